This is an optimization exercise on Yosys and OpenROAD, whose aim is small area and few clock cycles, not a production implementation. Where RTL was checked, it was by simulation tests only, not by an equivalence proof against the original. Runs are listed by start time; runs that overlapped did not see each other's results, and the first one shown may already differ from the original design. The series may have gaps, and a smaller design here may also do less where the tests do not look. No functional check of the RTL was part of runs 2 to 4, 6, 8 to 11, 14, 15, 21 and 25. No activity file was given, so power comes from the tool's default toggle rates.

[flow/run.sh]
#!/bin/bash
# synth_recipe.tcl (not shown) runs the flow's synth.tcl, then flattens the netlist and writes it again
# the make line also repeats each setting of config.mk as NAME=value (left out here)
make -C /OpenROAD-flow-scripts/flow DESIGN_CONFIG=/design/flow/config.mk WORK_HOME=/design/flow/orfs CLKGATE_MAP_FILE= SYNTH_SCRIPT=/design/flow/synth_recipe.tcl finish
[flow/config.mk]
export PLATFORM = sky130hd
export DESIGN_NAME = mul_divider
export DESIGN_NICKNAME = mul_divider
export VERILOG_FILES = /design/flow/design.v
export SDC_FILE = /design/flow/constraint.sdc
export NUM_CORES = 4
export LEC_CHECK = 0
export CAP_MARGIN = 20
export CORE_MARGIN = 2
export CORE_UTILIZATION = 40
export SLEW_MARGIN = 20
[flow/constraint.sdc]
create_clock -name core_clock -period 5.0 [get_ports {clk}]
set_input_delay 1.0000 -clock core_clock [delete_from_list [all_inputs] [get_ports {clk}]]
set_output_delay 1.0000 -clock core_clock [all_outputs]
set_load 0.01 [all_outputs]
[flow/design.v]
`timescale 1ns/1ns
module mul_divider
(
    input   wire    rst,
    input   wire    clk,
    output  wire    muldiv_int,
                                        input   wire    muldiv_cn_wctrl,
                                        input   wire    muldiv_ar_wctrl,
    output  wire  [7:0] muldiv_br,      input   wire    muldiv_br_wctrl,
    output  wire  [7:0] muldiv_hr,      input   wire    muldiv_hr_wctrl,
    output  wire  [7:0] muldiv_cr,      input   wire    muldiv_cr_wctrl,
    input   wire  [7:0] dbus_wdata
  );
reg           muldiv_run;      
reg           muldiv_f;
reg           muldiv_md;       
reg   [1:0]   muldiv_sm;       
reg   [7:0]   ar_reg;
reg   [7:0]   br_reg;
reg   [7:0]   hr_reg;
reg   [7:0]   cr_reg;
reg   [3:0]   cnt_reg;
assign  muldiv_br   =br_reg;
assign  muldiv_hr   =hr_reg;
assign  muldiv_cr   =cr_reg;
assign  muldiv_int  = muldiv_f;
wire  [8:0] cr_div={cr_reg,hr_reg[7]}-{1'b0,ar_reg};
always
@(negedge rst or posedge clk)
begin
  if(~rst)
  begin
    {muldiv_f,muldiv_run,muldiv_md,muldiv_sm}<=5'h0;
    ar_reg <=8'h0;
    br_reg <=8'h0;
    hr_reg <=8'h0;
    cr_reg <=8'h0;
    cnt_reg <=4'h0;
  end
  else  
  begin
    if(muldiv_run)
    begin
      if(~muldiv_md)   
      begin
        cnt_reg<=cnt_reg+1'b1;
        if(cnt_reg==4'h7) begin muldiv_run<=1'b0; muldiv_f<=1'b1; end
        if(ar_reg[7]) {hr_reg,cr_reg}<={hr_reg[6:0],cr_reg,1'b0}+br_reg;
        else          {hr_reg,cr_reg}<={hr_reg[6:0],cr_reg,1'b0};
        ar_reg<={ar_reg[6:0],ar_reg[7]};
      end
      else             
      begin
        cnt_reg<=cnt_reg+1'b1;
        if({cr_reg,hr_reg[7]}>={1'b0,ar_reg})
        begin
          cr_reg<=cr_div[7:0];
          {hr_reg,br_reg}<={hr_reg[6:0],br_reg,1'b1};
        end
        else
        begin
          cr_reg<={cr_reg[6:0],hr_reg[7]};
          {hr_reg,br_reg}<={hr_reg[6:0],br_reg,1'b0};
        end
        if(cnt_reg==4'hf) begin muldiv_run<=1'b0; muldiv_f<=1'b1; end
      end
    end
    else  cnt_reg<=4'h0;
    if(muldiv_cn_wctrl) begin {muldiv_f,muldiv_run,muldiv_md,muldiv_sm}<={dbus_wdata[6:5],dbus_wdata[3],dbus_wdata[1:0]};if(dbus_wdata[5]) cr_reg<=8'h0; end
    if(muldiv_ar_wctrl) begin ar_reg<=dbus_wdata; if(muldiv_sm==2'h1) begin muldiv_f<=1'b0; muldiv_run<=1'b1;   cr_reg<=8'h0;  end  end
    if(muldiv_br_wctrl) begin br_reg<=dbus_wdata; if(muldiv_sm==2'h2) begin muldiv_f<=1'b0; muldiv_run<=1'b1;   cr_reg<=8'h0;  end  end
    if(muldiv_hr_wctrl) begin hr_reg<=dbus_wdata; if(muldiv_sm==2'h3) begin muldiv_f<=1'b0; muldiv_run<=1'b1;   cr_reg<=8'h0;  end  end
    if(muldiv_cr_wctrl)       cr_reg<=dbus_wdata;
  end
end
endmodule
==> impl_metrics.yaml, run 1 <==
final_layout:
  final_area_um2: 3470
  final_cell_mix: "dfrtp_1 (41), clkdlybuf4s50_1 (38), o21ai_0 (34)"
  diodes: 0
  multi_input_area_um2: 1770
  area_growth_pct: 18.7
  seq_area_um2: 1030
  final_common_cell: "dfrtp_1"
  fill_cells: 697
  drive_above_1_share_pct: 6.20
  finalNetCount: 403
  utilization_pct: 48.3
timing:
  tns_ns: 0
  period_needed_ns: 3.49
  slew_viol_final: 0
  finClkSkew_ns: 0.00589
  clock.fmax_ghz: 0.287
  rsz0062_at_grt: "false"
  setup_violations: 0
  worst_pin_slew_ns: 0.946
  fin_crit_sh_pct: 69.8
  hold_viol_final: 0
  slew_headroom_pct: 37.0
power_and_ir_drop:
  seqPwrFrac_pct: 37.6
  p_leak_nw: 1.42
  power_frac_clock_pct: 19.2
  power_mw: 1.20
  vdd_ir_drop_max_mv: 0.210
  intPower_uw: 721
  comb_power_share_pct: 43.2
  power_density_nw_per_um2: 346
  power.switching_uw: 480
  switching_share_pct: 40.0
logic_synthesis:
  synth-async-reset-ratio_pct: 100
  synth_area_um2: 2920
  ys_seq_area_share_pct: 35.1
  synthesis.instances: 339
  ys_warn_count: 1
  synth_edf_count: 0
  ys_ff_latch: 41
  synth.distinct_cells: 59
  synth.avg_cell_area_um2: 8.62
  synth_nets: 372
  ys.flop_type: "dfrtp_1"
placed_design:
  dpl_cell_area_um2: 3380
  dp_hpwl_um: 5890
  port_buffers: 39
  place_congestion: 0.853
floorplan:
  core_um2: 7180
  ioPinCount: 40
  placementRows: 31
  fp.dieH_um: 89.5
  dieArea_um2: 8000
  start_util_pct: 40.7
  die_x_um: 89.5
detailed_routing:
  first_iter_violations: 236
  routedWlPerCell_um: 17.2
  wl_um: 8070
  drt-vias-per-instance: 5.69
  drc: 0
  dr.pass1.iters: 5
  vias: 2675
  antenna_left: 0
clock_network:
  path_clk_slew_ns: 0.09
  hold_buffers: 0
  clock_path_buffers: 2
  h-tree-depth: 2
  cts-resized-gates: 0
  ctsRootBufferMaster: "clkbuf_8"
  numClockSinks: 41
  insertion_delay_ns: 0.30
  tritoncts: "done"
  cts_buffers: 5
  cts_setup_buffers: 0
global_route:
  grt_max_degree: 42
  gr-usage-all-layers_pct: 22.0
  overflow: 0
  grt_pass1_wl_um: 13300
  grt_antenna_before_repair: 0
  grt_pass1_vias: 2562
critical_path:
  timing.setup.critical_path_class: "in -> reg"
  cp-end-kind: "flop"
  cp-start-kind: "input pin"
  reg2reg_depth: 7
  cp_max_fo: 20
  crit_required_ns: 5.20
  cp.arrival_ns: 3.69
  r2r_setup_slack_ns: 2.15
min_path:
  whs_path_depth: 1
  holdCritPathClass: "reg -> reg"
outcome:
  status: "complete, no violations"
run:
  maxCapViolCount: 0
-- Yosys cell counts, types with 3 or more instances --
cell type  instances  area [um^2]
inv_1             15         56.3
xnor2_1            7         61.3
nor2b_1            5         31.3
nand2b_1           4         25.0
nor3b_1            7         52.6
buf_2              4         20.0
o31ai_1            7         52.6
o21a_1             4         30.0
nand3_1            3         15.0
nor3_1             5         25.0
o21ai_0           34          170
a21oi_1           23          115
mux2_2             5         56.3
nor2_1            31          116
dfrtp_1           41         1030
o211ai_1           3         22.5
xor2_1             7         61.3
clkbuf_1          12         45.0
nand2_1           33          124
mux2i_1           10          100
a32oi_1            3         26.3
ha_1              16          200
a211oi_1           5         37.5
a21o_1             3         22.5
a22oi_1            4         30.0
-- cell type report --
cell class,count,share of cell area [%]
multi-input combinational,265,50.9
tap,99,3.57
timing repair buffer,41,11.5
clock inverter,3,0.649
clock buffer,5,1.98
inverter,16,1.73
sequential,41,29.6
-- cells by family after synthesis --
family	share of synthesized area (%)
AOI/OAI and AO/OA	24.5
and+or+nand+nor	18.2
DFF	35.1
buffers and inverters	4.41
adders and majority gates	8.22
muxes	5.35
xor gates and xnor gates	4.20
-- metal layers --
layer  vias to the layer above  track usage [%]  part of all wire [%]
met4                         0             4.07                   1.1
met1                      1286             31.0                    47
li1                       1298                -                     -
met5                         -                0                     0
met2                        80             36.5                    47
met3                        11             3.05                   4.6
-- worst paths after layout --
kind                                 start         end
setup reg to reg                 ar_reg[7]   cr_reg[4]
min in group asynchronous              rst   br_reg[5]
hold reg to reg                 cnt_reg[0]  cnt_reg[0]
setup / recovery           muldiv_hr_wctrl   cr_reg[1]
hold / removal                  cnt_reg[0]  cnt_reg[0]
max in group asynchronous              rst   cr_reg[5]
-- critical path, cell delays in order --
cell	delay, ns
clkdlybuf4s50_1	0.73
mux2_2	0.44
a221oi_1	0.48
nor2b_1	0.59
nand2_1	0.15
o31ai_1	0.29
-- power groups by stage --
| stage | Combinational, mW | Sequential (mW) | Clock, mW |
|---|---|---|---|
| 5_1_grt | 0.580 | 0.462 | 0.248 |
| 6_report | 0.519 | 0.452 | 0.230 |
| 3_3_place_gp | 0.511 | 0.458 | 0 |
| 3_5_place_dp | 0.516 | 0.459 | 0 |
| 2_1_floorplan | 0.347 | 0.447 | 0 |
| 4_1_cts | 0.519 | 0.452 | 0.233 |
-- metrics by stage --
stage | hold slack (ns) | cells | setup WS, ns
after global routing | 0.487 | 470 | 1.30
after CTS | 0.464 | 470 | 1.62
final | 0.469 | 470 | 1.51
after detailed placement | 0.451 | 462 | 1.29
after global placement | 0.451 | 462 | 1.36
after floorplan | 0.425 | 339 | 2.66
Testbench counts, summed over its fixed seeds: cycles 266,321.
==> run 2: changes to the inputs <==
==> flow/design.v (replaced) <==
`timescale 1ns/1ns
module mul_divider
#(parameter RM = 2, parameter RD = 2)
(
    input   wire    rst,
    input   wire    clk,
    output  wire    muldiv_int,
                                        input   wire    muldiv_cn_wctrl,
                                        input   wire    muldiv_ar_wctrl,
    output  wire  [7:0] muldiv_br,      input   wire    muldiv_br_wctrl,
    output  wire  [7:0] muldiv_hr,      input   wire    muldiv_hr_wctrl,
    output  wire  [7:0] muldiv_cr,      input   wire    muldiv_cr_wctrl,
    input   wire  [7:0] dbus_wdata
  );
localparam NM = 8/RM;      
localparam ND = 16/RD;     
reg           muldiv_run;
reg           muldiv_f;
reg           muldiv_md;
reg   [1:0]   muldiv_sm;
reg   [7:0]   ar_reg;
reg   [7:0]   br_reg;
reg   [7:0]   hr_reg;
reg   [7:0]   cr_reg;
reg   [3:0]   cnt_reg;
assign  muldiv_br   =br_reg;
assign  muldiv_hr   =hr_reg;
assign  muldiv_cr   =cr_reg;
assign  muldiv_int  = muldiv_f;
wire  [7:0] a0 = muldiv_ar_wctrl ? dbus_wdata : ar_reg;
wire  [7:0] b0 = muldiv_br_wctrl ? dbus_wdata : br_reg;
wire  [7:0] h0 = muldiv_hr_wctrl ? dbus_wdata : hr_reg;
wire        start = (muldiv_cn_wctrl & dbus_wdata[5])
                  | (muldiv_ar_wctrl & (muldiv_sm==2'h1))
                  | (muldiv_br_wctrl & (muldiv_sm==2'h2))
                  | (muldiv_hr_wctrl & (muldiv_sm==2'h3));
wire        md_eff = muldiv_cn_wctrl ? dbus_wdata[3] : muldiv_md;
wire  [7:0]    m_h = start ? 8'h0 : hr_reg;
wire  [7:0]    m_c = start ? a0   : cr_reg;
wire  [RM+7:0] m_s = m_h + m_c[RM-1:0] * b0;
wire  [15:0]   m_next = {m_s, m_c[7:RM]};       
wire           m_last = (NM == 1) | (~start & (cnt_reg == NM-2));
reg   [7:0]  r_rem;
reg   [15:0] r_x;
reg   [8:0]  r_t;
reg   [9:0]  r_d;
integer j;
always @*
begin
  r_rem = start ? 8'h0 : cr_reg;
  r_x   = {h0, b0};
  for (j = 0; j < RD; j = j + 1)
  begin
    r_t   = {r_rem, r_x[15]};
    r_d   = {1'b0, r_t} - {2'b0, a0};
    r_rem = r_d[9] ? r_t[7:0] : r_d[7:0];
    r_x   = {r_x[14:0], ~r_d[9]};
  end
end
wire           d_last = ~start & (cnt_reg == ND-2);
always
@(negedge rst or posedge clk)
begin
  if(~rst)
  begin
    {muldiv_f,muldiv_run,muldiv_md,muldiv_sm}<=5'h0;
    ar_reg <=8'h0;
    br_reg <=8'h0;
    hr_reg <=8'h0;
    cr_reg <=8'h0;
    cnt_reg <=4'h0;
  end
  else
  begin
    if(muldiv_cn_wctrl) {muldiv_f,muldiv_run,muldiv_md,muldiv_sm}<={dbus_wdata[6:5],dbus_wdata[3],dbus_wdata[1:0]};
    if(muldiv_ar_wctrl) ar_reg<=dbus_wdata;
    if(muldiv_br_wctrl) br_reg<=dbus_wdata;
    if(muldiv_hr_wctrl) hr_reg<=dbus_wdata;
    if(muldiv_cr_wctrl) cr_reg<=dbus_wdata;
    if(start | muldiv_run)
    begin
      cnt_reg <= start ? 4'h0 : cnt_reg + 1'b1;
      if(~md_eff)
      begin
        {hr_reg,cr_reg} <= m_next;
        muldiv_f   <= m_last;
        muldiv_run <= ~m_last;
      end
      else
      begin
        {hr_reg,br_reg} <= r_x;
        cr_reg <= r_rem;
        muldiv_f   <= d_last;
        muldiv_run <= ~d_last;
      end
      if(muldiv_cn_wctrl & ~dbus_wdata[5])
      begin
        muldiv_f   <= dbus_wdata[6];
        muldiv_run <= 1'b0;
      end
    end
  end
end
endmodule
--- a/flow/config.mk
+++ b/flow/config.mk
@@ -7,2 +7,3 @@
 export LEC_CHECK = 0
+export ABC_AREA = 1
 export CAP_MARGIN = 20
==> impl_metrics.yaml, run 2 <==
outcome:
  status: "complete, no violations"
placed_design:
  dp_hpwl_um: 8890
  port_buffers: 39
  place_ws_ns: -0.0356
  dp.cells: 713
  dpl_cell_area_um2: 4460
  place_congestion: 0.938
detailed_routing:
  antenna_left: 0
  wl_um: 11200
  drc: 0
  first_iter_violations: 238
  vias: 3750
  routedWlPerCell_um: 15.5
  dr.pass1.iters: 5
  drt-vias-per-instance: 5.20
logic_synthesis:
  synth_area_um2: 3710
  ys_ff_latch: 41
  synth.avg_cell_area_um2: 6.90
  yosysMostFrequentCell: "nand2_1"
  synth_edf_count: 0
  synthesis.instances: 538
  synth-async-reset-ratio_pct: 100
  synth_area_leader_cell: "dfrtp_1"
  ys_seq_area_share_pct: 27.6
  ys_warn_count: 1
  synth_nets: 589
  synthTopCellsByCount: "nand2_1 (170), inv_1 (84), o21ai_0 (48)"
  ys.flop_type: "dfrtp_1"
  synth.distinct_cells: 40
  ys_top_cells_by_area: "dfrtp_1 (28%), nand2_1 (17%), ha_1 (8.8%), inv_1 (8.5%), o21ai_0 (6.5%)"
  synth_top_area_share_pct: 27.6
timing:
  fin_crit_sh_pct: 92.5
  worst_pin_slew_ns: 0.964
  period_needed_ns: 4.62
  hold_viol_final: 0
  setup_violations: 0
  rsz0062_at_grt: "false"
  slew_headroom_pct: 35.8
  tns_ns: 0
  finClkSkew_ns: 0.00644
  setup_ws_ns: 0.376
  slew_viol_final: 0
  clock.fmax_ghz: 0.216
final_layout:
  final_common_cell: "nand2_1"
  drive_above_1_share_pct: 13.3
  final_area_um2: 4600
  fin_cells: 721
  finalNetCount: 660
  area_growth_pct: 23.9
  fill_cells: 903
  diodes: 0
  final_cell_mix: "nand2_1 (169), inv_1 (84), o21ai_0 (48)"
critical_path:
  worstReg2RegEnd: "cr_reg[4]"
  cp-end-kind: "flop"
  cp-start-kind: "input pin"
  rr_startpoint: "muldiv_sm[1]"
  cp_max_fo: 10
  r2r_setup_slack_ns: 1.12
  cp_slowest_cell: "clkdlybuf4s50_1"
  timing.setup.critical_path_class: "in -> reg"
  cp.arrival_ns: 4.86
  reg2reg_depth: 32
  cp_common_cell: "nand2_1"
  max_stage_delay_ns: 0.51
  crit_required_ns: 5.24
clock_network:
  insertion_delay_ns: 0.30
  hold_buffers: 0
  numClockSinks: 41
  clock_path_buffers: 2
  ctsRootBufferMaster: "clkbuf_8"
  tritoncts: "done"
  h-tree-depth: 2
  path_clk_slew_ns: 0.08
  cts_buffers: 5
power_and_ir_drop:
  intPower_mw: 1.33
  switching_share_pct: 46.3
  power.switching_mw: 1.14
  power_frac_clock_pct: 13.2
  power_mw: 2.47
  vdd_ir_drop_max_mv: 0.202
  comb_power_share_pct: 65.4
  seqPwrFrac_pct: 21.3
  power_density_nw_per_um2: 537
  p_leak_nw: 2.45
min_path:
  min_from: "cr_reg[4]"
  hold_end: "cr_reg[4]"
  whs_path_depth: 2
  holdCritPathClass: "reg -> reg"
floorplan:
  core_um2: 9110
  dieArea_um2: 10100
  ioPinCount: 40
  fp.dieH_um: 100
  die_x_um: 100
  placementRows: 35
  start_util_pct: 40.8
global_route:
  overflow: 0
  grt_pass1_wl_um: 18100
  grt_pass1_vias: 3556
  grt_max_degree: 42
  grt_antenna_before_repair: 0
  gr-usage-all-layers_pct: 22.9
run:
  maxCapViolCount: 0
[run 2: changes by cell type after synthesis, sizes merged, moves of 12 or more]
cell | before | now
nand4 | 2 | 14
o21ai | 34 | 52
nand3 | 3 | 28
inv | 16 | 93
nand2 | 33 | 176
[run 2: how the worst max path moves through the flow]
stage / start / end / slack, ns / depth (start not counted)
detailed placement: muldiv_br_wctrl / cr_reg[4] / -0.04 / 31
floorplan: muldiv_br_wctrl / cr_reg[6] / 0.48 / 31
CTS: muldiv_hr_wctrl / cr_reg[5] / 0.25 / 31
global placement: muldiv_hr_wctrl / cr_reg[5] / 0.04 / 31
finish: muldiv_hr_wctrl / cr_reg[4] / 0.38 / 32
global route: muldiv_ar_wctrl / hr_reg[6] / 0.01 / 21
[run 2: layer usage]
metal,global-route usage (%),part of all wire [%],up-vias
met5,0,0,-
met3,2.72,4.9,21
met4,7.59,2.4,0
met1,31.0,46,1752
li1,-,-,1853
met2,38.1,47,124
[run 2: layout make-up]
cell class	count	area (um^2)	area share, %
clock buffer	5	68.8	1.49
clock inverter	3	65.1	1.41
inverter	95	359	7.80
multi-input combinational	390	2280	49.6
sequential	41	1030	22.3
tap	111	139	3.02
timing repair buffer	76	663	14.4
[run 2: worst max-delay path: cells and delay by family]
kind                       cells  cell delay, ns
and+or+nand+nor               20            1.84
buffers and inverters          6            0.89
adders and majority gates      2            0.58
AOI/OAI and AO/OA              4            0.52
[run 2: cell families (layout without fill, tap and decap cells)]
| kind of cell | count (synthesis) | after routing | synth area share (%) |
|---|---|---|---|
| compound gates | 91 | 91 | 13.4 |
| flops | 41 | 41 | 27.6 |
| fa+ha+maj | 36 | 36 | 14.1 |
| simple gates | 252 | 252 | 30.9 |
| xor+xnor | 11 | 11 | 2.59 |
| buf+inv | 107 | 179 | 11.3 |
[run 2: power groups by stage]
stage	Combinational [mW]	Sequential [mW]	Clock [mW]
detailed placement	1.59	0.532	0
global route	1.81	0.537	0.344
CTS	1.60	0.527	0.331
finish	1.62	0.527	0.327
global placement	1.57	0.528	0
floorplan	1.00	0.540	0
[run 2: repair_timing]
action	CTS	global route
gates resized for setup	0	4
setup endpoints to repair	0	8
setup buffers	0	0
[run 2: stage by stage]
stage	util (%)	hold WS [ns]
floorplan	-	0.492
global placement	48.9	0.519
detailed placement	48.9	0.532
CTS	50.4	0.558
global route	50.5	0.588
finish	50.5	0.551
==> run 3: changes to the inputs <==
--- a/flow/config.mk
+++ b/flow/config.mk
@@ -11,2 +11,3 @@
 export CORE_UTILIZATION = 40
+export GPL_TIMING_DRIVEN = 0
 export SLEW_MARGIN = 20
==> impl_metrics.yaml, run 3 <==
outcome:
  status: "complete, no violations"
detailed_routing:
  wl_um: 10700
  vias: 3644
  antenna_left: 0
  drt-vias-per-instance: 5.18
  dr.pass1.iters: 4
  drc: 0
  routedWlPerCell_um: 15.2
  first_iter_violations: 191
critical_path:
  cp_max_fo: 9
  crit_buf_inv: 7
  crit_required_ns: 5.23
  timing.setup.critical_path_class: "in -> reg"
  crit_family: "simple AND/OR/NAND/NOR gates"
  cp-start-kind: "input pin"
  cp.arrival_ns: 4.91
  cp-end-kind: "flop"
  max_stage_delay_ns: 0.47
  cp_common_cell: "nand2_1"
  cp_slowest_cell: "clkdlybuf4s50_1"
timing:
  fin_crit_sh_pct: 93.5
  finClkSkew_ns: 0.00763
  setup_violations: 0
  worst_pin_slew_ns: 0.961
  tns_ns: 0
  hold_viol_final: 0
  clock.fmax_ghz: 0.214
  rsz0062_at_grt: "false"
  period_needed_ns: 4.68
  slew_viol_final: 0
  slew_headroom_pct: 35.3
logic_synthesis:
  synth-async-reset-ratio_pct: 100
  synthMuxAreaShare_pct: 0
  synth_area_um2: 3710
  synthAdderAreaFrac_pct: 14.1
  yosys.area_share.xor_xnor_pct: 2.59
  synth_compound_area_share_pct: 13.4
  yosys.area_share.simple_pct: 30.9
  ys_ff_latch: 41
  ys.flop_type: "dfrtp_1"
  synth_nets: 589
  synthesis.instances: 538
  ys_warn_count: 1
  synth.avg_cell_area_um2: 6.90
  yosysMostFrequentCell: "nand2_1"
  synthTopCellsByCount: "nand2_1 (170), inv_1 (84), o21ai_0 (48)"
  synth.distinct_cells: 40
  synth_top_area_share_pct: 27.6
  synth_area_leader_cell: "dfrtp_1"
  ys_seq_area_share_pct: 27.6
  ys_top_cells_by_area: "dfrtp_1 (28%), nand2_1 (17%), ha_1 (8.8%), inv_1 (8.5%), o21ai_0 (6.5%)"
  synth_top_family_by_area: "simple AND/OR/NAND/NOR gates"
  synth_edf_count: 0
power_and_ir_drop:
  comb_power_share_pct: 68.5
  seqPwrFrac_pct: 22.3
  vdd_ir_drop_max_mv: 0.180
  p_leak_nw: 2.34
  switching_share_pct: 48.7
  intPower_mw: 1.20
  power_density_nw_per_um2: 521
  power_frac_clock_pct: 9.2
  power.switching_mw: 1.14
clock_network:
  cts_buffers: 5
  path_clk_slew_ns: 0.08
  numClockSinks: 41
  ctsRootBufferMaster: "clkbuf_8"
  hold_buffers: 0
  insertion_delay_ns: 0.29
  h-tree-depth: 2
  tritoncts: "done"
  clock_path_buffers: 2
final_layout:
  diodes: 0
  final_cell_mix: "nand2_1 (164), inv_1 (82), o21ai_0 (47)"
  final_common_cell: "nand2_1"
  utilization_pct: 49.3
  drive_above_1_share_pct: 11.7
  area_growth_pct: 20.8
  finalNetCount: 642
floorplan:
  start_util_pct: 40.8
  placementRows: 35
  die_x_um: 100
  fp.dieH_um: 100
  dieArea_um2: 10100
  core_um2: 9110
  ioPinCount: 40
global_route:
  busiest_layer: "met2"
  grt_antenna_before_repair: 0
  grt_pass1_vias: 3385
  grt_pass1_wl_um: 16900
  grt.met1_usage_pct: 27.7
  grt_max_degree: 32
  overflow: 0
  gr-usage-all-layers_pct: 21.3
  met2_usage_pct: 37.1
  use_met3_pct: 2.72
placed_design:
  place_congestion: 0.920
  dp_hpwl_um: 8560
  port_buffers: 38
min_path:
  holdCritPathClass: "reg -> reg"
run:
  maxCapViolCount: 0
-- run 3: through the flow --
step | cell area [um^2] | setup WS, ns | hold WS, ns | std cells | total power, mW
after floorplan | 3710 | 0.481 | 0.492 | 538 | 1.54
after global placement | 4230 | -0.800 | 0.514 | 687 | 1.99
after detailed placement | 4250 | -0.810 | 0.514 | 688 | 2.02
after CTS | 4340 | 0.00809 | 0.540 | 696 | 2.25
after global routing | 4490 | 0.0122 | 0.565 | 703 | 2.56
final | 4490 | 0.323 | 0.536 | 703 | 2.34
-- run 3: logic make-up after synthesis --
kind of cell / Yosys count
and+or+nand+nor: 252
buffers and inverters: 107
AOI/OAI and AO/OA: 91
DFF: 41
adders and majority gates: 36
xor gates and xnor gates: 11
-- run 3: per-layer routing --
| metal | vias up | part of all wire [%] | wire length [um] |
|---|---|---|---|
| met5 | - | 0 | 0 |
| met2 | 89 | 49 | 5220 |
| met3 | 13 | 4.1 | 440 |
| met1 | 1715 | 46 | 4900 |
| li1 | 1827 | - | - |
| met4 | 0 | 1.4 | 145 |
-- run 3: cell type report --
type | count | area (um^2)
clock buffer | 8 | 80.1
timing repair buffer | 45 | 438
multi-input combinational | 391 | 2380
inverter | 95 | 362
buffer | 12 | 67.6
fill | 946 | 4620
sequential | 41 | 1030
tap | 111 | 139
-- run 3: worst paths after layout --
| check | startpoint | endpoint | slack [ns] | cells past startpoint |
|---|---|---|---|---|
| setup / recovery | dbus_wdata[5] | cr_reg[2] | 0.32 | 32 |
| hold / removal | cr_reg[4] | cr_reg[4] | 0.54 | 2 |
| setup reg to reg | muldiv_sm[1] | cr_reg[2] | 0.99 | 32 |
| hold reg to reg | cr_reg[4] | cr_reg[4] | 0.54 | 2 |
| max in group asynchronous | rst | br_reg[1] | 3.96 | 2 |
| min in group asynchronous | rst | cnt_reg[3] | 0.58 | 1 |
-- run 3: power groups by stage --
stage          logic [mW]  registers (mW)  clock network [mW]
2_1_floorplan        1.00           0.540                   0
3_3_place_gp         1.46           0.521                   0
3_5_place_dp         1.49           0.523                   0
4_1_cts              1.51           0.517               0.217
5_1_grt              1.80           0.533               0.232
6_report             1.60           0.521               0.216
-- run 3: repair_timing --
| item | in CTS | in global routing |
|---|---|---|
| endpoints found under the setup margin | 12 | 12 |
| cloned | 0 | 1 |
| pin swaps | 0 | 6 |
| setup buffers | 0 | 6 |
| resized for setup | 7 | 20 |
-- run 3: worst register-to-register path: cells and delay by family (launching register included) --
| family | cells | cell delay [ns] |
|---|---|---|
| compound gates | 3 | 0.46 |
| flops | 1 | 0.42 |
| fa+ha+maj | 2 | 0.51 |
| buf+inv | 7 | 0.73 |
| simple gates | 20 | 1.78 |
==> run 4: changes to the inputs <==
--- a/flow/config.mk
+++ b/flow/config.mk
@@ -10,4 +10,5 @@
 export CORE_MARGIN = 2
-export CORE_UTILIZATION = 40
+export CORE_UTILIZATION = 65
 export GPL_TIMING_DRIVEN = 0
+export PLACE_DENSITY = 0.75
 export SLEW_MARGIN = 20
==> impl_metrics.yaml, run 4 <==
outcome:
  status: "complete, no violations"
clock_network:
  cts_buffers: 5
  clock_path_buffers: 2
  tritoncts: "done"
  numClockSinks: 41
  h-tree-depth: 2
  insertion_delay_ns: 0.31
  ctsRootBufferMaster: "clkbuf_8"
  path_clk_slew_ns: 0.10
  hold_buffers: 0
run:
  maxCapViolCount: 0
global_route:
  grt_antenna_before_repair: 0
  grt_pass1_wl_um: 17200
  grt_max_degree: 32
  gr-usage-all-layers_pct: 35.3
  overflow: 0
  grt_pass1_vias: 3656
critical_path:
  cp_max_fo: 9
  max_stage_delay_ns: 0.47
  cp.arrival_ns: 4.93
  timing.setup.critical_path_class: "in -> reg"
  cp-end-kind: "flop"
  cp-start-kind: "input pin"
  crit_buf_inv: 8
  crit_family: "simple AND/OR/NAND/NOR gates"
  cp_slowest_cell: "clkdlybuf4s50_1"
  cp_common_cell: "nand2_1"
  crit_required_ns: 5.21
final_layout:
  final_common_cell: "nand2_1"
  drive_above_1_share_pct: 11.9
  diodes: 0
  utilization_pct: 81.0
  fill_cells: 396
  finalNetCount: 645
  area_growth_pct: 20.1
  multi_input_area_um2: 2370
  final_cell_mix: "nand2_1 (169), inv_1 (82), o21ai_0 (44)"
  seq_area_um2: 1030
timing:
  period_needed_ns: 4.72
  slew_viol_final: 0
  slew_headroom_pct: 42.2
  setup_violations: 0
  tns_ns: 0
  hold_viol_final: 0
  finClkSkew_ns: 0.0127
  worst_pin_slew_ns: 0.858
  clock.fmax_ghz: 0.212
  fin_crit_sh_pct: 94.4
logic_synthesis:
  synth.avg_cell_area_um2: 6.90
  ys_ff_latch: 41
  ys_top_cells_by_area: "dfrtp_1 (28%), nand2_1 (17%), ha_1 (8.8%), inv_1 (8.5%), o21ai_0 (6.5%)"
  ys_seq_area_share_pct: 27.6
  synthTopCellsByCount: "nand2_1 (170), inv_1 (84), o21ai_0 (48)"
  synth.distinct_cells: 40
  synth-async-reset-ratio_pct: 100
  synth_top_area_share_pct: 27.6
  synth_nets: 589
  synth_edf_count: 0
  yosysMostFrequentCell: "nand2_1"
  ys.flop_type: "dfrtp_1"
  ys_warn_count: 1
  synthesis.instances: 538
  synth_area_um2: 3710
  synth_area_leader_cell: "dfrtp_1"
power_and_ir_drop:
  power_density_nw_per_um2: 541
  vdd_ir_drop_max_mv: 0.349
  power_mw: 2.41
  p_leak_nw: 2.36
min_path:
  holdCritPathClass: "reg -> reg"
floorplan:
  fp.dieH_um: 79.6
  placementRows: 27
  die_x_um: 79.6
  ioPinCount: 40
  core_um2: 5510
  dieArea_um2: 6340
  start_util_pct: 67.5
detailed_routing:
  drc: 0
  drt-vias-per-instance: 5.85
  wl_um: 10900
  antenna_left: 0
  dr.pass1.iters: 5
  routedWlPerCell_um: 16.3
  vias: 3899
  first_iter_violations: 388
placed_design:
  dp_hpwl_um: 8290
  port_buffers: 38
  place_congestion: 0.978
==> run 4: cell counts after synthesis <==
No cell type changed its count.
==> run 4: report_power, final <==
part	leakage (nW)	internal (mW)	total [mW]	switching, mW
registers	0.489	0.430	0.513	0.0832
clock network	0.0447	0.101	0.238	0.137
logic	1.83	0.693	1.66	0.969
total	2.36	1.22	2.41	1.19
==> run 4: final timing paths <==
kind,from,to,slack [ns],depth (start not counted)
hold / removal,cr_reg[4],cr_reg[4],0.52,2
min in group asynchronous,rst,cr_reg[4],0.57,1
setup / recovery,dbus_wdata[5],cr_reg[4],0.28,34
max in group asynchronous,rst,hr_reg[4],3.95,2
hold reg to reg,cr_reg[4],cr_reg[4],0.52,2
setup reg to reg,muldiv_sm[0],cr_reg[4],0.90,33
==> run 4: logic make-up after synthesis <==
kind of cell               share of synthesized area (%)
adders and majority gates                           14.1
buffers and inverters                               11.3
and+or+nand+nor                                     30.9
AOI/OAI and AO/OA                                   13.4
xor gates and xnor gates                            2.59
DFF                                                 27.6
==> run 4: layout make-up <==
type / instances / area share (%)
Buffer: 12 / 1.51
Clock buffer: 5 / 1.54
Timing Repair Buffer: 48 / 10.2
Multi-Input combinational cell: 391 / 53.0
Clock inverter: 3 / 0.561
Inverter: 95 / 8.11
Sequential cell: 41 / 23.0
Tap cell: 72 / 2.02
==> run 4: repair_timing <==
action	4_1_cts	5_1_grt
endpoints found under the setup margin	10	12
setup buffers	0	9
pin swaps	0	7
gates resized for setup	9	16
cloned	0	1
==> run 4: routing by layer <==
metal	up-vias	track usage [%]	part of all wire (%)
li1	1839	-	-
met1	1816	44.6	41
met2	213	61.4	49
met3	31	3.39	7.0
met4	0	15.0	3.1
met5	-	0	0
==> run 4: tightest hold or removal path, cell delays in order (launching register included) <==
cell	delay, ns
dfrtp_1	0.38
nand2_1	0.06
nand2_1	0.06
==> run 4: stage by stage <==
stage	worst slack (ns)	cell area, um^2	cells	hold WS (ns)
3_5_place_dp	-0.887	4200	649	0.507
4_1_cts	0.0115	4310	657	0.528
2_1_floorplan	0.481	3710	538	0.492
5_1_grt	-0.0161	4460	667	0.547
3_3_place_gp	-0.768	4190	648	0.489
6_report	0.280	4460	667	0.523
==> run 5: changes to the inputs <==
--- a/flow/design.v
+++ b/flow/design.v
@@ -24,3 +24,3 @@
 reg   [7:0]   cr_reg;
-reg   [3:0]   cnt_reg;
+reg   [2:0]   cnt_reg;
 assign  muldiv_br   =br_reg;
@@ -70,3 +70,3 @@
     cr_reg <=8'h0;
-    cnt_reg <=4'h0;
+    cnt_reg <=3'h0;
   end
@@ -81,3 +81,3 @@
     begin
-      cnt_reg <= start ? 4'h0 : cnt_reg + 1'b1;
+      cnt_reg <= start ? 3'h0 : cnt_reg + 1'b1;
       if(~md_eff)
--- a/flow/config.mk
+++ b/flow/config.mk
@@ -7,8 +7,7 @@
 export LEC_CHECK = 0
-export ABC_AREA = 1
+export ABC_AREA = 0
 export CAP_MARGIN = 20
 export CORE_MARGIN = 2
-export CORE_UTILIZATION = 65
+export CORE_UTILIZATION = 40
 export GPL_TIMING_DRIVEN = 0
-export PLACE_DENSITY = 0.75
 export SLEW_MARGIN = 20
==> impl_metrics.yaml, run 5 <==
outcome:
  status: "complete, no violations"
power_and_ir_drop:
  power.switching_mw: 1.28
  seqPwrFrac_pct: 19.1
  comb_power_share_pct: 71.2
  switching_share_pct: 44.8
  vdd_ir_drop_max_mv: 0.273
  power_density_nw_per_um2: 600
  intPower_mw: 1.57
  power_frac_clock_pct: 9.7
  p_leak_nw: 2.08
detailed_routing:
  vias: 3472
  first_iter_violations: 184
  dr.pass1.iters: 7
  drc: 0
  antenna_left: 0
  drt-vias-per-instance: 5.90
  routedWlPerCell_um: 19.5
  wl_um: 11400
global_route:
  grt_pass1_wl_um: 18200
  overflow: 0
  grt_antenna_before_repair: 0
  grt_max_degree: 22
  gr-usage-all-layers_pct: 22.9
  grt_pass1_vias: 3382
logic_synthesis:
  synth.avg_cell_area_um2: 9.03
  synth.distinct_cells: 66
  ys.flop_type: "dfrtp_1"
  ys_seq_area_share_pct: 26.5
  ys_warn_count: 1
  synthTopCellsByCount: "nand2_1 (47), dfrtp_1 (40), inv_1 (35)"
  synth_top_area_share_pct: 26.5
  ys_top_cells_by_area: "dfrtp_1 (27%), ha_1 (8.6%), mux2i_1 (6.9%), fa_1 (5.3%), nand2_1 (4.7%)"
  yosysMostFrequentCell: "nand2_1"
  synth_area_leader_cell: "dfrtp_1"
  synth-async-reset-ratio_pct: 100
  synthesis.instances: 418
  synth_area_um2: 3770
  synth_nets: 469
  ys_ff_latch: 40
  synth_edf_count: 0
placed_design:
  place_congestion: 0.873
  place_ws_ns: -1.27
  port_buffers: 34
  dpl_cell_area_um2: 4370
  dp.cells: 564
  dp_hpwl_um: 8460
timing:
  clock.fmax_ghz: 0.203
  setup_violations: 0
  fin_crit_sh_pct: 98.7
  slew_viol_final: 0
  worst_pin_slew_ns: 0.725
  hold_viol_final: 0
  rsz0062_at_grt: "true"
  setup_ws_ns: 0.0652
  period_needed_ns: 4.93
  slew_headroom_pct: 51.5
  finClkSkew_ns: 0.00607
critical_path:
  cp-start-kind: "input pin"
  path_cells: "buf_12, mux2i_4, o211a_4, and2_4, ha_4, a21oi_4, nand2_2, o2111ai_4, a31o_4, and2_4, mux2i_4, ha_1, nor2b_1, o21a_1, o21a_1, o31a_1, o31ai_4, o21a_4, mux2_2, o31ai_2"
  crit_buf_inv: 1
  cp-end-kind: "flop"
  max_stage_delay_ns: 0.35
  crit_family: "compound AO/OA/AOI/OAI gates"
  crit_required_ns: 5.21
  cp_slowest_cell: "mux2_2"
  timing.setup.critical_path_class: "in -> reg"
  cp_max_fo: 9
  cp.arrival_ns: 5.14
final_layout:
  final_common_cell: "nand2_1"
  final_cell_mix: "nand2_1 (44), dfrtp_1 (40), inv_1 (33)"
  drive_above_1_share_pct: 20.5
  fin_cells: 588
  diodes: 0
  area_growth_pct: 26.0
  final_area_um2: 4750
  utilization_pct: 51.7
  finalNetCount: 527
floorplan:
  ioPinCount: 40
  fp.dieH_um: 101
  placementRows: 35
  dieArea_um2: 10200
  core_um2: 9200
  die_x_um: 101
  start_util_pct: 41.0
clock_network:
  insertion_delay_ns: 0.30
  path_clk_slew_ns: 0.08
  tritoncts: "done"
  h-tree-depth: 2
  ctsRootBufferMaster: "clkbuf_8"
  numClockSinks: 40
  clock_path_buffers: 2
  cts_buffers: 5
min_path:
  holdCritPathClass: "reg -> reg"
run:
  maxCapViolCount: 0
run 5: final timing paths:
path,slack [ns],to,cells after the start,startpoint
max,0.07,cr_reg[0],20,muldiv_hr_wctrl
min,0.54,ar_reg[0],1,ar_reg[0]
max reg2reg,0.32,cr_reg[0],19,muldiv_sm[0]
min reg2reg,0.54,ar_reg[0],1,ar_reg[0]
max in group asynchronous,3.81,ar_reg[0],2,rst
min in group asynchronous,0.68,muldiv_sm[0],1,rst
run 5: cells by family (layout without fill, tap and decap cells):
kind of cell | count (synthesis) | in the layout | share of synthesized area, %
mux | 46 | 46 | 14.9
buf+inv | 51 | 110 | 5.77
flops | 40 | 40 | 26.5
xor+xnor | 11 | 11 | 2.55
fa+ha+maj | 36 | 36 | 13.9
simple gates | 117 | 117 | 14.4
compound gates | 117 | 117 | 21.9
run 5: timing repair:
| item | 4_1_cts | 5_1_grt |
|---|---|---|
| gates resized for setup | 28 | 26 |
| hold buffers | 0 | 0 |
| pin swaps | 5 | 9 |
| endpoints found under the setup margin | 12 | 10 |
| setup buffers | 14 | 2 |
run 5: per-layer routing:
layer	vias to the layer above	track usage, %	share of wire (%)	wire length, um
met5	-	0	0	0
met3	9	3.04	5.1	587
li1	1622	-	-	-
met1	1724	33.7	47	5430
met4	0	4.57	0.68	78
met2	117	36.4	47	5340
run 5: metrics by stage:
step / TNS [ns] / total power, mW / hold slack, ns
after floorplan: -0.0608 / 1.82 / 0.486
after global placement: -10.53 / 2.32 / 0.512
after detailed placement: -11.33 / 2.35 / 0.520
after CTS: 0 / 2.75 / 0.540
after global routing: -0.258 / 3.08 / 0.557
final: 0 / 2.85 / 0.542
run 5: area by class of cell:
class                      count  area (um^2)
fill                         872         4440
multi-input combinational    327         2790
sequential                    40         1000
timing repair buffer          51          475
inverter                      37          139
tap                          111          139
buffer                        14          101
clock buffer                   5         68.8
clock inverter                 3         42.5
run 5: power by group through the flow:
| stage | logic [mW] | clock network [mW] | registers, mW |
|---|---|---|---|
| after floorplan | 1.27 | 0 | 0.547 |
| after global placement | 1.78 | 0 | 0.543 |
| after detailed placement | 1.81 | 0 | 0.545 |
| after CTS | 1.93 | 0.282 | 0.542 |
| after global routing | 2.22 | 0.296 | 0.558 |
| final | 2.03 | 0.277 | 0.544 |
Testbench counts for the RTL of run 5, summed over its fixed seeds: cycles 154,097.
==> run 6: changes to the inputs <==
--- a/flow/design.v
+++ b/flow/design.v
@@ -37,11 +37,9 @@
 wire        md_eff = muldiv_cn_wctrl ? dbus_wdata[3] : muldiv_md;
-wire  [7:0]    m_h = start ? 8'h0 : hr_reg;
-wire  [7:0]    m_c = start ? a0   : cr_reg;
-wire  [RM+7:0] m_s = m_h + m_c[RM-1:0] * b0;
-wire  [15:0]   m_next = {m_s, m_c[7:RM]};       
-wire           m_last = (NM == 1) | (~start & (cnt_reg == NM-2));
-reg   [7:0]  r_rem;
-reg   [15:0] r_x;
-reg   [8:0]  r_t;
-reg   [9:0]  r_d;
+wire           sub = md_eff;
+reg   [7:0]  u_h;        
+reg   [7:0]  u_c;        
+reg   [7:0]  u_rem;      
+reg   [15:0] u_x;        
+reg   [8:0]  u_a, u_b;
+reg   [9:0]  u_s;
 integer j;
@@ -49,12 +47,21 @@
 begin
-  r_rem = start ? 8'h0 : cr_reg;
-  r_x   = {h0, b0};
-  for (j = 0; j < RD; j = j + 1)
+  u_h   = start ? 8'h0 : hr_reg;
+  u_c   = start ? a0   : cr_reg;
+  u_rem = start ? 8'h0 : cr_reg;
+  u_x   = {h0, b0};
+  for (j = 0; j < 2; j = j + 1)
   begin
-    r_t   = {r_rem, r_x[15]};
-    r_d   = {1'b0, r_t} - {2'b0, a0};
-    r_rem = r_d[9] ? r_t[7:0] : r_d[7:0];
-    r_x   = {r_x[14:0], ~r_d[9]};
+    u_a = sub ? {u_rem, u_x[15]} : {1'b0, u_h};
+    u_b = sub ? ~{1'b0, a0}      : {1'b0, b0 & {8{u_c[0]}}};
+    u_s = {1'b0, u_a} + {1'b0, u_b} + {9'h0, sub};
+    u_rem = u_s[9] ? u_s[7:0] : u_a[7:0];
+    u_x   = {u_x[14:0], u_s[9]};
+    u_h   = u_s[8:1];
+    u_c   = {u_s[0], u_c[7:1]};
   end
 end
+wire  [15:0]   m_next = {u_h, u_c};
+wire           m_last = ~start & (cnt_reg == NM-2);
+wire  [7:0]    r_rem = u_rem;
+wire  [15:0]   r_x = u_x;
 wire           d_last = ~start & (cnt_reg == ND-2);
--- a/flow/config.mk
+++ b/flow/config.mk
@@ -7,3 +7,3 @@
 export LEC_CHECK = 0
-export ABC_AREA = 0
+export ABC_AREA = 1
 export CAP_MARGIN = 20
==> impl_metrics.yaml, run 6 <==
logic_synthesis:
  synth_area_leader_cell: "dfrtp_1"
  synth.avg_cell_area_um2: 6.61
  synth-async-reset-ratio_pct: 100
  yosysMostFrequentCell: "nand2_1"
  ys_seq_area_share_pct: 28.3
  synth_area_um2: 3540
  synthesis.instances: 536
  ys_ff_latch: 40
  synth.distinct_cells: 37
  synth_top_area_share_pct: 28.3
  synth_edf_count: 0
  synth_nets: 571
  ys_top_cells_by_area: "dfrtp_1 (28%), nand2_1 (20%), o21ai_0 (7.1%), inv_1 (6.7%), ha_1 (5.7%)"
  ys.flop_type: "dfrtp_1"
  ys_warn_count: 1
  synthTopCellsByCount: "nand2_1 (193), inv_1 (63), o21ai_0 (50)"
final_layout:
  fill_cells: 881
  drive_above_1_share_pct: 20.4
  final_area_um2: 4510
  diodes: 0
  finalNetCount: 634
  seq_area_um2: 1000
  final_common_cell: "nand2_1"
  area_growth_pct: 27.4
  final_cell_mix: "nand2_1 (185), inv_1 (58), o21ai_0 (40), dfrtp_1 (40), clkdlybuf4s50_1 (30)"
  multi_input_area_um2: 2320
critical_path:
  crit_end: "cr_reg[4]"
  cp_max_fo: 10
  crit_start: "muldiv_ar_wctrl"
  crit_required_ns: 5.20
  cp_slowest_cell: "o21ai_0"
  reg2reg_depth: 34
  cp.arrival_ns: 5.04
  timing.setup.critical_path_class: "in -> reg"
  cp-end-kind: "flop"
  cp-start-kind: "input pin"
  max_stage_delay_ns: 0.50
  cp_common_cell: "nand2_1"
  rr_startpoint: "muldiv_sm[0]"
  r2r_setup_slack_ns: 0.67
  worstReg2RegEnd: "cr_reg[4]"
placed_design:
  dp_hpwl_um: 9250
  dpl_cell_area_um2: 4060
  port_buffers: 37
  place_congestion: 0.922
  place_ws_ns: -1.11
global_route:
  grt_pass1_vias: 3522
  gr-usage-all-layers_pct: 24.8
  grt_pass1_wl_um: 18600
  grt_antenna_before_repair: 0
  grt_max_degree: 32
  overflow: 0
clock_network:
  hold_buffers: 0
  ctsRootBufferMaster: "clkbuf_8"
  clock_path_buffers: 2
  numClockSinks: 40
  insertion_delay_ns: 0.30
  path_clk_slew_ns: 0.09
  cts_buffers: 5
  tritoncts: "done"
  h-tree-depth: 2
detailed_routing:
  drc: 0
  wl_um: 12100
  antenna_left: 0
  routedWlPerCell_um: 17.1
  vias: 3762
  first_iter_violations: 210
  dr.pass1.iters: 5
  drt-vias-per-instance: 5.32
timing:
  setup_ws_ns: 0.165
  clock.fmax_ghz: 0.207
  fin_crit_sh_pct: 96.7
  setup_violations: 0
  slew_viol_final: 0
  tns_ns: 0
  slew_headroom_pct: 53.8
  period_needed_ns: 4.84
  finClkSkew_ns: 0.0112
  hold_viol_final: 0
  worst_pin_slew_ns: 0.690
floorplan:
  core_um2: 8640
  ioPinCount: 40
  die_x_um: 98.1
  dieArea_um2: 9620
  placementRows: 34
  start_util_pct: 41.0
  fp.dieH_um: 98.1
power_and_ir_drop:
  p_leak_nw: 2.25
  power_density_nw_per_um2: 559
  vdd_ir_drop_max_mv: 0.202
outcome:
  status: "complete, no violations"
min_path:
  whs_path_depth: 2
  holdCritPathClass: "reg -> reg"
run:
  maxCapViolCount: 0
run 6: kinds of logic after synthesis:
logic type | Yosys count | share of synthesized area, %
compound gates | 112 | 17.4
xor+xnor | 10 | 2.47
fa+ha+maj | 20 | 7.91
buf+inv | 91 | 12.2
flops | 40 | 28.3
simple gates | 263 | 31.8
run 6: worst min-delay path by stage:
stage               start    endpoint  slack, ns
4_1_cts        cnt_reg[1]  cnt_reg[1]       0.53
5_1_grt               rst  cnt_reg[2]       0.56
2_1_floorplan   ar_reg[6]   ar_reg[6]       0.48
3_3_place_gp   cnt_reg[1]  cnt_reg[1]       0.50
6_report       cnt_reg[1]  cnt_reg[1]       0.53
3_5_place_dp   cnt_reg[1]  cnt_reg[1]       0.51
run 6: layout make-up:
| class | count | area share [%] |
|---|---|---|
| Tap cell | 108 | 2.99 |
| Sequential cell | 40 | 22.2 |
| Clock buffer | 5 | 1.52 |
| Inverter | 72 | 6.43 |
| Multi-Input combinational cell | 405 | 51.5 |
| Buffer | 19 | 3.85 |
| Clock inverter | 2 | 0.277 |
| Timing Repair Buffer | 56 | 11.3 |
run 6: per-layer routing:
| layer | track usage, % | vias to the layer above | part of all wire, % | wire (um) |
|---|---|---|---|---|
| li1 | - | 1845 | - | - |
| met2 | 40.9 | 118 | 48 | 5770 |
| met1 | 35.1 | 1779 | 45 | 5450 |
| met4 | 4.59 | 0 | 1.8 | 220 |
| met5 | 0 | - | 0 | 0 |
| met3 | 3.36 | 20 | 5.3 | 642 |
run 6: stage by stage:
| stage | total power [mW] | std cells | utilization (%) | hold slack [ns] |
|---|---|---|---|---|
| 2_1_floorplan | 1.53 | 536 | - | 0.478 |
| 3_3_place_gp | 2.01 | 681 | 46.9 | 0.504 |
| 3_5_place_dp | 2.03 | 682 | 47.0 | 0.510 |
| 4_1_cts | 2.31 | 698 | 49.2 | 0.532 |
| 5_1_grt | 2.74 | 707 | 52.3 | 0.562 |
| 6_report | 2.52 | 707 | 52.3 | 0.533 |
run 6: report_power, final:
part / internal, mW / switching, mW
clock: 0.0947 / 0.122
combinational: 0.756 / 1.03
sequential: 0.426 / 0.0965
total: 1.28 / 1.25
run 6: timing repair:
action,CTS,global route
buffers inserted,9,9
setup endpoints to repair,17,13
gates resized for setup,25,64
pin swaps,7,20
run 6: worst max-delay path: cells and delay by family:
family          cells  cell delay, ns
fa+ha+maj           2            0.55
compound gates      8            1.38
simple gates       13            1.22
buf+inv             6            0.88
==> run 7: changes to the inputs <==
--- a/flow/design.v
+++ b/flow/design.v
@@ -37,9 +37,11 @@
 wire        md_eff = muldiv_cn_wctrl ? dbus_wdata[3] : muldiv_md;
-wire           sub = md_eff;
-reg   [7:0]  u_h;        
-reg   [7:0]  u_c;        
-reg   [7:0]  u_rem;      
-reg   [15:0] u_x;        
-reg   [8:0]  u_a, u_b;
-reg   [9:0]  u_s;
+wire  [7:0]    m_h = start ? 8'h0 : hr_reg;
+wire  [7:0]    m_c = start ? a0   : cr_reg;
+wire  [RM+7:0] m_s = m_h + m_c[RM-1:0] * b0;
+wire  [15:0]   m_next = {m_s, m_c[7:RM]};       
+wire           m_last = (NM == 1) | (~start & (cnt_reg == NM-2));
+reg   [7:0]  r_rem;
+reg   [15:0] r_x;
+reg   [8:0]  r_t;
+reg   [9:0]  r_d;
 integer j;
@@ -47,21 +49,12 @@
 begin
-  u_h   = start ? 8'h0 : hr_reg;
-  u_c   = start ? a0   : cr_reg;
-  u_rem = start ? 8'h0 : cr_reg;
-  u_x   = {h0, b0};
-  for (j = 0; j < 2; j = j + 1)
+  r_rem = start ? 8'h0 : cr_reg;
+  r_x   = {h0, b0};
+  for (j = 0; j < RD; j = j + 1)
   begin
-    u_a = sub ? {u_rem, u_x[15]} : {1'b0, u_h};
-    u_b = sub ? ~{1'b0, a0}      : {1'b0, b0 & {8{u_c[0]}}};
-    u_s = {1'b0, u_a} + {1'b0, u_b} + {9'h0, sub};
-    u_rem = u_s[9] ? u_s[7:0] : u_a[7:0];
-    u_x   = {u_x[14:0], u_s[9]};
-    u_h   = u_s[8:1];
-    u_c   = {u_s[0], u_c[7:1]};
+    r_t   = {r_rem, r_x[15]};
+    r_d   = {1'b0, r_t} - {2'b0, a0};
+    r_rem = r_d[9] ? r_t[7:0] : r_d[7:0];
+    r_x   = {r_x[14:0], ~r_d[9]};
   end
 end
-wire  [15:0]   m_next = {u_h, u_c};
-wire           m_last = ~start & (cnt_reg == NM-2);
-wire  [7:0]    r_rem = u_rem;
-wire  [15:0]   r_x = u_x;
 wire           d_last = ~start & (cnt_reg == ND-2);
==> impl_metrics.yaml, run 7 <==
min_path:
  whs_path_depth: 2
  min_from: "cnt_reg[1]"
  hold_end: "cnt_reg[1]"
  holdCritPathClass: "reg -> reg"
timing:
  fin_crit_sh_pct: 95.0
  slew_headroom_pct: 42.5
  setup_violations: 0
  period_needed_ns: 4.75
  rsz0062_at_grt: "true"
  slew_viol_final: 0
  hold_viol_final: 0
  clock.fmax_ghz: 0.211
  finClkSkew_ns: 0.00860
  worst_pin_slew_ns: 0.854
  setup_ws_ns: 0.250
logic_synthesis:
  ys.flop_type: "dfrtp_1"
  ys_warn_count: 1
  synth.avg_cell_area_um2: 6.88
  synth_edf_count: 0
  synthTopCellsByCount: "nand2_1 (171), inv_1 (80), o21ai_0 (50)"
  synth_area_um2: 3650
  synth_area_leader_cell: "dfrtp_1"
  synthesis.instances: 530
  ys_ff_latch: 40
  synth_nets: 581
  ys_top_cells_by_area: "dfrtp_1 (27%), nand2_1 (18%), ha_1 (8.9%), inv_1 (8.2%), o21ai_0 (6.9%)"
  yosysMostFrequentCell: "nand2_1"
  synth_top_area_share_pct: 27.4
  synth.distinct_cells: 38
  ys_seq_area_share_pct: 27.4
  synth-async-reset-ratio_pct: 100
critical_path:
  reg2reg_depth: 31
  cp-start-kind: "input pin"
  crit_required_ns: 5.20
  cp_common_cell: "nand2_1"
  crit_family: "simple AND/OR/NAND/NOR gates"
  crit_buf_inv: 3
  timing.setup.critical_path_class: "in -> reg"
  cp-end-kind: "flop"
  max_stage_delay_ns: 0.49
  worstReg2RegEnd: "cr_reg[4]"
  r2r_setup_slack_ns: 0.98
  cp_slowest_cell: "clkdlybuf4s50_1"
  cp_max_fo: 9
  rr_startpoint: "muldiv_sm[1]"
  cp.arrival_ns: 4.95
floorplan:
  placementRows: 34
  die_x_um: 99.5
  ioPinCount: 40
  fp.dieH_um: 99.5
  core_um2: 8760
  dieArea_um2: 9900
  start_util_pct: 41.6
clock_network:
  hold_buffers: 0
  insertion_delay_ns: 0.30
  cts_buffers: 5
  tritoncts: "done"
  path_clk_slew_ns: 0.09
  clock_path_buffers: 2
  h-tree-depth: 2
  ctsRootBufferMaster: "clkbuf_8"
  numClockSinks: 40
placed_design:
  dp_hpwl_um: 8550
  port_buffers: 38
  place_ws_ns: -0.793
  dpl_cell_area_um2: 4190
  place_congestion: 0.919
detailed_routing:
  routedWlPerCell_um: 15.7
  drc: 0
  first_iter_violations: 192
  wl_um: 10900
  drt-vias-per-instance: 5.15
  dr.pass1.iters: 5
  vias: 3555
  antenna_left: 0
final_layout:
  fill_cells: 914
  area_growth_pct: 21.5
  final_cell_mix: "nand2_1 (166), inv_1 (79), o21ai_0 (47)"
  multi_input_area_um2: 2330
  drive_above_1_share_pct: 10.8
  final_area_um2: 4430
  seq_area_um2: 1000
  diodes: 0
  final_common_cell: "nand2_1"
  finalNetCount: 632
global_route:
  gr-usage-all-layers_pct: 22.6
  grt_antenna_before_repair: 0
  overflow: 0
  grt_max_degree: 22
  grt_pass1_wl_um: 17500
  grt_pass1_vias: 3316
power_and_ir_drop:
  power.switching_mw: 1.13
  p_leak_nw: 2.31
  vdd_ir_drop_max_mv: 0.232
  power_mw: 2.39
  power_density_nw_per_um2: 540
  seqPwrFrac_pct: 21.2
  intPower_mw: 1.27
  comb_power_share_pct: 66.3
  switching_share_pct: 47.1
  power_frac_clock_pct: 12.5
outcome:
  status: "complete, no violations"
run:
  maxCapViolCount: 0
## run 7: cell types whose count changed after synthesis, moves of 5 or more
cell | before | now
o21ai_1 | 6 | 1
clkbuf_1 | 3 | 8
nand4_1 | 1 | 12
ha_1 | 16 | 26
nand2_1 | 193 | 171
nand3_1 | 28 | 23
a21oi_1 | 36 | 23
inv_1 | 63 | 80
fa_1 | 4 | 10
buf_6 | 6 | 0
## run 7: cells by family (layout without fill, tap and decap cells)
family | Yosys count | after routing | share of synthesized area [%]
XOR/XNOR | 10 | 10 | 2.40
buffers and inverters | 102 | 154 | 10.8
adder cells (fa/ha/maj) | 36 | 36 | 14.4
AND/OR/NAND/NOR | 250 | 250 | 31.0
flip-flops | 40 | 40 | 27.4
AO/OA/AOI/OAI | 92 | 92 | 13.9
## run 7: worst max path at each step
stage                                from        end  cells after the start
final                       dbus_wdata[5]  cr_reg[4]                     27
after global routing        dbus_wdata[2]  cr_reg[4]                     29
after CTS                 muldiv_ar_wctrl  cr_reg[4]                     31
after detailed placement  muldiv_ar_wctrl  cr_reg[4]                     31
after global placement    muldiv_ar_wctrl  cr_reg[4]                     31
after floorplan           muldiv_br_wctrl  cr_reg[6]                     30
## run 7: repair_timing
action | in CTS | in global routing
pin swaps | 0 | 2
cloned | 0 | 0
gates resized for setup | 6 | 21
buffers inserted | 0 | 5
setup endpoints to repair | 14 | 12
## run 7: per-layer routing
layer  part of all wire [%]  up-vias  wire length, um  global-route usage, %
li1                       -     1801                -                      -
met1                     49     1642             5310                   33.9
met2                     44      104             4830                   35.8
met3                    5.9        8              639                   2.53
met4                   0.72        0               78                   3.79
met5                      0        -                0                      0
## run 7: area by class of cell
type / instances / share of cell area, %
Multi-Input combinational cell: 388 / 52.7
Clock inverter: 1 / 0.678
Tap cell: 108 / 3.05
Timing Repair Buffer: 44 / 9.80
Buffer: 11 / 1.10
Clock buffer: 7 / 2.17
Inverter: 91 / 7.93
Sequential cell: 40 / 22.6
## run 7: worst register-to-register path: cells and delay by family, from the launching register on
kind / cells / cell delay (ns)
AOI/OAI and AO/OA: 3 / 0.44
adders and majority gates: 2 / 0.62
buffers and inverters: 5 / 0.37
DFF: 1 / 0.41
and+or+nand+nor: 21 / 2.10
## run 7: power by group through the flow
stage / logic [mW] / clock network [mW] / registers, mW
after floorplan: 1.00 / 0 / 0.531
after detailed placement: 1.49 / 0 / 0.512
final: 1.59 / 0.300 / 0.508
after global routing: 1.79 / 0.312 / 0.522
after CTS: 1.51 / 0.300 / 0.506
after global placement: 1.47 / 0 / 0.511
## run 7: per-stage QoR
step | setup TNS (ns) | hold slack, ns | util (%) | std cells
2_1_floorplan | 0 | 0.481 | - | 530
3_5_place_dp | -8.91 | 0.497 | 47.8 | 677
3_3_place_gp | -8.40 | 0.489 | 47.5 | 676
4_1_cts | -0.00934 | 0.514 | 49.3 | 685
6_report | 0 | 0.526 | 50.6 | 690
5_1_grt | -0.0896 | 0.558 | 50.6 | 690
Testbench counts for the RTL of run 7, summed over its fixed seeds: cycles 154,097.
==> run 8: changes to the inputs <==
==> flow/design.v (replaced) <==
`timescale 1ns/1ns
module mul_divider
(
    input   wire    rst,
    input   wire    clk,
    output  wire    muldiv_int,
                                        input   wire    muldiv_cn_wctrl,
                                        input   wire    muldiv_ar_wctrl,
    output  wire  [7:0] muldiv_br,      input   wire    muldiv_br_wctrl,
    output  wire  [7:0] muldiv_hr,      input   wire    muldiv_hr_wctrl,
    output  wire  [7:0] muldiv_cr,      input   wire    muldiv_cr_wctrl,
    input   wire  [7:0] dbus_wdata
  );
reg           muldiv_f;
reg           muldiv_md;       
reg   [1:0]   muldiv_sm;       
reg   [7:0]   ar_reg;
reg   [7:0]   br_reg;
reg   [7:0]   hr_reg;
reg   [7:0]   cr_reg;
reg   [2:0]   cnt_reg;
wire          muldiv_run = |cnt_reg;
assign  muldiv_br   =br_reg;
assign  muldiv_hr   =hr_reg;
assign  muldiv_cr   =cr_reg;
assign  muldiv_int  = muldiv_f;
wire  [7:0] a0 = muldiv_ar_wctrl ? dbus_wdata : ar_reg;
wire  [7:0] b0 = muldiv_br_wctrl ? dbus_wdata : br_reg;
wire  [7:0] h0 = muldiv_hr_wctrl ? dbus_wdata : hr_reg;
wire        start = (muldiv_cn_wctrl & dbus_wdata[5])
                  | (muldiv_ar_wctrl & (muldiv_sm==2'h1))
                  | (muldiv_br_wctrl & (muldiv_sm==2'h2))
                  | (muldiv_hr_wctrl & (muldiv_sm==2'h3));
wire        md_eff = muldiv_cn_wctrl ? dbus_wdata[3] : muldiv_md;
wire        last   = ~start & (cnt_reg == 3'h7);
function [9:0] add9;
  input [8:0] a;
  input [8:0] b;
  input       cin;
  reg   [9:0] g, p, gg, pp, ng, np;
  integer i, l, d;
  begin
    g  = {a & b, cin};
    p  = {a ^ b, 1'b0};
    gg = g; pp = p;
    for (l = 0; l < 4; l = l + 1)
    begin
      d  = 1 << l;
      ng = gg; np = pp;
      for (i = 0; i < 10; i = i + 1)
        if ((i / d) % 2 == 1)
        begin
          ng[i] = gg[i] | (pp[i] & gg[(i / d) * d - 1]);
          np[i] = pp[i] & pp[(i / d) * d - 1];
        end
      gg = ng; pp = np;
    end
    add9 = {gg[9], p[9:1] ^ gg[8:0]};
  end
endfunction
reg   [7:0]  u_h;
reg   [7:0]  u_c;
reg   [7:0]  r_rem;
reg   [15:0] r_x;
reg   [8:0]  u_a, u_b;
reg   [9:0]  u_s;
integer j;
always @*
begin
  u_h   = start ? 8'h0 : hr_reg;
  u_c   = start ? a0   : cr_reg;
  r_rem = start ? 8'h0 : cr_reg;
  r_x   = {h0, b0};
  for (j = 0; j < 2; j = j + 1)
  begin
    u_a   = md_eff ? {r_rem, r_x[15]} : {1'b0, u_h};
    u_b   = md_eff ? ~{1'b0, a0}      : {1'b0, b0 & {8{u_c[0]}}};
    u_s   = add9(u_a, u_b, md_eff);
    r_rem = u_s[9] ? u_s[7:0] : u_a[7:0];
    r_x   = {r_x[14:0], u_s[9]};
    u_h   = u_s[8:1];
    u_c   = {u_s[0], u_c[7:1]};
  end
end
wire  [15:0] m_next = {u_h, u_c};
always
@(negedge rst or posedge clk)
begin
  if(~rst)
  begin
    {muldiv_f,muldiv_md,muldiv_sm}<=4'h0;
    ar_reg <=8'h0;
    br_reg <=8'h0;
    hr_reg <=8'h0;
    cr_reg <=8'h0;
    cnt_reg <=3'h0;
  end
  else
  begin
    if(muldiv_cn_wctrl) begin {muldiv_f,muldiv_md,muldiv_sm}<={dbus_wdata[6],dbus_wdata[3],dbus_wdata[1:0]}; cnt_reg<=3'h0; end
    if(muldiv_ar_wctrl) ar_reg<=dbus_wdata;
    if(muldiv_br_wctrl) br_reg<=dbus_wdata;
    if(muldiv_hr_wctrl) hr_reg<=dbus_wdata;
    if(muldiv_cr_wctrl) cr_reg<=dbus_wdata;
    if(start | (muldiv_run & ~muldiv_cn_wctrl))
    begin
      cnt_reg <= start ? (md_eff ? 3'h1 : 3'h5) : cnt_reg + 1'b1;
      muldiv_f <= last;
      if(~md_eff)
        {hr_reg,cr_reg} <= m_next;
      else
      begin
        {hr_reg,br_reg} <= r_x;
        cr_reg <= r_rem;
      end
    end
  end
end
endmodule
==> flow/flow/run.sh (new file) <==
#!/bin/bash
# Standard layout (standard.sh), with the port buffers made from the
# smallest buffer cell instead of the default one.
export BUFFER_PORTS_ARGS="-buffer_cell sky130_fd_sc_hd__buf_1"
bash standard.sh > standard.log 2>&1
==> flow/standard.sh (new file) <==
#!/bin/bash
# synth_recipe.tcl (not shown) runs the flow's synth.tcl, then flattens the netlist and writes it again
# the make line also repeats each setting of config.mk as NAME=value (left out here)
make -C /OpenROAD-flow-scripts/flow DESIGN_CONFIG=/design/flow/config.mk WORK_HOME=/design/flow/orfs CLKGATE_MAP_FILE= SYNTH_SCRIPT=/design/flow/synth_recipe.tcl "${@:-finish}"
removed: flow/run.sh
==> impl_metrics.yaml, run 8 <==
floorplan:
  ioPinCount: 40
  start_util_pct: 41.4
  die_x_um: 96.2
  fp.dieH_um: 96.2
  core_um2: 8220
  dieArea_um2: 9260
  placementRows: 33
critical_path:
  cp.arrival_ns: 4.94
  worstReg2RegEnd: "cr_reg[7]"
  timing.setup.critical_path_class: "in -> reg"
  rr_startpoint: "muldiv_sm[0]"
  crit_required_ns: 5.19
  cp-end-kind: "flop"
  cp-start-kind: "input pin"
  crit_start: "muldiv_br_wctrl"
  cp_max_fo: 7
  r2r_setup_slack_ns: 0.65
  crit_end: "cr_reg[7]"
  reg2reg_depth: 27
detailed_routing:
  dr.pass1.iters: 5
  antenna_left: 0
  drt-vias-per-instance: 5.23
  vias: 3485
  drc: 0
  routedWlPerCell_um: 16.4
  first_iter_violations: 221
  wl_um: 10900
logic_synthesis:
  synth_nets: 542
  yosysMostFrequentCell: "nand2_1"
  synth_area_leader_cell: "dfrtp_1"
  synthesis.instances: 502
  synth-async-reset-ratio_pct: 100
  yosys.area_share.xor_xnor_pct: 2.06
  ys_warn_count: 1
  ys_top_cells_by_area: "dfrtp_1 (29%), nand2_1 (19%), o21ai_0 (7.5%), inv_1 (6.5%), ha_1 (6.3%)"
  synth.avg_cell_area_um2: 6.77
  synthMuxAreaShare_pct: 0
  ys_seq_area_share_pct: 28.7
  synth.distinct_cells: 38
  synth_area_um2: 3400
  synth_top_family_by_area: "simple AND/OR/NAND/NOR gates"
  ys.flop_type: "dfrtp_1"
  ys_ff_latch: 39
  synthTopCellsByCount: "nand2_1 (170), inv_1 (59), o21ai_0 (51)"
  synthAdderAreaFrac_pct: 11.0
  synth_top_area_share_pct: 28.7
  yosys.area_share.simple_pct: 31.4
  synth_edf_count: 0
  synth_compound_area_share_pct: 16.6
global_route:
  gr-usage-all-layers_pct: 24.7
  grt_max_degree: 25
  grt_antenna_before_repair: 0
  grt_pass1_vias: 3321
  grt_pass1_wl_um: 17100
  overflow: 0
placed_design:
  port_buffers: 38
  dp_hpwl_um: 8700
  dp.cells: 646
  place_congestion: 0.918
timing:
  period_needed_ns: 4.76
  rsz0062_at_grt: "false"
  clock.fmax_ghz: 0.210
  slew_headroom_pct: 49.3
  worst_pin_slew_ns: 0.752
  fin_crit_sh_pct: 95.1
  tns_ns: 0
  slew_viol_final: 0
  hold_viol_final: 0
  finClkSkew_ns: 0.0174
  setup_violations: 0
final_layout:
  final_cell_mix: "nand2_1 (161), inv_1 (54), o21ai_0 (41)"
  diodes: 0
  fin_cells: 666
  area_growth_pct: 22.1
  drive_above_1_share_pct: 20.5
  finalNetCount: 600
  final_common_cell: "nand2_1"
outcome:
  status: "complete, no violations"
clock_network:
  numClockSinks: 39
  tritoncts: "done"
  path_clk_slew_ns: 0.08
  insertion_delay_ns: 0.30
  ctsRootBufferMaster: "clkbuf_8"
  clock_path_buffers: 2
  h-tree-depth: 2
  cts_buffers: 5
power_and_ir_drop:
  power_density_nw_per_um2: 506
  p_leak_nw: 2.08
  vdd_ir_drop_max_mv: 0.232
run:
  maxCapViolCount: 0
min_path:
  whs_path_depth: 2
  holdCritPathClass: "reg -> reg"
[run 8: changes by cell type in the layout (fill, tap and decap cells not counted), sizes merged, moves of 9 or more]
cell / previous run / this run
clkdlybuf4s50: 34 / 0
buf: 10 / 62
inv: 89 / 68
nand4: 14 / 1
ha: 26 / 17
a21oi: 23 / 38
[run 8: final cells by class]
type / count / area [um^2]
plain buffers: 15 / 125
clock buffers: 5 / 68.8
clock inverters: 3 / 43.8
fillers: 852 / 4060
inverters: 68 / 268
multi-input cells: 379 / 2260
flip-flops and latches: 39 / 976
well taps: 105 / 131
repair buffers: 52 / 283
[run 8: worst min path at each step]
stage / startpoint / endpoint
floorplan: ar_reg[2] / ar_reg[2]
global placement: ar_reg[6] / ar_reg[6]
detailed placement: ar_reg[6] / ar_reg[6]
CTS: ar_reg[4] / ar_reg[4]
global route: ar_reg[0] / ar_reg[0]
finish: ar_reg[0] / ar_reg[0]
[run 8: where the power goes]
part	internal [mW]	switching (mW)	leakage, nW	total, mW
Combinational	0.507	0.832	1.57	1.34
Sequential	0.407	0.0859	0.460	0.493
Clock	0.149	0.121	0.0581	0.270
[run 8: cells by family after synthesis]
family | count (synthesis)
buffers and inverters | 84
AOI/OAI and AO/OA | 106
and+or+nand+nor | 240
xor gates and xnor gates | 8
DFF | 39
adders and majority gates | 25
[run 8: repair_timing]
item | CTS | global route
gates resized for setup | 26 | 65
pin swaps | 5 | 23
gates cloned | 0 | 1
buffers inserted | 1 | 11
setup endpoints to repair | 15 | 14
hold buffers | 0 | 0
[run 8: metal layers]
layer  vias up  routed length (um)  GRT usage (%)
met4         0                 238           6.43
met3        19                 645           4.46
met2       126                4990           39.9
met5         -                   0              0
li1       1728                   -              -
met1      1612                5030           33.9
[run 8: stage by stage]
step	power [mW]	util [%]	instance area (um^2)	setup WS, ns	hold WS (ns)
after floorplan	1.33	-	3400	0.107	0.481
after global placement	1.64	44.7	3670	-0.879	0.523
after detailed placement	1.66	45.1	3700	-1.01	0.530
after CTS	1.96	47.2	3880	0.00386	0.557
after global routing	2.29	50.6	4150	0.0176	0.559
final	2.10	50.6	4150	0.244	0.519
[run 8: critical path, stage by stage]
cell and delay, ns:
buf_4 0.14, inv_4 0.06, nand2_1 0.06, nand3_2 0.13, nand2_2 0.09, buf_12 0.14
o21ai_4 0.19, inv_4 0.08, nand2_2 0.07, a21oi_2 0.05, ha_1 0.33, a21oi_2 0.16
nand2_2 0.10, fa_2 0.41, xnor2_2 0.16, a21oi_1 0.09, o21ai_1 0.15, nand2_1 0.08
ha_1 0.34, nand2_1 0.08, inv_1 0.06, nand3_2 0.08, nand3_2 0.10, fa_1 0.50
nand2_1 0.07, nand3_1 0.07, nand2_1 0.08, nand2_1 0.05
==> run 9: changes to the inputs <==
--- a/flow/design.v
+++ b/flow/design.v
@@ -60,8 +60,10 @@
 endfunction
-reg   [7:0]  u_h;
-reg   [7:0]  u_c;
+wire  [7:0]    m_h = start ? 8'h0 : hr_reg;
+wire  [7:0]    m_c = start ? a0   : cr_reg;
+wire  [9:0]    m_s = m_h + m_c[1:0] * b0;
+wire  [15:0]   m_next = {m_s, m_c[7:2]};
 reg   [7:0]  r_rem;
 reg   [15:0] r_x;
-reg   [8:0]  u_a, u_b;
-reg   [9:0]  u_s;
+reg   [8:0]  r_t;
+reg   [9:0]  r_d;
 integer j;
@@ -69,4 +71,2 @@
 begin
-  u_h   = start ? 8'h0 : hr_reg;
-  u_c   = start ? a0   : cr_reg;
   r_rem = start ? 8'h0 : cr_reg;
@@ -75,12 +75,9 @@
   begin
-    u_a   = md_eff ? {r_rem, r_x[15]} : {1'b0, u_h};
-    u_b   = md_eff ? ~{1'b0, a0}      : {1'b0, b0 & {8{u_c[0]}}};
-    u_s   = add9(u_a, u_b, md_eff);
-    r_rem = u_s[9] ? u_s[7:0] : u_a[7:0];
-    r_x   = {r_x[14:0], u_s[9]};
-    u_h   = u_s[8:1];
-    u_c   = {u_s[0], u_c[7:1]};
+    r_t   = {r_rem, r_x[15]};
+    r_d   = add9(r_t, ~{1'b0, a0}, 1'b1);
+    r_d[9] = ~r_d[9];
+    r_rem = r_d[9] ? r_t[7:0] : r_d[7:0];
+    r_x   = {r_x[14:0], ~r_d[9]};
   end
 end
-wire  [15:0] m_next = {u_h, u_c};
 always
==> impl_metrics.yaml, run 9 <==
detailed_routing:
  routedWlPerCell_um: 16.2
  drt-vias-per-instance: 5.19
  drc: 0
  vias: 3423
  antenna_left: 0
  first_iter_violations: 168
  wl_um: 10700
  dr.pass1.iters: 4
final_layout:
  area_growth_pct: 15.8
  drive_above_1_share_pct: 13.0
  final_cell_mix: "nand2_1 (154), inv_1 (73), dfrtp_1 (39)"
  diodes: 0
  fill_cells: 890
  finalNetCount: 604
  fin_cells: 660
  final_common_cell: "nand2_1"
  final_area_um2: 4090
  utilization_pct: 47.4
floorplan:
  ioPinCount: 40
  placementRows: 34
  die_x_um: 98.0
  core_um2: 8640
  start_util_pct: 40.9
  fp.dieH_um: 98.0
  dieArea_um2: 9600
clock_network:
  insertion_delay_ns: 0.30
  cts_buffers: 5
  clock_path_buffers: 2
  tritoncts: "done"
  path_clk_slew_ns: 0.08
  h-tree-depth: 2
  numClockSinks: 39
  hold_buffers: 0
  ctsRootBufferMaster: "clkbuf_8"
critical_path:
  cp_slowest_cell: "ha_4"
  cp.arrival_ns: 4.92
  cp_common_cell: "nand2_1"
  crit_required_ns: 5.20
  cp-start-kind: "input pin"
  timing.setup.critical_path_class: "in -> reg"
  max_stage_delay_ns: 0.23
  cp_max_fo: 10
  cp-end-kind: "flop"
logic_synthesis:
  synth_area_um2: 3530
  synth_edf_count: 0
  ys.flop_type: "dfrtp_1"
  ys_ff_latch: 39
  synth_nets: 554
  synth.distinct_cells: 42
  synth_area_leader_cell: "dfrtp_1"
  yosysMostFrequentCell: "nand2_1"
  ys_top_cells_by_area: "dfrtp_1 (28%), nand2_1 (17%), ha_1 (9.6%), inv_1 (7.9%), fa_1 (6.2%)"
  ys_seq_area_share_pct: 27.6
  synthTopCellsByCount: "nand2_1 (156), inv_1 (74), o21ai_0 (40)"
  synth_top_area_share_pct: 27.6
  synthesis.instances: 501
  synth-async-reset-ratio_pct: 100
  synth.avg_cell_area_um2: 7.05
  ys_warn_count: 1
power_and_ir_drop:
  vdd_ir_drop_max_mv: 0.250
  power_density_nw_per_um2: 512
  p_leak_nw: 2.13
placed_design:
  dp_hpwl_um: 8320
  dp.cells: 647
  place_congestion: 0.938
  dpl_cell_area_um2: 3830
  port_buffers: 37
outcome:
  status: "complete, no violations"
global_route:
  gr-usage-all-layers_pct: 22.7
  grt_antenna_before_repair: 0
  grt_pass1_wl_um: 17300
  grt_pass1_vias: 3346
  overflow: 0
  grt_max_degree: 26
timing:
  hold_viol_final: 0
  slew_viol_final: 0
  slew_headroom_pct: 56.3
  worst_pin_slew_ns: 0.648
  clock.fmax_ghz: 0.212
  whs_ns: 0.527
  period_needed_ns: 4.72
  fin_crit_sh_pct: 94.5
  finClkSkew_ns: 0.00776
  setup_violations: 0
min_path:
  holdCritPathClass: "reg -> reg"
run:
  maxCapViolCount: 0
run 9: cell count changes after synthesis, moves of 4 or more:
cell,previous run,this run
inv_1,59,74
o21ai_2,1,7
o22ai_1,6,2
nand2_2,9,5
nor2_1,24,29
ha_1,17,27
nand2_1,170,156
a21oi_1,37,20
o21ai_0,51,40
run 9: logic make-up (layout without fill, tap and decap cells):
family / after synthesis / count (layout) / share of synthesized area (%)
buffers and inverters: 93 / 144 / 10.7
and+or+nand+nor: 232 / 232 / 28.9
xor gates and xnor gates: 9 / 9 / 2.23
adders and majority gates: 38 / 38 / 15.8
DFF: 39 / 39 / 27.6
AOI/OAI and AO/OA: 90 / 90 / 14.8
run 9: area by class of cell:
cell class | instances | area (um^2) | area share, %
clock buffer | 8 | 100 | 2.45
buffer | 12 | 88.8 | 2.17
timing repair buffer | 43 | 206 | 5.05
inverter | 81 | 312 | 7.62
multi-input combinational | 369 | 2270 | 55.6
sequential | 39 | 976 | 23.9
tap | 108 | 135 | 3.30
run 9: final timing paths:
| check | end | from | depth (start not counted) | slack, ns |
|---|---|---|---|---|
| worst min register to register | cr_reg[1] | cr_reg[1] | 2 | 0.53 |
| max in group asynchronous | muldiv_sm[0] | rst | 2 | 3.92 |
| worst max-delay path | cr_reg[1] | muldiv_br_wctrl | 35 | 0.28 |
| worst min-delay path | cr_reg[1] | cr_reg[1] | 2 | 0.53 |
| min in group asynchronous | cnt_reg[1] | rst | 1 | 0.60 |
| worst max register to register | cr_reg[1] | muldiv_sm[0] | 35 | 0.67 |
run 9: stage by stage:
step | total power [mW] | setup slack, ns | setup TNS, ns
after floorplan | 1.41 | 0.0784 | 0
after global placement | 1.72 | -1.00 | -9.03
after detailed placement | 1.76 | -1.11 | -10.15
after CTS | 2.03 | 0.00770 | 0
after global routing | 2.30 | -0.0188 | -0.0353
final | 2.10 | 0.276 | 0
run 9: power breakdown:
group / switching (mW) / internal [mW] / leakage [nW]
Clock: 0.119 / 0.126 / 0.0515
Combinational: 0.853 / 0.515 / 1.62
Sequential: 0.0765 / 0.406 / 0.461
run 9: what timing repair did:
action / in CTS / in global routing
gates cloned: 0 / 0
gates resized for setup: 15 / 18
pin swaps: 4 / 6
endpoints found under the setup margin: 10 / 9
buffers inserted: 3 / 2
run 9: per-layer routing:
metal	track usage [%]	up-vias	wire, um
met5	0	-	0
li1	-	1700	-
met4	7.91	0	204
met2	37.5	94	5120
met3	2.72	17	445
met1	30.9	1612	4910
run 9: critical path: cells and delay by family:
family | cells | cell delay [ns]
compound gates | 6 | 0.85
fa+ha+maj | 2 | 0.44
buf+inv | 6 | 0.75
simple gates | 21 | 1.88
==> run 10: changes to the inputs <==
--- a/flow/config.mk
+++ b/flow/config.mk
@@ -11,2 +11,4 @@
 export CORE_UTILIZATION = 40
+export CTS_CLUSTER_DIAMETER = 100
+export CTS_CLUSTER_SIZE = 50
 export GPL_TIMING_DRIVEN = 0
==> impl_metrics.yaml, run 10 <==
logic_synthesis:
  synth_area_leader_cell: "dfrtp_1"
  ys_ff_latch: 39
  ys_top_cells_by_area: "dfrtp_1 (28%), nand2_1 (17%), ha_1 (9.6%), inv_1 (7.9%), fa_1 (6.2%)"
  ys_seq_area_share_pct: 27.6
  synth_edf_count: 0
  synth_area_um2: 3530
  ys_warn_count: 1
  synthesis.instances: 501
  synth-async-reset-ratio_pct: 100
  synth.distinct_cells: 42
  synth.avg_cell_area_um2: 7.05
  ys.flop_type: "dfrtp_1"
  synthTopCellsByCount: "nand2_1 (156), inv_1 (74), o21ai_0 (40)"
  synth_nets: 554
  synth_top_area_share_pct: 27.6
  yosysMostFrequentCell: "nand2_1"
timing:
  worst_pin_slew_ns: 0.648
  fin_crit_sh_pct: 94.5
  tns_ns: 0
  clock.fmax_ghz: 0.212
  setup_violations: 0
  slew_viol_final: 0
  period_needed_ns: 4.72
  setup_ws_ns: 0.276
  hold_viol_final: 0
  whs_ns: 0.527
  slew_headroom_pct: 56.3
  finClkSkew_ns: 0.00776
critical_path:
  r2r_setup_slack_ns: 0.67
  cp.arrival_ns: 4.92
  cp_slowest_cell: "ha_4"
  timing.setup.critical_path_class: "in -> reg"
  cp_max_fo: 10
  crit_buf_inv: 6
  cp_common_cell: "nand2_1"
  max_stage_delay_ns: 0.23
  cp-end-kind: "flop"
  crit_required_ns: 5.20
  crit_family: "simple AND/OR/NAND/NOR gates"
  cp-start-kind: "input pin"
placed_design:
  place_congestion: 0.938
  port_buffers: 37
  dp.cells: 647
  place_ws_ns: -1.11
  dp_hpwl_um: 8320
  dpl_cell_area_um2: 3830
global_route:
  grt_pass1_wl_um: 17300
  gr-usage-all-layers_pct: 22.7
  grt_pass1_vias: 3346
  grt_antenna_before_repair: 0
  grt_max_degree: 26
  overflow: 0
clock_network:
  ctsRootBufferMaster: "clkbuf_8"
  cts_buffers: 5
  path_clk_slew_ns: 0.08
  h-tree-depth: 2
  hold_buffers: 0
  numClockSinks: 39
  clock_path_buffers: 2
  insertion_delay_ns: 0.30
  tritoncts: "done"
power_and_ir_drop:
  power_density_nw_per_um2: 512
  p_leak_nw: 2.13
  power_mw: 2.10
  vdd_ir_drop_max_mv: 0.250
outcome:
  status: "complete, no violations"
floorplan:
  placementRows: 34
  core_um2: 8640
  ioPinCount: 40
  fp.dieH_um: 98.0
  die_x_um: 98.0
  start_util_pct: 40.9
  dieArea_um2: 9600
final_layout:
  final_area_um2: 4090
  final_common_cell: "nand2_1"
  final_cell_mix: "nand2_1 (154), inv_1 (73), dfrtp_1 (39)"
  area_growth_pct: 15.8
  utilization_pct: 47.4
  finalNetCount: 604
  fin_cells: 660
  drive_above_1_share_pct: 13.0
  diodes: 0
detailed_routing:
  routedWlPerCell_um: 16.2
  antenna_left: 0
  wl_um: 10700
  drt-vias-per-instance: 5.19
  vias: 3423
  first_iter_violations: 168
  drc: 0
  dr.pass1.iters: 4
run:
  maxCapViolCount: 0
min_path:
  holdCritPathClass: "reg -> reg"
[run 10: worst register-to-register path, delay by kind of cell, from the launching register on]
| kind | cells | cell delay (ns) |
|---|---|---|
| simple gates | 20 | 1.74 |
| flops | 1 | 0.42 |
| compound gates | 6 | 0.90 |
| buf+inv | 7 | 0.61 |
| fa+ha+maj | 2 | 0.55 |
[run 10: final timing paths]
check,startpoint,endpoint,cells past startpoint
worst max-delay path,muldiv_br_wctrl,cr_reg[1],35
worst min-delay path,cr_reg[1],cr_reg[1],2
worst max register to register,muldiv_sm[0],cr_reg[1],35
worst min register to register,cr_reg[1],cr_reg[1],2
max in group asynchronous,rst,muldiv_sm[0],2
min in group asynchronous,rst,cnt_reg[1],1
[run 10: layout make-up]
cell class	count	area, um^2
fill	890	4550
buffer	12	88.8
inverter	81	312
timing repair buffer	43	206
tap	108	135
multi-input combinational	369	2270
sequential	39	976
clock buffer	8	100
[run 10: cell families after synthesis]
group,count (synthesis),synth area share (%)
and+or+nand+nor,232,28.9
buffers and inverters,93,10.7
DFF,39,27.6
xor gates and xnor gates,9,2.23
AOI/OAI and AO/OA,90,14.8
adders and majority gates,38,15.8
[run 10: where the power goes]
| part | internal, mW | total, mW | switching (mW) |
|---|---|---|---|
| clock network | 0.126 | 0.246 | 0.119 |
| logic | 0.515 | 1.37 | 0.853 |
| registers | 0.406 | 0.483 | 0.0765 |
| total | 1.05 | 2.10 | 1.05 |
[run 10: metal layers]
| layer | global-route usage [%] | routed length, um |
|---|---|---|
| met5 | 0 | 0 |
| met4 | 7.91 | 204 |
| met3 | 2.72 | 445 |
| met2 | 37.5 | 5120 |
| met1 | 30.9 | 4910 |
[run 10: what timing repair did]
item | CTS | global route
pin swaps | 4 | 6
endpoints found under the setup margin | 10 | 9
setup buffers | 3 | 2
gates resized for setup | 15 | 18
gates cloned | 0 | 0
==> run 11: changes to the inputs <==
--- a/flow/config.mk
+++ b/flow/config.mk
@@ -11,4 +11,4 @@
 export CORE_UTILIZATION = 40
-export CTS_CLUSTER_DIAMETER = 100
-export CTS_CLUSTER_SIZE = 50
+export CTS_BUF_LIST = sky130_fd_sc_hd__clkbuf_4 sky130_fd_sc_hd__clkbuf_8
+export CTS_CLUSTER_SIZE = 20
 export GPL_TIMING_DRIVEN = 0
==> impl_metrics.yaml, run 11 <==
timing:
  slew_headroom_pct: 56.3
  fin_crit_sh_pct: 94.3
  finClkSkew_ns: 0.00747
  hold_viol_final: 0
  period_needed_ns: 4.71
  slew_viol_final: 0
  worst_pin_slew_ns: 0.648
  clock.fmax_ghz: 0.212
  setup_violations: 0
clock_network:
  path_clk_slew_ns: 0.08
  clock_path_buffers: 2
  numClockSinks: 39
  ctsRootBufferMaster: "clkbuf_8"
  tritoncts: "done"
  cts_buffers: 5
  h-tree-depth: 2
  insertion_delay_ns: 0.30
global_route:
  overflow: 0
  grt_pass1_wl_um: 17300
  grt_max_degree: 26
  gr-usage-all-layers_pct: 22.7
  grt_pass1_vias: 3346
  grt_antenna_before_repair: 0
detailed_routing:
  first_iter_violations: 167
  drt-vias-per-instance: 5.20
  vias: 3432
  routedWlPerCell_um: 16.2
  drc: 0
  wl_um: 10700
  dr.pass1.iters: 7
  antenna_left: 0
final_layout:
  final_common_cell: "nand2_1"
  finalNetCount: 604
  fill_cells: 888
  diodes: 0
  multi_input_area_um2: 2270
  drive_above_1_share_pct: 13.2
  final_area_um2: 4090
  seq_area_um2: 976
  area_growth_pct: 15.9
  final_cell_mix: "nand2_1 (154), inv_1 (73), dfrtp_1 (39)"
floorplan:
  dieArea_um2: 9600
  core_um2: 8640
  fp.dieH_um: 98.0
  die_x_um: 98.0
  placementRows: 34
  start_util_pct: 40.9
  ioPinCount: 40
power_and_ir_drop:
  power_mw: 2.10
  power_density_nw_per_um2: 514
  vdd_ir_drop_max_mv: 0.250
  p_leak_nw: 2.13
critical_path:
  reg2reg_depth: 35
  crit_end: "cr_reg[1]"
  cp_common_cell: "nand2_1"
  worstReg2RegEnd: "cr_reg[1]"
  crit_family: "simple AND/OR/NAND/NOR gates"
  cp-end-kind: "flop"
  rr_startpoint: "muldiv_sm[0]"
  cp_max_fo: 10
  crit_start: "muldiv_br_wctrl"
  cp_slowest_cell: "ha_4"
  crit_required_ns: 5.20
  r2r_setup_slack_ns: 0.68
  crit_buf_inv: 6
  cp.depth: 35
  max_stage_delay_ns: 0.23
  cp.arrival_ns: 4.91
  timing.setup.critical_path_class: "in -> reg"
  cp-start-kind: "input pin"
placed_design:
  place_congestion: 0.938
  dpl_cell_area_um2: 3830
  dp_hpwl_um: 8320
  port_buffers: 37
logic_synthesis:
  synth_top_area_share_pct: 27.6
  synth.avg_cell_area_um2: 7.05
  ys_seq_area_share_pct: 27.6
  synthTopCellsByCount: "nand2_1 (156), inv_1 (74), o21ai_0 (40)"
  ys_warn_count: 1
  synth-async-reset-ratio_pct: 100
  ys.flop_type: "dfrtp_1"
  ys_top_cells_by_area: "dfrtp_1 (28%), nand2_1 (17%), ha_1 (9.6%), inv_1 (7.9%), fa_1 (6.2%)"
  ys_ff_latch: 39
  synth_area_um2: 3530
  synth_edf_count: 0
  synth.distinct_cells: 42
  synth_area_leader_cell: "dfrtp_1"
  synth_nets: 554
  yosysMostFrequentCell: "nand2_1"
  synthesis.instances: 501
run:
  maxCapViolCount: 0
outcome:
  status: "complete, no violations"
min_path:
  holdCritPathClass: "reg -> reg"
==> run 11: cells by family (layout without fill, tap and decap cells) <==
family          count (synthesis)  in the layout  synth area share (%)
compound gates                 90             90                  14.8
fa+ha+maj                      38             38                  15.8
simple gates                  232            232                  28.9
buf+inv                        93            144                  10.7
flops                          39             39                  27.6
xor+xnor                        9              9                  2.23
==> run 11: timing repair <==
item / in CTS / in global routing
endpoints found under the setup margin: 10 / 9
resized for setup: 15 / 18
hold buffers: 0 / 0
pin swaps: 4 / 6
buffers inserted: 3 / 2
==> run 11: metrics by stage <==
step           instances  util [%]  hold WS, ns  TNS (ns)  worst slack (ns)
2_1_floorplan        501         -        0.487         0            0.0784
3_3_place_gp         646      44.1        0.504     -9.03             -1.00
3_5_place_dp         647      44.3        0.512    -10.15             -1.11
4_1_cts              658      46.3        0.534         0           0.00770
5_1_grt              660      47.4        0.563   -0.0358           -0.0193
6_report             660      47.4        0.527         0             0.285
==> run 11: cell type report <==
type | instances | area share [%]
plain buffers | 12 | 2.17
multi-input cells | 369 | 55.5
flip-flops and latches | 39 | 23.8
repair buffers | 43 | 5.04
clock buffers | 8 | 2.54
well taps | 108 | 3.30
inverters | 81 | 7.61
==> run 11: how the worst min path moves through the flow <==
| stage | start | endpoint | cells past startpoint |
|---|---|---|---|
| after detailed placement | cr_reg[1] | cr_reg[1] | 2 |
| after floorplan | ar_reg[5] | ar_reg[5] | 2 |
| after global placement | cr_reg[1] | cr_reg[1] | 2 |
| after CTS | cr_reg[1] | cr_reg[1] | 2 |
| after global routing | cr_reg[1] | cr_reg[1] | 2 |
| final | cr_reg[1] | cr_reg[1] | 2 |
==> run 11: metal layers <==
metal / vias up / GRT usage [%] / wire length, um
met4: 0 / 7.91 / 206
met5: - / 0 / 0
met2: 107 / 37.5 / 5120
li1: 1702 / - / -
met1: 1606 / 30.9 / 4810
met3: 17 / 2.72 / 561
==> run 11: power breakdown <==
group | total (mW) | switching (mW) | internal (mW)
combinational | 1.37 | 0.852 | 0.515
sequential | 0.482 | 0.0763 | 0.406
clock | 0.253 | 0.122 | 0.132
total | 2.10 | 1.05 | 1.05
==> run 11: worst reg2reg max path, delay by kind of cell (launching register included) <==
family,cells,cell delay [ns]
buffers and inverters,7,0.61
AO/OA/AOI/OAI,6,0.90
AND/OR/NAND/NOR,20,1.74
adder cells (fa/ha/maj),2,0.55
flip-flops,1,0.42
==> run 12: changes to the inputs <==
--- a/flow/design.v
+++ b/flow/design.v
@@ -60,4 +60,4 @@
 endfunction
-wire  [7:0]    m_h = start ? 8'h0 : hr_reg;
-wire  [7:0]    m_c = start ? a0   : cr_reg;
+wire  [7:0]    m_h = muldiv_run ? hr_reg : 8'h0;
+wire  [7:0]    m_c = muldiv_run ? cr_reg : a0;
 wire  [9:0]    m_s = m_h + m_c[1:0] * b0;
@@ -71,3 +71,3 @@
 begin
-  r_rem = start ? 8'h0 : cr_reg;
+  r_rem = muldiv_run ? cr_reg : 8'h0;
   r_x   = {h0, b0};
--- a/flow/config.mk
+++ b/flow/config.mk
@@ -11,4 +11,2 @@
 export CORE_UTILIZATION = 40
-export CTS_BUF_LIST = sky130_fd_sc_hd__clkbuf_4 sky130_fd_sc_hd__clkbuf_8
-export CTS_CLUSTER_SIZE = 20
 export GPL_TIMING_DRIVEN = 0
==> impl_metrics.yaml, run 12 <==
outcome:
  status: "complete, no violations"
final_layout:
  area_growth_pct: 11.8
  finalNetCount: 609
  fill_cells: 928
  seq_area_um2: 976
  diodes: 0
  multi_input_area_um2: 2210
  utilization_pct: 45.8
  fin_cells: 665
  final_common_cell: "nand2_1"
  drive_above_1_share_pct: 10.4
  final_cell_mix: "nand2_1 (155), inv_1 (77), dfrtp_1 (39)"
detailed_routing:
  first_iter_violations: 203
  wl_um: 10500
  vias: 3465
  routedWlPerCell_um: 15.8
  drt-vias-per-instance: 5.21
  antenna_left: 0
  dr.pass1.iters: 5
  drc: 0
critical_path:
  cp_max_fo: 10
  cp-end-kind: "flop"
  cp_common_cell: "nand2_1"
  max_stage_delay_ns: 0.34
  crit_buf_inv: 5
  cp-start-kind: "input pin"
  crit_required_ns: 5.19
  cp.arrival_ns: 4.74
  timing.setup.critical_path_class: "in -> reg"
  crit_family: "simple AND/OR/NAND/NOR gates"
  cp_slowest_cell: "ha_1"
floorplan:
  fp.dieH_um: 98.3
  dieArea_um2: 9650
  die_x_um: 98.3
  start_util_pct: 40.9
  core_um2: 8680
  ioPinCount: 40
  placementRows: 34
logic_synthesis:
  synth_area_leader_cell: "dfrtp_1"
  synth_top_area_share_pct: 27.5
  yosysMostFrequentCell: "nand2_1"
  ys.flop_type: "dfrtp_1"
  synthTopCellsByCount: "nand2_1 (155), inv_1 (77), dfrtp_1 (39), o21ai_0 (39), nor2_1 (29)"
  ys_top_cells_by_area: "dfrtp_1 (27%), nand2_1 (16%), ha_1 (9.5%), inv_1 (8.1%), fa_1 (6.2%)"
  synth_edf_count: 0
  ys_warn_count: 1
  ys_seq_area_share_pct: 27.5
  ys_ff_latch: 39
  synthesis.instances: 511
  synth.distinct_cells: 34
  synth.avg_cell_area_um2: 6.95
  synth_nets: 564
  synth-async-reset-ratio_pct: 100
  synth_area_um2: 3550
clock_network:
  ctsRootBufferMaster: "clkbuf_8"
  clock_path_buffers: 2
  numClockSinks: 39
  hold_buffers: 0
  insertion_delay_ns: 0.30
  tritoncts: "done"
  cts_buffers: 5
  path_clk_slew_ns: 0.08
  h-tree-depth: 2
timing:
  hold_viol_final: 0
  finClkSkew_ns: 0.00848
  fin_crit_sh_pct: 91.0
  tns_ns: 0
  worst_pin_slew_ns: 0.734
  slew_headroom_pct: 50.6
  rsz0062_at_grt: "false"
  setup_violations: 0
  period_needed_ns: 4.55
  clock.fmax_ghz: 0.220
  slew_viol_final: 0
placed_design:
  place_congestion: 0.877
  port_buffers: 37
  dp_hpwl_um: 8240
  dp.cells: 657
global_route:
  grt_pass1_wl_um: 17500
  gr-usage-all-layers_pct: 22.8
  overflow: 0
  grt_antenna_before_repair: 0
  grt_max_degree: 23
  grt_pass1_vias: 3427
min_path:
  holdCritPathClass: "reg -> reg"
run:
  maxCapViolCount: 0
run 12: layer usage:
metal | vias to the layer above | part of all wire (%) | track usage (%)
li1 | 1713 | - | -
met1 | 1612 | 47 | 33.8
met2 | 128 | 45 | 35.9
met3 | 12 | 7.3 | 3.08
met4 | 0 | 1.2 | 4.64
met5 | - | 0 | 0
run 12: final cells by class:
type,count,share of cell area (%)
multi-input cells,378,55.5
flip-flops and latches,39,24.6
inverters,83,7.84
repair buffers,38,4.25
well taps,108,3.40
clock buffers,5,1.73
plain buffers,11,1.57
clock inverters,3,1.10
run 12: cell families (layout without fill, tap and decap cells):
kind of cell / count (synthesis) / after routing / synth area share (%)
simple gates: 234 / 234 / 28.4
compound gates: 97 / 97 / 15.7
buf+inv: 94 / 140 / 10.5
flops: 39 / 39 / 27.5
fa+ha+maj: 38 / 38 / 15.7
xor+xnor: 9 / 9 / 2.22
run 12: path summary, 6_finish.rpt:
path                                 start         to  slack [ns]  cells past startpoint
max in group asynchronous              rst  ar_reg[7]        3.80                      2
max reg2reg                     cnt_reg[0]  cr_reg[3]        0.64                     28
min in group asynchronous              rst  ar_reg[5]        0.69                      1
max                        muldiv_ar_wctrl  cr_reg[3]        0.45                     27
min                              cr_reg[3]  cr_reg[3]        0.52                      2
min reg2reg                      cr_reg[3]  cr_reg[3]        0.52                      2
run 12: what timing repair did:
item / CTS / global route
buffers inserted: 0 / 0
endpoints found under the setup margin: 0 / 9
endpoints found under the hold margin: 0 / 0
resized for setup: 0 / 4
run 12: worst reg2reg max path: cells and delay by family, from the launching register on:
family | cells | cell delay [ns]
AO/OA/AOI/OAI | 5 | 0.93
buffers and inverters | 5 | 0.51
flip-flops | 1 | 0.39
adder cells (fa/ha/maj) | 3 | 0.78
AND/OR/NAND/NOR | 15 | 1.63
run 12: stage by stage:
stage	hold slack (ns)	cell area (um^2)	worst slack, ns
4_1_cts	0.520	3970	0.125
5_1_grt	0.548	3970	0.0997
3_5_place_dp	0.499	3860	-0.177
6_report	0.515	3970	0.449
3_3_place_gp	0.494	3830	-0.0728
2_1_floorplan	0.485	3550	0.813
Testbench counts for the RTL of run 12, summed over its fixed seeds: cycles 154,097.
Power of run 12 is not shown: the default activity estimate is doubtful for this run.
==> run 13: changes to the inputs <==
--- a/flow/config.mk
+++ b/flow/config.mk
@@ -8,3 +8,3 @@
 export ABC_AREA = 1
-export CAP_MARGIN = 20
+export CAP_MARGIN = 0
 export CORE_MARGIN = 2
@@ -12,2 +12,2 @@
 export GPL_TIMING_DRIVEN = 0
-export SLEW_MARGIN = 20
+export SLEW_MARGIN = 0
==> impl_metrics.yaml, run 13 <==
timing:
  setup_ws_ns: 0.428
  slew_headroom_pct: 50.1
  setup_violations: 0
  slew_viol_final: 0
  period_needed_ns: 4.57
  clock.fmax_ghz: 0.219
  worst_pin_slew_ns: 0.741
  fin_crit_sh_pct: 91.4
  rsz0062_at_grt: "false"
  hold_viol_final: 0
  finClkSkew_ns: 0.0104
  whs_ns: 0.512
logic_synthesis:
  synth.avg_cell_area_um2: 6.95
  synth_edf_count: 0
  synthesis.instances: 511
  synthAdderAreaFrac_pct: 15.7
  synth_top_family_by_area: "simple AND/OR/NAND/NOR gates"
  ys_ff_latch: 39
  ys.flop_type: "dfrtp_1"
  yosys.area_share.simple_pct: 28.4
  synthMuxAreaShare_pct: 0
  synth.distinct_cells: 34
  ys_seq_area_share_pct: 27.5
  ys_top_cells_by_area: "dfrtp_1 (27%), nand2_1 (16%), ha_1 (9.5%), inv_1 (8.1%), fa_1 (6.2%)"
  synth_top_area_share_pct: 27.5
  yosysMostFrequentCell: "nand2_1"
  synthTopCellsByCount: "nand2_1 (155), inv_1 (77), dfrtp_1 (39), o21ai_0 (39), nor2_1 (29)"
  synth_nets: 564
  synth-async-reset-ratio_pct: 100
  yosys.area_share.xor_xnor_pct: 2.22
  synth_area_um2: 3550
  ys_warn_count: 1
  synth_compound_area_share_pct: 15.7
  synth_area_leader_cell: "dfrtp_1"
clock_network:
  h-tree-depth: 2
  path_clk_slew_ns: 0.09
  ctsRootBufferMaster: "clkbuf_8"
  clock_path_buffers: 2
  hold_buffers: 0
  cts_buffers: 5
  numClockSinks: 39
  tritoncts: "done"
  insertion_delay_ns: 0.31
placed_design:
  dpl_cell_area_um2: 3850
  port_buffers: 37
  place_ws_ns: -0.139
  dp.cells: 657
  place_congestion: 0.877
  dp_hpwl_um: 8240
critical_path:
  cp-end-kind: "flop"
  cp_max_fo: 10
  reg2reg_depth: 28
  timing.setup.critical_path_class: "in -> reg"
  cp-start-kind: "input pin"
  crit_end: "cr_reg[3]"
  r2r_setup_slack_ns: 0.59
  worstReg2RegEnd: "cr_reg[3]"
  cp.arrival_ns: 4.78
  crit_start: "muldiv_ar_wctrl"
  crit_required_ns: 5.20
  rr_startpoint: "cnt_reg[0]"
outcome:
  status: "complete, no violations"
min_path:
  holdCritPathClass: "in -> async"
global_route:
  overflow: 0
  grt_pass1_vias: 3433
  gr-usage-all-layers_pct: 23.0
  grt_max_degree: 35
  grt_pass1_wl_um: 17600
  grt_antenna_before_repair: 0
final_layout:
  drive_above_1_share_pct: 10.4
  area_growth_pct: 11.6
  final_cell_mix: "nand2_1 (155), inv_1 (77), dfrtp_1 (39)"
  diodes: 0
  finalNetCount: 609
  final_area_um2: 3970
  final_common_cell: "nand2_1"
  fin_cells: 665
floorplan:
  die_x_um: 98.3
  core_um2: 8680
  fp.dieH_um: 98.3
  placementRows: 34
  start_util_pct: 40.9
  ioPinCount: 40
  dieArea_um2: 9650
detailed_routing:
  dr.pass1.iters: 5
  drt-vias-per-instance: 5.28
  routedWlPerCell_um: 16.0
  antenna_left: 0
  vias: 3511
  first_iter_violations: 286
  drc: 0
  wl_um: 10700
run:
  maxCapViolCount: 0
-- run 13: changes by cell type in the layout (fill, tap and decap cells not counted) --
cell	change
buf_12	+1
buf_16	-1
-- run 13: cells by family (layout without fill, tap and decap cells) --
kind of cell,after synthesis,after routing
compound gates,97,97
xor+xnor,9,9
fa+ha+maj,38,38
buf+inv,94,140
flops,39,39
simple gates,234,234
-- run 13: worst min-delay path by stage --
stage / from / to / slack, ns / cells past startpoint
final: rst / ar_reg[1] / 0.51 / 1
after global placement: cr_reg[5] / cr_reg[5] / 0.49 / 2
after floorplan: ar_reg[5] / ar_reg[5] / 0.49 / 2
after CTS: rst / cr_reg[2] / 0.52 / 1
after global routing: rst / ar_reg[3] / 0.53 / 1
after detailed placement: cr_reg[5] / cr_reg[5] / 0.50 / 2
-- run 13: timing repair --
action / CTS / global route
gates resized for setup: 0 / 4
buffers inserted: 0 / 0
setup endpoints to repair: 0 / 9
-- run 13: critical path, stage by stage --
cell,delay (ns)
clkbuf_2,0.15
inv_2,0.09
or2_2,0.29
o21ai_2,0.12
ha_1,0.33
a21o_1,0.20
nand2_1,0.06
nand2_1,0.07
a21oi_2,0.17
nand2_2,0.09
nand2_4,0.09
nand2_4,0.08
buf_6,0.17
o21ai_1,0.24
inv_1,0.08
ha_1,0.34
a21o_1,0.18
a31oi_1,0.17
nand2_1,0.11
nand2_1,0.13
inv_1,0.09
nor2_4,0.18
nand2_1,0.07
nand3_1,0.06
nand2_1,0.06
nand2_1,0.09
nand2_1,0.05
-- run 13: metal layers --
layer	vias up	part of all wire (%)	routed length (um)	global-route usage [%]
li1	1715	-	-	-
met1	1669	48	5160	33.7
met2	118	44	4740	35.9
met3	9	6.2	662	3.22
met4	0	0.97	103	5.58
met5	-	0	0	0
-- run 13: cell type report --
| cell class | instances | area, um^2 |
|---|---|---|
| repair buffers | 38 | 161 |
| flip-flops and latches | 39 | 976 |
| plain buffers | 11 | 62.6 |
| fillers | 894 | 4710 |
| multi-input cells | 378 | 2210 |
| inverters | 83 | 312 |
| clock inverters | 3 | 43.8 |
| well taps | 108 | 135 |
| clock buffers | 5 | 68.8 |
-- run 13: metrics by stage --
stage          util, %  setup TNS, ns
2_1_floorplan        -              0
3_3_place_gp      44.1         -0.206
3_5_place_dp      44.3         -0.658
4_1_cts           45.6              0
5_1_grt           45.7              0
6_report          45.7              0
Power of run 13 is not shown: the default activity estimate is doubtful for this run.
==> run 14: changes to the inputs <==
--- a/flow/design.v
+++ b/flow/design.v
@@ -64,2 +64,3 @@
 wire  [15:0]   m_next = {m_s, m_c[7:2]};
+wire         d_skip = ~muldiv_run & ~muldiv_ar_wctrl & ~muldiv_hr_wctrl & (hr_reg < ar_reg);
 reg   [7:0]  r_rem;
@@ -71,4 +72,4 @@
 begin
-  r_rem = muldiv_run ? cr_reg : 8'h0;
-  r_x   = {h0, b0};
+  r_rem = muldiv_run ? cr_reg : (d_skip ? hr_reg : 8'h0);
+  r_x   = d_skip ? {b0, 8'h0} : {h0, b0};
   for (j = 0; j < 2; j = j + 1)
@@ -103,3 +104,3 @@
     begin
-      cnt_reg <= start ? (md_eff ? 3'h1 : 3'h5) : cnt_reg + 1'b1;
+      cnt_reg <= start ? (md_eff ? (d_skip ? 3'h5 : 3'h1) : 3'h5) : cnt_reg + 1'b1;
       muldiv_f <= last;
--- a/flow/config.mk
+++ b/flow/config.mk
@@ -8,3 +8,3 @@
 export ABC_AREA = 1
-export CAP_MARGIN = 0
+export CAP_MARGIN = 20
 export CORE_MARGIN = 2
@@ -12,2 +12,2 @@
 export GPL_TIMING_DRIVEN = 0
-export SLEW_MARGIN = 0
+export SLEW_MARGIN = 20
==> impl_metrics.yaml, run 14 <==
critical_path:
  cp_max_fo: 10
  timing.setup.critical_path_class: "in -> reg"
  cp-start-kind: "input pin"
  worstReg2RegEnd: "cr_reg[6]"
  r2r_setup_slack_ns: 0.29
  crit_required_ns: 5.24
  cp_slowest_cell: "ha_1"
  cp_common_cell: "nand2_1"
  cp-end-kind: "flop"
  max_stage_delay_ns: 0.27
  rr_startpoint: "cnt_reg[0]"
  reg2reg_depth: 36
  cp.arrival_ns: 5.00
min_path:
  hold_end: "cr_reg[1]"
  min_from: "cr_reg[1]"
  holdCritPathClass: "reg -> reg"
  whs_path_depth: 2
detailed_routing:
  vias: 3891
  drt-vias-per-instance: 5.19
  routedWlPerCell_um: 16.1
  drc: 0
  antenna_left: 0
  first_iter_violations: 210
  wl_um: 12100
  dr.pass1.iters: 5
floorplan:
  die_x_um: 102
  fp.dieH_um: 102
  ioPinCount: 40
  placementRows: 35
  dieArea_um2: 10500
  start_util_pct: 41.4
  core_um2: 9330
logic_synthesis:
  synth_top_area_share_pct: 25.2
  synth_edf_count: 0
  synth-async-reset-ratio_pct: 100
  yosysMostFrequentCell: "nand2_1"
  synthesis.instances: 569
  ys_ff_latch: 39
  ys_seq_area_share_pct: 25.2
  ys_warn_count: 1
  synth.avg_cell_area_um2: 6.79
  ys_top_cells_by_area: "dfrtp_1 (25%), nand2_1 (16%), ha_1 (11%), inv_1 (9.3%), o21ai_0 (8.0%)"
  synth_area_leader_cell: "dfrtp_1"
  ys.flop_type: "dfrtp_1"
  synth_nets: 631
  synth_area_um2: 3870
  synthTopCellsByCount: "nand2_1 (166), inv_1 (96), o21ai_0 (62)"
  synth.distinct_cells: 36
timing:
  worst_pin_slew_ns: 0.868
  hold_viol_final: 0
  setup_violations: 0
  finClkSkew_ns: 0.00805
  clock.fmax_ghz: 0.210
  period_needed_ns: 4.76
  setup_ws_ns: 0.244
  tns_ns: 0
  rsz0062_at_grt: "true"
  slew_headroom_pct: 41.5
  fin_crit_sh_pct: 95.1
  slew_viol_final: 0
placed_design:
  place_congestion: 0.935
  dp_hpwl_um: 9420
  dp.cells: 735
  port_buffers: 36
  place_ws_ns: -0.622
global_route:
  grt_antenna_before_repair: 0
  gr-usage-all-layers_pct: 24.1
  overflow: 0
  grt_pass1_wl_um: 19300
  grt_max_degree: 27
  grt_pass1_vias: 3830
clock_network:
  ctsRootBufferMaster: "clkbuf_8"
  cts_buffers: 5
  tritoncts: "done"
  numClockSinks: 39
  h-tree-depth: 2
  path_clk_slew_ns: 0.09
  insertion_delay_ns: 0.30
  clock_path_buffers: 2
final_layout:
  final_cell_mix: "nand2_1 (160), inv_1 (95), o21ai_0 (60)"
  final_common_cell: "nand2_1"
  drive_above_1_share_pct: 10.6
  area_growth_pct: 15.2
  finalNetCount: 683
  diodes: 0
  fin_cells: 750
outcome:
  status: "complete, no violations"
run:
  maxCapViolCount: 0
[run 14: cell types whose count changed after synthesis, moves of 7 or more]
cell     delta
o21ai_0    +23
nand3_1    +12
inv_1      +19
nand2_1    +11
nand2_2     -9
ha_1        +8
a31oi_1     -9
a21oi_1     +7
[run 14: what timing repair did]
item	4_1_cts	5_1_grt
buffers inserted	4	4
cloned	0	0
pin swaps	3	5
endpoints found under the setup margin	9	11
hold buffers	0	0
resized for setup	7	22
[run 14: logic make-up (layout without fill, tap and decap cells)]
logic type      Yosys count  in the layout  share of synthesized area (%)
compound gates          113            113                           15.8
xor+xnor                  8              8                           1.81
buf+inv                 116            168                           12.1
simple gates            246            246                           27.5
flops                    39             39                           25.2
fa+ha+maj                47             47                           17.5
[run 14: layout make-up]
type	count	area [um^2]
tap	129	161
timing repair buffer	45	216
clock inverter	1	30.0
inverter	98	370
buffer	18	113
multi-input combinational	414	2510
fill	1027	4870
clock buffer	6	72.6
sequential	39	976
[run 14: worst max path at each step]
stage	start	endpoint	slack, ns	depth (start not counted)
finish	muldiv_hr_wctrl	cr_reg[6]	0.24	34
global route	muldiv_hr_wctrl	cr_reg[5]	-0.09	36
CTS	muldiv_hr_wctrl	cr_reg[6]	0.006	31
detailed placement	muldiv_ar_wctrl	cr_reg[6]	-0.62	27
global placement	muldiv_ar_wctrl	cr_reg[6]	-0.49	27
floorplan	muldiv_hr_wctrl	cr_reg[4]	0.23	32
[run 14: worst max-delay path, delay by kind of cell]
kind | cells | cell delay [ns]
compound gates | 5 | 0.76
fa+ha+maj | 2 | 0.53
buf+inv | 7 | 0.82
simple gates | 20 | 1.88
[run 14: stage by stage]
step,hold slack (ns),utilization (%),area (um^2)
3_3_place_gp,0.490,44.6,4160
5_1_grt,0.547,47.7,4450
2_1_floorplan,0.502,-,3870
4_1_cts,0.520,46.5,4340
6_report,0.509,47.7,4450
3_5_place_dp,0.502,44.9,4180
[run 14: per-layer routing]
layer / wire (um) / part of all wire [%] / vias up / track usage [%]
li1: - / - / 1904 / -
met1: 5690 / 47 / 1825 / 33.0
met2: 5500 / 46 / 137 / 40.6
met3: 617 / 5.1 / 25 / 2.87
met4: 282 / 2.3 / 0 / 5.74
met5: 0 / 0 / - / 0
Power of run 14 is not shown: the default activity estimate is doubtful for this run.
==> run 15: changes to the inputs <==
--- a/flow/design.v
+++ b/flow/design.v
@@ -60,11 +60,8 @@
 endfunction
-wire  [7:0]    m_h = muldiv_run ? hr_reg : 8'h0;
-wire  [7:0]    m_c = muldiv_run ? cr_reg : a0;
-wire  [9:0]    m_s = m_h + m_c[1:0] * b0;
-wire  [15:0]   m_next = {m_s, m_c[7:2]};
-wire         d_skip = ~muldiv_run & ~muldiv_ar_wctrl & ~muldiv_hr_wctrl & (hr_reg < ar_reg);
+reg   [7:0]  u_h;
+reg   [7:0]  u_c;
 reg   [7:0]  r_rem;
 reg   [15:0] r_x;
-reg   [8:0]  r_t;
-reg   [9:0]  r_d;
+reg   [8:0]  u_a, u_b;
+reg   [9:0]  u_s;
 integer j;
@@ -72,13 +69,18 @@
 begin
-  r_rem = muldiv_run ? cr_reg : (d_skip ? hr_reg : 8'h0);
-  r_x   = d_skip ? {b0, 8'h0} : {h0, b0};
+  u_h   = muldiv_run ? hr_reg : 8'h0;
+  u_c   = muldiv_run ? cr_reg : a0;
+  r_rem = muldiv_run ? cr_reg : 8'h0;
+  r_x   = {h0, b0};
   for (j = 0; j < 2; j = j + 1)
   begin
-    r_t   = {r_rem, r_x[15]};
-    r_d   = add9(r_t, ~{1'b0, a0}, 1'b1);
-    r_d[9] = ~r_d[9];
-    r_rem = r_d[9] ? r_t[7:0] : r_d[7:0];
-    r_x   = {r_x[14:0], ~r_d[9]};
+    u_a   = md_eff ? {r_rem, r_x[15]} : {1'b0, u_h};
+    u_b   = md_eff ? ~{1'b0, a0}      : {1'b0, b0 & {8{u_c[0]}}};
+    u_s   = add9(u_a, u_b, md_eff);
+    r_rem = u_s[9] ? u_s[7:0] : u_a[7:0];
+    r_x   = {r_x[14:0], u_s[9]};
+    u_h   = u_s[8:1];
+    u_c   = {u_s[0], u_c[7:1]};
   end
 end
+wire  [15:0] m_next = {u_h, u_c};
 always
@@ -104,3 +106,3 @@
     begin
-      cnt_reg <= start ? (md_eff ? (d_skip ? 3'h5 : 3'h1) : 3'h5) : cnt_reg + 1'b1;
+      cnt_reg <= start ? (md_eff ? 3'h1 : 3'h5) : cnt_reg + 1'b1;
       muldiv_f <= last;
==> impl_metrics.yaml, run 15 <==
final_layout:
  diodes: 0
  final_area_um2: 4310
  area_growth_pct: 22.6
  final_common_cell: "nand2_1"
  drive_above_1_share_pct: 22.1
  finalNetCount: 609
  fill_cells: 906
  final_cell_mix: "nand2_1 (154), inv_1 (65), dfrtp_1 (39)"
global_route:
  gr-usage-all-layers_pct: 24.9
  grt_pass1_wl_um: 18400
  grt_max_degree: 25
  overflow: 0
  grt_pass1_vias: 3316
  grt_antenna_before_repair: 0
power_and_ir_drop:
  power_frac_clock_pct: 7.8
  vdd_ir_drop_max_mv: 0.514
  power_density_nw_per_um2: 654
  comb_power_share_pct: 74.4
  switching_share_pct: 54.6
  seqPwrFrac_pct: 17.8
  intPower_mw: 1.28
  p_leak_nw: 2.17
  power.switching_mw: 1.54
critical_path:
  crit_required_ns: 5.19
  cp_max_fo: 10
  cp-end-kind: "flop"
  cp_slowest_cell: "fa_1"
  cp-start-kind: "input pin"
  cp_common_cell: "nand2_1"
  max_stage_delay_ns: 0.49
  cp.arrival_ns: 5.01
  timing.setup.critical_path_class: "in -> reg"
timing:
  period_needed_ns: 4.82
  tns_ns: 0
  hold_viol_final: 0
  clock.fmax_ghz: 0.208
  setup_ws_ns: 0.181
  finClkSkew_ns: 0.00790
  setup_violations: 0
  worst_pin_slew_ns: 0.467
  slew_viol_final: 0
  slew_headroom_pct: 68.6
  fin_crit_sh_pct: 96.4
logic_synthesis:
  synth_area_um2: 3510
  ys.flop_type: "dfrtp_1"
  yosysMostFrequentCell: "nand2_1"
  synth_nets: 552
  ys_warn_count: 1
  synthTopCellsByCount: "nand2_1 (160), inv_1 (72), o21ai_0 (51)"
  synth_area_leader_cell: "dfrtp_1"
  synth_edf_count: 0
  synthesis.instances: 512
  synth.distinct_cells: 35
  synth.avg_cell_area_um2: 6.86
  ys_seq_area_share_pct: 27.8
  ys_top_cells_by_area: "dfrtp_1 (28%), nand2_1 (17%), inv_1 (7.7%), o21ai_0 (7.3%), ha_1 (6.1%)"
  synth-async-reset-ratio_pct: 100
  ys_ff_latch: 39
  synth_top_area_share_pct: 27.8
clock_network:
  tritoncts: "done"
  path_clk_slew_ns: 0.08
  h-tree-depth: 2
  ctsRootBufferMaster: "clkbuf_8"
  numClockSinks: 39
  cts_buffers: 5
  hold_buffers: 0
  insertion_delay_ns: 0.30
  clock_path_buffers: 2
floorplan:
  placementRows: 34
  fp.dieH_um: 97.7
  dieArea_um2: 9540
  core_um2: 8640
  die_x_um: 97.7
  start_util_pct: 40.7
  ioPinCount: 40
detailed_routing:
  antenna_left: 0
  wl_um: 11900
  first_iter_violations: 282
  drc: 0
  vias: 3642
  routedWlPerCell_um: 17.5
  dr.pass1.iters: 6
  drt-vias-per-instance: 5.37
placed_design:
  dpl_cell_area_um2: 3860
  dp_hpwl_um: 9220
  place_congestion: 0.972
  port_buffers: 39
  place_ws_ns: -1.09
outcome:
  status: "complete, no violations"
min_path:
  holdCritPathClass: "reg -> reg"
run:
  maxCapViolCount: 0
[run 15: final cells by class]
class	instances	area (um^2)	share of cell area, %
clock inverters	2	12.5	0.291
inverters	77	294	6.83
clock buffers	6	72.6	1.69
well taps	108	135	3.14
flip-flops and latches	39	976	22.7
repair buffers	48	241	5.61
multi-input cells	383	2420	56.2
plain buffers	15	155	3.60
[run 15: power by group through the flow]
stage                     registers (mW)  logic (mW)  clock network (mW)
final                              0.501        2.10               0.219
after global routing               0.511        2.30               0.236
after CTS                          0.498        1.89               0.222
after detailed placement           0.504        1.78                   0
after global placement             0.499        1.76                   0
after floorplan                    0.519        1.26                   0
[run 15: final timing paths]
kind                                 startpoint    endpoint  slack, ns  cells past startpoint
max in group asynchronous                   rst   br_reg[3]       3.91                      2
worst min register to register        cr_reg[7]   cr_reg[7]       0.52                      2
worst max-delay path            muldiv_cn_wctrl   cr_reg[7]       0.18                     31
min in group asynchronous                   rst  cnt_reg[1]       0.63                      1
worst max register to register       cnt_reg[0]   cr_reg[7]       0.33                     31
worst min-delay path                  cr_reg[7]   cr_reg[7]       0.52                      2
[run 15: critical path: cells and delay by family]
kind,cells,cell delay [ns]
buffers and inverters,9,0.81
AND/OR/NAND/NOR,15,1.14
XOR/XNOR,1,0.23
adder cells (fa/ha/maj),4,1.56
AO/OA/AOI/OAI,2,0.22
[run 15: stage by stage]
stage / utilization (%) / cells / hold slack (ns) / total power, mW
2_1_floorplan: - / 512 / 0.475 / 1.78
3_3_place_gp: 44.4 / 659 / 0.490 / 2.26
3_5_place_dp: 44.8 / 660 / 0.499 / 2.29
4_1_cts: 47.2 / 674 / 0.519 / 2.61
5_1_grt: 49.9 / 678 / 0.544 / 3.05
6_report: 49.9 / 678 / 0.516 / 2.82
[run 15: cell families after synthesis]
logic type	share of synthesized area, %
buffers and inverters	10.7
XOR/XNOR	1.75
multiplexers	0.285
flip-flops	27.8
adder cells (fa/ha/maj)	10.6
AO/OA/AOI/OAI	15.7
AND/OR/NAND/NOR	33.1
[run 15: layer usage]
layer / GRT usage, % / vias to the layer above / routed length [um]
met1: 36.5 / 1707 / 5300
met2: 38.2 / 163 / 5410
met4: 7.26 / 0 / 285
li1: - / 1751 / -
met5: 0 / - / 0
met3: 3.38 / 21 / 874
[run 15: timing repair]
action	4_1_cts	5_1_grt
resized for setup	31	63
pin swaps	7	16
endpoints found under the setup margin	15	13
setup buffers	6	2
gates cloned	0	2
==> run 16: changes to the inputs <==
--- a/flow/design.v
+++ b/flow/design.v
@@ -60,8 +60,10 @@
 endfunction
-reg   [7:0]  u_h;
-reg   [7:0]  u_c;
+wire  [7:0]    m_h = muldiv_run ? hr_reg : 8'h0;
+wire  [7:0]    m_c = muldiv_run ? cr_reg : a0;
+wire  [9:0]    m_s = m_h + m_c[1:0] * b0;
+wire  [15:0]   m_next = {m_s, m_c[7:2]};
 reg   [7:0]  r_rem;
 reg   [15:0] r_x;
-reg   [8:0]  u_a, u_b;
-reg   [9:0]  u_s;
+reg   [8:0]  r_t;
+reg   [9:0]  r_d;
 integer j;
@@ -69,4 +71,2 @@
 begin
-  u_h   = muldiv_run ? hr_reg : 8'h0;
-  u_c   = muldiv_run ? cr_reg : a0;
   r_rem = muldiv_run ? cr_reg : 8'h0;
@@ -75,12 +75,9 @@
   begin
-    u_a   = md_eff ? {r_rem, r_x[15]} : {1'b0, u_h};
-    u_b   = md_eff ? ~{1'b0, a0}      : {1'b0, b0 & {8{u_c[0]}}};
-    u_s   = add9(u_a, u_b, md_eff);
-    r_rem = u_s[9] ? u_s[7:0] : u_a[7:0];
-    r_x   = {r_x[14:0], u_s[9]};
-    u_h   = u_s[8:1];
-    u_c   = {u_s[0], u_c[7:1]};
+    r_t   = {r_rem, r_x[15]};
+    r_d   = add9(r_t, ~{1'b0, a0}, 1'b1);
+    r_d[9] = ~r_d[9];
+    r_rem = r_d[9] ? r_t[7:0] : r_d[7:0];
+    r_x   = {r_x[14:0], ~r_d[9]};
   end
 end
-wire  [15:0] m_next = {u_h, u_c};
 always
==> flow/flow/run.sh (replaced) <==
#!/bin/bash
# Standard layout (standard.sh), with the port buffers made from the
# smallest buffer cell instead of the default one, and a clock tree built
# from large buffers with large sink clusters.
export BUFFER_PORTS_ARGS="-buffer_cell sky130_fd_sc_hd__buf_1"
export CTS_ARGS="-sink_clustering_enable -repair_clock_nets -sink_clustering_size 40 -sink_clustering_max_diameter 400 -buf_list sky130_fd_sc_hd__clkbuf_16 -root_buf sky130_fd_sc_hd__clkbuf_16"
bash standard.sh > standard.log 2>&1
==> impl_metrics.yaml, run 16 <==
outcome:
  status: "complete, no violations"
clock_network:
  hold_buffers: 0
  path_clk_slew_ns: 0.06
  h-tree-depth: 2
  insertion_delay_ns: 0.28
  clock_path_buffers: 2
  ctsRootBufferMaster: "clkbuf_16"
  cts_buffers: 5
  numClockSinks: 39
  tritoncts: "done"
logic_synthesis:
  ys_top_cells_by_area: "dfrtp_1 (27%), nand2_1 (16%), ha_1 (9.5%), inv_1 (8.1%), fa_1 (6.2%)"
  synth_top_area_share_pct: 27.5
  synth.avg_cell_area_um2: 6.95
  ys.flop_type: "dfrtp_1"
  synth_top_family_by_area: "simple AND/OR/NAND/NOR gates"
  yosys.area_share.xor_xnor_pct: 2.22
  synth_edf_count: 0
  synthesis.instances: 511
  ys_seq_area_share_pct: 27.5
  yosysMostFrequentCell: "nand2_1"
  ys_warn_count: 1
  synthTopCellsByCount: "nand2_1 (155), inv_1 (77), dfrtp_1 (39), o21ai_0 (39), nor2_1 (29)"
  synth_area_um2: 3550
  synthAdderAreaFrac_pct: 15.7
  synth_compound_area_share_pct: 15.7
  synthMuxAreaShare_pct: 0
  yosys.area_share.simple_pct: 28.4
  synth.distinct_cells: 34
  synth_area_leader_cell: "dfrtp_1"
  synth-async-reset-ratio_pct: 100
  synth_nets: 564
  ys_ff_latch: 39
placed_design:
  place_ws_ns: -0.177
  dp_hpwl_um: 8240
  dp.cells: 657
  place_congestion: 0.877
  port_buffers: 37
final_layout:
  finalNetCount: 609
  diodes: 0
  fin_cells: 665
  drive_above_1_share_pct: 10.4
  final_common_cell: "nand2_1"
  final_cell_mix: "nand2_1 (155), inv_1 (77), dfrtp_1 (39)"
  area_growth_pct: 13.4
critical_path:
  reg2reg_depth: 28
  cp_max_fo: 10
  cp-start-kind: "input pin"
  crit_required_ns: 5.17
  r2r_setup_slack_ns: 0.63
  cp.arrival_ns: 4.74
  rr_startpoint: "cnt_reg[0]"
  worstReg2RegEnd: "cr_reg[3]"
  timing.setup.critical_path_class: "in -> reg"
  cp-end-kind: "flop"
global_route:
  grt_max_degree: 23
  use_met3_pct: 3.08
  grt.met1_usage_pct: 33.7
  met2_usage_pct: 36.4
  grt_pass1_wl_um: 17600
  grt_antenna_before_repair: 0
  gr-usage-all-layers_pct: 22.9
  grt_pass1_vias: 3440
  overflow: 0
  busiest_layer: "met2"
detailed_routing:
  drt-vias-per-instance: 5.23
  drc: 0
  vias: 3476
  dr.pass1.iters: 5
  antenna_left: 0
  first_iter_violations: 273
  routedWlPerCell_um: 15.9
  wl_um: 10600
timing:
  finClkSkew_ns: 0.00510
  rsz0062_at_grt: "false"
  setup_violations: 0
  setup_ws_ns: 0.431
  hold_viol_final: 0
  worst_pin_slew_ns: 0.747
  fin_crit_sh_pct: 91.4
  clock.fmax_ghz: 0.219
  slew_headroom_pct: 49.7
  slew_viol_final: 0
  period_needed_ns: 4.57
  whs_ns: 0.510
min_path:
  holdCritPathClass: "reg -> reg"
  min_from: "cr_reg[3]"
  whs_path_depth: 2
  hold_end: "cr_reg[3]"
floorplan:
  core_um2: 8680
  dieArea_um2: 9650
  die_x_um: 98.3
  placementRows: 34
  start_util_pct: 40.9
  ioPinCount: 40
  fp.dieH_um: 98.3
run:
  maxCapViolCount: 0
==> run 16: stage by stage <==
step / TNS, ns / utilization (%) / area (um^2)
2_1_floorplan: 0 / - / 3550
3_5_place_dp: -0.954 / 44.4 / 3860
5_1_grt: 0 / 46.4 / 4030
3_3_place_gp: -0.206 / 44.1 / 3830
6_report: 0 / 46.4 / 4030
4_1_cts: 0 / 46.4 / 4030
==> run 16: worst max path at each step <==
| stage | depth (start not counted) | to | slack, ns | from |
|---|---|---|---|---|
| 6_report | 27 | cr_reg[3] | 0.43 | muldiv_ar_wctrl |
| 2_1_floorplan | 24 | cr_reg[3] | 0.81 | muldiv_ar_wctrl |
| 5_1_grt | 27 | cr_reg[3] | 0.08 | muldiv_ar_wctrl |
| 3_3_place_gp | 27 | cr_reg[3] | -0.07 | muldiv_ar_wctrl |
| 3_5_place_dp | 27 | cr_reg[3] | -0.18 | muldiv_ar_wctrl |
| 4_1_cts | 27 | cr_reg[3] | 0.10 | muldiv_ar_wctrl |
==> run 16: cell type report <==
| type | instances | area, um^2 |
|---|---|---|
| buffer | 11 | 62.6 |
| clock buffer | 5 | 125 |
| clock inverter | 3 | 43.8 |
| fill | 923 | 4650 |
| inverter | 83 | 312 |
| multi-input combinational | 378 | 2210 |
| sequential | 39 | 976 |
| tap | 108 | 135 |
| timing repair buffer | 38 | 169 |
==> run 16: cells by family after synthesis <==
family,after synthesis
XOR/XNOR,9
AND/OR/NAND/NOR,234
buffers and inverters,94
adder cells (fa/ha/maj),38
AO/OA/AOI/OAI,97
flip-flops,39
==> run 16: what timing repair did <==
action	CTS	global route
buffers inserted	0	0
resized for setup	0	4
setup endpoints to repair	0	9
==> run 16: per-layer routing <==
| layer | up-vias | share of wire [%] |
|---|---|---|
| met5 | - | 0 |
| met3 | 12 | 5.4 |
| met1 | 1646 | 48 |
| met2 | 104 | 45 |
| li1 | 1714 | - |
| met4 | 0 | 1.2 |
==> run 16: critical path, cell delays in order <==
cell	delay [ns]
clkbuf_2	0.15
inv_2	0.09
or2_2	0.28
o21ai_2	0.13
ha_1	0.33
a21o_1	0.19
nand2_1	0.06
nand2_1	0.07
a21oi_2	0.17
nand2_2	0.09
nand2_4	0.09
nand2_4	0.08
buf_6	0.17
o21ai_1	0.23
inv_1	0.08
ha_1	0.34
a21o_1	0.18
a31oi_1	0.15
nand2_1	0.10
nand2_1	0.12
inv_1	0.09
nor2_4	0.18
nand2_1	0.07
nand3_1	0.06
nand2_1	0.05
nand2_1	0.09
nand2_1	0.06
Testbench counts for the RTL of run 16, summed over its fixed seeds: cycles 154,097.
Power of run 16 is not shown: the default activity estimate is doubtful for this run.
==> run 17: changes to the inputs <==
==> flow/flow/run.sh (replaced) <==
#!/bin/bash
# Standard layout (standard.sh), with the port buffers made from the
# smallest buffer cell instead of the default one, and a clock tree without dummy loads.
export BUFFER_PORTS_ARGS="-buffer_cell sky130_fd_sc_hd__buf_1"
export CTS_ARGS="-sink_clustering_enable -repair_clock_nets -dont_use_dummy_load"
bash standard.sh > standard.log 2>&1
--- a/flow/config.mk
+++ b/flow/config.mk
@@ -8,3 +8,3 @@
 export ABC_AREA = 1
-export CAP_MARGIN = 20
+export CAP_MARGIN = 0
 export CORE_MARGIN = 2
@@ -12,2 +12,2 @@
 export GPL_TIMING_DRIVEN = 0
-export SLEW_MARGIN = 20
+export SLEW_MARGIN = 0
==> impl_metrics.yaml, run 17 <==
global_route:
  grt_antenna_before_repair: 0
  overflow: 0
  grt_max_degree: 35
  grt_pass1_vias: 3412
  grt_pass1_wl_um: 17500
  gr-usage-all-layers_pct: 22.9
timing:
  finClkSkew_ns: 0.0207
  slew_headroom_pct: 45.1
  worst_pin_slew_ns: 0.815
  clock.fmax_ghz: 0.217
  slew_viol_final: 0
  whs_ns: 0.511
  hold_viol_final: 0
  fin_crit_sh_pct: 92.0
  setup_violations: 0
  rsz0062_at_grt: "false"
  period_needed_ns: 4.60
critical_path:
  cp_max_fo: 10
  max_stage_delay_ns: 0.34
  cp_common_cell: "nand2_1"
  worstReg2RegEnd: "cr_reg[3]"
  cp-start-kind: "input pin"
  rr_startpoint: "cnt_reg[0]"
  crit_buf_inv: 5
  reg2reg_depth: 28
  cp.arrival_ns: 4.79
  cp-end-kind: "flop"
  cp_slowest_cell: "ha_1"
  crit_required_ns: 5.19
  timing.setup.critical_path_class: "in -> reg"
  r2r_setup_slack_ns: 0.58
  crit_family: "simple AND/OR/NAND/NOR gates"
clock_network:
  tritoncts: "done"
  cts-resized-gates: 0
  ctsRootBufferMaster: "clkbuf_8"
  numClockSinks: 39
  clock_path_buffers: 2
  hold_buffers: 0
  path_clk_slew_ns: 0.07
  cts_setup_buffers: 0
  cts_buffers: 5
  insertion_delay_ns: 0.31
  h-tree-depth: 2
detailed_routing:
  wl_um: 10700
  vias: 3478
  first_iter_violations: 307
  routedWlPerCell_um: 16.1
  drt-vias-per-instance: 5.25
  drc: 0
  dr.pass1.iters: 5
  antenna_left: 0
logic_synthesis:
  yosysMostFrequentCell: "nand2_1"
  synth_area_um2: 3550
  synth_top_area_share_pct: 27.5
  ys.flop_type: "dfrtp_1"
  synthesis.instances: 511
  synthTopCellsByCount: "nand2_1 (155), inv_1 (77), dfrtp_1 (39), o21ai_0 (39), nor2_1 (29)"
  synth.avg_cell_area_um2: 6.95
  synth_nets: 564
  synth.distinct_cells: 34
  synth_edf_count: 0
  synth-async-reset-ratio_pct: 100
  ys_top_cells_by_area: "dfrtp_1 (27%), nand2_1 (16%), ha_1 (9.5%), inv_1 (8.1%), fa_1 (6.2%)"
  ys_ff_latch: 39
  synth_area_leader_cell: "dfrtp_1"
  ys_warn_count: 1
  ys_seq_area_share_pct: 27.5
floorplan:
  fp.dieH_um: 98.3
  dieArea_um2: 9650
  ioPinCount: 40
  placementRows: 34
  start_util_pct: 40.9
  die_x_um: 98.3
  core_um2: 8680
final_layout:
  fill_cells: 905
  fin_cells: 662
  drive_above_1_share_pct: 9.93
  final_common_cell: "nand2_1"
  final_cell_mix: "nand2_1 (155), inv_1 (77), dfrtp_1 (39)"
  finalNetCount: 609
  area_growth_pct: 10.4
  diodes: 0
placed_design:
  dp.cells: 657
  place_congestion: 0.877
  dp_hpwl_um: 8240
  port_buffers: 37
min_path:
  holdCritPathClass: "reg -> reg"
  hold_end: "cr_reg[3]"
  whs_path_depth: 2
  min_from: "cr_reg[3]"
run:
  maxCapViolCount: 0
outcome:
  status: "complete, no violations"
## run 17: routing by layer
| metal | vias to the layer above | track usage, % | part of all wire (%) |
|---|---|---|---|
| li1 | 1711 | - | - |
| met1 | 1646 | 33.6 | 48 |
| met2 | 107 | 35.7 | 45 |
| met5 | - | 0 | 0 |
| met4 | 0 | 5.48 | 1.3 |
| met3 | 14 | 3.29 | 5.6 |
## run 17: how the worst max path moves through the flow
stage               startpoint   endpoint  slack (ns)  cells after the start
5_1_grt        muldiv_ar_wctrl  cr_reg[3]        0.09                     27
3_5_place_dp   muldiv_ar_wctrl  cr_reg[3]       -0.14                     27
4_1_cts        muldiv_ar_wctrl  cr_reg[3]        0.15                     27
2_1_floorplan  muldiv_ar_wctrl  cr_reg[3]        0.81                     24
6_report       muldiv_ar_wctrl  cr_reg[3]        0.40                     27
3_3_place_gp   muldiv_ar_wctrl  cr_reg[3]       -0.07                     27
## run 17: cell type report
| type | instances | area (um^2) | share of cell area (%) |
|---|---|---|---|
| Clock buffer | 5 | 68.8 | 1.75 |
| Timing Repair Buffer | 38 | 161 | 4.11 |
| Buffer | 11 | 62.6 | 1.59 |
| Multi-Input combinational cell | 378 | 2210 | 56.3 |
| Sequential cell | 39 | 976 | 24.9 |
| Tap cell | 108 | 135 | 3.44 |
| Inverter | 83 | 312 | 7.94 |
## run 17: tightest hold or removal path: stages, from the launching register on
cell and delay (ns):
dfrtp_1 0.37, nand2_1 0.06, nand2_1 0.05
## run 17: logic make-up after synthesis
| family | after synthesis | share of synthesized area, % |
|---|---|---|
| AND/OR/NAND/NOR | 234 | 28.4 |
| XOR/XNOR | 9 | 2.22 |
| buffers and inverters | 94 | 10.5 |
| flip-flops | 39 | 27.5 |
| AO/OA/AOI/OAI | 97 | 15.7 |
| adder cells (fa/ha/maj) | 38 | 15.7 |
## run 17: metrics by stage
| stage | cell area, um^2 | utilization [%] | worst slack [ns] | TNS, ns |
|---|---|---|---|---|
| floorplan | 3550 | - | 0.813 | 0 |
| global placement | 3830 | 44.1 | -0.0728 | -0.206 |
| detailed placement | 3850 | 44.3 | -0.139 | -0.658 |
| CTS | 3920 | 45.1 | 0.147 | 0 |
| global route | 3920 | 45.2 | 0.0864 | 0 |
| finish | 3920 | 45.2 | 0.399 | 0 |
Power of run 17 is not shown: the default activity estimate is doubtful for this run.
==> run 18: changes to the inputs <==
--- a/flow/flow/run.sh
+++ b/flow/flow/run.sh
@@ -4,3 +4,3 @@
 export BUFFER_PORTS_ARGS="-buffer_cell sky130_fd_sc_hd__buf_1"
-export CTS_ARGS="-sink_clustering_enable -repair_clock_nets -dont_use_dummy_load"
+export CTS_ARGS="-sink_clustering_enable -repair_clock_nets -dont_use_dummy_load -sink_clustering_size 25 -sink_clustering_max_diameter 200"
 bash standard.sh > standard.log 2>&1
--- a/flow/config.mk
+++ b/flow/config.mk
@@ -8,3 +8,3 @@
 export ABC_AREA = 1
-export CAP_MARGIN = 0
+export CAP_MARGIN = 20
 export CORE_MARGIN = 2
@@ -12,2 +12,2 @@
 export GPL_TIMING_DRIVEN = 0
-export SLEW_MARGIN = 0
+export SLEW_MARGIN = 20
==> impl_metrics.yaml, run 18 <==
floorplan:
  placementRows: 34
  start_util_pct: 40.9
  die_x_um: 98.3
  core_um2: 8680
  fp.dieH_um: 98.3
  ioPinCount: 40
  dieArea_um2: 9650
timing:
  whs_ns: 0.513
  hold_viol_final: 0
  tns_ns: 0
  slew_headroom_pct: 50.9
  rsz0062_at_grt: "false"
  setup_violations: 0
  period_needed_ns: 4.59
  finClkSkew_ns: 0.0218
  fin_crit_sh_pct: 91.7
  clock.fmax_ghz: 0.218
  slew_viol_final: 0
  worst_pin_slew_ns: 0.728
global_route:
  overflow: 0
  grt_antenna_before_repair: 0
  grt_pass1_vias: 3407
  grt_max_degree: 23
  grt_pass1_wl_um: 17500
  gr-usage-all-layers_pct: 22.8
clock_network:
  hold_buffers: 0
  ctsRootBufferMaster: "clkbuf_8"
  tritoncts: "done"
  cts_buffers: 5
  insertion_delay_ns: 0.31
  path_clk_slew_ns: 0.07
  h-tree-depth: 2
  numClockSinks: 39
  clock_path_buffers: 2
logic_synthesis:
  ys_ff_latch: 39
  synth_top_area_share_pct: 27.5
  synth.avg_cell_area_um2: 6.95
  synthesis.instances: 511
  synth_area_leader_cell: "dfrtp_1"
  synth_nets: 564
  ys_seq_area_share_pct: 27.5
  synth.distinct_cells: 34
  synth_edf_count: 0
  yosysMostFrequentCell: "nand2_1"
  synth_area_um2: 3550
  synthTopCellsByCount: "nand2_1 (155), inv_1 (77), dfrtp_1 (39), o21ai_0 (39), nor2_1 (29)"
  ys_warn_count: 1
  ys_top_cells_by_area: "dfrtp_1 (27%), nand2_1 (16%), ha_1 (9.5%), inv_1 (8.1%), fa_1 (6.2%)"
  ys.flop_type: "dfrtp_1"
  synth-async-reset-ratio_pct: 100
final_layout:
  fin_cells: 662
  finalNetCount: 609
  final_area_um2: 3930
  drive_above_1_share_pct: 9.93
  diodes: 0
  final_cell_mix: "nand2_1 (155), inv_1 (77), dfrtp_1 (39)"
  area_growth_pct: 10.6
  fill_cells: 933
  final_common_cell: "nand2_1"
detailed_routing:
  dr.pass1.iters: 5
  drt-vias-per-instance: 5.21
  drc: 0
  vias: 3446
  wl_um: 10600
  antenna_left: 0
  first_iter_violations: 227
  routedWlPerCell_um: 16.0
critical_path:
  timing.setup.critical_path_class: "in -> reg"
  r2r_setup_slack_ns: 0.60
  worstReg2RegEnd: "cr_reg[3]"
  cp-start-kind: "input pin"
  cp-end-kind: "flop"
  reg2reg_depth: 28
  rr_startpoint: "cnt_reg[0]"
  cp.arrival_ns: 4.77
  cp_max_fo: 10
  crit_required_ns: 5.18
placed_design:
  dp_hpwl_um: 8240
  port_buffers: 37
  place_congestion: 0.877
  dpl_cell_area_um2: 3860
  dp.cells: 657
min_path:
  holdCritPathClass: "reg -> reg"
  min_from: "cr_reg[3]"
  hold_end: "cr_reg[3]"
  whs_path_depth: 2
outcome:
  status: "complete, no violations"
run:
  maxCapViolCount: 0
run 18: cell count changes in the layout (fill, tap and decap cells not counted):
cell / before / now
buf_12: 1 / 0
buf_16: 0 / 1
run 18: how the worst max path moves through the flow:
| stage | from | to | slack [ns] | cells after the start |
|---|---|---|---|---|
| after floorplan | muldiv_ar_wctrl | cr_reg[3] | 0.81 | 24 |
| final | muldiv_ar_wctrl | cr_reg[3] | 0.41 | 27 |
| after CTS | muldiv_ar_wctrl | cr_reg[3] | 0.11 | 27 |
| after detailed placement | muldiv_ar_wctrl | cr_reg[3] | -0.18 | 27 |
| after global routing | muldiv_ar_wctrl | cr_reg[3] | 0.09 | 27 |
| after global placement | muldiv_ar_wctrl | cr_reg[3] | -0.07 | 27 |
run 18: per-layer routing:
metal	track usage [%]	vias up	share of wire, %
li1	-	1708	-
met1	34.0	1614	47
met2	35.8	113	45
met3	2.93	11	6.3
met4	4.74	0	1.2
met5	0	-	0
run 18: repair_timing:
action                     in CTS  in global routing
resized for setup               0                  4
setup buffers                   0                  0
hold endpoints to repair        0                  0
setup endpoints to repair       0                  9
run 18: area by class of cell:
class	instances	area (um^2)	share of cell area, %
clock buffer	5	68.8	1.75
timing repair buffer	38	169	4.30
buffer	11	62.6	1.59
inverter	83	312	7.93
tap	108	135	3.44
sequential	39	976	24.8
multi-input combinational	378	2210	56.2
run 18: logic make-up after synthesis:
logic type | after synthesis | synth area share [%]
xor gates and xnor gates | 9 | 2.22
AOI/OAI and AO/OA | 97 | 15.7
DFF | 39 | 27.5
adders and majority gates | 38 | 15.7
and+or+nand+nor | 234 | 28.4
buffers and inverters | 94 | 10.5
run 18: worst max-delay path: stages:
cell      delay [ns]
clkbuf_2        0.15
inv_2           0.09
or2_2           0.29
o21ai_2         0.13
ha_1            0.33
a21o_1          0.19
nand2_1         0.06
nand2_1         0.07
a21oi_2         0.17
nand2_2         0.09
nand2_4         0.09
nand2_4         0.08
buf_6           0.17
o21ai_1         0.24
inv_1           0.08
ha_1            0.34
a21o_1          0.18
a31oi_1         0.17
nand2_1         0.10
nand2_1         0.12
inv_1           0.10
nor2_4          0.18
nand2_1         0.07
nand3_1         0.06
nand2_1         0.05
nand2_1         0.09
nand2_1         0.06
run 18: stage by stage:
stage,worst slack [ns],utilization (%)
after floorplan,0.813,-
after global placement,-0.0728,44.1
after detailed placement,-0.177,44.4
after CTS,0.110,45.2
after global routing,0.0936,45.3
final,0.414,45.3
Power of run 18 is not shown: the default activity estimate is doubtful for this run.
==> run 19: changes to the inputs <==
==> flow/flow/run.sh (replaced) <==
#!/bin/bash
# Standard layout (standard.sh), with the port buffers made from the
# smallest buffer cell instead of the default one, and a clock tree without dummy loads.
export BUFFER_PORTS_ARGS="-buffer_cell sky130_fd_sc_hd__buf_1"
export CTS_ARGS="-sink_clustering_enable -repair_clock_nets -dont_use_dummy_load"
bash standard.sh > standard.log 2>&1
==> impl_metrics.yaml, run 19 <==
critical_path:
  max_stage_delay_ns: 0.34
  cp_slowest_cell: "ha_1"
  cp_common_cell: "nand2_1"
  cp-end-kind: "flop"
  cp_max_fo: 10
  timing.setup.critical_path_class: "in -> reg"
  cp-start-kind: "input pin"
  cp.arrival_ns: 4.77
  crit_required_ns: 5.18
logic_synthesis:
  ys.flop_type: "dfrtp_1"
  yosysMostFrequentCell: "nand2_1"
  synthesis.instances: 511
  synth-async-reset-ratio_pct: 100
  synth_area_leader_cell: "dfrtp_1"
  ys_top_cells_by_area: "dfrtp_1 (27%), nand2_1 (16%), ha_1 (9.5%), inv_1 (8.1%), fa_1 (6.2%)"
  synth_nets: 564
  synth.distinct_cells: 34
  synth.avg_cell_area_um2: 6.95
  synth_top_area_share_pct: 27.5
  synth_area_um2: 3550
  ys_seq_area_share_pct: 27.5
  ys_ff_latch: 39
  synth_edf_count: 0
  synthTopCellsByCount: "nand2_1 (155), inv_1 (77), dfrtp_1 (39), o21ai_0 (39), nor2_1 (29)"
  ys_warn_count: 1
clock_network:
  h-tree-depth: 2
  cts_setup_buffers: 0
  ctsRootBufferMaster: "clkbuf_8"
  path_clk_slew_ns: 0.07
  tritoncts: "done"
  insertion_delay_ns: 0.31
  numClockSinks: 39
  cts_buffers: 5
  clock_path_buffers: 2
min_path:
  holdCritPathClass: "reg -> reg"
timing:
  rsz0062_at_grt: "false"
  whs_ns: 0.513
  tns_ns: 0
  period_needed_ns: 4.59
  fin_crit_sh_pct: 91.7
  setup_violations: 0
  clock.fmax_ghz: 0.218
  slew_headroom_pct: 50.9
  hold_viol_final: 0
  worst_pin_slew_ns: 0.728
  finClkSkew_ns: 0.0218
  slew_viol_final: 0
placed_design:
  dp_hpwl_um: 8240
  dpl_cell_area_um2: 3860
  dp.cells: 657
  place_congestion: 0.877
  port_buffers: 37
global_route:
  gr-usage-all-layers_pct: 22.8
  grt_pass1_vias: 3407
  grt_pass1_wl_um: 17500
  grt_antenna_before_repair: 0
  overflow: 0
  grt_max_degree: 23
outcome:
  status: "complete, no violations"
final_layout:
  fill_cells: 933
  area_growth_pct: 10.6
  diodes: 0
  fin_cells: 662
  drive_above_1_share_pct: 9.93
  final_common_cell: "nand2_1"
  finalNetCount: 609
  final_cell_mix: "nand2_1 (155), inv_1 (77), dfrtp_1 (39)"
  final_area_um2: 3930
detailed_routing:
  vias: 3446
  wl_um: 10600
  first_iter_violations: 227
  drc: 0
  dr.pass1.iters: 5
  antenna_left: 0
  routedWlPerCell_um: 16.0
  drt-vias-per-instance: 5.21
run:
  maxCapViolCount: 0
floorplan:
  die_x_um: 98.3
  placementRows: 34
  fp.dieH_um: 98.3
  ioPinCount: 40
  dieArea_um2: 9650
  core_um2: 8680
  start_util_pct: 40.9
==> run 19: cell counts after synthesis <==
Identical to the previous run, type by type.
==> run 19: layer usage <==
layer	GRT usage, %	part of all wire, %	vias to the layer above
li1	-	-	1708
met1	34.0	47	1614
met2	35.8	45	113
met3	2.93	6.3	11
met4	4.74	1.2	0
met5	0	0	-
==> run 19: final timing paths <==
check / startpoint / endpoint / slack [ns] / cells after the start
hold reg to reg: cr_reg[3] / cr_reg[3] / 0.51 / 2
max in group asynchronous: rst / ar_reg[7] / 3.79 / 2
hold / removal: cr_reg[3] / cr_reg[3] / 0.51 / 2
setup / recovery: muldiv_ar_wctrl / cr_reg[3] / 0.41 / 27
setup reg to reg: cnt_reg[0] / cr_reg[3] / 0.60 / 28
min in group asynchronous: rst / muldiv_sm[0] / 0.68 / 1
==> run 19: layout make-up <==
| class | instances | area (um^2) | area share [%] |
|---|---|---|---|
| buffer | 11 | 62.6 | 1.59 |
| clock buffer | 5 | 68.8 | 1.75 |
| inverter | 83 | 312 | 7.93 |
| multi-input combinational | 378 | 2210 | 56.2 |
| sequential | 39 | 976 | 24.8 |
| tap | 108 | 135 | 3.44 |
| timing repair buffer | 38 | 169 | 4.30 |
==> run 19: what timing repair did <==
action                                  CTS  global route
gates resized for setup                   0             4
hold buffers                              0             0
hold endpoints to repair                  0             0
endpoints found under the setup margin    0             9
==> run 19: critical path, delay by kind of cell <==
kind / cells / cell delay, ns
AOI/OAI and AO/OA: 6 / 1.08
buffers and inverters: 5 / 0.59
and+or+nand+nor: 14 / 1.41
adders and majority gates: 2 / 0.67
==> run 19: logic make-up (layout without fill, tap and decap cells) <==
group	after synthesis	in the layout	share of synthesized area [%]
simple gates	234	234	28.4
buf+inv	94	137	10.5
fa+ha+maj	38	38	15.7
compound gates	97	97	15.7
flops	39	39	27.5
xor+xnor	9	9	2.22
==> run 19: per-stage QoR <==
step,worst slack (ns),utilization (%)
after floorplan,0.813,-
after global placement,-0.0728,44.1
after detailed placement,-0.177,44.4
after CTS,0.110,45.2
after global routing,0.0936,45.3
final,0.414,45.3
Power of run 19 is not shown: the default activity estimate is doubtful for this run.
==> run 20: changes to the inputs <==
--- a/flow/flow/run.sh
+++ b/flow/flow/run.sh
@@ -4,3 +4,3 @@
 export BUFFER_PORTS_ARGS="-buffer_cell sky130_fd_sc_hd__buf_1"
-export CTS_ARGS="-sink_clustering_enable -repair_clock_nets -dont_use_dummy_load"
+export CTS_ARGS="-repair_clock_nets -dont_use_dummy_load -buf_list {sky130_fd_sc_hd__clkbuf_4 sky130_fd_sc_hd__clkbuf_8}"
 bash standard.sh > standard.log 2>&1
==> impl_metrics.yaml, run 20 <==
timing:
  rsz0062_at_grt: "false"
  worst_pin_slew_ns: 0.728
  setup_violations: 0
  hold_viol_final: 0
  slew_headroom_pct: 50.9
  slew_viol_final: 0
  finClkSkew_ns: 0.0218
  clock.fmax_ghz: 0.218
  period_needed_ns: 4.59
  fin_crit_sh_pct: 91.7
critical_path:
  crit_family: "simple AND/OR/NAND/NOR gates"
  cp-start-kind: "input pin"
  max_stage_delay_ns: 0.34
  cp_max_fo: 10
  r2r_setup_slack_ns: 0.60
  crit_required_ns: 5.18
  cp_slowest_cell: "ha_1"
  crit_buf_inv: 5
  timing.setup.critical_path_class: "in -> reg"
  cp.arrival_ns: 4.77
  cp-end-kind: "flop"
  cp_common_cell: "nand2_1"
logic_synthesis:
  ys_seq_area_share_pct: 27.5
  yosysMostFrequentCell: "nand2_1"
  synth_top_area_share_pct: 27.5
  synthTopCellsByCount: "nand2_1 (155), inv_1 (77), dfrtp_1 (39), o21ai_0 (39), nor2_1 (29)"
  synth_area_leader_cell: "dfrtp_1"
  ys_ff_latch: 39
  synth_edf_count: 0
  ys.flop_type: "dfrtp_1"
  synth-async-reset-ratio_pct: 100
  synth.avg_cell_area_um2: 6.95
  synth_area_um2: 3550
  ys_top_cells_by_area: "dfrtp_1 (27%), nand2_1 (16%), ha_1 (9.5%), inv_1 (8.1%), fa_1 (6.2%)"
  ys_warn_count: 1
  synth_nets: 564
  synthesis.instances: 511
  synth.distinct_cells: 34
placed_design:
  port_buffers: 37
  place_congestion: 0.877
  dp_hpwl_um: 8240
  dp.cells: 657
  dpl_cell_area_um2: 3860
global_route:
  grt_antenna_before_repair: 0
  grt_max_degree: 23
  gr-usage-all-layers_pct: 22.8
  grt_pass1_vias: 3407
  overflow: 0
  grt_pass1_wl_um: 17500
run:
  maxCapViolCount: 0
clock_network:
  ctsRootBufferMaster: "clkbuf_8"
  insertion_delay_ns: 0.31
  h-tree-depth: 2
  cts_buffers: 5
  tritoncts: "done"
  cts_setup_buffers: 0
  clock_path_buffers: 2
  path_clk_slew_ns: 0.07
  numClockSinks: 39
floorplan:
  ioPinCount: 40
  fp.dieH_um: 98.3
  dieArea_um2: 9650
  placementRows: 34
  start_util_pct: 40.9
  core_um2: 8680
  die_x_um: 98.3
detailed_routing:
  antenna_left: 0
  drt-vias-per-instance: 5.21
  drc: 0
  first_iter_violations: 227
  wl_um: 10600
  routedWlPerCell_um: 16.0
  vias: 3446
  dr.pass1.iters: 5
final_layout:
  final_area_um2: 3930
  area_growth_pct: 10.6
  fill_cells: 933
  diodes: 0
  finalNetCount: 609
  final_cell_mix: "nand2_1 (155), inv_1 (77), dfrtp_1 (39)"
  final_common_cell: "nand2_1"
  drive_above_1_share_pct: 9.93
  fin_cells: 662
outcome:
  status: "complete, no violations"
min_path:
  holdCritPathClass: "reg -> reg"
==> run 20: cell counts after synthesis <==
Identical to the previous run, type by type.
==> run 20: metal layers <==
metal,wire length [um],track usage [%],part of all wire [%]
met5,0,0,0
met4,124,4.74,1.2
met3,670,2.93,6.3
met2,4780,35.8,45
met1,4980,34.0,47
==> run 20: cell type report <==
| class | instances | area (um^2) | share of cell area [%] |
|---|---|---|---|
| Timing Repair Buffer | 38 | 169 | 4.30 |
| Clock buffer | 5 | 68.8 | 1.75 |
| Inverter | 83 | 312 | 7.93 |
| Sequential cell | 39 | 976 | 24.8 |
| Buffer | 11 | 62.6 | 1.59 |
| Multi-Input combinational cell | 378 | 2210 | 56.2 |
| Tap cell | 108 | 135 | 3.44 |
==> run 20: final timing paths <==
check / cells past startpoint / to / from
hold reg to reg: 2 / cr_reg[3] / cr_reg[3]
setup / recovery: 27 / cr_reg[3] / muldiv_ar_wctrl
max in group asynchronous: 2 / ar_reg[7] / rst
min in group asynchronous: 1 / muldiv_sm[0] / rst
setup reg to reg: 28 / cr_reg[3] / cnt_reg[0]
hold / removal: 2 / cr_reg[3] / cr_reg[3]
==> run 20: kinds of logic (layout without fill, tap and decap cells) <==
| logic type | count (synthesis) | after routing | synth area share [%] |
|---|---|---|---|
| simple gates | 234 | 234 | 28.4 |
| buf+inv | 94 | 137 | 10.5 |
| compound gates | 97 | 97 | 15.7 |
| xor+xnor | 9 | 9 | 2.22 |
| flops | 39 | 39 | 27.5 |
| fa+ha+maj | 38 | 38 | 15.7 |
==> run 20: worst min-delay path: cells and delay by family (launching register included) <==
kind | cells | cell delay (ns)
simple gates | 2 | 0.11
flops | 1 | 0.37
==> run 20: repair_timing <==
action | 4_1_cts | 5_1_grt
setup endpoints to repair | 0 | 9
resized for setup | 0 | 4
endpoints found under the hold margin | 0 | 0
hold buffers | 0 | 0
==> run 20: per-stage QoR <==
stage	util (%)	hold WS (ns)	setup WS, ns	TNS, ns
global placement	44.1	0.494	-0.0728	-0.206
global route	45.3	0.543	0.0936	0
finish	45.3	0.513	0.414	0
detailed placement	44.4	0.499	-0.177	-0.954
floorplan	-	0.485	0.813	0
CTS	45.2	0.516	0.110	0
Power of run 20 is not shown: the default activity estimate is doubtful for this run.
==> run 21: changes to the inputs <==
--- a/flow/design.v
+++ b/flow/design.v
@@ -62,3 +62,8 @@
 wire  [7:0]    m_c = muldiv_run ? cr_reg : a0;
-wire  [9:0]    m_s = m_h + m_c[1:0] * b0;
+wire  [8:0]    m_p0 = {1'b0, b0 & {8{m_c[0]}}};
+wire  [8:0]    m_p1 = {b0 & {8{m_c[1]}}, 1'b0};
+wire  [8:0]    m_p2 = {1'b0, m_h};
+wire  [8:0]    m_sv = m_p0 ^ m_p1 ^ m_p2;
+wire  [8:0]    m_cv = {(m_p0[7:0] & m_p1[7:0]) | (m_p0[7:0] & m_p2[7:0]) | (m_p1[7:0] & m_p2[7:0]), 1'b0};
+wire  [9:0]    m_s;
 wire  [15:0]   m_next = {m_s, m_c[7:2]};
@@ -68,2 +73,3 @@
 reg   [9:0]  r_d;
+reg   [9:0]  r_s;
 integer j;
@@ -76,3 +82,9 @@
     r_t   = {r_rem, r_x[15]};
-    r_d   = add9(r_t, ~{1'b0, a0}, 1'b1);
+    if (j == 0)
+    begin
+      r_d = add9(md_eff ? r_t : m_sv, md_eff ? ~{1'b0, a0} : m_cv, md_eff);
+      r_s = r_d;
+    end
+    else
+      r_d = add9(r_t, ~{1'b0, a0}, 1'b1);
     r_d[9] = ~r_d[9];
@@ -82,2 +94,3 @@
 end
+assign m_s = r_s;
 always
==> flow/flow/run.sh (replaced) <==
#!/bin/bash
# Standard layout (standard.sh), with the port buffers made from the
# smallest buffer cell instead of the default one, and a clock tree without dummy loads.
export BUFFER_PORTS_ARGS="-buffer_cell sky130_fd_sc_hd__buf_1"
export CTS_ARGS="-sink_clustering_enable -repair_clock_nets -dont_use_dummy_load"
bash standard.sh > standard.log 2>&1
==> impl_metrics.yaml, run 21 <==
placed_design:
  dp_hpwl_um: 9130
  place_ws_ns: -1.18
  place_congestion: 0.934
  port_buffers: 38
  dpl_cell_area_um2: 3850
critical_path:
  reg2reg_depth: 33
  cp-end-kind: "flop"
  cp-start-kind: "input pin"
  worstReg2RegEnd: "br_reg[0]"
  cp_max_fo: 6
  rr_startpoint: "cnt_reg[1]"
  r2r_setup_slack_ns: 0.04
  crit_required_ns: 5.15
  cp_common_cell: "nand2_2"
  max_stage_delay_ns: 0.50
  cp.arrival_ns: 5.21
  timing.setup.critical_path_class: "in -> reg"
  cp_slowest_cell: "fa_1"
global_route:
  gr-usage-all-layers_pct: 24.8
  grt_max_degree: 22
  grt.met1_usage_pct: 34.8
  use_met3_pct: 3.67
  grt_pass1_vias: 3532
  grt_antenna_before_repair: 0
  overflow: 0
  grt_pass1_wl_um: 18500
  met2_usage_pct: 40.3
  busiest_layer: "met2"
floorplan:
  core_um2: 8590
  placementRows: 34
  dieArea_um2: 9530
  fp.dieH_um: 97.6
  ioPinCount: 40
  start_util_pct: 40.8
  die_x_um: 97.6
logic_synthesis:
  synthTopCellsByCount: "nand2_1 (144), inv_1 (82), o21ai_0 (69)"
  synth_nets: 556
  ys_top_cells_by_area: "dfrtp_1 (28%), nand2_1 (15%), o21ai_0 (9.9%), inv_1 (8.8%), ha_1 (7.5%)"
  ys_seq_area_share_pct: 27.8
  synth_top_area_share_pct: 27.8
  synth-async-reset-ratio_pct: 100
  synth.distinct_cells: 34
  synth_edf_count: 0
  synth_area_um2: 3510
  yosysMostFrequentCell: "nand2_1"
  ys_warn_count: 1
  ys.flop_type: "dfrtp_1"
  ys_ff_latch: 39
  synth_area_leader_cell: "dfrtp_1"
  synth.avg_cell_area_um2: 6.91
  synthesis.instances: 507
clock_network:
  insertion_delay_ns: 0.29
  hold_buffers: 0
  cts_buffers: 5
  clock_path_buffers: 2
  ctsRootBufferMaster: "clkbuf_8"
  h-tree-depth: 2
  numClockSinks: 39
  path_clk_slew_ns: 0.08
  tritoncts: "done"
min_path:
  hold_end: "cr_reg[0]"
  min_from: "cr_reg[0]"
  holdCritPathClass: "reg -> reg"
  whs_path_depth: 2
run:
  maxCapViolCount: 0
final_layout:
  drive_above_1_share_pct: 23.5
  final_common_cell: "nand2_1"
  final_area_um2: 4510
  area_growth_pct: 28.6
  multi_input_area_um2: 2450
  diodes: 0
  final_cell_mix: "nand2_1 (127), inv_1 (74), o21ai_0 (58)"
  fill_cells: 902
  finalNetCount: 633
  seq_area_um2: 976
timing:
  tns_ns: -0.496
  fin_crit_sh_pct: 101
  finClkSkew_ns: 0.0200
  slew_headroom_pct: 39.5
  setup_ws_ns: -0.0633
  clock.fmax_ghz: 0.198
  period_needed_ns: 5.06
  worst_pin_slew_ns: 0.898
  rsz0062_at_grt: "true"
  setup_violations: 9
  slew_viol_final: 0
  hold_viol_final: 0
detailed_routing:
  vias: 3647
  antenna_left: 0
  drt-vias-per-instance: 5.29
  routedWlPerCell_um: 17.1
  drc: 0
  dr.pass1.iters: 5
  first_iter_violations: 250
  wl_um: 11800
outcome:
  so_faults: "negative setup slack"
  status: "failed layout checks"
-- run 21: cell count changes after synthesis, moves of 4 or more --
cell	before	now
a21o_1	4	0
a21oi_1	21	15
a31oi_1	11	1
ha_1	27	21
inv_1	77	82
nand2_1	155	144
nand2_2	14	6
nand3_1	17	26
nor2_1	29	33
o21ai_0	39	69
or2_2	5	1
-- run 21: through the flow --
stage,std cells,utilization (%),hold slack (ns)
floorplan,507,-,0.498
CTS,674,49.0,0.524
finish,690,52.5,0.522
global placement,653,44.5,0.496
detailed placement,654,44.8,0.507
global route,690,52.5,0.563
-- run 21: worst max path at each step --
stage | cells past startpoint | to | startpoint | slack (ns)
5_1_grt | 32 | cr_reg[5] | muldiv_ar_wctrl | -0.25
6_report | 30 | br_reg[0] | muldiv_ar_wctrl | -0.06
4_1_cts | 27 | cr_reg[4] | dbus_wdata[0] | 0.002
3_3_place_gp | 26 | cr_reg[6] | muldiv_ar_wctrl | -1.14
2_1_floorplan | 29 | cr_reg[2] | muldiv_br_wctrl | 0.01
3_5_place_dp | 28 | cr_reg[6] | muldiv_ar_wctrl | -1.18
-- run 21: layer usage --
layer	vias to the layer above	share of wire (%)
li1	1748	-
met1	1728	44
met2	152	47
met3	19	7.2
met4	0	1.7
met5	-	0
-- run 21: logic make-up (layout without fill, tap and decap cells) --
group / count (synthesis) / count (layout) / share of synthesized area [%]
flops: 39 / 39 / 27.8
xor+xnor: 9 / 9 / 2.25
buf+inv: 101 / 176 / 11.5
compound gates: 104 / 104 / 16.6
fa+ha+maj: 34 / 34 / 14.9
simple gates: 220 / 220 / 26.9
-- run 21: area by class of cell --
| cell class | instances | area share (%) |
|---|---|---|
| Multi-Input combinational cell | 367 | 54.3 |
| Sequential cell | 39 | 21.6 |
| Timing Repair Buffer | 70 | 10.0 |
| Inverter | 85 | 7.13 |
| Tap cell | 108 | 3.00 |
| Buffer | 16 | 2.33 |
| Clock buffer | 5 | 1.53 |
-- run 21: repair_timing --
action	in CTS	in global routing
resized for setup	41	57
pin swaps	19	42
buffers inserted	15	16
endpoints found under the setup margin	9	9
-- run 21: worst max-delay path, delay by kind of cell --
kind                     cells  cell delay (ns)
adder cells (fa/ha/maj)      4             1.38
AO/OA/AOI/OAI                7             0.95
AND/OR/NAND/NOR             10             0.85
buffers and inverters        8             0.79
XOR/XNOR                     1             0.21
Power of run 21 is not shown: the default activity estimate is doubtful for this run.
==> run 22: changes to the inputs <==
--- a/flow/design.v
+++ b/flow/design.v
@@ -62,8 +62,3 @@
 wire  [7:0]    m_c = muldiv_run ? cr_reg : a0;
-wire  [8:0]    m_p0 = {1'b0, b0 & {8{m_c[0]}}};
-wire  [8:0]    m_p1 = {b0 & {8{m_c[1]}}, 1'b0};
-wire  [8:0]    m_p2 = {1'b0, m_h};
-wire  [8:0]    m_sv = m_p0 ^ m_p1 ^ m_p2;
-wire  [8:0]    m_cv = {(m_p0[7:0] & m_p1[7:0]) | (m_p0[7:0] & m_p2[7:0]) | (m_p1[7:0] & m_p2[7:0]), 1'b0};
-wire  [9:0]    m_s;
+wire  [9:0]    m_s = m_h + m_c[1:0] * b0;
 wire  [15:0]   m_next = {m_s, m_c[7:2]};
@@ -73,3 +68,2 @@
 reg   [9:0]  r_d;
-reg   [9:0]  r_s;
 integer j;
@@ -82,9 +76,3 @@
     r_t   = {r_rem, r_x[15]};
-    if (j == 0)
-    begin
-      r_d = add9(md_eff ? r_t : m_sv, md_eff ? ~{1'b0, a0} : m_cv, md_eff);
-      r_s = r_d;
-    end
-    else
-      r_d = add9(r_t, ~{1'b0, a0}, 1'b1);
+    r_d   = add9(r_t, ~{1'b0, a0}, 1'b1);
     r_d[9] = ~r_d[9];
@@ -94,3 +82,2 @@
 end
-assign m_s = r_s;
 always
--- a/flow/config.mk
+++ b/flow/config.mk
@@ -10,4 +10,5 @@
 export CORE_MARGIN = 2
-export CORE_UTILIZATION = 40
+export CORE_UTILIZATION = 60
 export GPL_TIMING_DRIVEN = 0
+export PLACE_DENSITY = 0.75
 export SLEW_MARGIN = 20
==> impl_metrics.yaml, run 22 <==
global_route:
  grt_max_degree: 32
  grt_pass1_vias: 3240
  gr-usage-all-layers_pct: 32.7
  grt_antenna_before_repair: 1
  grt_pass1_wl_um: 16000
  overflow: 0
clock_network:
  ctsRootBufferMaster: "clkbuf_8"
  tritoncts: "done"
  cts_buffers: 5
  numClockSinks: 39
  clock_path_buffers: 2
  h-tree-depth: 2
  path_clk_slew_ns: 0.06
  cts_setup_buffers: 0
  insertion_delay_ns: 0.31
placed_design:
  place_congestion: 0.973
  port_buffers: 37
  dp_hpwl_um: 7790
logic_synthesis:
  ys_warn_count: 1
  synth_area_um2: 3550
  synthesis.instances: 511
  ys_top_cells_by_area: "dfrtp_1 (27%), nand2_1 (16%), ha_1 (9.5%), inv_1 (8.1%), fa_1 (6.2%)"
  synth_top_area_share_pct: 27.5
  synth.distinct_cells: 34
  ys.flop_type: "dfrtp_1"
  synthTopCellsByCount: "nand2_1 (155), inv_1 (77), dfrtp_1 (39), o21ai_0 (39), nor2_1 (29)"
  ys_seq_area_share_pct: 27.5
  synth-async-reset-ratio_pct: 100
  synth_edf_count: 0
  synth_area_leader_cell: "dfrtp_1"
  synth_nets: 564
  synth.avg_cell_area_um2: 6.95
  ys_ff_latch: 39
  yosysMostFrequentCell: "nand2_1"
critical_path:
  cp_common_cell: "nand2_1"
  r2r_setup_slack_ns: 0.70
  crit_buf_inv: 4
  cp-end-kind: "flop"
  cp_slowest_cell: "ha_1"
  timing.setup.critical_path_class: "in -> reg"
  crit_required_ns: 5.17
  cp-start-kind: "input pin"
  crit_family: "simple AND/OR/NAND/NOR gates"
  cp_max_fo: 10
  cp.arrival_ns: 4.70
  max_stage_delay_ns: 0.34
detailed_routing:
  antenna_left: 0
  first_iter_violations: 347
  drc: 0
  routedWlPerCell_um: 16.0
  drt-vias-per-instance: 5.65
  wl_um: 10100
  vias: 3552
  dr.pass1.iters: 5
final_layout:
  area_growth_pct: 9.12
  final_cell_mix: "nand2_1 (155), inv_1 (77), dfrtp_1 (39)"
  diodes: 0
  drive_above_1_share_pct: 9.75
  finalNetCount: 609
  final_common_cell: "nand2_1"
min_path:
  holdCritPathClass: "reg -> reg"
timing:
  setup_violations: 0
  slew_viol_final: 0
  rsz0062_at_grt: "false"
  fin_crit_sh_pct: 90.6
  period_needed_ns: 4.53
  slew_headroom_pct: 49.9
  clock.fmax_ghz: 0.221
  finClkSkew_ns: 0.0277
  tns_ns: 0
  hold_viol_final: 0
  worst_pin_slew_ns: 0.744
floorplan:
  placementRows: 28
  fp.dieH_um: 81.0
  dieArea_um2: 6550
  die_x_um: 81.0
  core_um2: 5820
  start_util_pct: 61.1
  ioPinCount: 40
run:
  maxCapViolCount: 0
outcome:
  status: "complete, no violations"
## run 22: area by class of cell
cell class	count	area, um^2
multi-input cells	378	2200
fillers	556	1940
flip-flops and latches	39	976
inverters	83	312
repair buffers	38	161
well taps	75	93.8
clock buffers	5	68.8
plain buffers	11	62.6
## run 22: final timing paths
kind | startpoint | end | cells past startpoint
min in group asynchronous | rst | cnt_reg[0] | 1
min | cr_reg[5] | cr_reg[5] | 2
max in group asynchronous | rst | cr_reg[5] | 2
max reg2reg | cnt_reg[0] | cr_reg[4] | 26
min reg2reg | cr_reg[5] | cr_reg[5] | 2
max | muldiv_ar_wctrl | cr_reg[4] | 25
## run 22: worst min-delay path: cells and delay by family (launching register included)
kind	cells	cell delay, ns
flops	1	0.37
simple gates	2	0.12
## run 22: repair_timing
action / 4_1_cts / 5_1_grt
resized for setup: 0 / 3
setup endpoints to repair: 0 / 8
hold buffers: 0 / 0
## run 22: cells by family after synthesis
group	count (synthesis)	synth area share, %
and+or+nand+nor	234	28.4
AOI/OAI and AO/OA	97	15.7
buffers and inverters	94	10.5
DFF	39	27.5
adders and majority gates	38	15.7
xor gates and xnor gates	9	2.22
## run 22: routing by layer
layer,global-route usage (%),share of wire (%),routed length [um]
met5,0,0,0
met1,47.9,44,4450
met3,4.56,9.3,940
met2,49.3,43,4370
met4,11.5,3.2,323
## run 22: stage by stage
step	utilization (%)	area, um^2	instances	worst slack (ns)	hold slack [ns]
5_1_grt	66.7	3880	629	0.120	0.542
3_3_place_gp	65.1	3790	623	0.0587	0.489
2_1_floorplan	-	3550	511	0.813	0.485
6_report	66.7	3880	629	0.469	0.510
3_5_place_dp	65.5	3810	624	-0.0444	0.500
4_1_cts	66.7	3880	629	0.227	0.518
Testbench counts for the RTL of run 22, summed over its fixed seeds: cycles 154,097.
Power of run 22 is not shown: the default activity estimate is doubtful for this run.
==> run 23: changes to the inputs <==
--- a/flow/config.mk
+++ b/flow/config.mk
@@ -10,5 +10,5 @@
 export CORE_MARGIN = 2
-export CORE_UTILIZATION = 60
+export CORE_UTILIZATION = 40
 export GPL_TIMING_DRIVEN = 0
-export PLACE_DENSITY = 0.75
+export PLACE_DENSITY = 0.45
 export SLEW_MARGIN = 20
==> impl_metrics.yaml, run 23 <==
logic_synthesis:
  ys_seq_area_share_pct: 27.5
  synth_area_leader_cell: "dfrtp_1"
  synth_top_area_share_pct: 27.5
  ys_warn_count: 1
  synthTopCellsByCount: "nand2_1 (155), inv_1 (77), dfrtp_1 (39), o21ai_0 (39), nor2_1 (29)"
  synth.distinct_cells: 34
  synth-async-reset-ratio_pct: 100
  synth_edf_count: 0
  synthesis.instances: 511
  ys_ff_latch: 39
  yosysMostFrequentCell: "nand2_1"
  synth_area_um2: 3550
  ys.flop_type: "dfrtp_1"
  synth_nets: 564
  synth.avg_cell_area_um2: 6.95
  ys_top_cells_by_area: "dfrtp_1 (27%), nand2_1 (16%), ha_1 (9.5%), inv_1 (8.1%), fa_1 (6.2%)"
detailed_routing:
  vias: 3415
  met2_length_um: 4960
  top_layer_used: "met4"
  dr.pass1.iters: 5
  antenna_left: 0
  wl_um: 11400
  routedWlPerCell_um: 17.2
  route.met3.wl_um: 523
  drt-vias-per-instance: 5.16
  wl_met1_um: 5800
  drc: 0
  first_iter_violations: 162
timing:
  worst_pin_slew_ns: 0.747
  slew_viol_final: 0
  fin_crit_sh_pct: 90.6
  rsz0062_at_grt: "false"
  whs_ns: 0.515
  slew_headroom_pct: 49.7
  setup_violations: 0
  clock.fmax_ghz: 0.221
  finClkSkew_ns: 0.0206
  hold_viol_final: 0
  period_needed_ns: 4.53
final_layout:
  drive_above_1_share_pct: 9.75
  finalNetCount: 609
  area_growth_pct: 10.3
  final_area_um2: 3920
  diodes: 0
  fill_cells: 935
  utilization_pct: 45.2
  final_common_cell: "nand2_1"
  final_cell_mix: "nand2_1 (155), inv_1 (77), dfrtp_1 (39)"
clock_network:
  cts_buffers: 5
  numClockSinks: 39
  insertion_delay_ns: 0.31
  ctsRootBufferMaster: "clkbuf_8"
  tritoncts: "done"
  path_clk_slew_ns: 0.07
  hold_buffers: 0
  clock_path_buffers: 2
  h-tree-depth: 2
  cts_setup_buffers: 0
critical_path:
  timing.setup.critical_path_class: "in -> reg"
  max_stage_delay_ns: 0.34
  cp-start-kind: "input pin"
  crit_buf_inv: 4
  cp_max_fo: 10
  crit_required_ns: 5.18
  cp_common_cell: "nand2_1"
  cp-end-kind: "flop"
  crit_family: "simple AND/OR/NAND/NOR gates"
  cp.arrival_ns: 4.71
  cp_slowest_cell: "ha_1"
floorplan:
  fp.dieH_um: 98.3
  dieArea_um2: 9650
  die_x_um: 98.3
  core_um2: 8680
  start_util_pct: 40.9
  placementRows: 34
  ioPinCount: 40
global_route:
  grt_pass1_vias: 3294
  grt_pass1_wl_um: 18200
  overflow: 0
  gr-usage-all-layers_pct: 24.5
  grt_max_degree: 25
  grt_antenna_before_repair: 0
placed_design:
  dp_hpwl_um: 8940
  dpl_cell_area_um2: 3850
  place_congestion: 0.849
  port_buffers: 37
run:
  maxCapViolCount: 0
outcome:
  status: "complete, no violations"
min_path:
  holdCritPathClass: "reg -> reg"
run 23: logic make-up after synthesis:
logic type / Yosys count / share of synthesized area (%)
buf+inv: 94 / 10.5
fa+ha+maj: 38 / 15.7
flops: 39 / 27.5
xor+xnor: 9 / 2.22
simple gates: 234 / 28.4
compound gates: 97 / 15.7
run 23: layout make-up:
type / count / area [um^2] / share of cell area, %
multi-input cells: 378 / 2200 / 56.2
flip-flops and latches: 39 / 976 / 24.9
inverters: 83 / 312 / 7.95
repair buffers: 38 / 161 / 4.12
well taps: 108 / 135 / 3.45
clock buffers: 5 / 68.8 / 1.76
plain buffers: 11 / 62.6 / 1.60
run 23: worst reg2reg max path, delay by kind of cell, from the launching register on:
kind	cells	cell delay, ns
compound gates	5	0.86
fa+ha+maj	3	0.79
buf+inv	4	0.40
flops	1	0.39
simple gates	14	1.78
run 23: final timing paths:
check	startpoint	to	slack [ns]	cells past startpoint
max	muldiv_ar_wctrl	cr_reg[4]	0.47	25
max reg2reg	cnt_reg[0]	cr_reg[4]	0.66	26
min reg2reg	cr_reg[5]	cr_reg[5]	0.52	2
min	cr_reg[5]	cr_reg[5]	0.52	2
max in group asynchronous	rst	cr_reg[5]	3.88	2
min in group asynchronous	rst	muldiv_f	0.61	1
run 23: routing by layer:
metal	up-vias	track usage (%)
met2	78	37.2
met5	-	0
met3	5	3.22
met4	0	4.32
li1	1702	-
met1	1630	37.7
run 23: per-stage QoR:
stage / std cells / worst slack (ns) / TNS [ns]
floorplan: 511 / 0.813 / 0
global placement: 656 / -0.0644 / -0.311
detailed placement: 657 / -0.126 / -0.738
CTS: 662 / 0.169 / 0
global route: 662 / 0.0882 / 0
finish: 662 / 0.468 / 0
run 23: timing repair:
item                                    CTS  global route
endpoints found under the setup margin    0             8
gates resized for setup                   0             3
endpoints found under the hold margin     0             0
Power of run 23 is not shown: the default activity estimate is doubtful for this run.
==> run 24: changes to the inputs <==
--- a/flow/design.v
+++ b/flow/design.v
@@ -62,3 +62,8 @@
 wire  [7:0]    m_c = muldiv_run ? cr_reg : a0;
-wire  [9:0]    m_s = m_h + m_c[1:0] * b0;
+wire  [8:0]    m_p0 = {1'b0, b0 & {8{m_c[0]}}};
+wire  [8:0]    m_p1 = {b0 & {8{m_c[1]}}, 1'b0};
+wire  [8:0]    m_p2 = {1'b0, m_h};
+wire  [8:0]    m_sv = m_p0 ^ m_p1 ^ m_p2;
+wire  [8:0]    m_cv = {(m_p0[7:0] & m_p1[7:0]) | (m_p0[7:0] & m_p2[7:0]) | (m_p1[7:0] & m_p2[7:0]), 1'b0};
+wire  [9:0]    m_s = add9(m_sv, m_cv, 1'b0);
 wire  [15:0]   m_next = {m_s, m_c[7:2]};
--- a/flow/config.mk
+++ b/flow/config.mk
@@ -12,3 +12,2 @@
 export GPL_TIMING_DRIVEN = 0
-export PLACE_DENSITY = 0.45
 export SLEW_MARGIN = 20
==> impl_metrics.yaml, run 24 <==
clock_network:
  cts_setup_buffers: 0
  insertion_delay_ns: 0.31
  cts_buffers: 5
  numClockSinks: 39
  ctsRootBufferMaster: "clkbuf_8"
  tritoncts: "done"
  clock_path_buffers: 2
  path_clk_slew_ns: 0.06
  h-tree-depth: 2
  hold_buffers: 0
  cts-resized-gates: 3
logic_synthesis:
  synth_edf_count: 0
  synth-async-reset-ratio_pct: 100
  synth_nets: 547
  synth.distinct_cells: 32
  synth_top_area_share_pct: 27.8
  synthTopCellsByCount: "nand2_1 (124), inv_1 (77), o21ai_0 (55)"
  ys.flop_type: "dfrtp_1"
  ys_warn_count: 1
  synth_area_um2: 3510
  ys_ff_latch: 39
  synthesis.instances: 493
  yosysMostFrequentCell: "nand2_1"
  synth.avg_cell_area_um2: 7.12
  ys_seq_area_share_pct: 27.8
  synth_area_leader_cell: "dfrtp_1"
  ys_top_cells_by_area: "dfrtp_1 (28%), nand2_1 (13%), ha_1 (9.3%), inv_1 (8.2%), o21ai_0 (7.8%)"
floorplan:
  dieArea_um2: 9540
  start_util_pct: 40.8
  ioPinCount: 40
  fp.dieH_um: 97.7
  placementRows: 34
  die_x_um: 97.7
  core_um2: 8590
critical_path:
  timing.setup.critical_path_class: "in -> reg"
  max_stage_delay_ns: 0.33
  cp-end-kind: "flop"
  cp_common_cell: "nand2_1"
  cp_max_fo: 10
  cp_slowest_cell: "ha_1"
  crit_required_ns: 5.17
  cp.arrival_ns: 4.76
  cp-start-kind: "input pin"
  crit_start: "muldiv_ar_wctrl"
  rr_startpoint: "cnt_reg[0]"
placed_design:
  place_congestion: 0.888
  place_ws_ns: -0.284
  port_buffers: 36
  dp_hpwl_um: 8030
  dpl_cell_area_um2: 3800
min_path:
  holdCritPathClass: "reg -> reg"
  min_from: "cr_reg[5]"
timing:
  clock.fmax_ghz: 0.218
  hold_viol_final: 0
  fin_crit_sh_pct: 91.8
  period_needed_ns: 4.59
  slew_headroom_pct: 62.7
  finClkSkew_ns: 0.0328
  slew_viol_final: 0
  setup_violations: 0
  worst_pin_slew_ns: 0.554
  setup_ws_ns: 0.408
detailed_routing:
  drc: 0
  drt-vias-per-instance: 5.19
  first_iter_violations: 176
  antenna_left: 0
  routedWlPerCell_um: 15.6
  vias: 3335
  dr.pass1.iters: 4
  wl_um: 10000
final_layout:
  drive_above_1_share_pct: 9.72
  diodes: 0
  final_cell_mix: "nand2_1 (124), inv_1 (77), o21ai_0 (48)"
  area_growth_pct: 11.1
  final_area_um2: 3900
  final_common_cell: "nand2_1"
  finalNetCount: 591
global_route:
  grt_pass1_wl_um: 16500
  overflow: 0
  gr-usage-all-layers_pct: 21.8
  grt_pass1_vias: 3370
  grt_max_degree: 29
  grt_antenna_before_repair: 0
outcome:
  status: "complete, no violations"
run:
  maxCapViolCount: 0
-- run 24: cell count changes in the layout (fill, tap and decap cells not counted), sizes merged, moves of 5 or more --
cell | before | now
nor2 | 31 | 48
o21ai | 49 | 62
nand2 | 171 | 136
mux2i | 0 | 5
or2 | 5 | 0
a31oi | 11 | 3
a21oi | 24 | 17
-- run 24: cell families after synthesis --
kind of cell / count (synthesis) / share of synthesized area (%)
buffers and inverters: 97 / 11.3
XOR/XNOR: 9 / 2.25
multiplexers: 5 / 1.43
AND/OR/NAND/NOR: 210 / 25.3
AO/OA/AOI/OAI: 94 / 15.3
adder cells (fa/ha/maj): 39 / 16.7
flip-flops: 39 / 27.8
-- run 24: worst max-delay path, delay by kind of cell --
family / cells / cell delay [ns]
AOI/OAI and AO/OA: 7 / 1.32
buffers and inverters: 3 / 0.47
adders and majority gates: 2 / 0.66
and+or+nand+nor: 15 / 1.30
-- run 24: path summary, 6_finish.rpt --
check | depth (start not counted) | slack (ns) | to
worst max-delay path | 27 | 0.41 | cr_reg[5]
worst min-delay path | 2 | 0.52 | cr_reg[5]
worst max register to register | 24 | 0.53 | hr_reg[6]
worst min register to register | 2 | 0.52 | cr_reg[5]
max in group asynchronous | 2 | 3.95 | cr_reg[4]
min in group asynchronous | 1 | 0.56 | muldiv_f
-- run 24: cell type report --
type	count	area, um^2
Buffer	15	91.3
Clock buffer	5	68.8
Fill cell	945	4690
Inverter	82	310
Multi-Input combinational cell	357	2160
Sequential cell	39	976
Tap cell	108	135
Timing Repair Buffer	37	156
-- run 24: metrics by stage --
step	util, %	hold WS, ns	setup TNS, ns	cells
floorplan	-	0.485	0	493
global placement	44.0	0.507	-1.44	637
detailed placement	44.2	0.505	-2.28	638
CTS	45.1	0.519	0	643
global route	45.4	0.542	-0.00407	643
finish	45.4	0.516	0	643
-- run 24: routing by layer --
metal	global-route usage [%]	part of all wire, %
met5	0	0
met4	9.94	2.9
met2	38.5	50
met3	2.37	5.0
met1	26.5	43
Testbench counts for the RTL of run 24, summed over its fixed seeds: cycles 154,097.
Power of run 24 is not shown: the default activity estimate is doubtful for this run.
==> run 25: changes to the inputs <==
--- a/flow/design.v
+++ b/flow/design.v
@@ -39,21 +39,19 @@
   input       cin;
-  reg   [9:0] g, p, gg, pp, ng, np;
-  integer i, l, d;
+  reg   [8:0] g, p;
+  reg   [9:0] c;
+  reg         gg, pp;
+  integer i, k;
   begin
-    g  = {a & b, cin};
-    p  = {a ^ b, 1'b0};
-    gg = g; pp = p;
-    for (l = 0; l < 4; l = l + 1)
+    g = a & b;
+    p = a ^ b;
+    c[0] = cin;
+    for (k = 0; k < 3; k = k + 1)
     begin
-      d  = 1 << l;
-      ng = gg; np = pp;
-      for (i = 0; i < 10; i = i + 1)
-        if ((i / d) % 2 == 1)
-        begin
-          ng[i] = gg[i] | (pp[i] & gg[(i / d) * d - 1]);
-          np[i] = pp[i] & pp[(i / d) * d - 1];
-        end
-      gg = ng; pp = np;
+      gg = g[3*k+2] | (p[3*k+2] & g[3*k+1]) | (p[3*k+2] & p[3*k+1] & g[3*k]);
+      pp = p[3*k+2] & p[3*k+1] & p[3*k];
+      c[3*k+1] = g[3*k]   | (p[3*k]   & c[3*k]);
+      c[3*k+2] = g[3*k+1] | (p[3*k+1] & g[3*k]) | (p[3*k+1] & p[3*k] & c[3*k]);
+      c[3*k+3] = gg | (pp & c[3*k]);
     end
-    add9 = {gg[9], p[9:1] ^ gg[8:0]};
+    add9 = {c[9], p ^ c[8:0]};
   end
--- a/flow/config.mk
+++ b/flow/config.mk
@@ -10,4 +10,5 @@
 export CORE_MARGIN = 2
-export CORE_UTILIZATION = 40
+export CORE_UTILIZATION = 60
 export GPL_TIMING_DRIVEN = 0
+export PLACE_DENSITY = 0.75
 export SLEW_MARGIN = 20
==> impl_metrics.yaml, run 25 <==
outcome:
  status: "complete, no violations"
logic_synthesis:
  ys_top_cells_by_area: "dfrtp_1 (28%), nand2_1 (13%), ha_1 (10%), fa_1 (8.0%), inv_1 (7.8%)"
  ys.flop_type: "dfrtp_1"
  synthMuxAreaShare_pct: 1.44
  synth_area_leader_cell: "dfrtp_1"
  yosysMostFrequentCell: "nand2_1"
  ys_warn_count: 1
  ys_ff_latch: 39
  synth.distinct_cells: 32
  synth.avg_cell_area_um2: 7.27
  synthesis.instances: 479
  synthTopCellsByCount: "nand2_1 (120), inv_1 (72), o21ai_0 (53)"
  synthAdderAreaFrac_pct: 18.5
  synth_compound_area_share_pct: 14.3
  yosys.area_share.xor_xnor_pct: 3.02
  synth_edf_count: 0
  ys_seq_area_share_pct: 28.0
  synth_area_um2: 3480
  synth_nets: 537
  synth_top_family_by_area: "simple AND/OR/NAND/NOR gates"
  synth-async-reset-ratio_pct: 100
  yosys.area_share.simple_pct: 24.6
  synth_top_area_share_pct: 28.0
clock_network:
  h-tree-depth: 2
  ctsRootBufferMaster: "clkbuf_8"
  clock_path_buffers: 2
  path_clk_slew_ns: 0.06
  numClockSinks: 39
  hold_buffers: 0
  cts_buffers: 5
  tritoncts: "done"
  insertion_delay_ns: 0.30
timing:
  clock.fmax_ghz: 0.212
  finClkSkew_ns: 0.0123
  period_needed_ns: 4.71
  worst_pin_slew_ns: 0.809
  fin_crit_sh_pct: 94.2
  setup_violations: 0
  rsz0062_at_grt: "false"
  slew_headroom_pct: 45.5
  slew_viol_final: 0
  hold_viol_final: 0
critical_path:
  cp_max_fo: 10
  cp-end-kind: "flop"
  timing.setup.critical_path_class: "in -> reg"
  crit_required_ns: 5.18
  cp-start-kind: "input pin"
  cp.arrival_ns: 4.89
global_route:
  grt_antenna_before_repair: 0
  grt_max_degree: 32
  grt_pass1_wl_um: 15200
  gr-usage-all-layers_pct: 31.5
  overflow: 0
  grt_pass1_vias: 3229
detailed_routing:
  drt-vias-per-instance: 5.63
  routedWlPerCell_um: 16.1
  drc: 0
  antenna_left: 0
  dr.pass1.iters: 6
  wl_um: 9560
  vias: 3346
  first_iter_violations: 223
floorplan:
  fp.dieH_um: 80.2
  ioPinCount: 40
  core_um2: 5540
  start_util_pct: 62.9
  die_x_um: 80.2
  placementRows: 27
  dieArea_um2: 6430
final_layout:
  final_common_cell: "nand2_1"
  seq_area_um2: 976
  diodes: 0
  final_cell_mix: "nand2_1 (120), inv_1 (72), o21ai_0 (51)"
  fill_cells: 514
  utilization_pct: 69.5
  drive_above_1_share_pct: 7.28
  final_area_um2: 3850
  finalNetCount: 582
  area_growth_pct: 10.5
  multi_input_area_um2: 2190
placed_design:
  dpl_cell_area_um2: 3730
  dp_hpwl_um: 7390
  place_congestion: 0.912
  port_buffers: 37
min_path:
  holdCritPathClass: "reg -> reg"
run:
  maxCapViolCount: 0
## run 25: changes by cell type in the layout (fill, tap and decap cells not counted), moves of 4 or more
cell and change:
nor2_1 -13, a21oi_1 +5, nand2_1 -4, inv_1 -5, o21ai_1 -6, inv_2 -4
xnor2_1 +5, nand3_1 +16, nand2_2 -4
## run 25: worst paths after layout
check | start | end | slack [ns] | depth (start not counted)
min in group asynchronous | rst | br_reg[3] | 0.56 | 1
max in group asynchronous | rst | cr_reg[6] | 3.99 | 2
setup / recovery | muldiv_ar_wctrl | cr_reg[7] | 0.29 | 27
setup reg to reg | cnt_reg[0] | cr_reg[7] | 0.35 | 29
hold reg to reg | cr_reg[5] | cr_reg[5] | 0.53 | 2
hold / removal | cr_reg[5] | cr_reg[5] | 0.53 | 2
## run 25: cell type report
type	count	share of cell area, %
tap	72	2.34
clock buffer	5	1.79
sequential	39	25.3
timing repair buffer	38	4.19
buffer	13	2.05
inverter	74	7.31
multi-input combinational	353	57.0
## run 25: through the flow
stage / hold slack [ns] / instances / setup slack, ns / setup TNS (ns)
after detailed placement: 0.499 / 589 / -0.650 / -5.50
after floorplan: 0.458 / 479 / 0.428 / 0
final: 0.526 / 594 / 0.290 / 0
after CTS: 0.522 / 594 / 0.0857 / 0
after global placement: 0.485 / 588 / -0.464 / -3.67
after global routing: 0.554 / 594 / 0.000516 / 0
## run 25: kinds of logic after synthesis
kind of cell,count (synthesis)
simple gates,204
compound gates,89
buf+inv,87
fa+ha+maj,43
flops,39
xor+xnor,12
mux,5
## run 25: timing repair
item | CTS | global route
setup buffers | 0 | 0
gates cloned | 0 | 0
pin swaps | 0 | 0
gates resized for setup | 3 | 13
endpoints found under the setup margin | 9 | 10
## run 25: worst max-delay path: stages
cell and delay, ns:
clkbuf_2 0.17, clkbuf_4 0.23, nand2_1 0.07, nand2_1 0.13, inv_1 0.09, ha_1 0.37, nand3_1 0.11, nand3_1 0.15
nand2_1 0.10, nand2_1 0.10, nand2_2 0.12, nand2_2 0.10, buf_6 0.17, o21ai_2 0.13, inv_1 0.05, ha_1 0.34
a21oi_2 0.19, nand3_2 0.15, nand2_1 0.10, nand3_1 0.11, fa_1 0.42, xnor2_1 0.16, nand2_1 0.07, nand3_1 0.09
nand2_1 0.06, nand2_1 0.05, nand2_1 0.05
## run 25: metal layers
metal / routed length [um] / track usage, % / vias up
met3: 479 / 3.60 / 30
met4: 323 / 15.1 / 0
met2: 4530 / 52.6 / 123
li1: - / - / 1622
met1: 4230 / 40.6 / 1571
met5: 0 / 0 / -
Power of run 25 is not shown: the default activity estimate is doubtful for this run.
==> run 26: changes to the inputs <==
--- a/flow/design.v
+++ b/flow/design.v
@@ -39,19 +39,21 @@
   input       cin;
-  reg   [8:0] g, p;
-  reg   [9:0] c;
-  reg         gg, pp;
-  integer i, k;
+  reg   [9:0] g, p, gg, pp, ng, np;
+  integer i, l, d;
   begin
-    g = a & b;
-    p = a ^ b;
-    c[0] = cin;
-    for (k = 0; k < 3; k = k + 1)
+    g  = {a & b, cin};
+    p  = {a ^ b, 1'b0};
+    gg = g; pp = p;
+    for (l = 0; l < 4; l = l + 1)
     begin
-      gg = g[3*k+2] | (p[3*k+2] & g[3*k+1]) | (p[3*k+2] & p[3*k+1] & g[3*k]);
-      pp = p[3*k+2] & p[3*k+1] & p[3*k];
-      c[3*k+1] = g[3*k]   | (p[3*k]   & c[3*k]);
-      c[3*k+2] = g[3*k+1] | (p[3*k+1] & g[3*k]) | (p[3*k+1] & p[3*k] & c[3*k]);
-      c[3*k+3] = gg | (pp & c[3*k]);
+      d  = 1 << l;
+      ng = gg; np = pp;
+      for (i = 0; i < 10; i = i + 1)
+        if ((i / d) % 2 == 1)
+        begin
+          ng[i] = gg[i] | (pp[i] & gg[(i / d) * d - 1]);
+          np[i] = pp[i] & pp[(i / d) * d - 1];
+        end
+      gg = ng; pp = np;
     end
-    add9 = {c[9], p ^ c[8:0]};
+    add9 = {gg[9], p[9:1] ^ gg[8:0]};
   end
==> impl_metrics.yaml, run 26 <==
outcome:
  status: "complete, no violations"
clock_network:
  cts_buffers: 5
  insertion_delay_ns: 0.29
  tritoncts: "done"
  hold_buffers: 0
  path_clk_slew_ns: 0.07
  clock_path_buffers: 2
  numClockSinks: 39
  ctsRootBufferMaster: "clkbuf_8"
  h-tree-depth: 2
logic_synthesis:
  ys_seq_area_share_pct: 27.8
  yosysMostFrequentCell: "nand2_1"
  synth.avg_cell_area_um2: 7.12
  synth_area_leader_cell: "dfrtp_1"
  ys_top_cells_by_area: "dfrtp_1 (28%), nand2_1 (13%), ha_1 (9.3%), inv_1 (8.2%), o21ai_0 (7.8%)"
  synth_nets: 547
  synth_compound_area_share_pct: 15.3
  synth_edf_count: 0
  synthesis.instances: 493
  synthMuxAreaShare_pct: 1.43
  synthTopCellsByCount: "nand2_1 (124), inv_1 (77), o21ai_0 (55)"
  synth_area_um2: 3510
  synth_top_area_share_pct: 27.8
  ys.flop_type: "dfrtp_1"
  yosys.area_share.simple_pct: 25.3
  synth_top_family_by_area: "simple AND/OR/NAND/NOR gates"
  ys_warn_count: 1
  ys_ff_latch: 39
  synth.distinct_cells: 32
  synthAdderAreaFrac_pct: 16.7
  yosys.area_share.xor_xnor_pct: 2.25
  synth-async-reset-ratio_pct: 100
floorplan:
  core_um2: 5570
  start_util_pct: 62.9
  fp.dieH_um: 80.5
  ioPinCount: 40
  placementRows: 27
  die_x_um: 80.5
  dieArea_um2: 6470
detailed_routing:
  dr.pass1.iters: 5
  vias: 3347
  top_layer_used: "met4"
  drc: 0
  wl_met1_um: 4240
  first_iter_violations: 247
  wl_um: 9540
  met2_length_um: 4430
  routedWlPerCell_um: 15.7
  drt-vias-per-instance: 5.51
  route.met3.wl_um: 726
  antenna_left: 0
final_layout:
  drive_above_1_share_pct: 9.35
  fill_cells: 507
  diodes: 0
  area_growth_pct: 9.49
  final_common_cell: "nand2_1"
  final_cell_mix: "nand2_1 (124), inv_1 (77), o21ai_0 (50)"
  finalNetCount: 591
critical_path:
  cp_slowest_cell: "ha_1"
  crit_required_ns: 5.17
  crit_start: "muldiv_ar_wctrl"
  crit_family: "compound AO/OA/AOI/OAI gates"
  rr_startpoint: "cnt_reg[0]"
  max_stage_delay_ns: 0.32
  crit_buf_inv: 3
  cp_common_cell: "nand2_1"
  timing.setup.critical_path_class: "in -> reg"
  cp.arrival_ns: 4.76
  cp-end-kind: "flop"
  cp-start-kind: "input pin"
  cp_max_fo: 10
timing:
  slew_viol_final: 0
  setup_ws_ns: 0.417
  whs_ns: 0.512
  period_needed_ns: 4.58
  clock.fmax_ghz: 0.218
  fin_crit_sh_pct: 91.7
  setup_violations: 0
  hold_viol_final: 0
  slew_headroom_pct: 52.7
  rsz0062_at_grt: "false"
  worst_pin_slew_ns: 0.710
  finClkSkew_ns: 0.0110
global_route:
  grt_antenna_before_repair: 0
  grt_max_degree: 27
  overflow: 0
  grt_pass1_wl_um: 15400
  grt_pass1_vias: 3126
  gr-usage-all-layers_pct: 31.9
run:
  maxCapViolCount: 0
min_path:
  min_from: "cr_reg[5]"
  holdCritPathClass: "reg -> reg"
placed_design:
  place_congestion: 0.981
  port_buffers: 36
  place_ws_ns: -0.199
  dp_hpwl_um: 7530
==> run 26: what timing repair did <==
action	CTS	global route
endpoints found under the setup margin	1	11
pin swaps	0	0
gates resized for setup	1	12
hold endpoints to repair	0	0
setup buffers	0	0
==> run 26: final cells by class <==
type	instances	area, um^2	share of cell area (%)
well taps	72	90.1	2.35
multi-input cells	357	2150	56.0
repair buffers	37	156	4.07
flip-flops and latches	39	976	25.4
inverters	82	310	8.08
clock buffers	5	68.8	1.79
plain buffers	15	87.6	2.28
==> run 26: final timing paths <==
kind                              end  slack, ns  cells past startpoint
max reg2reg                 hr_reg[6]       0.45                     24
max                         cr_reg[5]       0.42                     27
min                         cr_reg[5]       0.51                      2
min reg2reg                 cr_reg[5]       0.51                      2
max in group asynchronous   hr_reg[4]       3.93                      2
min in group asynchronous  cnt_reg[1]       0.60                      1
==> run 26: through the flow <==
step	cell area (um^2)	setup TNS, ns	std cells	utilization, %
finish	3840	0	607	68.9
global route	3840	0	607	68.9
CTS	3830	0	607	68.6
detailed placement	3750	-1.22	602	67.4
global placement	3730	-0.903	601	67.0
floorplan	3510	0	493	-
==> run 26: routing by layer <==
metal  vias up  global-route usage [%]
met5         -                       0
met4         0                    8.81
met3        18                    5.84
met2       143                    50.9
met1      1545                    44.6
li1       1641                       -
==> run 26: cell families (layout without fill, tap and decap cells) <==
family,count (synthesis),after routing
buffers and inverters,97,139
muxes,5,5
DFF,39,39
adders and majority gates,39,39
and+or+nand+nor,210,210
xor gates and xnor gates,9,9
AOI/OAI and AO/OA,94,94
==> run 26: worst register-to-register path: stages, from the launching register on <==
cell and delay [ns]:
dfrtp_1 0.38, inv_1 0.09, ha_1 0.24, inv_1 0.07, nor2_2 0.30, clkbuf_2 0.33
a21oi_1 0.28, nor2_1 0.18, fa_1 0.45, ha_1 0.22, inv_1 0.08, fa_1 0.18
nor2_1 0.06, a211oi_2 0.23, nor2_1 0.07, nor2_1 0.08, inv_1 0.05, nand2_1 0.05
inv_1 0.04, nor2_1 0.11, inv_1 0.08, fa_1 0.43, xor2_1 0.15, o211ai_1 0.16
o21ai_0 0.10
Testbench counts for the RTL of run 26, summed over its fixed seeds: cycles 154,097.
Power of run 26 is not shown: the default activity estimate is doubtful for this run.
==> run 27: changes to the inputs <==
--- a/flow/design.v
+++ b/flow/design.v
@@ -69,2 +69,4 @@
 wire  [15:0]   m_next = {m_s, m_c[7:2]};
+wire         d_skip = ~muldiv_run & ~muldiv_ar_wctrl & ~muldiv_hr_wctrl
+                    & ({2'b0, hr_reg[7:2]} < ar_reg);
 reg   [7:0]  r_rem;
@@ -76,4 +78,4 @@
 begin
-  r_rem = muldiv_run ? cr_reg : 8'h0;
-  r_x   = {h0, b0};
+  r_rem = muldiv_run ? cr_reg : (d_skip ? {2'b0, hr_reg[7:2]} : 8'h0);
+  r_x   = d_skip ? {hr_reg[1:0], b0, 6'h0} : {h0, b0};
   for (j = 0; j < 2; j = j + 1)
@@ -108,3 +110,3 @@
     begin
-      cnt_reg <= start ? (md_eff ? 3'h1 : 3'h5) : cnt_reg + 1'b1;
+      cnt_reg <= start ? (md_eff ? (d_skip ? 3'h4 : 3'h1) : 3'h5) : cnt_reg + 1'b1;
       muldiv_f <= last;
==> impl_metrics.yaml, run 27 <==
critical_path:
  cp-end-kind: "flop"
  cp_common_cell: "nand2_1"
  reg2reg_depth: 32
  crit_required_ns: 5.19
  cp-start-kind: "input pin"
  timing.setup.critical_path_class: "in -> reg"
  cp.arrival_ns: 4.92
  cp_slowest_cell: "ha_1"
  cp_max_fo: 10
  r2r_setup_slack_ns: 0.38
  max_stage_delay_ns: 0.31
detailed_routing:
  first_iter_violations: 367
  routedWlPerCell_um: 16.4
  drc: 0
  drt-vias-per-instance: 5.78
  dr.pass1.iters: 5
  antenna_left: 0
  vias: 3951
  wl_um: 11200
final_layout:
  finalNetCount: 669
  final_common_cell: "nand2_1"
  drive_above_1_share_pct: 11.4
  final_cell_mix: "nand2_1 (157), inv_1 (83), o21ai_0 (47)"
  utilization_pct: 67.6
  diodes: 0
  area_growth_pct: 10.5
  fill_cells: 565
logic_synthesis:
  synth.distinct_cells: 40
  synth_area_um2: 3840
  ys_top_cells_by_area: "dfrtp_1 (25%), nand2_1 (15%), ha_1 (10%), inv_1 (8.1%), fa_1 (7.3%)"
  ys_warn_count: 1
  synthesis.instances: 557
  synth-async-reset-ratio_pct: 100
  synth.avg_cell_area_um2: 6.89
  yosysMostFrequentCell: "nand2_1"
  synth_area_leader_cell: "dfrtp_1"
  synth_edf_count: 0
  synth_nets: 618
  synth_top_area_share_pct: 25.4
  ys_ff_latch: 39
  ys.flop_type: "dfrtp_1"
  synthTopCellsByCount: "nand2_1 (158), inv_1 (83), o21ai_0 (48)"
  ys_seq_area_share_pct: 25.4
floorplan:
  placementRows: 29
  dieArea_um2: 7050
  ioPinCount: 40
  start_util_pct: 61.1
  core_um2: 6280
  die_x_um: 84.0
  fp.dieH_um: 84.0
timing:
  hold_viol_final: 0
  finClkSkew_ns: 0.0144
  fin_crit_sh_pct: 94.6
  setup_violations: 0
  slew_headroom_pct: 49.7
  period_needed_ns: 4.73
  clock.fmax_ghz: 0.211
  worst_pin_slew_ns: 0.746
  slew_viol_final: 0
clock_network:
  clock_path_buffers: 2
  cts_buffers: 5
  tritoncts: "done"
  hold_buffers: 0
  numClockSinks: 39
  path_clk_slew_ns: 0.08
  h-tree-depth: 2
  ctsRootBufferMaster: "clkbuf_8"
  insertion_delay_ns: 0.29
min_path:
  whs_path_depth: 2
  holdCritPathClass: "reg -> reg"
global_route:
  grt_pass1_vias: 3756
  grt_max_degree: 28
  grt_antenna_before_repair: 0
  grt_pass1_wl_um: 18100
  gr-usage-all-layers_pct: 32.3
  overflow: 0
placed_design:
  dp_hpwl_um: 8800
  port_buffers: 38
  place_congestion: 0.940
run:
  maxCapViolCount: 0
outcome:
  status: "complete, no violations"
[run 27: changes by cell type after synthesis, moves of 6 or more]
| cell | delta |
|---|---|
| nor2_1 | -10 |
| nand2_1 | +34 |
| inv_1 | +6 |
| o21ai_1 | +21 |
| ha_1 | +6 |
| o211ai_1 | -7 |
| a21oi_1 | +7 |
| inv_2 | +10 |
| o21ai_0 | -7 |
| nand3_1 | +8 |
[run 27: routing by layer]
| metal | global-route usage [%] | vias up | part of all wire (%) |
|---|---|---|---|
| li1 | - | 1869 | - |
| met1 | 44.4 | 1833 | 43 |
| met2 | 52.7 | 230 | 46 |
| met3 | 5.24 | 19 | 9.6 |
| met4 | 9.68 | 0 | 1.7 |
| met5 | 0 | - | 0 |
[run 27: area by class of cell]
type	instances	area, um^2	share of cell area [%]
multi-input combinational	409	2460	58.0
sequential	39	976	23.0
inverter	98	374	8.82
timing repair buffer	43	194	4.57
tap	77	96.3	2.27
buffer	12	73.8	1.74
clock buffer	5	68.8	1.62
[run 27: final timing paths]
check | from | endpoint
setup / recovery | muldiv_ar_wctrl | cr_reg[0]
hold / removal | cr_reg[0] | cr_reg[0]
setup reg to reg | cnt_reg[0] | cr_reg[0]
hold reg to reg | cr_reg[0] | cr_reg[0]
max in group asynchronous | rst | hr_reg[3]
min in group asynchronous | rst | muldiv_sm[1]
[run 27: timing repair]
item,4_1_cts,5_1_grt
gates resized for setup,1,11
setup buffers,0,4
pin swaps,0,3
endpoints found under the setup margin,7,11
gates cloned,0,1
[run 27: cells by family after synthesis]
family / synth area share (%)
AOI/OAI and AO/OA: 15.6
and+or+nand+nor: 27.7
adders and majority gates: 17.7
DFF: 25.4
buffers and inverters: 11.5
xor gates and xnor gates: 2.05
[run 27: per-stage QoR]
stage,instance area [um^2],hold slack (ns),setup TNS (ns),setup slack [ns],instances
2_1_floorplan,3840,0.527,0,0.672,557
3_3_place_gp,4080,0.481,-2.15,-0.283,672
3_5_place_dp,4100,0.486,-3.20,-0.396,673
4_1_cts,4170,0.504,0,0.154,678
5_1_grt,4240,0.550,-0.0425,-0.0337,683
6_report,4240,0.508,0,0.271,683
[run 27: worst max-delay path: cells and delay by family]
family                   cells  cell delay (ns)
AO/OA/AOI/OAI                4             0.77
adder cells (fa/ha/maj)      2             0.49
buffers and inverters        7             0.83
AND/OR/NAND/NOR             17             1.79
Testbench counts for the RTL of run 27, summed over its fixed seeds: cycles 138,347.
Power of run 27 is not shown: the default activity estimate is doubtful for this run.
==> run 28: changes to the inputs <==
--- a/flow/design.v
+++ b/flow/design.v
@@ -69,4 +69,4 @@
 wire  [15:0]   m_next = {m_s, m_c[7:2]};
-wire         d_skip = ~muldiv_run & ~muldiv_ar_wctrl & ~muldiv_hr_wctrl
-                    & ({2'b0, hr_reg[7:2]} < ar_reg);
+wire         d_skip = ~muldiv_run & (muldiv_ar_wctrl ? (dbus_wdata[7] | dbus_wdata[6])
+                                                     : (ar_reg[7] | ar_reg[6]));
 reg   [7:0]  r_rem;
@@ -78,4 +78,4 @@
 begin
-  r_rem = muldiv_run ? cr_reg : (d_skip ? {2'b0, hr_reg[7:2]} : 8'h0);
-  r_x   = d_skip ? {hr_reg[1:0], b0, 6'h0} : {h0, b0};
+  r_rem = muldiv_run ? cr_reg : (d_skip ? {2'b0, h0[7:2]} : 8'h0);
+  r_x   = d_skip ? {h0[1:0], b0, 6'h0} : {h0, b0};
   for (j = 0; j < 2; j = j + 1)
==> impl_metrics.yaml, run 28 <==
outcome:
  status: "complete, no violations"
critical_path:
  crit_end: "hr_reg[5]"
  cp-end-kind: "flop"
  cp.arrival_ns: 4.94
  cp_max_fo: 10
  worstReg2RegEnd: "hr_reg[5]"
  cp-start-kind: "input pin"
  reg2reg_depth: 21
  rr_startpoint: "cnt_reg[0]"
  crit_start: "muldiv_ar_wctrl"
  timing.setup.critical_path_class: "in -> reg"
  crit_required_ns: 5.17
  r2r_setup_slack_ns: 0.49
final_layout:
  area_growth_pct: 8.92
  drive_above_1_share_pct: 11.7
  final_common_cell: "nand2_1"
  diodes: 0
  fill_cells: 560
  final_cell_mix: "nand2_1 (135), inv_1 (78), o21ai_0 (45)"
  finalNetCount: 622
detailed_routing:
  dr.pass1.iters: 6
  vias: 3632
  antenna_left: 0
  wl_um: 10500
  drt-vias-per-instance: 5.68
  drc: 0
  first_iter_violations: 316
  routedWlPerCell_um: 16.4
logic_synthesis:
  synth_area_leader_cell: "dfrtp_1"
  synth.avg_cell_area_um2: 7.19
  synth_edf_count: 0
  synth.distinct_cells: 43
  ys_top_cells_by_area: "dfrtp_1 (26%), nand2_1 (14%), ha_1 (9.0%), inv_1 (7.8%), fa_1 (7.5%)"
  synth_area_um2: 3740
  ys_seq_area_share_pct: 26.1
  synth-async-reset-ratio_pct: 100
  ys_warn_count: 1
  synthTopCellsByCount: "nand2_1 (135), inv_1 (78), o21ai_0 (45)"
  synth_top_area_share_pct: 26.1
  ys.flop_type: "dfrtp_1"
  synthesis.instances: 521
  synth_nets: 577
  yosysMostFrequentCell: "nand2_1"
  ys_ff_latch: 39
clock_network:
  path_clk_slew_ns: 0.07
  tritoncts: "done"
  hold_buffers: 0
  h-tree-depth: 2
  clock_path_buffers: 2
  cts_setup_buffers: 0
  cts_buffers: 5
  cts-resized-gates: 0
  numClockSinks: 39
  ctsRootBufferMaster: "clkbuf_8"
  insertion_delay_ns: 0.29
floorplan:
  placementRows: 28
  dieArea_um2: 6890
  start_util_pct: 62.5
  fp.dieH_um: 83
  die_x_um: 83
  ioPinCount: 40
  core_um2: 5990
timing:
  clock.fmax_ghz: 0.209
  worst_pin_slew_ns: 0.812
  period_needed_ns: 4.78
  finClkSkew_ns: 0.0105
  setup_violations: 0
  tns_ns: 0
  slew_viol_final: 0
  hold_viol_final: 0
  fin_crit_sh_pct: 95.5
  slew_headroom_pct: 45.3
  rsz0062_at_grt: "false"
global_route:
  grt.met1_usage_pct: 46.2
  met2_usage_pct: 49.4
  overflow: 0
  grt_pass1_vias: 3538
  grt_max_degree: 22
  gr-usage-all-layers_pct: 31.5
  grt_antenna_before_repair: 0
  busiest_layer: "met2"
  use_met3_pct: 4.87
  grt_pass1_wl_um: 17500
min_path:
  holdCritPathClass: "reg -> reg"
placed_design:
  place_congestion: 0.942
  port_buffers: 37
  dp_hpwl_um: 8430
run:
  maxCapViolCount: 0
-- run 28: layout make-up --
class                   instances  area [um^2]  share of cell area, %
multi-input cells             380         2330                   57.1
plain buffers                  14          113                   2.76
clock buffers                   5         68.8                   1.69
flip-flops and latches         39          976                   23.9
inverters                      88          330                   8.10
repair buffers                 38          168                   4.11
well taps                      75         93.8                   2.30
-- run 28: stage by stage --
step	hold WS, ns	utilization, %	cell area (um^2)	worst slack, ns	std cells
after floorplan	0.502	-	3740	0.764	521
after global placement	0.492	66.4	3980	0.0582	633
after detailed placement	0.499	66.9	4010	0.0128	634
after CTS	0.519	68.0	4080	0.292	639
after global routing	0.545	68.1	4080	0.00273	639
final	0.522	68.1	4080	0.223	639
-- run 28: logic make-up (layout without fill, tap and decap cells) --
logic type / after synthesis / in the layout / share of synthesized area (%)
and+or+nand+nor: 224 / 224 / 26.4
buffers and inverters: 102 / 145 / 11.8
xor gates and xnor gates: 7 / 7 / 1.64
DFF: 39 / 39 / 26.1
AOI/OAI and AO/OA: 108 / 108 / 17.6
adders and majority gates: 41 / 41 / 16.5
-- run 28: worst min path at each step --
stage / slack (ns) / depth (start not counted) / start / to
finish: 0.52 / 2 / cr_reg[3] / cr_reg[3]
global route: 0.55 / 2 / cr_reg[5] / cr_reg[5]
CTS: 0.52 / 2 / cr_reg[5] / cr_reg[5]
detailed placement: 0.50 / 2 / cr_reg[3] / cr_reg[3]
global placement: 0.49 / 2 / cr_reg[5] / cr_reg[5]
floorplan: 0.50 / 2 / muldiv_sm[0] / muldiv_sm[0]
-- run 28: layer usage --
metal  vias up  wire length, um
li1       1751                -
met1      1710             4650
met2       146             4690
met3        25              858
met4         0              255
met5         -                0
-- run 28: worst max-delay path, cell delays in order --
cell	delay (ns)
buf_1	0.12
buf_2	0.21
nand2_1	0.09
nand2_1	0.20
o21ai_1	0.65
nor2_1	0.15
fa_1	0.54
ha_1	0.14
inv_1	0.05
fa_1	0.35
inv_1	0.11
nand3_1	0.08
nand2_1	0.10
nand2_1	0.06
nand2_1	0.09
nand2_1	0.06
nand2_1	0.10
fa_1	0.43
nand2_1	0.08
nand2_1	0.05
o32a_1	0.29
Testbench counts for the RTL of run 28, summed over its fixed seeds: cycles 135,911.
Power of run 28 is not shown: the default activity estimate is doubtful for this run.
==> run 29: changes to the inputs <==
--- a/flow/config.mk
+++ b/flow/config.mk
@@ -10,5 +10,4 @@
 export CORE_MARGIN = 2
-export CORE_UTILIZATION = 60
+export CORE_UTILIZATION = 40
 export GPL_TIMING_DRIVEN = 0
-export PLACE_DENSITY = 0.75
 export SLEW_MARGIN = 20
==> impl_metrics.yaml, run 29 <==
floorplan:
  fp.dieH_um: 101
  dieArea_um2: 10200
  die_x_um: 101
  start_util_pct: 40.9
  ioPinCount: 40
  core_um2: 9150
  placementRows: 35
placed_design:
  port_buffers: 37
  dp_hpwl_um: 8540
  place_ws_ns: -0.102
  place_congestion: 0.869
  dp.cells: 670
clock_network:
  tritoncts: "done"
  numClockSinks: 39
  clock_path_buffers: 2
  cts_setup_buffers: 0
  path_clk_slew_ns: 0.07
  ctsRootBufferMaster: "clkbuf_8"
  insertion_delay_ns: 0.29
  cts_buffers: 5
  h-tree-depth: 2
logic_synthesis:
  synthesis.instances: 521
  yosysMostFrequentCell: "nand2_1"
  synthTopCellsByCount: "nand2_1 (135), inv_1 (78), o21ai_0 (45)"
  synth_top_area_share_pct: 26.1
  ys_warn_count: 1
  synth.avg_cell_area_um2: 7.19
  ys_seq_area_share_pct: 26.1
  synth_edf_count: 0
  synth-async-reset-ratio_pct: 100
  synth_area_um2: 3740
  synth.distinct_cells: 43
  synth_area_leader_cell: "dfrtp_1"
  synth_nets: 577
  ys_ff_latch: 39
  ys_top_cells_by_area: "dfrtp_1 (26%), nand2_1 (14%), ha_1 (9.0%), inv_1 (7.8%), fa_1 (7.5%)"
  ys.flop_type: "dfrtp_1"
timing:
  period_needed_ns: 4.61
  hold_viol_final: 0
  slew_viol_final: 0
  clock.fmax_ghz: 0.217
  setup_violations: 0
  rsz0062_at_grt: "false"
  fin_crit_sh_pct: 92.2
  slew_headroom_pct: 47.1
  worst_pin_slew_ns: 0.786
  setup_ws_ns: 0.388
  finClkSkew_ns: 0.0106
global_route:
  grt_max_degree: 29
  overflow: 0
  grt_pass1_vias: 3375
  grt_pass1_wl_um: 17400
  gr-usage-all-layers_pct: 22.1
  grt_antenna_before_repair: 0
final_layout:
  diodes: 0
  finalNetCount: 622
  fin_cells: 675
  final_common_cell: "nand2_1"
  drive_above_1_share_pct: 11.9
  final_cell_mix: "nand2_1 (135), inv_1 (78), o21ai_0 (45)"
  area_growth_pct: 10.0
critical_path:
  cp-start-kind: "input pin"
  cp_common_cell: "nand2_1"
  crit_required_ns: 5.17
  cp_slowest_cell: "fa_1"
  cp_max_fo: 8
  max_stage_delay_ns: 0.57
  timing.setup.critical_path_class: "in -> reg"
  cp-end-kind: "flop"
  cp.arrival_ns: 4.78
  path_cells: "buf_1, inv_2, nand2_1, o21ai_0, o21ai_2, nor2_1, fa_1, ha_1, inv_1, fa_1, inv_1, nand3_1, nand2_1, nand2_1, nand2_1, nand2_1, nand2_1, fa_1, nand2_1, nand2_1, o32a_1"
detailed_routing:
  routedWlPerCell_um: 15.9
  antenna_left: 0
  drc: 0
  vias: 3514
  wl_um: 10700
  drt-vias-per-instance: 5.21
  dr.pass1.iters: 5
  first_iter_violations: 204
run:
  maxCapViolCount: 0
min_path:
  holdCritPathClass: "reg -> reg"
outcome:
  status: "complete, no violations"
==> run 29: cell counts after synthesis <==
Identical to the previous run, type by type.
==> run 29: worst paths after layout <==
check / cells after the start / to / from / slack (ns)
worst min-delay path: 2 / cr_reg[1] / cr_reg[1] / 0.51
worst max-delay path: 21 / hr_reg[5] / muldiv_ar_wctrl / 0.39
min in group asynchronous: 1 / br_reg[5] / rst / 0.59
worst max register to register: 26 / cr_reg[2] / cnt_reg[0] / 0.62
worst min register to register: 2 / cr_reg[1] / cr_reg[1] / 0.51
max in group asynchronous: 2 / cr_reg[1] / rst / 3.95
==> run 29: layout make-up <==
cell class	instances	area (um^2)
fillers	960	5030
multi-input cells	380	2330
flip-flops and latches	39	976
inverters	88	330
repair buffers	38	160
well taps	111	139
plain buffers	14	113
clock buffers	5	68.8
==> run 29: repair_timing <==
item,4_1_cts,5_1_grt
resized for setup,0,2
hold buffers,0,0
setup endpoints to repair,0,2
==> run 29: logic make-up after synthesis <==
group	after synthesis	share of synthesized area, %
XOR/XNOR	7	1.64
AND/OR/NAND/NOR	224	26.4
buffers and inverters	102	11.8
AO/OA/AOI/OAI	108	17.6
adder cells (fa/ha/maj)	41	16.5
flip-flops	39	26.1
==> run 29: critical path: cells and delay by family <==
kind                       cells  cell delay (ns)
AOI/OAI and AO/OA              3             1.01
adders and majority gates      4             1.54
buffers and inverters          4             0.45
and+or+nand+nor               10             0.79
==> run 29: stage by stage <==
step	hold slack (ns)	setup TNS [ns]	utilization (%)	cell area, um^2
after CTS	0.515	0	44.9	4110
after global placement	0.491	-0.0518	44.0	4020
after detailed placement	0.499	-0.102	44.2	4040
final	0.512	0	45.0	4120
after global routing	0.535	0	45.0	4120
after floorplan	0.502	0	-	3740
==> run 29: routing by layer <==
| layer | vias to the layer above | track usage (%) | wire [um] |
|---|---|---|---|
| met5 | - | 0 | 0 |
| met4 | 0 | 4.32 | 122 |
| met3 | 9 | 2.29 | 451 |
| met2 | 100 | 35.2 | 4840 |
| met1 | 1658 | 32.7 | 5290 |
| li1 | 1747 | - | - |
Power of run 29 is not shown: the default activity estimate is doubtful for this run.
==> run 30: changes to the inputs <==
--- a/flow/config.mk
+++ b/flow/config.mk
@@ -10,4 +10,6 @@
 export CORE_MARGIN = 2
-export CORE_UTILIZATION = 40
+export CORE_UTILIZATION = 60
+export GPL_ROUTABILITY_DRIVEN = 0
 export GPL_TIMING_DRIVEN = 0
+export PLACE_DENSITY = 0.75
 export SLEW_MARGIN = 20
==> impl_metrics.yaml, run 30 <==
clock_network:
  cts-resized-gates: 0
  tritoncts: "done"
  h-tree-depth: 2
  cts_setup_buffers: 0
  insertion_delay_ns: 0.29
  hold_buffers: 0
  numClockSinks: 39
  clock_path_buffers: 2
  ctsRootBufferMaster: "clkbuf_8"
  path_clk_slew_ns: 0.07
  cts_buffers: 5
logic_synthesis:
  ys.flop_type: "dfrtp_1"
  ys_warn_count: 1
  synthTopCellsByCount: "nand2_1 (135), inv_1 (78), o21ai_0 (45)"
  synth_edf_count: 0
  synthesis.instances: 521
  ys_seq_area_share_pct: 26.1
  synth_area_leader_cell: "dfrtp_1"
  synth_nets: 577
  ys_top_cells_by_area: "dfrtp_1 (26%), nand2_1 (14%), ha_1 (9.0%), inv_1 (7.8%), fa_1 (7.5%)"
  synth_area_um2: 3740
  synth_top_area_share_pct: 26.1
  synth.distinct_cells: 43
  synth.avg_cell_area_um2: 7.19
  yosysMostFrequentCell: "nand2_1"
  ys_ff_latch: 39
  synth-async-reset-ratio_pct: 100
critical_path:
  crit_start: "muldiv_ar_wctrl"
  cp_max_fo: 10
  crit_required_ns: 5.16
  cp.arrival_ns: 4.91
  timing.setup.critical_path_class: "in -> reg"
  reg2reg_depth: 21
  crit_end: "hr_reg[5]"
  r2r_setup_slack_ns: 0.51
  worstReg2RegEnd: "hr_reg[5]"
  cp-end-kind: "flop"
  cp-start-kind: "input pin"
  rr_startpoint: "cnt_reg[0]"
floorplan:
  die_x_um: 83
  core_um2: 5990
  fp.dieH_um: 83
  dieArea_um2: 6890
  placementRows: 28
  ioPinCount: 40
  start_util_pct: 62.5
final_layout:
  area_growth_pct: 8.69
  final_cell_mix: "nand2_1 (135), inv_1 (78), o21ai_0 (45)"
  finalNetCount: 622
  final_common_cell: "nand2_1"
  drive_above_1_share_pct: 11.5
  fill_cells: 542
global_route:
  met2_usage_pct: 49.0
  use_met3_pct: 4.17
  overflow: 0
  grt_pass1_vias: 3590
  grt_pass1_wl_um: 17300
  busiest_layer: "met2"
  gr-usage-all-layers_pct: 31.4
  grt.met1_usage_pct: 44.7
  grt_max_degree: 28
  grt_antenna_before_repair: 0
timing:
  finClkSkew_ns: 0.0175
  slew_headroom_pct: 48.0
  setup_violations: 0
  rsz0062_at_grt: "false"
  fin_crit_sh_pct: 95.1
  clock.fmax_ghz: 0.210
  slew_viol_final: 0
  hold_viol_final: 0
  tns_ns: 0
  worst_pin_slew_ns: 0.772
  period_needed_ns: 4.75
placed_design:
  port_buffers: 37
  dp_hpwl_um: 8270
min_path:
  holdCritPathClass: "reg -> reg"
detailed_routing:
  drc: 0
  drt-vias-per-instance: 5.62
  first_iter_violations: 319
  antenna_left: 0
  routedWlPerCell_um: 16.1
  wl_um: 10300
  dr.pass1.iters: 5
  vias: 3599
run:
  maxCapViolCount: 0
outcome:
  status: "complete, no violations"
-- run 30: cell count changes in the layout (fill, tap and decap cells not counted), sizes merged --
cell / change
diode: +1
-- run 30: per-layer routing --
layer  vias up  wire [um]
li1       1749          -
met1      1684       4840
met2       142       4530
met3        24        658
met4         0        266
met5         -          0
-- run 30: worst min path at each step --
stage	startpoint	end	slack, ns	cells after the start
floorplan	muldiv_sm[0]	muldiv_sm[0]	0.50	2
global placement	cr_reg[5]	cr_reg[5]	0.49	2
detailed placement	cr_reg[5]	cr_reg[5]	0.51	2
CTS	cr_reg[5]	cr_reg[5]	0.52	2
global route	muldiv_f	muldiv_f	0.55	2
finish	cr_reg[5]	cr_reg[5]	0.51	2
-- run 30: cell families after synthesis --
| group | Yosys count | share of synthesized area [%] |
|---|---|---|
| fa+ha+maj | 41 | 16.5 |
| compound gates | 108 | 17.6 |
| simple gates | 224 | 26.4 |
| flops | 39 | 26.1 |
| xor+xnor | 7 | 1.64 |
| buf+inv | 102 | 11.8 |
-- run 30: through the flow --
step | std cells | cell area [um^2] | setup slack (ns) | hold WS [ns] | utilization, %
finish | 640 | 4070 | 0.246 | 0.514 | 67.9
global route | 639 | 4070 | 0.0454 | 0.545 | 67.9
CTS | 639 | 4070 | 0.295 | 0.521 | 67.9
detailed placement | 634 | 4000 | 0.0182 | 0.505 | 66.8
global placement | 633 | 3980 | 0.0680 | 0.492 | 66.4
floorplan | 521 | 3740 | 0.764 | 0.502 | -
-- run 30: cell type report --
class	instances	area, um^2	share of cell area, %
sequential	39	976	24.0
multi-input combinational	380	2330	57.1
timing repair buffer	38	160	3.93
inverter	88	330	8.12
tap	75	93.8	2.31
clock buffer	5	68.8	1.69
buffer	14	113	2.77
antenna	1	2.50	0.0615
-- run 30: critical path: stages --
cell,delay (ns)
buf_1,0.13
buf_2,0.21
nand2_1,0.09
nand2_1,0.21
o21ai_1,0.64
nor2_1,0.13
fa_1,0.54
ha_1,0.14
inv_1,0.05
fa_1,0.36
inv_1,0.10
nand3_1,0.08
nand2_1,0.10
nand2_1,0.05
nand2_1,0.09
nand2_1,0.06
nand2_1,0.09
fa_1,0.41
nand2_1,0.08
nand2_1,0.05
o32a_1,0.30
Power of run 30 is not shown: the default activity estimate is doubtful for this run.
==> run 31: changes to the inputs <==
==> flow/run.sh (new file) <==
#!/bin/bash
# synth_recipe.tcl (not shown) runs the flow's synth.tcl, then flattens the netlist and writes it again
# the make line also repeats each setting of config.mk as NAME=value (left out here)
make -C /OpenROAD-flow-scripts/flow DESIGN_CONFIG=/design/flow/config.mk WORK_HOME=/design/flow/orfs CLKGATE_MAP_FILE= SYNTH_SCRIPT=/design/flow/synth_recipe.tcl finish
--- a/flow/config.mk
+++ b/flow/config.mk
@@ -11,3 +11,2 @@
 export CORE_UTILIZATION = 60
-export GPL_ROUTABILITY_DRIVEN = 0
 export GPL_TIMING_DRIVEN = 0
removed: flow/flow/run.sh
removed: flow/standard.sh
==> impl_metrics.yaml, run 31 <==
outcome:
  status: "complete, no violations"
clock_network:
  ctsRootBufferMaster: "clkbuf_8"
  h-tree-depth: 2
  insertion_delay_ns: 0.31
  numClockSinks: 39
  clock_path_buffers: 2
  path_clk_slew_ns: 0.07
  tritoncts: "done"
  cts_buffers: 5
final_layout:
  final_common_cell: "nand2_1"
  diodes: 0
  drive_above_1_share_pct: 13.5
  fill_cells: 505
  area_growth_pct: 16.4
  final_cell_mix: "nand2_1 (133), inv_1 (75), nor2_1 (41)"
  finalNetCount: 624
logic_synthesis:
  ys_ff_latch: 39
  synth.avg_cell_area_um2: 7.19
  synth_top_area_share_pct: 26.1
  ys_seq_area_share_pct: 26.1
  synth_edf_count: 0
  synth.distinct_cells: 43
  ys_top_cells_by_area: "dfrtp_1 (26%), nand2_1 (14%), ha_1 (9.0%), inv_1 (7.8%), fa_1 (7.5%)"
  synth_area_leader_cell: "dfrtp_1"
  yosysMostFrequentCell: "nand2_1"
  synthesis.instances: 521
  synth_nets: 577
  synth-async-reset-ratio_pct: 100
  ys_warn_count: 1
  ys.flop_type: "dfrtp_1"
  synth_area_um2: 3740
  synthTopCellsByCount: "nand2_1 (135), inv_1 (78), o21ai_0 (45)"
placed_design:
  place_congestion: 0.916
  dp_hpwl_um: 8520
  port_buffers: 37
  place_ws_ns: -0.445
min_path:
  holdCritPathClass: "reg -> reg"
detailed_routing:
  routedWlPerCell_um: 16.8
  first_iter_violations: 398
  drc: 0
  wl_um: 10800
  dr.pass1.iters: 5
  drt-vias-per-instance: 5.76
  vias: 3712
  antenna_left: 0
timing:
  slew_viol_final: 0
  tns_ns: 0
  clock.fmax_ghz: 0.208
  slew_headroom_pct: 52.5
  whs_ns: 0.521
  worst_pin_slew_ns: 0.705
  setup_ws_ns: 0.201
  period_needed_ns: 4.80
  fin_crit_sh_pct: 96.0
  finClkSkew_ns: 0.0153
  setup_violations: 0
  hold_viol_final: 0
critical_path:
  timing.setup.critical_path_class: "in -> reg"
  crit_required_ns: 5.18
  cp_max_fo: 10
  cp-end-kind: "flop"
  cp-start-kind: "input pin"
  cp.arrival_ns: 4.98
global_route:
  gr-usage-all-layers_pct: 32.5
  grt_max_degree: 24
  grt.met1_usage_pct: 46.7
  grt_pass1_vias: 3574
  grt_pass1_wl_um: 17900
  busiest_layer: "met2"
  use_met3_pct: 4.77
  met2_usage_pct: 51.6
  grt_antenna_before_repair: 0
  overflow: 0
floorplan:
  start_util_pct: 62.5
  die_x_um: 83
  dieArea_um2: 6890
  core_um2: 5990
  fp.dieH_um: 83
  placementRows: 28
  ioPinCount: 40
run:
  maxCapViolCount: 0
==> run 31: critical path: stages <==
cell	delay [ns]
clkdlybuf4s50_1	0.63
buf_2	0.29
nand2_1	0.09
o21ai_1	0.28
nor2_1	0.14
fa_1	0.56
ha_1	0.14
inv_1	0.05
fa_1	0.36
inv_1	0.11
nand3_1	0.08
nand2_1	0.11
nand2_1	0.06
nand2_1	0.09
nand2_1	0.06
nand2_1	0.10
fa_1	0.41
nand2_1	0.07
nand2_1	0.05
o32a_1	0.30
==> run 31: logic make-up after synthesis <==
kind of cell             share of synthesized area, %
adder cells (fa/ha/maj)                          16.5
flip-flops                                       26.1
AND/OR/NAND/NOR                                  26.4
buffers and inverters                            11.8
AO/OA/AOI/OAI                                    17.6
XOR/XNOR                                         1.64
==> run 31: final timing paths <==
check	slack [ns]	endpoint	start	depth (start not counted)
min in group asynchronous	0.63	muldiv_f	rst	1
setup reg to reg	0.63	cr_reg[3]	cnt_reg[0]	29
max in group asynchronous	3.88	hr_reg[7]	rst	2
hold / removal	0.52	cr_reg[3]	cr_reg[3]	2
hold reg to reg	0.52	cr_reg[3]	cr_reg[3]	2
setup / recovery	0.20	hr_reg[5]	muldiv_br_wctrl	20
==> run 31: final cells by class <==
class | instances | area [um^2] | area share [%]
Buffer | 14 | 113 | 2.58
Clock buffer | 7 | 76.3 | 1.75
Multi-Input combinational cell | 380 | 2350 | 54.0
Tap cell | 75 | 93.8 | 2.15
Inverter | 88 | 330 | 7.58
Clock inverter | 1 | 5.00 | 0.115
Sequential cell | 39 | 976 | 22.4
Timing Repair Buffer | 40 | 413 | 9.47
==> run 31: metal layers <==
| layer | vias to the layer above | part of all wire [%] |
|---|---|---|
| li1 | 1767 | - |
| met1 | 1731 | 45 |
| met2 | 180 | 45 |
| met3 | 34 | 8.3 |
| met4 | 0 | 2.4 |
| met5 | - | 0 |
==> run 31: what timing repair did <==
action                     CTS  global route
pin swaps                    0             0
hold buffers                 0             0
setup buffers                0             2
resized for setup            2            16
setup endpoints to repair    2            11
==> run 31: through the flow <==
step | utilization, % | instance area, um^2 | std cells
5_1_grt | 72.8 | 4360 | 644
3_3_place_gp | 70.3 | 4210 | 633
2_1_floorplan | - | 3740 | 521
6_report | 72.8 | 4360 | 644
4_1_cts | 72.1 | 4320 | 642
3_5_place_dp | 70.6 | 4230 | 634
Power of run 31 is not shown: the default activity estimate is doubtful for this run.

-- static timing again, ports no longer ideal --
How much do the figures lean on ideal ports? The routed layouts below were timed once more, with nothing changed but the port constraints.
Step 1 (the two cells are an assumption about what drives the block):
set clk [get_ports {clk}]
set_driving_cell -lib_cell sky130_fd_sc_hd__clkbuf_16 $clk
set_driving_cell -lib_cell sky130_fd_sc_hd__buf_2 [delete_from_list [all_inputs] $clk]
Step 2 moves the port delays by t, midway between the first and last clock arrival at a register: inputs arrive t later, outputs are due t later. That takes back most of the time a late clock gives input paths.
Slacks: ideal ports / drivers / drivers and shift; pairs: ideal ports / drivers.
run | t (ns) | setup WS [ns] | worst hold slack (ns) | worst data-port slew with drivers (ns) | cell pins on the clock port's net
run 1 | 0.329 | 1.512 / 1.519 / 1.191 | 0.469 / 0.469 / 0.469 | 0.03 | 1
run 2 | 0.326 | 0.376 / 0.370 / 0.044 | 0.551 / 0.551 / 0.551 | 0.04 | 1
run 3 | 0.321 | 0.323 / 0.329 / 0.008 | 0.536 / 0.536 / 0.536 | 0.04 | 1
run 4 | 0.331 | 0.280 / 0.274 / -0.057 | 0.523 / 0.523 / 0.523 | 0.04 | 1
run 5 | 0.326 | 0.065 / 0.036 / -0.290 | 0.542 / 0.542 / 0.542 | 0.06 | 1
run 6 | 0.328 | 0.165 / 0.177 / -0.150 | 0.533 / 0.533 / 0.533 | 0.04 | 1
run 7 | 0.326 | 0.250 / 0.250 / -0.076 | 0.526 / 0.526 / 0.526 | 0.04 | 1
run 8 | 0.328 | 0.244 / 0.250 / -0.077 | 0.519 / 0.519 / 0.519 | 0.04 | 1
run 9 | 0.326 | 0.276 / 0.282 / -0.044 | 0.527 / 0.527 / 0.527 | 0.04 | 1
run 10 | 0.326 | 0.276 / 0.282 / -0.044 | 0.527 / 0.527 / 0.527 | 0.04 | 1
run 11 | 0.327 | 0.285 / 0.292 / -0.035 | 0.527 / 0.527 / 0.527 | 0.04 | 1
run 12 | 0.323 | 0.449 / 0.454 / 0.131 | 0.515 / 0.515 / 0.515 | 0.03 | 1
run 13 | 0.334 | 0.428 / 0.431 / 0.097 | 0.512 / 0.507 / 0.513 | 0.03 | 1
run 14 | 0.329 | 0.244 / 0.252 / -0.077 | 0.509 / 0.509 / 0.509 | 0.04 | 1
run 15 | 0.321 | 0.181 / 0.188 / -0.132 | 0.516 / 0.516 / 0.516 | 0.04 | 1
run 16 | 0.317 | 0.431 / 0.441 / 0.124 | 0.510 / 0.510 / 0.510 | 0.03 | 1
run 17 | 0.326 | 0.399 / 0.402 / 0.076 | 0.511 / 0.511 / 0.511 | 0.03 | 1
run 18 | 0.325 | 0.414 / 0.419 / 0.094 | 0.513 / 0.513 / 0.513 | 0.03 | 1
run 19 | 0.325 | 0.414 / 0.419 / 0.094 | 0.513 / 0.513 / 0.513 | 0.03 | 1
run 20 | 0.325 | 0.414 / 0.419 / 0.094 | 0.513 / 0.513 / 0.513 | 0.03 | 1
run 21 | 0.314 | -0.063 / -0.089 / -0.403 | 0.522 / 0.522 / 0.522 | 0.07 | 1
run 22 | 0.321 | 0.469 / 0.475 / 0.154 | 0.510 / 0.510 / 0.510 | 0.03 | 1
run 23 | 0.331 | 0.468 / 0.474 / 0.144 | 0.515 / 0.515 / 0.515 | 0.03 | 1
run 24 | 0.321 | 0.408 / 0.406 / 0.085 | 0.516 / 0.516 / 0.516 | 0.04 | 1
run 25 | 0.321 | 0.290 / 0.296 / -0.025 | 0.526 / 0.526 / 0.526 | 0.03 | 1
run 26 | 0.315 | 0.417 / 0.413 / 0.098 | 0.512 / 0.512 / 0.512 | 0.04 | 1
run 27 | 0.314 | 0.271 / 0.274 / -0.040 | 0.508 / 0.508 / 0.508 | 0.04 | 1
run 28 | 0.312 | 0.223 / 0.222 / -0.091 | 0.522 / 0.522 / 0.522 | 0.03 | 1
run 29 | 0.318 | 0.388 / 0.392 / 0.075 | 0.512 / 0.512 / 0.512 | 0.03 | 1
run 30 | 0.315 | 0.246 / 0.248 / -0.067 | 0.514 / 0.514 / 0.514 | 0.03 | 1
run 31 | 0.328 | 0.201 / 0.208 / -0.120 | 0.521 / 0.521 / 0.521 | 0.03 | 1
With both steps, setup timing fails in 15 of these runs, where it was met with ideal ports. The setup slack of run 5, which loses most, moves by -0.029 ns with the drivers and by -0.355 ns with both steps.
